Background: an optimization exercise with open tools, aiming at small area. Do not read the settings as production practice. Only simulation tests tie the RTL to the original design; equivalence was not proved. Order is by start time. A run may have started before the one above it ended, and the first run may already hold edits. The series may have gaps, and a smaller design here may also do less where the tests do not look. Power figures rest on the tool's default switching activity, not on a simulated workload.

$ cat flow/config.mk
export PLATFORM = sky130hd
export DESIGN_NAME = systolic_array
export DESIGN_NICKNAME = systolic_array
export VERILOG_FILES = /design/flow/design.v
export SDC_FILE = /design/flow/constraint.sdc
export NUM_CORES = 8
export LEC_CHECK = 0
export CAP_MARGIN = 20
export CORE_MARGIN = 2
export CORE_UTILIZATION = 40
export SLEW_MARGIN = 20
$ cat flow/constraint.sdc
create_clock -name core_clock -period 12.0 [get_ports {clk}]
set_input_delay 2.4000 -clock core_clock [delete_from_list [all_inputs] [get_ports {clk}]]
set_output_delay 2.4000 -clock core_clock [all_outputs]
set_load 0.01 [all_outputs]
$ cat flow/design.v
module mac_unit #(
    parameter DATA_WIDTH = 8,
    parameter ACC_WIDTH = 32
)(
    input wire clk,
    input wire rst_n,
    input wire enable,
    input wire acc_clear,
    input wire signed [DATA_WIDTH-1:0] a_in,       
    input wire signed [DATA_WIDTH-1:0] w_in,       
    input wire signed [ACC_WIDTH-1:0] acc_in,      
    output reg signed [DATA_WIDTH-1:0] a_out,      
    output reg signed [DATA_WIDTH-1:0] w_out,      
    output reg signed [ACC_WIDTH-1:0] acc_out      
);
    reg signed [ACC_WIDTH-1:0] accumulator;
    wire signed [2*DATA_WIDTH-1:0] mult_result;
    assign mult_result = a_in * w_in;
    always @(posedge clk or negedge rst_n) begin
        if (!rst_n) begin
            accumulator <= {ACC_WIDTH{1'b0}};
            a_out <= {DATA_WIDTH{1'b0}};
            w_out <= {DATA_WIDTH{1'b0}};
            acc_out <= {ACC_WIDTH{1'b0}};
        end else if (enable) begin
            a_out <= a_in;
            w_out <= w_in;
            if (acc_clear) begin
                accumulator <= {{(ACC_WIDTH-2*DATA_WIDTH){mult_result[2*DATA_WIDTH-1]}}, mult_result};
            end else begin
                accumulator <= accumulator + {{(ACC_WIDTH-2*DATA_WIDTH){mult_result[2*DATA_WIDTH-1]}}, mult_result};
            end
            acc_out <= accumulator;
        end
    end
endmodule
module systolic_array #(
    parameter SIZE = 4,               
    parameter DATA_WIDTH = 8,
    parameter ACC_WIDTH = 32
)(
    input wire clk,
    input wire rst_n,
    input wire enable,
    input wire acc_clear,
    input wire signed [DATA_WIDTH-1:0] a_in_0,
    input wire signed [DATA_WIDTH-1:0] a_in_1,
    input wire signed [DATA_WIDTH-1:0] a_in_2,
    input wire signed [DATA_WIDTH-1:0] a_in_3,
    input wire signed [DATA_WIDTH-1:0] w_in_0,
    input wire signed [DATA_WIDTH-1:0] w_in_1,
    input wire signed [DATA_WIDTH-1:0] w_in_2,
    input wire signed [DATA_WIDTH-1:0] w_in_3,
    output wire signed [ACC_WIDTH-1:0] acc_out_00, acc_out_01, acc_out_02, acc_out_03,
    output wire signed [ACC_WIDTH-1:0] acc_out_10, acc_out_11, acc_out_12, acc_out_13,
    output wire signed [ACC_WIDTH-1:0] acc_out_20, acc_out_21, acc_out_22, acc_out_23,
    output wire signed [ACC_WIDTH-1:0] acc_out_30, acc_out_31, acc_out_32, acc_out_33
);
    wire signed [DATA_WIDTH-1:0] a_wire [0:SIZE-1][0:SIZE];
    wire signed [DATA_WIDTH-1:0] w_wire [0:SIZE][0:SIZE-1];
    wire signed [ACC_WIDTH-1:0] acc_wire [0:SIZE-1][0:SIZE-1];
    assign a_wire[0][0] = a_in_0;
    assign a_wire[1][0] = a_in_1;
    assign a_wire[2][0] = a_in_2;
    assign a_wire[3][0] = a_in_3;
    assign w_wire[0][0] = w_in_0;
    assign w_wire[0][1] = w_in_1;
    assign w_wire[0][2] = w_in_2;
    assign w_wire[0][3] = w_in_3;
    assign acc_out_00 = acc_wire[0][0];
    assign acc_out_01 = acc_wire[0][1];
    assign acc_out_02 = acc_wire[0][2];
    assign acc_out_03 = acc_wire[0][3];
    assign acc_out_10 = acc_wire[1][0];
    assign acc_out_11 = acc_wire[1][1];
    assign acc_out_12 = acc_wire[1][2];
    assign acc_out_13 = acc_wire[1][3];
    assign acc_out_20 = acc_wire[2][0];
    assign acc_out_21 = acc_wire[2][1];
    assign acc_out_22 = acc_wire[2][2];
    assign acc_out_23 = acc_wire[2][3];
    assign acc_out_30 = acc_wire[3][0];
    assign acc_out_31 = acc_wire[3][1];
    assign acc_out_32 = acc_wire[3][2];
    assign acc_out_33 = acc_wire[3][3];
    genvar row, col;
    generate
        for (row = 0; row < SIZE; row = row + 1) begin : gen_row
            for (col = 0; col < SIZE; col = col + 1) begin : gen_col
                mac_unit #(
                    .DATA_WIDTH(DATA_WIDTH),
                    .ACC_WIDTH(ACC_WIDTH)
                ) pe (
                    .clk(clk),
                    .rst_n(rst_n),
                    .enable(enable),
                    .acc_clear(acc_clear),
                    .a_in(a_wire[row][col]),
                    .w_in(w_wire[row][col]),
                    .acc_in({ACC_WIDTH{1'b0}}),   
                    .a_out(a_wire[row][col+1]),
                    .w_out(w_wire[row+1][col]),
                    .acc_out(acc_wire[row][col])
                );
            end
        end
    endgenerate
endmodule
$ cat flow/run.sh
#!/bin/bash
# synth_recipe.tcl (not shown) runs the flow's synth.tcl, then flattens the netlist and writes it again
# the make line also repeats each setting of config.mk as NAME=value (left out here)
make -C /OpenROAD-flow-scripts/flow DESIGN_CONFIG=/design/flow/config.mk WORK_HOME=/design/flow/orfs CLKGATE_MAP_FILE= SYNTH_SCRIPT=/design/flow/synth_recipe.tcl finish
==> results.cfg, run 1 <==
[die]
start_util_pct = 40.18
core_area_um2 = 276300
die_y_um = 530.8
chipWidth_um = 530.8
ios = 580
die-area_um2 = 281700
core.rowCount = 193

[cts]
cts.htree.levels = 4
post_cts_buffers = 0
hold_buffers = 0
cts_resized = 0
cts.sinks = 1216
insertion_delay_ns = 0.87
cts-root-buf = clkbuf_16
clk_pin_slew_ns = 0.06
numCtsBuffers = 158
cts_tree = built
cts_max_path_buffers = 4

[critical_path]
rr_worst_depth = 29
crit_path_end_kind = register
critical_path.reg2reg.endpoint = gen_row[2].gen_col[1].pe.accumulator[31]
critPathMaxStageDelay_ns = 0.61
r2r_start = gen_row[2].gen_col[0].pe.a_out[5]
cp.arrival_ns = 10.46
cp.required_ns = 12.67
crit_type = input port to register
critPathSlowestCell = clkdlybuf4s50_1
cp-start-kind = input port
worst-path-max-fanout = 16
reg2reg_setup_slack_ns = 3.83
cp_common_cell = inv_1

[synthesis]
synth_compound_area_share_pct = 13.84
synth_cell_types = 100
syn_inst = 11500
synth.top_cell.area_share_pct = 27.41
muxShareOfSynthArea_pct = 8.064
yosys_warnings = 2
synth_edf_count = 0
avgSynthCellArea_um2 = 9.653
synth_top_family_by_area = adder cells
synth-main-ff-cell = dfrtp_1
synth_area_leader_cell = dfrtp_1
netlist_area_um2 = 111000
syn-num-nets = 13420
synth-seq-cells = 1216
synthSimpleGateAreaFrac_pct = 12.20
yosys-top-cells-count = inv_1 (1518), dfrtp_1 (1216), ha_1 (960)
ys_top_cells_by_area = dfrtp_1 (27%), fa_1 (16%), ha_1 (11%), mux2_2 (7.5%), inv_1 (5.1%)
ys_seq_area_share_pct = 27.41
synth_fa_ha_area_share_pct = 26.98
ys_async_sr_fraction_pct = 100.0
synth_most_common_cell = inv_1
synth_xor_area_share_pct = 5.208

[grt]
gr-total-overflow = 0
grt_pass1_wl_um = 502000
grt_max_degree = 179
antenna_found_initial = 40
grt_pass1_vias = 87350
grtUsageTotal_pct = 22.54

[finish]
nFillCells = 26160
multi_input_area_um2 = 73700
nNetsFinal = 13880
drive_gt1_share_pct = 9.546
area_growth_pct = 13.99
final-seq-area_um2 = 30430

[route]
routed_wl_um = 316000
viasPerCell = 5.338
wl_per_cell_um = 20.01
via_count = 84290
drc = 0
dr.pass1.iters = 6
drtAntennaViolNets = 0
drt_iter0_markers = 4805

[timing]
fin_crit_sh_pct = 81.57
fin_ws_ns = 2.212
slew_headroom_pct = 32.33
fin_tns_setup_ns = 0
grt_setup_unrepaired = no
setup_viol = 0
skew_ns = 0.06379
finalCriticalPeriod_ns = 9.788
final_hold_viol_count = 0
fmax_mhz = 102.2
worst_pin_slew_ns = 1.004
report.final.slew_viol_count = 0

[run_status]
status = finished clean

[placement]
place_hpwl_um = 241300
gp_congestion = 0.9043
place_ws_ns = 1.358
portBuffers = 579

[hold_path]
worst_hold_path.endpoint = gen_row[1].gen_col[2].pe.acc_out[6]
hold_path_startpoint = gen_row[1].gen_col[2].pe.acc_out[6]
min_path_type = register to register
hold_depth = 1

[run]
maxCapViolCount = 0
-- worst max-delay path: cells and delay by family --
family / cells / cell delay (ns)
AO/OA/AOI/OAI: 13 / 2.60
XOR/XNOR: 1 / 0.50
adder cells (fa/ha/maj): 6 / 2.81
buffers and inverters: 7 / 1.36
multiplexers: 1 / 0.33
AND/OR/NAND/NOR: 2 / 0.44
-- sequential cells by signal (all words and copies together) (netlist names) --
register,flops
gen_row.gen_col.pe.w_out,96
gen_row.gen_col.pe.accumulator,512
gen_row.gen_col.pe.a_out,96
gen_row.gen_col.pe.acc_out,512
-- layout by cell type, fill, tap and decap left out, drive strengths merged, types with 52 or more instances in the layout --
| cell | count |
|---|---|
| a211oi | 70 |
| a21o | 301 |
| a21oi | 879 |
| a31oi | 127 |
| and2 | 719 |
| and3 | 52 |
| buf | 60 |
| clkbuf | 210 |
| clkdlybuf4s50 | 576 |
| dfrtp | 1216 |
| fa | 896 |
| ha | 960 |
| inv | 1525 |
| mux2 | 738 |
| mux2i | 64 |
| nand2 | 578 |
| nand2b | 100 |
| nand3 | 111 |
| nor2 | 721 |
| nor2b | 162 |
| nor3 | 100 |
| o211ai | 80 |
| o21a | 109 |
| o21ai | 363 |
| o21bai | 122 |
| o22a | 60 |
| xnor2 | 492 |
| xor2 | 168 |
-- worst max path at each step --
stage                   start                                  endpoint  slack (ns)  depth (start not counted)
floorplan           a_in_0[7]  gen_row[0].gen_col[0].pe.accumulator[31]        2.84                         26
global placement    w_in_1[2]  gen_row[0].gen_col[1].pe.accumulator[31]        1.46                         30
detailed placement  w_in_1[2]  gen_row[0].gen_col[1].pe.accumulator[31]        1.36                         30
CTS                 w_in_1[2]  gen_row[0].gen_col[1].pe.accumulator[31]        2.25                         30
global route        w_in_1[2]  gen_row[0].gen_col[1].pe.accumulator[31]        1.77                         30
finish              w_in_1[2]  gen_row[0].gen_col[1].pe.accumulator[31]        2.21                         30
-- layout make-up --
type	instances	area share, %
multi-input combinational	8424	58.25
sequential	1216	24.05
timing repair buffer	636	5.085
inverter	1518	4.511
tap	3705	3.664
clock buffer	210	3.600
clock inverter	74	0.8267
antenna	8	0.01582
-- stage by stage --
stage               hold WS (ns)  util, %  cells  instance area (µm²)
global route              0.5135    45.80  15790               126500
detailed placement        0.4947    43.75  15500               120900
CTS                       0.5074    45.78  15780               126500
finish                    0.5005    45.80  15790               126500
floorplan                 0.4732        -  11500               111000
global placement          0.4916    43.75  15500               120900
-- cells by family (layout without fill, tap and decap cells) --
| group | count (synthesis) | count (layout) |
|---|---|---|
| adder cells (fa/ha/maj) | 1856 | 1856 |
| multiplexers | 802 | 802 |
| AO/OA/AOI/OAI | 2399 | 2399 |
| other | 0 | 8 |
| flip-flops | 1216 | 1216 |
| XOR/XNOR | 660 | 660 |
| AND/OR/NAND/NOR | 2707 | 2707 |
| buffers and inverters | 1860 | 2438 |
-- metal layers --
metal  vias to the layer above  track usage [%]  wire length, µm
li1                      39730                -                -
met1                     42210            30.72           142500
met2                      1855            36.37           144800
met3                       458            3.287            16270
met4                        34            8.099            12270
met5                         -                0              194
Power of run 1 is not shown: default switching activity piles up to over one toggle a cycle in this logic, so the estimate is an artifact.
==> run 2, diff against run 1 <==
--- a/flow/design.v
+++ b/flow/design.v
@@ -7,28 +7,508 @@
     input wire enable,
-    input wire acc_clear,
-    input wire signed [DATA_WIDTH-1:0] a_in,       
-    input wire signed [DATA_WIDTH-1:0] w_in,       
-    input wire signed [ACC_WIDTH-1:0] acc_in,      
-    output reg signed [DATA_WIDTH-1:0] a_out,      
-    output reg signed [DATA_WIDTH-1:0] w_out,      
-    output reg signed [ACC_WIDTH-1:0] acc_out      
+    input wire clr,
+    input wire signed [7:0] a_in,
+    input wire signed [7:0] w_in,
+    output reg signed [7:0] a_out,
+    output reg signed [7:0] w_out,
+    output reg signed [31:0] acc_out
 );
-    reg signed [ACC_WIDTH-1:0] accumulator;
-    wire signed [2*DATA_WIDTH-1:0] mult_result;
-    assign mult_result = a_in * w_in;
+    wire [7:0] ag = a_out & {8{enable}};
+    wire [31:0] base = acc_out & {32{~clr}};
+    wire [31:0] nxt;
+    wire pp1;
+    wire pp2;
+    wire pp3;
+    wire pp4;
+    wire pp5;
+    wire pp6;
+    wire pp7;
+    wire pp8;
+    wire pp9;
+    wire pp10;
+    wire pp11;
+    wire pp12;
+    wire pp13;
+    wire pp14;
+    wire pp15;
+    wire pp16;
+    wire pp17;
+    wire pp18;
+    wire pp19;
+    wire pp20;
+    wire pp21;
+    wire pp22;
+    wire pp23;
+    wire pp24;
+    wire pp25;
+    wire pp26;
+    wire pp27;
+    wire pp28;
+    wire pp29;
+    wire pp30;
+    wire pp31;
+    wire pp32;
+    wire pp33;
+    wire pp34;
+    wire pp35;
+    wire pp36;
+    wire pp37;
+    wire pp38;
+    wire pp39;
+    wire pp40;
+    wire pp41;
+    wire pp42;
+    wire pp43;
+    wire pp44;
+    wire pp45;
+    wire pp46;
+    wire pp47;
+    wire pp48;
+    wire pp49;
+    wire pp50;
+    wire pp51;
+    wire pp52;
+    wire pp53;
+    wire pp54;
+    wire pp55;
+    wire pp56;
+    wire pp57;
+    wire pp58;
+    wire pp59;
+    wire pp60;
+    wire pp61;
+    wire pp62;
+    wire pp63;
+    wire pp64;
+    wire s65;
+    wire c66;
+    wire s67;
+    wire c68;
+    wire s69;
+    wire c70;
+    wire s71;
+    wire c72;
+    wire s73;
+    wire c74;
+    wire s75;
+    wire c76;
+    wire s77;
+    wire c78;
+    wire s79;
+    wire c80;
+    wire s81;
+    wire c82;
+    wire s83;
+    wire c84;
+    wire s85;
+    wire c86;
+    wire s87;
+    wire c88;
+    wire s89;
+    wire c90;
+    wire s91;
+    wire c92;
+    wire s93;
+    wire c94;
+    wire s95;
+    wire c96;
+    wire s97;
+    wire c98;
+    wire s99;
+    wire c100;
+    wire s101;
+    wire c102;
+    wire s103;
+    wire c104;
+    wire s105;
+    wire c106;
+    wire s107;
+    wire c108;
+    wire s109;
+    wire c110;
+    wire s111;
+    wire c112;
+    wire s113;
+    wire c114;
+    wire s115;
+    wire c116;
+    wire s117;
+    wire c118;
+    wire s119;
+    wire c120;
+    wire s121;
+    wire c122;
+    wire s123;
+    wire c124;
+    wire s125;
+    wire c126;
+    wire s127;
+    wire c128;
+    wire s129;
+    wire c130;
+    wire s131;
+    wire c132;
+    wire s133;
+    wire c134;
+    wire s135;
+    wire c136;
+    wire s137;
+    wire c138;
+    wire s139;
+    wire c140;
+    wire s141;
+    wire c142;
+    wire s143;
+    wire c144;
+    wire s145;
+    wire c146;
+    wire s147;
+    wire c148;
+    wire s149;
+    wire c150;
+    wire s151;
+    wire c152;
+    wire s153;
+    wire c154;
+    wire s155;
+    wire c156;
+    wire s157;
+    wire c158;
+    wire s159;
+    wire c160;
+    wire s161;
+    wire c162;
+    wire s163;
+    wire c164;
+    wire s165;
+    wire c166;
+    wire s167;
+    wire c168;
+    wire s169;
+    wire c170;
+    wire s171;
+    wire c172;
+    wire s173;
+    wire c174;
+    wire s175;
+    wire c176;
+    wire s177;
+    wire c178;
+    wire s179;
+    wire c180;
+    wire s181;
+    wire c182;
+    wire s183;
+    wire c184;
+    wire s185;
+    wire c186;
+    wire s187;
+    wire c188;
+    wire s189;
+    wire c190;
+    wire s191;
+    wire c192;
+    wire s193;
+    wire c194;
+    wire s195;
+    wire c196;
+    wire s197;
+    wire c198;
+    wire s199;
+    wire c200;
+    wire s201;
+    wire c202;
+    wire s203;
+    wire c204;
+    wire s205;
+    wire c206;
+    wire s207;
+    wire c208;
+    wire s209;
+    wire c210;
+    wire sg211;
+    wire s212;
+    wire c213;
+    wire s214;
+    wire c215;
+    wire s216;
+    wire c217;
+    wire s218;
+    wire c219;
+    wire s220;
+    wire c221;
+    wire s222;
+    wire c223;
+    wire s224;
+    wire c225;
+    wire s226;
+    wire c227;
+    wire s228;
+    wire c229;
+    wire s230;
+    wire c231;
+    wire s232;
+    wire c233;
+    wire s234;
+    wire c235;
+    wire s236;
+    wire c237;
+    wire s238;
+    wire c239;
+    wire s240;
+    wire c241;
+    wire s242;
+    assign pp1 = ag[0] & w_out[0];
+    assign pp2 = ag[0] & w_out[1];
+    assign pp3 = ag[0] & w_out[2];
+    assign pp4 = ag[0] & w_out[3];
+    assign pp5 = ag[0] & w_out[4];
+    assign pp6 = ag[0] & w_out[5];
+    assign pp7 = ag[0] & w_out[6];
+    assign pp8 = ~(ag[0] & w_out[7]);
+    assign pp9 = ag[1] & w_out[0];
+    assign pp10 = ag[1] & w_out[1];
+    assign pp11 = ag[1] & w_out[2];
+    assign pp12 = ag[1] & w_out[3];
+    assign pp13 = ag[1] & w_out[4];
+    assign pp14 = ag[1] & w_out[5];
+    assign pp15 = ag[1] & w_out[6];
+    assign pp16 = ~(ag[1] & w_out[7]);
+    assign pp17 = ag[2] & w_out[0];
+    assign pp18 = ag[2] & w_out[1];
+    assign pp19 = ag[2] & w_out[2];
+    assign pp20 = ag[2] & w_out[3];
+    assign pp21 = ag[2] & w_out[4];
+    assign pp22 = ag[2] & w_out[5];
+    assign pp23 = ag[2] & w_out[6];
+    assign pp24 = ~(ag[2] & w_out[7]);
+    assign pp25 = ag[3] & w_out[0];
+    assign pp26 = ag[3] & w_out[1];
+    assign pp27 = ag[3] & w_out[2];
+    assign pp28 = ag[3] & w_out[3];
+    assign pp29 = ag[3] & w_out[4];
+    assign pp30 = ag[3] & w_out[5];
+    assign pp31 = ag[3] & w_out[6];
+    assign pp32 = ~(ag[3] & w_out[7]);
+    assign pp33 = ag[4] & w_out[0];
+    assign pp34 = ag[4] & w_out[1];
+    assign pp35 = ag[4] & w_out[2];
+    assign pp36 = ag[4] & w_out[3];
+    assign pp37 = ag[4] & w_out[4];
+    assign pp38 = ag[4] & w_out[5];
+    assign pp39 = ag[4] & w_out[6];
+    assign pp40 = ~(ag[4] & w_out[7]);
+    assign pp41 = ag[5] & w_out[0];
+    assign pp42 = ag[5] & w_out[1];
+    assign pp43 = ag[5] & w_out[2];
+    assign pp44 = ag[5] & w_out[3];
+    assign pp45 = ag[5] & w_out[4];
+    assign pp46 = ag[5] & w_out[5];
+    assign pp47 = ag[5] & w_out[6];
+    assign pp48 = ~(ag[5] & w_out[7]);
+    assign pp49 = ag[6] & w_out[0];
+    assign pp50 = ag[6] & w_out[1];
+    assign pp51 = ag[6] & w_out[2];
+    assign pp52 = ag[6] & w_out[3];
+    assign pp53 = ag[6] & w_out[4];
+    assign pp54 = ag[6] & w_out[5];
+    assign pp55 = ag[6] & w_out[6];
+    assign pp56 = ~(ag[6] & w_out[7]);
+    assign pp57 = ~(ag[7] & w_out[0]);
+    assign pp58 = ~(ag[7] & w_out[1]);
+    assign pp59 = ~(ag[7] & w_out[2]);
+    assign pp60 = ~(ag[7] & w_out[3]);
+    assign pp61 = ~(ag[7] & w_out[4]);
+    assign pp62 = ~(ag[7] & w_out[5]);
+    assign pp63 = ~(ag[7] & w_out[6]);
+    assign pp64 = ag[7] & w_out[7];
+    assign s65 = base[0] ^ pp1;
+    assign c66 = base[0] & pp1;
+    assign s67 = base[1] ^ pp2 ^ pp9;
+    assign c68 = (base[1] & pp2) | (pp9 & (base[1] ^ pp2));
+    assign s69 = c66 ^ s67;
+    assign c70 = c66 & s67;
+    assign s71 = base[2] ^ pp10 ^ pp17;
+    assign c72 = (base[2] & pp10) | (pp17 & (base[2] ^ pp10));
+    assign s73 = pp3 ^ c68 ^ s71;
+    assign c74 = (pp3 & c68) | (s71 & (pp3 ^ c68));
+    assign s75 = c70 ^ s73;
+    assign c76 = c70 & s73;
+    assign s77 = base[3] ^ pp11 ^ pp18;
+    assign c78 = (base[3] & pp11) | (pp18 & (base[3] ^ pp11));
+    assign s79 = pp25 ^ pp4 ^ c72;
+    assign c80 = (pp25 & pp4) | (c72 & (pp25 ^ pp4));
+    assign s81 = s77 ^ c74 ^ s79;
+    assign c82 = (s77 & c74) | (s79 & (s77 ^ c74));
+    assign s83 = c76 ^ s81;
+    assign c84 = c76 & s81;
+    assign s85 = base[4] ^ pp12 ^ pp19;
+    assign c86 = (base[4] & pp12) | (pp19 & (base[4] ^ pp12));
+    assign s87 = pp26 ^ pp33 ^ pp5;
+    assign c88 = (pp26 & pp33) | (pp5 & (pp26 ^ pp33));
+    assign s89 = c78 ^ s85 ^ s87;
+    assign c90 = (c78 & s85) | (s87 & (c78 ^ s85));
+    assign s91 = c80 ^ s89 ^ c82;
+    assign c92 = (c80 & s89) | (c82 & (c80 ^ s89));
+    assign s93 = c84 ^ s91;
+    assign c94 = c84 & s91;
+    assign s95 = base[5] ^ pp13 ^ pp20;
+    assign c96 = (base[5] & pp13) | (pp20 & (base[5] ^ pp13));
+    assign s97 = pp27 ^ pp34 ^ pp41;
+    assign c98 = (pp27 & pp34) | (pp41 & (pp27 ^ pp34));
+    assign s99 = pp6 ^ c86 ^ c88;
+    assign c100 = (pp6 & c86) | (c88 & (pp6 ^ c86));
+    assign s101 = s95 ^ s97 ^ c90;
+    assign c102 = (s95 & s97) | (c90 & (s95 ^ s97));
+    assign s103 = s99 ^ s101 ^ c92;
+    assign c104 = (s99 & s101) | (c92 & (s99 ^ s101));
+    assign s105 = c94 ^ s103;
+    assign c106 = c94 & s103;
+    assign s107 = base[6] ^ pp14 ^ pp21;
+    assign c108 = (base[6] & pp14) | (pp21 & (base[6] ^ pp14));
+    assign s109 = pp28 ^ pp35 ^ pp42;
+    assign c110 = (pp28 & pp35) | (pp42 & (pp28 ^ pp35));
+    assign s111 = pp49 ^ pp7 ^ c96;
+    assign c112 = (pp49 & pp7) | (c96 & (pp49 ^ pp7));
+    assign s113 = c98 ^ s107 ^ s109;
+    assign c114 = (c98 & s107) | (s109 & (c98 ^ s107));
+    assign s115 = c100 ^ s111 ^ s113;
+    assign c116 = (c100 & s111) | (s113 & (c100 ^ s111));
+    assign s117 = c102 ^ s115 ^ c104;
+    assign c118 = (c102 & s115) | (c104 & (c102 ^ s115));
+    assign s119 = c106 ^ s117;
+    assign c120 = c106 & s117;
+    assign s121 = base[7] ^ pp15 ^ pp22;
+    assign c122 = (base[7] & pp15) | (pp22 & (base[7] ^ pp15));
+    assign s123 = pp29 ^ pp36 ^ pp43;
+    assign c124 = (pp29 & pp36) | (pp43 & (pp29 ^ pp36));
+    assign s125 = pp50 ^ pp57 ^ pp8;
+    assign c126 = (pp50 & pp57) | (pp8 & (pp50 ^ pp57));
+    assign s127 = c108 ^ c110 ^ s121;
+    assign c128 = (c108 & c110) | (s121 & (c108 ^ c110));
+    assign s129 = s123 ^ s125 ^ c112;
+    assign c130 = (s123 & s125) | (c112 & (s123 ^ s125));
+    assign s131 = c114 ^ s127 ^ s129;
+    assign c132 = (c114 & s127) | (s129 & (c114 ^ s127));
+    assign s133 = c116 ^ s131 ^ c118;
+    assign c134 = (c116 & s131) | (c118 & (c116 ^ s131));
+    assign s135 = c120 ^ s133;
+    assign c136 = c120 & s133;
+    assign s137 = 1'b1 ^ base[8] ^ pp16;
+    assign c138 = (1'b1 & base[8]) | (pp16 & (1'b1 ^ base[8]));
+    assign s139 = pp23 ^ pp30 ^ pp37;
+    assign c140 = (pp23 & pp30) | (pp37 & (pp23 ^ pp30));
+    assign s141 = pp44 ^ pp51 ^ pp58;
+    assign c142 = (pp44 & pp51) | (pp58 & (pp44 ^ pp51));
+    assign s143 = c122 ^ c124 ^ c126;
+    assign c144 = (c122 & c124) | (c126 & (c122 ^ c124));
+    assign s145 = s137 ^ s139 ^ s141;
+    assign c146 = (s137 & s139) | (s141 & (s137 ^ s139));
+    assign s147 = c128 ^ s143 ^ s145;
+    assign c148 = (c128 & s143) | (s145 & (c128 ^ s143));
+    assign s149 = c130 ^ s147 ^ c132;
+    assign c150 = (c130 & s147) | (c132 & (c130 ^ s147));
+    assign s151 = s149 ^ c134 ^ c136;
+    assign c152 = (s149 & c134) | (c136 & (s149 ^ c134));
+    assign s153 = base[9] ^ pp24 ^ pp31;
+    assign c154 = (base[9] & pp24) | (pp31 & (base[9] ^ pp24));
+    assign s155 = pp38 ^ pp45 ^ pp52;
+    assign c156 = (pp38 & pp45) | (pp52 & (pp38 ^ pp45));
+    assign s157 = pp59 ^ c138 ^ c140;
+    assign c158 = (pp59 & c138) | (c140 & (pp59 ^ c138));
+    assign s159 = c142 ^ s153 ^ s155;
+    assign c160 = (c142 & s153) | (s155 & (c142 ^ s153));
+    assign s161 = c144 ^ c146 ^ s157;
+    assign c162 = (c144 & c146) | (s157 & (c144 ^ c146));
+    assign s163 = s159 ^ c148 ^ s161;
+    assign c164 = (s159 & c148) | (s161 & (s159 ^ c148));
+    assign s165 = s163 ^ c150 ^ c152;
+    assign c166 = (s163 & c150) | (c152 & (s163 ^ c150));
+    assign s167 = base[10] ^ pp32 ^ pp39;
+    assign c168 = (base[10] & pp32) | (pp39 & (base[10] ^ pp32));
+    assign s169 = pp46 ^ pp53 ^ pp60;
+    assign c170 = (pp46 & pp53) | (pp60 & (pp46 ^ pp53));
+    assign s171 = c154 ^ c156 ^ s167;
+    assign c172 = (c154 & c156) | (s167 & (c154 ^ c156));
+    assign s173 = s169 ^ c158 ^ c160;
+    assign c174 = (s169 & c158) | (c160 & (s169 ^ c158));
+    assign s175 = s171 ^ c162 ^ s173;
+    assign c176 = (s171 & c162) | (s173 & (s171 ^ c162));
+    assign s177 = c164 ^ s175 ^ c166;
+    assign c178 = (c164 & s175) | (c166 & (c164 ^ s175));
+    assign s179 = base[11] ^ pp40 ^ pp47;
+    assign c180 = (base[11] & pp40) | (pp47 & (base[11] ^ pp40));
+    assign s181 = pp54 ^ pp61 ^ c168;
+    assign c182 = (pp54 & pp61) | (c168 & (pp54 ^ pp61));
+    assign s183 = c170 ^ s179 ^ c172;
+    assign c184 = (c170 & s179) | (c172 & (c170 ^ s179));
+    assign s185 = s181 ^ c174 ^ s183;
+    assign c186 = (s181 & c174) | (s183 & (s181 ^ c174));
+    assign s187 = c176 ^ s185 ^ c178;
+    assign c188 = (c176 & s185) | (c178 & (c176 ^ s185));
+    assign s189 = base[12] ^ pp48 ^ pp55;
+    assign c190 = (base[12] & pp48) | (pp55 & (base[12] ^ pp48));
+    assign s191 = pp62 ^ c180 ^ s189;
+    assign c192 = (pp62 & c180) | (s189 & (pp62 ^ c180));
+    assign s193 = c182 ^ s191 ^ c184;
+    assign c194 = (c182 & s191) | (c184 & (c182 ^ s191));
+    assign s195 = c186 ^ s193 ^ c188;
+    assign c196 = (c186 & s193) | (c188 & (c186 ^ s193));
+    assign s197 = base[13] ^ pp56 ^ pp63;
+    assign c198 = (base[13] & pp56) | (pp63 & (base[13] ^ pp56));
+    assign s199 = c190 ^ s197 ^ c192;
+    assign c200 = (c190 & s197) | (c192 & (c190 ^ s197));
+    assign s201 = s199 ^ c194 ^ c196;
+    assign c202 = (s199 & c194) | (c196 & (s199 ^ c194));
+    assign s203 = base[14] ^ pp64 ^ c198;
+    assign c204 = (base[14] & pp64) | (c198 & (base[14] ^ pp64));
+    assign s205 = s203 ^ c200 ^ c202;
+    assign c206 = (s203 & c200) | (c202 & (s203 ^ c200));
+    assign s207 = 1'b1 ^ base[15] ^ c204;
+    assign c208 = (1'b1 & base[15]) | (c204 & (1'b1 ^ base[15]));
+    assign s209 = s207 ^ c206;
+    assign c210 = s207 & c206;
+    assign sg211 = ~c208;
+    assign s212 = base[16] ^ sg211 ^ c210;
+    assign c213 = (base[16] & sg211) | (c210 & (base[16] ^ sg211));
+    assign s214 = base[17] ^ sg211 ^ c213;
+    assign c215 = (base[17] & sg211) | (c213 & (base[17] ^ sg211));
+    assign s216 = base[18] ^ sg211 ^ c215;
+    assign c217 = (base[18] & sg211) | (c215 & (base[18] ^ sg211));
+    assign s218 = base[19] ^ sg211 ^ c217;
+    assign c219 = (base[19] & sg211) | (c217 & (base[19] ^ sg211));
+    assign s220 = base[20] ^ sg211 ^ c219;
+    assign c221 = (base[20] & sg211) | (c219 & (base[20] ^ sg211));
+    assign s222 = base[21] ^ sg211 ^ c221;
+    assign c223 = (base[21] & sg211) | (c221 & (base[21] ^ sg211));
+    assign s224 = base[22] ^ sg211 ^ c223;
+    assign c225 = (base[22] & sg211) | (c223 & (base[22] ^ sg211));
+    assign s226 = base[23] ^ sg211 ^ c225;
+    assign c227 = (base[23] & sg211) | (c225 & (base[23] ^ sg211));
+    assign s228 = base[24] ^ sg211 ^ c227;
+    assign c229 = (base[24] & sg211) | (c227 & (base[24] ^ sg211));
+    assign s230 = base[25] ^ sg211 ^ c229;
+    assign c231 = (base[25] & sg211) | (c229 & (base[25] ^ sg211));
+    assign s232 = base[26] ^ sg211 ^ c231;
+    assign c233 = (base[26] & sg211) | (c231 & (base[26] ^ sg211));
+    assign s234 = base[27] ^ sg211 ^ c233;
+    assign c235 = (base[27] & sg211) | (c233 & (base[27] ^ sg211));
+    assign s236 = base[28] ^ sg211 ^ c235;
+    assign c237 = (base[28] & sg211) | (c235 & (base[28] ^ sg211));
+    assign s238 = base[29] ^ sg211 ^ c237;
+    assign c239 = (base[29] & sg211) | (c237 & (base[29] ^ sg211));
+    assign s240 = base[30] ^ sg211 ^ c239;
+    assign c241 = (base[30] & sg211) | (c239 & (base[30] ^ sg211));
+    assign s242 = base[31] ^ sg211 ^ c241;
+    assign nxt = {s242, s240, s238, s236, s234, s232, s230, s228, s226, s224, s222, s220, s218, s216, s214, s212, s209, s205, s201, s195, s187, s177, s165, s151, s135, s119, s105, s93, s83, s75, s69, s65};
     always @(posedge clk or negedge rst_n) begin
         if (!rst_n) begin
-            accumulator <= {ACC_WIDTH{1'b0}};
-            a_out <= {DATA_WIDTH{1'b0}};
-            w_out <= {DATA_WIDTH{1'b0}};
-            acc_out <= {ACC_WIDTH{1'b0}};
-        end else if (enable) begin
-            a_out <= a_in;
-            w_out <= w_in;
-            if (acc_clear) begin
-                accumulator <= {{(ACC_WIDTH-2*DATA_WIDTH){mult_result[2*DATA_WIDTH-1]}}, mult_result};
-            end else begin
-                accumulator <= accumulator + {{(ACC_WIDTH-2*DATA_WIDTH){mult_result[2*DATA_WIDTH-1]}}, mult_result};
+            a_out <= 8'd0;
+            w_out <= 8'd0;
+            acc_out <= 32'd0;
+        end else begin
+            if (enable) begin
+                a_out <= a_in;
+                w_out <= w_in;
             end
-            acc_out <= accumulator;
+            acc_out <= nxt;
         end
@@ -85,2 +565,10 @@
     assign acc_out_33 = acc_wire[3][3];
+    reg clr_q;
+    always @(posedge clk or negedge rst_n) begin
+        if (!rst_n)
+            clr_q <= 1'b0;
+        else if (enable)
+            clr_q <= acc_clear;
+    end
+    wire clr = enable & clr_q;
     genvar row, col;
@@ -96,6 +584,5 @@
                     .enable(enable),
-                    .acc_clear(acc_clear),
+                    .clr(clr),
                     .a_in(a_wire[row][col]),
                     .w_in(w_wire[row][col]),
-                    .acc_in({ACC_WIDTH{1'b0}}),   
                     .a_out(a_wire[row][col+1]),
==> run 2 against run 1 <==
Synthesized cell count decreased by 56%. Routed wire length is 44% lower. The layout now fails its checks (setup timing). Global-route usage is 0.60 points higher. Non-clock buffer count grew 361. Final area down 38%. Critical path type unchanged. Maximum frequency is 30% lower. Synthesized area fell by 44%. Clock skew decreased by 0.026 ns. Worst hold slack improved by 0.056 ns.
==> results.cfg, run 2 <==
[run_status]
status = finished with violations
violations = setup timing

[route]
dr.pass1.iters = 5
routed_wl_um = 175900
drtAntennaViolNets = 0
via_count = 39850
drc = 0
drt_iter0_markers = 2513
wl_per_cell_um = 22.33
viasPerCell = 5.057

[timing]
slew_headroom_pct = 35.91
worst_pin_slew_ns = 0.9614
fmax_mhz = 71.68
skew_ns = 0.03777
setup_viol = 98
grt_setup_unrepaired = yes
final_hold_viol_count = 0
fin_crit_sh_pct = 116.3
report.final.slew_viol_count = 0
finalCriticalPeriod_ns = 13.95
fin_ws_ns = -1.950

[critical_path]
crit_family = adder cells
worst-path-max-fanout = 9
crit_type = input port to register
critPathMaxStageDelay_ns = 0.49
r2r_start = clr_q
worstSetupStartpoint = enable
cp.required_ns = 12.60
cp_num_buf_inv = 6
cp.arrival_ns = 14.55
cp-start-kind = input port
crit_path_end_kind = register
critPathSlowestCell = fa_1
cp_common_cell = fa_2

[grt]
use_met1_pct = 31.65
grt_pass1_wl_um = 279900
grt_use_met3_pct = 5.408
grt_pass1_vias = 45750
gr-max-usage-layer = met2
grt_use_met2_pct = 36.40
grt_max_degree = 152
grtUsageTotal_pct = 23.14
gr-total-overflow = 0
antenna_found_initial = 11

[cts]
insertion_delay_ns = 0.72
cts_max_path_buffers = 3
hold_buffers = 0
numCtsBuffers = 96
cts.htree.levels = 3
cts-root-buf = clkbuf_16
clk_pin_slew_ns = 0.06
cts.sinks = 769
cts_tree = built

[finish]
nNetsFinal = 7230
layout_commonest_cell = dfrtp_1
top_register = gen_row.gen_col.pe.acc_out
mostFrequentLayoutCells = dfrtp_1 (769), fa_1 (756), inv_1 (641), and3_1 (623), clkdlybuf4s50_1 (577)
top_regs = gen_row.gen_col.pe.acc_out x512, gen_row.gen_col.pe.a_out x128, gen_row.gen_col.pe.w_out x128
drive_gt1_share_pct = 24.20
area_growth_pct = 25.38
largest_register_ffs = 512
nFillCells = 13410

[hold_path]
hold_path_startpoint = gen_row[0].gen_col[3].pe.w_out[4]
min_path_type = register to register

[die]
core.rowCount = 144
start_util_pct = 40.30
chipWidth_um = 397.9
die-area_um2 = 158400
ios = 580
core_area_um2 = 154000
die_y_um = 397.9

[synthesis]
synth_xor_area_share_pct = 0.4515
synth.top_cell.area_share_pct = 39.73
synth-seq-cells = 769
synth-main-ff-cell = dfrtp_1
synth_top_family_by_area = adder cells
synth_compound_area_share_pct = 0.1935
ys_top_cells_by_area = fa_1 (40%), dfrtp_1 (31%), and3_1 (6.3%), mux2_2 (4.6%), inv_1 (3.9%)
netlist_area_um2 = 62080
synth_edf_count = 0
muxShareOfSynthArea_pct = 4.662
synth_most_common_cell = fa_1
yosys_warnings = 2
avgSynthCellArea_um2 = 12.40
ys_async_sr_fraction_pct = 100.0
synth_area_leader_cell = fa_1
synth_fa_ha_area_share_pct = 43.28
synthSimpleGateAreaFrac_pct = 13.78
yosys-top-cells-count = fa_1 (1232), dfrtp_1 (769), inv_1 (642)
synth_cell_types = 21
syn-num-nets = 6483
syn_inst = 5007
ys_seq_area_share_pct = 31.00

[run]
maxCapViolCount = 0

[placement]
gp_congestion = 0.8687
place_ws_ns = -2.851
portBuffers = 579
place_hpwl_um = 133800
## run 2: cell types whose count changed in the layout (fill, tap and decap cells not counted), sizes merged, moves of 460 or more
cell	delta
and3	+574
mux2	-481
inv	-879
ha	-784
nor2	-721
a21oi	-879
xnor2	-460
## run 2: logic make-up after synthesis
family                   after synthesis
XOR/XNOR                              32
multiplexers                         257
AO/OA/AOI/OAI                         16
flip-flops                           769
adder cells (fa/ha/maj)             1408
AND/OR/NAND/NOR                     1535
buffers and inverters                990
## run 2: metal layers
metal	vias up	wire length, µm
li1	17160	-
met1	21310	73560
met2	1117	83380
met3	263	13070
met4	2	5914
met5	-	12
## run 2: through the flow
stage	util (%)	cells	area, µm²	setup TNS [ns]	hold slack, ns
2_1_floorplan	-	5007	63630	-120.38	0.5166
3_3_place_gp	47.32	7641	72890	-194.76	0.5450
3_5_place_dp	47.32	7641	72890	-208.17	0.5399
4_1_cts	50.21	7859	77350	-101.58	0.5594
5_1_grt	50.52	7876	77820	-127.95	0.5792
6_report	50.52	7880	77830	-105.30	0.5567
## run 2: cell type report
type | count | area [µm²] | share of cell area (%)
Antenna cell | 6 | 15.01 | 0.01929
Clock inverter | 47 | 556.8 | 0.7154
Timing Repair Buffer | 997 | 9893 | 12.71
Clock buffer | 127 | 2701 | 3.471
Multi-Input combinational cell | 3248 | 40450 | 51.98
Sequential cell | 769 | 19240 | 24.73
Tap cell | 2044 | 2557 | 3.286
Inverter | 642 | 2410 | 3.096
## run 2: timing repair
action                                 in CTS  in global routing
setup buffers                              35                 11
cloned                                     11                  5
endpoints found under the hold margin       0                  0
pin swaps                                  30                 18
setup endpoints to repair                 101                112
gates resized for setup                   128                 56
## run 2: worst paths after layout
kind	endpoint	slack, ns	depth (start not counted)
min in group asynchronous	gen_row[3].gen_col[3].pe.acc_out[0]	1.68	1
setup / recovery	gen_row[0].gen_col[3].pe.acc_out[31]	-1.95	41
setup reg to reg	gen_row[0].gen_col[0].pe.acc_out[31]	-0.61	37
hold / removal	gen_row[0].gen_col[3].pe.w_out[4]	0.56	1
hold reg to reg	gen_row[0].gen_col[3].pe.w_out[4]	0.56	1
max in group asynchronous	gen_row[0].gen_col[0].pe.acc_out[30]	8.18	3
Power of run 2 is not shown: the default activity estimate is doubtful for this run.
==> run 3, diff against run 2 <==
==> flow/design.v (replaced) <==
module mac_unit #(
    parameter DATA_WIDTH = 8,
    parameter ACC_WIDTH = 32
)(
    input wire clk,
    input wire rst_n,
    input wire enable,
    input wire clr,
    input wire signed [7:0] a_in,
    input wire signed [7:0] w_in,
    output reg signed [7:0] a_out,
    output reg signed [7:0] w_out,
    output reg signed [31:0] acc_out
);
    wire [7:0] ag = a_out & {8{enable}};
    wire [31:0] base = acc_out & {32{~clr}};
    wire [31:0] nxt;
    wire pp1;
    wire pp2;
    wire pp3;
    wire pp4;
    wire pp5;
    wire pp6;
    wire pp7;
    wire pp8;
    wire pp9;
    wire pp10;
    wire pp11;
    wire pp12;
    wire pp13;
    wire pp14;
    wire pp15;
    wire pp16;
    wire pp17;
    wire pp18;
    wire pp19;
    wire pp20;
    wire pp21;
    wire pp22;
    wire pp23;
    wire pp24;
    wire pp25;
    wire pp26;
    wire pp27;
    wire pp28;
    wire pp29;
    wire pp30;
    wire pp31;
    wire pp32;
    wire pp33;
    wire pp34;
    wire pp35;
    wire pp36;
    wire pp37;
    wire pp38;
    wire pp39;
    wire pp40;
    wire pp41;
    wire pp42;
    wire pp43;
    wire pp44;
    wire pp45;
    wire pp46;
    wire pp47;
    wire pp48;
    wire pp49;
    wire pp50;
    wire pp51;
    wire pp52;
    wire pp53;
    wire pp54;
    wire pp55;
    wire pp56;
    wire pp57;
    wire pp58;
    wire pp59;
    wire pp60;
    wire pp61;
    wire pp62;
    wire pp63;
    wire pp64;
    wire s65;
    wire c66;
    wire s67;
    wire c68;
    wire s69;
    wire c70;
    wire s71;
    wire c72;
    wire s73;
    wire c74;
    wire s75;
    wire c76;
    wire s77;
    wire c78;
    wire s79;
    wire c80;
    wire s81;
    wire c82;
    wire s83;
    wire c84;
    wire s85;
    wire c86;
    wire s87;
    wire c88;
    wire s89;
    wire c90;
    wire s91;
    wire c92;
    wire s93;
    wire c94;
    wire s95;
    wire c96;
    wire s97;
    wire c98;
    wire s99;
    wire c100;
    wire s101;
    wire c102;
    wire s103;
    wire c104;
    wire s105;
    wire c106;
    wire s107;
    wire c108;
    wire s109;
    wire c110;
    wire s111;
    wire c112;
    wire s113;
    wire c114;
    wire s115;
    wire c116;
    wire s117;
    wire c118;
    wire s119;
    wire c120;
    wire s121;
    wire c122;
    wire s123;
    wire c124;
    wire s125;
    wire c126;
    wire s127;
    wire c128;
    wire s129;
    wire c130;
    wire s131;
    wire c132;
    wire s133;
    wire c134;
    wire s135;
    wire c136;
    wire s137;
    wire c138;
    wire s139;
    wire c140;
    wire s141;
    wire c142;
    wire s143;
    wire c144;
    wire s145;
    wire c146;
    wire s147;
    wire c148;
    wire s149;
    wire c150;
    wire s151;
    wire c152;
    wire s153;
    wire c154;
    wire s155;
    wire c156;
    wire s157;
    wire c158;
    wire s159;
    wire c160;
    wire s161;
    wire c162;
    wire s163;
    wire c164;
    wire s165;
    wire c166;
    wire s167;
    wire c168;
    wire s169;
    wire c170;
    wire s171;
    wire c172;
    wire s173;
    wire c174;
    wire s175;
    wire c176;
    wire s177;
    wire c178;
    wire s179;
    wire c180;
    wire s181;
    wire c182;
    wire s183;
    wire c184;
    wire s185;
    wire c186;
    wire s187;
    wire c188;
    wire s189;
    wire c190;
    wire s191;
    wire c192;
    wire s193;
    wire c194;
    wire s195;
    wire c196;
    wire s197;
    wire c198;
    wire s199;
    wire c200;
    wire s201;
    wire c202;
    wire s203;
    wire c204;
    wire s205;
    wire c206;
    wire s207;
    wire c208;
    wire s209;
    wire up210;
    wire dn211;
    wire s212;
    wire ao213;
    wire az214;
    wire s215;
    wire ao216;
    wire az217;
    wire s218;
    wire ao219;
    wire az220;
    wire s221;
    wire ao222;
    wire az223;
    wire s224;
    wire ao225;
    wire az226;
    wire s227;
    wire ao228;
    wire az229;
    wire s230;
    wire ao231;
    wire az232;
    wire s233;
    wire ao234;
    wire az235;
    wire s236;
    wire ao237;
    wire az238;
    wire s239;
    wire ao240;
    wire az241;
    wire s242;
    wire ao243;
    wire az244;
    wire s245;
    wire ao246;
    wire az247;
    wire s248;
    wire ao249;
    wire az250;
    wire s251;
    wire ao252;
    wire az253;
    wire s254;
    wire ao255;
    wire az256;
    wire s257;
    assign pp1 = ag[0] & w_out[0];
    assign pp2 = ag[0] & w_out[1];
    assign pp3 = ag[1] & w_out[0];
    assign pp4 = ag[0] & w_out[2];
    assign pp5 = ag[1] & w_out[1];
    assign pp6 = ag[2] & w_out[0];
    assign pp7 = ag[0] & w_out[3];
    assign pp8 = ag[1] & w_out[2];
    assign pp9 = ag[2] & w_out[1];
    assign pp10 = ag[3] & w_out[0];
    assign pp11 = ag[0] & w_out[4];
    assign pp12 = ag[1] & w_out[3];
    assign pp13 = ag[2] & w_out[2];
    assign pp14 = ag[3] & w_out[1];
    assign pp15 = ag[4] & w_out[0];
    assign pp16 = ag[0] & w_out[5];
    assign pp17 = ag[1] & w_out[4];
    assign pp18 = ag[2] & w_out[3];
    assign pp19 = ag[3] & w_out[2];
    assign pp20 = ag[4] & w_out[1];
    assign pp21 = ag[5] & w_out[0];
    assign pp22 = ag[0] & w_out[6];
    assign pp23 = ag[1] & w_out[5];
    assign pp24 = ag[2] & w_out[4];
    assign pp25 = ag[3] & w_out[3];
    assign pp26 = ag[4] & w_out[2];
    assign pp27 = ag[5] & w_out[1];
    assign pp28 = ag[6] & w_out[0];
    assign pp29 = ~(ag[0] & w_out[7]);
    assign pp30 = ag[1] & w_out[6];
    assign pp31 = ag[2] & w_out[5];
    assign pp32 = ag[3] & w_out[4];
    assign pp33 = ag[4] & w_out[3];
    assign pp34 = ag[5] & w_out[2];
    assign pp35 = ag[6] & w_out[1];
    assign pp36 = ~(ag[7] & w_out[0]);
    assign pp37 = ~(ag[1] & w_out[7]);
    assign pp38 = ag[2] & w_out[6];
    assign pp39 = ag[3] & w_out[5];
    assign pp40 = ag[4] & w_out[4];
    assign pp41 = ag[5] & w_out[3];
    assign pp42 = ag[6] & w_out[2];
    assign pp43 = ~(ag[7] & w_out[1]);
    assign pp44 = ~(ag[2] & w_out[7]);
    assign pp45 = ag[3] & w_out[6];
    assign pp46 = ag[4] & w_out[5];
    assign pp47 = ag[5] & w_out[4];
    assign pp48 = ag[6] & w_out[3];
    assign pp49 = ~(ag[7] & w_out[2]);
    assign pp50 = ~(ag[3] & w_out[7]);
    assign pp51 = ag[4] & w_out[6];
    assign pp52 = ag[5] & w_out[5];
    assign pp53 = ag[6] & w_out[4];
    assign pp54 = ~(ag[7] & w_out[3]);
    assign pp55 = ~(ag[4] & w_out[7]);
    assign pp56 = ag[5] & w_out[6];
    assign pp57 = ag[6] & w_out[5];
    assign pp58 = ~(ag[7] & w_out[4]);
    assign pp59 = ~(ag[5] & w_out[7]);
    assign pp60 = ag[6] & w_out[6];
    assign pp61 = ~(ag[7] & w_out[5]);
    assign pp62 = ~(ag[6] & w_out[7]);
    assign pp63 = ~(ag[7] & w_out[6]);
    assign pp64 = ag[7] & w_out[7];
    mac_ha u_s65 (.a(base[0]), .b(pp1), .s(s65), .co(c66));
    mac_fa u_s67 (.a(base[1]), .b(pp2), .c(pp3), .s(s67), .co(c68));
    mac_ha u_s69 (.a(c66), .b(s67), .s(s69), .co(c70));
    mac_fa u_s71 (.a(base[2]), .b(pp4), .c(pp5), .s(s71), .co(c72));
    mac_fa u_s73 (.a(pp6), .b(c68), .c(s71), .s(s73), .co(c74));
    mac_ha u_s75 (.a(c70), .b(s73), .s(s75), .co(c76));
    mac_fa u_s77 (.a(base[3]), .b(pp10), .c(pp7), .s(s77), .co(c78));
    mac_fa u_s79 (.a(pp8), .b(pp9), .c(c72), .s(s79), .co(c80));
    mac_fa u_s81 (.a(s77), .b(c74), .c(s79), .s(s81), .co(c82));
    mac_ha u_s83 (.a(c76), .b(s81), .s(s83), .co(c84));
    mac_fa u_s85 (.a(base[4]), .b(pp11), .c(pp12), .s(s85), .co(c86));
    mac_fa u_s87 (.a(pp13), .b(pp14), .c(pp15), .s(s87), .co(c88));
    mac_fa u_s89 (.a(c78), .b(s85), .c(s87), .s(s89), .co(c90));
    mac_fa u_s91 (.a(c80), .b(s89), .c(c82), .s(s91), .co(c92));
    mac_ha u_s93 (.a(c84), .b(s91), .s(s93), .co(c94));
    mac_fa u_s95 (.a(base[5]), .b(pp16), .c(pp17), .s(s95), .co(c96));
    mac_fa u_s97 (.a(pp18), .b(pp19), .c(pp20), .s(s97), .co(c98));
    mac_fa u_s99 (.a(pp21), .b(c86), .c(c88), .s(s99), .co(c100));
    mac_fa u_s101 (.a(s95), .b(s97), .c(c90), .s(s101), .co(c102));
    mac_fa u_s103 (.a(s99), .b(s101), .c(c92), .s(s103), .co(c104));
    mac_ha u_s105 (.a(c94), .b(s103), .s(s105), .co(c106));
    mac_fa u_s107 (.a(base[6]), .b(pp22), .c(pp23), .s(s107), .co(c108));
    mac_fa u_s109 (.a(pp24), .b(pp25), .c(pp26), .s(s109), .co(c110));
    mac_fa u_s111 (.a(pp27), .b(pp28), .c(c96), .s(s111), .co(c112));
    mac_fa u_s113 (.a(c98), .b(s107), .c(s109), .s(s113), .co(c114));
    mac_fa u_s115 (.a(c100), .b(s111), .c(s113), .s(s115), .co(c116));
    mac_fa u_s117 (.a(c102), .b(s115), .c(c104), .s(s117), .co(c118));
    mac_ha u_s119 (.a(c106), .b(s117), .s(s119), .co(c120));
    mac_fa u_s121 (.a(base[7]), .b(pp29), .c(pp30), .s(s121), .co(c122));
    mac_fa u_s123 (.a(pp31), .b(pp32), .c(pp33), .s(s123), .co(c124));
    mac_fa u_s125 (.a(pp34), .b(pp35), .c(pp36), .s(s125), .co(c126));
    mac_fa u_s127 (.a(c108), .b(c110), .c(s121), .s(s127), .co(c128));
    mac_fa u_s129 (.a(s123), .b(s125), .c(c112), .s(s129), .co(c130));
    mac_fa u_s131 (.a(c114), .b(s127), .c(s129), .s(s131), .co(c132));
    mac_fa u_s133 (.a(c116), .b(s131), .c(c118), .s(s133), .co(c134));
    mac_ha u_s135 (.a(c120), .b(s133), .s(s135), .co(c136));
    mac_fa u_s137 (.a(base[8]), .b(pp37), .c(pp38), .s(s137), .co(c138));
    mac_fa u_s139 (.a(pp39), .b(pp40), .c(pp41), .s(s139), .co(c140));
    mac_fa u_s141 (.a(pp42), .b(pp43), .c(c122), .s(s141), .co(c142));
    mac_fa u_s143 (.a(c124), .b(c126), .c(s137), .s(s143), .co(c144));
    mac_fa u_s145 (.a(s139), .b(c128), .c(s141), .s(s145), .co(c146));
    mac_fa u_s147 (.a(s143), .b(c130), .c(s145), .s(s147), .co(c148));
    mac_fa u_s149 (.a(c132), .b(s147), .c(c134), .s(s149), .co(c150));
    assign s151 = ~(c136 ^ s149);
    assign c152 = c136 | s149;
    mac_fa u_s153 (.a(base[9]), .b(pp44), .c(pp45), .s(s153), .co(c154));
    mac_fa u_s155 (.a(pp46), .b(pp47), .c(pp48), .s(s155), .co(c156));
    mac_fa u_s157 (.a(pp49), .b(c138), .c(c140), .s(s157), .co(c158));
    mac_fa u_s159 (.a(s153), .b(s155), .c(c142), .s(s159), .co(c160));
    mac_fa u_s161 (.a(c144), .b(s157), .c(c146), .s(s161), .co(c162));
    mac_fa u_s163 (.a(s159), .b(c148), .c(s161), .s(s163), .co(c164));
    mac_fa u_s165 (.a(s163), .b(c150), .c(c152), .s(s165), .co(c166));
    mac_fa u_s167 (.a(base[10]), .b(pp50), .c(pp51), .s(s167), .co(c168));
    mac_fa u_s169 (.a(pp52), .b(pp53), .c(pp54), .s(s169), .co(c170));
    mac_fa u_s171 (.a(c154), .b(c156), .c(s167), .s(s171), .co(c172));
    mac_fa u_s173 (.a(s169), .b(c158), .c(s171), .s(s173), .co(c174));
    mac_fa u_s175 (.a(c160), .b(s173), .c(c162), .s(s175), .co(c176));
    mac_fa u_s177 (.a(s175), .b(c164), .c(c166), .s(s177), .co(c178));
    mac_fa u_s179 (.a(base[11]), .b(pp55), .c(pp56), .s(s179), .co(c180));
    mac_fa u_s181 (.a(pp57), .b(pp58), .c(c168), .s(s181), .co(c182));
    mac_fa u_s183 (.a(c170), .b(s179), .c(c172), .s(s183), .co(c184));
    mac_fa u_s185 (.a(s181), .b(c174), .c(s183), .s(s185), .co(c186));
    mac_fa u_s187 (.a(s185), .b(c176), .c(c178), .s(s187), .co(c188));
    mac_fa u_s189 (.a(base[12]), .b(pp59), .c(pp60), .s(s189), .co(c190));
    mac_fa u_s191 (.a(pp61), .b(c180), .c(s189), .s(s191), .co(c192));
    mac_fa u_s193 (.a(c182), .b(s191), .c(c184), .s(s193), .co(c194));
    mac_fa u_s195 (.a(s193), .b(c186), .c(c188), .s(s195), .co(c196));
    mac_fa u_s197 (.a(base[13]), .b(pp62), .c(pp63), .s(s197), .co(c198));
    mac_fa u_s199 (.a(c190), .b(s197), .c(c192), .s(s199), .co(c200));
    mac_fa u_s201 (.a(s199), .b(c194), .c(c196), .s(s201), .co(c202));
    mac_fa u_s203 (.a(base[14]), .b(pp64), .c(c198), .s(s203), .co(c204));
    mac_fa u_s205 (.a(s203), .b(c200), .c(c202), .s(s205), .co(c206));
    mac_fa u_s207 (.a(base[15]), .b(c204), .c(c206), .s(s207), .co(c208));
    assign s209 = ~s207;
    assign up210 = c208 & s207;
    assign dn211 = ~(c208 | s207);
    assign s212 = base[16] ^ (up210 | dn211);
    assign ao213 = base[16];
    assign az214 = ~base[16];
    assign s215 = base[17] ^ ((up210 & ao213) | (dn211 & az214));
    assign ao216 = ao213 & base[17];
    assign az217 = az214 & ~base[17];
    assign s218 = base[18] ^ ((up210 & ao216) | (dn211 & az217));
    assign ao219 = ao216 & base[18];
    assign az220 = az217 & ~base[18];
    assign s221 = base[19] ^ ((up210 & ao219) | (dn211 & az220));
    assign ao222 = ao219 & base[19];
    assign az223 = az220 & ~base[19];
    assign s224 = base[20] ^ ((up210 & ao222) | (dn211 & az223));
    assign ao225 = ao222 & base[20];
    assign az226 = az223 & ~base[20];
    assign s227 = base[21] ^ ((up210 & ao225) | (dn211 & az226));
    assign ao228 = ao225 & base[21];
    assign az229 = az226 & ~base[21];
    assign s230 = base[22] ^ ((up210 & ao228) | (dn211 & az229));
    assign ao231 = ao228 & base[22];
    assign az232 = az229 & ~base[22];
    assign s233 = base[23] ^ ((up210 & ao231) | (dn211 & az232));
    assign ao234 = ao231 & base[23];
    assign az235 = az232 & ~base[23];
    assign s236 = base[24] ^ ((up210 & ao234) | (dn211 & az235));
    assign ao237 = ao234 & base[24];
    assign az238 = az235 & ~base[24];
    assign s239 = base[25] ^ ((up210 & ao237) | (dn211 & az238));
    assign ao240 = ao237 & base[25];
    assign az241 = az238 & ~base[25];
    assign s242 = base[26] ^ ((up210 & ao240) | (dn211 & az241));
    assign ao243 = ao240 & base[26];
    assign az244 = az241 & ~base[26];
    assign s245 = base[27] ^ ((up210 & ao243) | (dn211 & az244));
    assign ao246 = ao243 & base[27];
    assign az247 = az244 & ~base[27];
    assign s248 = base[28] ^ ((up210 & ao246) | (dn211 & az247));
    assign ao249 = ao246 & base[28];
    assign az250 = az247 & ~base[28];
    assign s251 = base[29] ^ ((up210 & ao249) | (dn211 & az250));
    assign ao252 = ao249 & base[29];
    assign az253 = az250 & ~base[29];
    assign s254 = base[30] ^ ((up210 & ao252) | (dn211 & az253));
    assign ao255 = ao252 & base[30];
    assign az256 = az253 & ~base[30];
    assign s257 = base[31] ^ ((up210 & ao255) | (dn211 & az256));
    assign nxt = {s257, s254, s251, s248, s245, s242, s239, s236, s233, s230, s227, s224, s221, s218, s215, s212, s209, s205, s201, s195, s187, s177, s165, s151, s135, s119, s105, s93, s83, s75, s69, s65};
    always @(posedge clk or negedge rst_n) begin
        if (!rst_n) begin
            a_out <= 8'd0;
            w_out <= 8'd0;
            acc_out <= 32'd0;
        end else begin
            if (enable) begin
                a_out <= a_in;
                w_out <= w_in;
            end
            acc_out <= nxt;
        end
    end
endmodule
module mac_fa (
    input wire a,
    input wire b,
    input wire c,
    output wire s,
    output wire co
);
    assign s = a ^ b ^ c;
    assign co = (a & b) | (c & (a | b));
endmodule
module mac_ha (
    input wire a,
    input wire b,
    output wire s,
    output wire co
);
    assign s = a ^ b;
    assign co = a & b;
endmodule
module systolic_array #(
    parameter SIZE = 4,               
    parameter DATA_WIDTH = 8,
    parameter ACC_WIDTH = 32
)(
    input wire clk,
    input wire rst_n,
    input wire enable,
    input wire acc_clear,
    input wire signed [DATA_WIDTH-1:0] a_in_0,
    input wire signed [DATA_WIDTH-1:0] a_in_1,
    input wire signed [DATA_WIDTH-1:0] a_in_2,
    input wire signed [DATA_WIDTH-1:0] a_in_3,
    input wire signed [DATA_WIDTH-1:0] w_in_0,
    input wire signed [DATA_WIDTH-1:0] w_in_1,
    input wire signed [DATA_WIDTH-1:0] w_in_2,
    input wire signed [DATA_WIDTH-1:0] w_in_3,
    output wire signed [ACC_WIDTH-1:0] acc_out_00, acc_out_01, acc_out_02, acc_out_03,
    output wire signed [ACC_WIDTH-1:0] acc_out_10, acc_out_11, acc_out_12, acc_out_13,
    output wire signed [ACC_WIDTH-1:0] acc_out_20, acc_out_21, acc_out_22, acc_out_23,
    output wire signed [ACC_WIDTH-1:0] acc_out_30, acc_out_31, acc_out_32, acc_out_33
);
    wire signed [DATA_WIDTH-1:0] a_wire [0:SIZE-1][0:SIZE];
    wire signed [DATA_WIDTH-1:0] w_wire [0:SIZE][0:SIZE-1];
    wire signed [ACC_WIDTH-1:0] acc_wire [0:SIZE-1][0:SIZE-1];
    assign a_wire[0][0] = a_in_0;
    assign a_wire[1][0] = a_in_1;
    assign a_wire[2][0] = a_in_2;
    assign a_wire[3][0] = a_in_3;
    assign w_wire[0][0] = w_in_0;
    assign w_wire[0][1] = w_in_1;
    assign w_wire[0][2] = w_in_2;
    assign w_wire[0][3] = w_in_3;
    assign acc_out_00 = acc_wire[0][0];
    assign acc_out_01 = acc_wire[0][1];
    assign acc_out_02 = acc_wire[0][2];
    assign acc_out_03 = acc_wire[0][3];
    assign acc_out_10 = acc_wire[1][0];
    assign acc_out_11 = acc_wire[1][1];
    assign acc_out_12 = acc_wire[1][2];
    assign acc_out_13 = acc_wire[1][3];
    assign acc_out_20 = acc_wire[2][0];
    assign acc_out_21 = acc_wire[2][1];
    assign acc_out_22 = acc_wire[2][2];
    assign acc_out_23 = acc_wire[2][3];
    assign acc_out_30 = acc_wire[3][0];
    assign acc_out_31 = acc_wire[3][1];
    assign acc_out_32 = acc_wire[3][2];
    assign acc_out_33 = acc_wire[3][3];
    reg clr_q;
    always @(posedge clk or negedge rst_n) begin
        if (!rst_n)
            clr_q <= 1'b0;
        else if (enable)
            clr_q <= acc_clear;
    end
    wire clr = enable & clr_q;
    genvar row, col;
    generate
        for (row = 0; row < SIZE; row = row + 1) begin : gen_row
            for (col = 0; col < SIZE; col = col + 1) begin : gen_col
                mac_unit #(
                    .DATA_WIDTH(DATA_WIDTH),
                    .ACC_WIDTH(ACC_WIDTH)
                ) pe (
                    .clk(clk),
                    .rst_n(rst_n),
                    .enable(enable),
                    .clr(clr),
                    .a_in(a_wire[row][col]),
                    .w_in(w_wire[row][col]),
                    .a_out(a_wire[row][col+1]),
                    .w_out(w_wire[row+1][col]),
                    .acc_out(acc_wire[row][col])
                );
            end
        end
    endgenerate
endmodule
--- a/flow/config.mk
+++ b/flow/config.mk
@@ -7,2 +7,3 @@
 export LEC_CHECK = 0
+export ABC_AREA = 1
 export CAP_MARGIN = 20
@@ -11 +12,3 @@
 export SLEW_MARGIN = 20
+export SYNTH_HIERARCHICAL = 1
+export SYNTH_MINIMUM_KEEP_SIZE = 0
==> run 3 against run 2 <==
Now clean on timing, DRC and antenna. Routed wire length down 3.8%. Sequential cell count unchanged. Via count up 9.8%. Final cell count up 12%. Count of clock-buffer cells in the layout up 7. Clock skew down 0.016 ns. Global-route usage down 0.82 points. Final area down 7.2%. Setup slack better by 3.2 ns. First-iteration DRC count up 9.7%. Largest cell class unchanged. Highest routed layer unchanged.
==> results.cfg, run 3 <==
[synthesis]
syn-num-nets = 7387
synth-seq-cells = 769
synth_xor_area_share_pct = 3.003
ys_seq_area_share_pct = 31.72
ys_top_cells_by_area = fa_1 (33%), dfrtp_1 (32%), nor2_1 (7.7%), nand2_1 (5.6%), inv_1 (4.9%)
yosys_warnings = 8
synth_cell_types = 22
synth_edf_count = 0
muxShareOfSynthArea_pct = 2.376
avgSynthCellArea_um2 = 9.888
synth_compound_area_share_pct = 2.772
synth-main-ff-cell = dfrtp_1
synth_top_family_by_area = adder cells
yosys-top-cells-count = nor2_1 (1248), fa_1 (1008), nand2_1 (900)
syn_inst = 6135
synth_area_leader_cell = fa_1
synth_fa_ha_area_share_pct = 36.89
netlist_area_um2 = 60670
synth.top_cell.area_share_pct = 33.26
synth_most_common_cell = nor2_1
ys_async_sr_fraction_pct = 100.0
synthSimpleGateAreaFrac_pct = 17.28

[timing]
grt_setup_unrepaired = no
setup_viol = 0
finalCriticalPeriod_ns = 10.77
worst_pin_slew_ns = 0.9163
fmax_mhz = 92.89
skew_ns = 0.02196
slew_headroom_pct = 38.91
fin_tns_setup_ns = 0
report.final.slew_viol_count = 0
fin_crit_sh_pct = 89.71
final_hold_viol_count = 0

[die]
chipWidth_um = 393.4
core_area_um2 = 150100
die_y_um = 393.4
core.rowCount = 142
start_util_pct = 40.41
ios = 580
die-area_um2 = 154800

[finish]
area_growth_pct = 19.10
layout_commonest_cell = nor2_1
nNetsFinal = 7993
multi_input_area_um2 = 37810
finalInstanceArea_um2 = 72250
nFillCells = 13920
postLayoutCoreUtil_pct = 48.13
final-seq-area_um2 = 19240
top_register = gen_row.gen_col.pe.acc_out
mostFrequentLayoutCells = nor2_1 (1248), fa_1 (1008), nand2_1 (900), inv_1 (785), dfrtp_1 (769)
top_regs = gen_row.gen_col.pe.acc_out x512, gen_row.gen_col.pe.a_out x128, gen_row.gen_col.pe.w_out x128
largest_register_ffs = 512
drive_gt1_share_pct = 6.238

[route]
routed_wl_um = 169200
wl_per_cell_um = 19.16
drt_iter0_markers = 2756
drc = 0
drtAntennaViolNets = 0
viasPerCell = 4.956
dr.pass1.iters = 5
via_count = 43770

[grt]
gr-total-overflow = 0
grt_max_degree = 126
grtUsageTotal_pct = 22.32
grt_pass1_vias = 47180
antenna_found_initial = 6
grt_pass1_wl_um = 271000

[run_status]
status = finished clean

[placement]
place_hpwl_um = 134700
portBuffers = 579
gp_congestion = 0.9160
placed_area_um2 = 68890

[cts]
cts_max_path_buffers = 3
cts_tree = built
clk_pin_slew_ns = 0.05
cts.htree.levels = 3
cts.sinks = 769
insertion_delay_ns = 0.69
cts_resized = 0
numCtsBuffers = 96
hold_buffers = 0
cts-root-buf = clkbuf_16
post_cts_buffers = 0

[critical_path]
critPathMaxStageDelay_ns = 0.49
crit_type = input port to register
cp.arrival_ns = 11.33
crit_family = adder cells
worst-path-max-fanout = 27
crit_path_end_kind = register
critPathSlowestCell = fa_1
r2r_start = clr_q
cp.required_ns = 12.57
cp_num_buf_inv = 7
cp-start-kind = input port
cp_common_cell = fa_1
worstSetupStartpoint = enable

[power_and_ir_drop]
p_leak_nw = 34.96
p_per_area_nw_per_um2 = 300.2
ir_drop_v = 0.0002013

[hold_path]
hold_path_startpoint = gen_row[0].gen_col[3].pe.a_out[7]
min_path_type = register to register

[run]
maxCapViolCount = 0
==> run 3: path summary, 6_finish.rpt <==
kind	end	slack (ns)	cells after the start
max	gen_row[1].gen_col[2].pe.acc_out[28]	1.23	35
min	gen_row[0].gen_col[3].pe.a_out[7]	0.51	1
max reg2reg	gen_row[2].gen_col[1].pe.acc_out[28]	2.81	35
min reg2reg	gen_row[0].gen_col[3].pe.a_out[7]	0.51	1
max in group asynchronous	gen_row[0].gen_col[3].pe.acc_out[25]	7.94	3
min in group asynchronous	gen_row[1].gen_col[1].pe.acc_out[31]	1.75	1
==> run 3: logic make-up after synthesis <==
kind of cell / after synthesis
buf+inv: 930
fa+ha+maj: 1184
xor+xnor: 208
mux: 128
flops: 769
compound gates: 320
simple gates: 2596
==> run 3: report_power, final <==
part / switching (W) / internal [W]
Clock: 0.00122 / 0.00191
Combinational: 0.00752 / 0.00640
Sequential: 0.000777 / 0.00386
==> run 3: final cells by class <==
| type | count | area share (%) |
|---|---|---|
| flip-flops and latches | 769 | 26.63 |
| inverters | 802 | 4.177 |
| well taps | 2016 | 3.491 |
| diodes | 1 | 0.003463 |
| multi-input cells | 4436 | 52.33 |
| clock inverters | 36 | 0.7325 |
| clock buffers | 134 | 3.915 |
| repair buffers | 636 | 8.714 |
==> run 3: per-layer routing <==
layer  routed length (µm)  global-route usage [%]  vias to the layer above  part of all wire, %
met5                   65                       0                        -                0.038
met4                 5507                   7.308                       10                  3.3
met3                12340                   5.405                      261                  7.3
met2                79770                   35.92                     1279                   47
met1                71520                   29.67                    22160                   42
li1                     -                       -                    20050                    -
==> run 3: per-module statistics from Yosys (local to each module, per instance), excerpt <==
module,cells inside,flip-flops and latches
mac_fa,1,0
mac_ha,1,0
systolic_array,7,1
==> run 3: metrics by stage <==
| step | total power [W] | cells | setup slack, ns | hold WS, ns |
|---|---|---|---|---|
| 2_1_floorplan | 0.01382 | 6135 | 0.1482 | 0.4409 |
| 5_1_grt | 0.02426 | 8830 | 0.7151 | 0.5146 |
| 4_1_cts | 0.02220 | 8829 | 1.284 | 0.5081 |
| 6_report | 0.02169 | 8830 | 1.234 | 0.5070 |
| 3_3_place_gp | 0.01849 | 8659 | 0.6234 | 0.4936 |
| 3_5_place_dp | 0.01879 | 8659 | 0.4766 | 0.4962 |
==> run 4, diff against run 3 <==
--- a/flow/design.v
+++ b/flow/design.v
@@ -7,2 +7,3 @@
     input wire enable,
+    input wire gate,
     input wire clr,
@@ -14,3 +15,3 @@
 );
-    wire [7:0] ag = a_out & {8{enable}};
+    wire [7:0] ag = a_out & {8{gate}};
     wire [31:0] base = acc_out & {32{~clr}};
@@ -461,14 +462,13 @@
     assign nxt = {s257, s254, s251, s248, s245, s242, s239, s236, s233, s230, s227, s224, s221, s218, s215, s212, s209, s205, s201, s195, s187, s177, s165, s151, s135, s119, s105, s93, s83, s75, s69, s65};
+    always @(posedge clk) begin
+        if (enable) begin
+            a_out <= a_in;
+            w_out <= w_in;
+        end
+    end
     always @(posedge clk or negedge rst_n) begin
-        if (!rst_n) begin
-            a_out <= 8'd0;
-            w_out <= 8'd0;
+        if (!rst_n)
             acc_out <= 32'd0;
-        end else begin
-            if (enable) begin
-                a_out <= a_in;
-                w_out <= w_in;
-            end
+        else
             acc_out <= nxt;
-        end
     end
@@ -551,2 +551,9 @@
     wire clr = enable & clr_q;
+    reg [SIZE-1:0] loaded;
+    always @(posedge clk or negedge rst_n) begin
+        if (!rst_n)
+            loaded <= {SIZE{1'b0}};
+        else if (enable)
+            loaded <= {loaded[SIZE-2:0], 1'b1};
+    end
     genvar row, col;
@@ -562,2 +569,3 @@
                     .enable(enable),
+                    .gate(enable & loaded[(row > col) ? row : col]),
                     .clr(clr),
==> run 4 against run 3 <==
Still clean. Global-route usage shrank 0.24 points. Die area shrank 1.9%. Worst hold slack lost 0.052 ns. Synthesized cell count shrank 8.8%. Non-clock buffer count shrank 16. Sequential power shrank 2%. Utilization shrank 0.094 points. Count of clock-buffer cells in the layout is the same. Routed wire length shrank 3.8%. Final cell count shrank 6.6%. Largest cell class unchanged.
==> results.cfg, run 4 <==
[run_status]
status = finished clean

[critical_path]
crit_type = input port to register
cp-start-kind = input port
worstSetupStartpoint = enable
crit_path_end_kind = register
critPathSlowestCell = fa_1
critical_path.reg2reg.endpoint = gen_row[2].gen_col[3].pe.acc_out[30]
cp.arrival_ns = 11.59
r2r_start = loaded[3]
cp.required_ns = 12.63
worst-path-max-fanout = 59
cp_common_cell = fa_1
critPathCapture = gen_row[2].gen_col[3].pe.acc_out[30]
rr_worst_depth = 35
critPathMaxStageDelay_ns = 0.46
reg2reg_setup_slack_ns = 2.70

[timing]
skew_ns = 0.03399
finalCriticalPeriod_ns = 10.97
final_hold_viol_count = 0
grt_setup_unrepaired = no
report.final.slew_viol_count = 0
setup_viol = 0
slew_headroom_pct = 39.24
fin_tns_setup_ns = 0
fmax_mhz = 91.18
fin_crit_sh_pct = 91.39
worst_pin_slew_ns = 0.9114

[synthesis]
avgSynthCellArea_um2 = 10.64
yosys-top-cells-count = nor2_1 (1200), fa_1 (1008), inv_1 (741)
synth-seq-cells = 773
syn_inst = 5594
synth_most_common_cell = nor2_1
netlist_area_um2 = 59500
synth_area_leader_cell = fa_1
ys_seq_area_share_pct = 34.66
synth_cell_types = 27
synth-main-ff-cell = dfrtp_1
yosys_warnings = 8
ys_async_sr_fraction_pct = 66.88
syn-num-nets = 6846
synth.top_cell.area_share_pct = 33.91
ys_top_cells_by_area = fa_1 (34%), dfrtp_1 (22%), edfxtp_1 (13%), nor2_1 (7.6%), inv_1 (4.7%)
synth_edf_count = 256

[cts]
post_cts_buffers = 0
cts_max_path_buffers = 3
numCtsBuffers = 97
cts-root-buf = clkbuf_16
cts_tree = built
hold_buffers = 0
cts.htree.levels = 3
insertion_delay_ns = 0.71
cts_resized = 0
cts.sinks = 773
clk_pin_slew_ns = 0.06

[run]
maxCapViolCount = 0

[finish]
nFillCells = 13410
fin_cells = 8250
multi_input_area_um2 = 35470
layout_commonest_cell = nor2_1
final-seq-area_um2 = 20620
top_regs = gen_row.gen_col.pe.acc_out x512, gen_row.gen_col.pe.a_out x128, gen_row.gen_col.pe.w_out x128
drive_gt1_share_pct = 7.253
area_growth_pct = 19.19
top_register = gen_row.gen_col.pe.acc_out
largest_register_ffs = 512
finalInstanceArea_um2 = 70920
nNetsFinal = 7485
postLayoutCoreUtil_pct = 48.03
mostFrequentLayoutCells = nor2_1 (1200), fa_1 (1008), inv_1 (738), nand2_1 (702), clkdlybuf4s50_1 (577)

[grt]
grt_pass1_vias = 44480
grt_max_degree = 141
antenna_found_initial = 12
grt_pass1_wl_um = 257800
grtUsageTotal_pct = 22.08
gr-total-overflow = 0

[placement]
placed_cells = 8064
placed_area_um2 = 67670
portBuffers = 579
gp_congestion = 0.9277
place_hpwl_um = 130600

[route]
viasPerCell = 4.953
via_count = 40860
drt_iter0_markers = 2511
routed_wl_um = 162800
drc = 0
drtAntennaViolNets = 0
wl_per_cell_um = 19.73
dr.pass1.iters = 5

[die]
die_y_um = 389.7
core_area_um2 = 147700
core.rowCount = 141
start_util_pct = 40.30
die-area_um2 = 151900
chipWidth_um = 389.7
ios = 580

[power_and_ir_drop]
p_leak_nw = 33.37
p_per_area_nw_per_um2 = 279.2
ir_drop_v = 0.0002245

[hold_path]
min_path_type = register to register
-- run 4: final cells by class --
class	instances	area share (%)
tap	1930	3.405
sequential	773	29.08
antenna	5	0.01764
timing repair buffer	620	8.725
inverter	790	4.193
clock buffer	134	3.892
multi-input combinational	3951	50.02
clock inverter	47	0.6721
-- run 4: worst min-delay path by stage --
stage | start | endpoint | cells past startpoint
after detailed placement | gen_row[1].gen_col[0].pe.a_out[7] | gen_row[1].gen_col[1].pe.a_out[7] | 0
after CTS | gen_row[1].gen_col[0].pe.a_out[7] | gen_row[1].gen_col[1].pe.a_out[7] | 0
after global routing | gen_row[1].gen_col[0].pe.a_out[7] | gen_row[1].gen_col[1].pe.a_out[7] | 0
after floorplan | gen_row[0].gen_col[0].pe.w_out[7] | gen_row[1].gen_col[0].pe.w_out[7] | 0
final | gen_row[1].gen_col[0].pe.a_out[7] | gen_row[1].gen_col[1].pe.a_out[7] | 0
after global placement | gen_row[2].gen_col[0].pe.a_out[7] | gen_row[2].gen_col[1].pe.a_out[7] | 0
-- run 4: worst max-delay path: cells and delay by family --
family                   cells  cell delay (ns)
AO/OA/AOI/OAI                1             0.10
adder cells (fa/ha/maj)     17             6.53
buffers and inverters        7             1.05
AND/OR/NAND/NOR             11             1.38
-- run 4: metrics by stage --
stage	hold WS, ns	power, W	worst slack, ns
after floorplan	0.4244	0.01243	0.9611
after global placement	0.4310	0.01673	0.4563
after detailed placement	0.4409	0.01691	0.3494
after CTS	0.4565	0.02019	1.119
after global routing	0.4630	0.02197	0.5590
final	0.4545	0.01981	1.033
-- run 4: logic make-up after synthesis --
logic type      after synthesis  synth area share [%]
simple gates               2335                 16.58
xor+xnor                    224                 3.297
flops                       773                 34.66
compound gates              208                 2.120
buf+inv                     870                 5.724
fa+ha+maj                  1184                 37.61
-- run 4: where the power goes --
group | internal, W | total, W | switching, W | leakage, nW
clock | 0.00175 | 0.00299 | 0.00124 | 1.57
combinational | 0.00567 | 0.0123 | 0.00659 | 22.8
sequential | 0.00384 | 0.00456 | 0.000719 | 8.97
-- run 4: Yosys stat by module, one instance, submodules excluded, excerpt --
module / flip-flops and latches / copies in the design / cells inside
mac_fa: 0 / 1008 / 1
systolic_array: 5 / 1 / 26
mac_ha: 0 / 128 / 1
-- run 4: layer usage --
metal	global-route usage (%)	share of wire, %	vias up
li1	-	-	18520
met2	35.76	48	1283
met5	0	0.050	-
met4	7.526	3.6	12
met3	6.434	8.1	272
met1	28.39	40	20770
==> run 5, diff against run 4 <==
--- a/flow/design.v
+++ b/flow/design.v
@@ -7,3 +7,2 @@
     input wire enable,
-    input wire gate,
     input wire clr,
@@ -15,3 +14,3 @@
 );
-    wire [7:0] ag = a_out & {8{gate}};
+    wire [7:0] ag = a_out & {8{enable}};
     wire [31:0] base = acc_out & {32{~clr}};
@@ -462,13 +461,14 @@
     assign nxt = {s257, s254, s251, s248, s245, s242, s239, s236, s233, s230, s227, s224, s221, s218, s215, s212, s209, s205, s201, s195, s187, s177, s165, s151, s135, s119, s105, s93, s83, s75, s69, s65};
-    always @(posedge clk) begin
-        if (enable) begin
-            a_out <= a_in;
-            w_out <= w_in;
-        end
-    end
     always @(posedge clk or negedge rst_n) begin
-        if (!rst_n)
+        if (!rst_n) begin
+            a_out <= 8'd0;
+            w_out <= 8'd0;
             acc_out <= 32'd0;
-        else
+        end else begin
+            if (enable) begin
+                a_out <= a_in;
+                w_out <= w_in;
+            end
             acc_out <= nxt;
+        end
     end
@@ -551,9 +551,2 @@
     wire clr = enable & clr_q;
-    reg [SIZE-1:0] loaded;
-    always @(posedge clk or negedge rst_n) begin
-        if (!rst_n)
-            loaded <= {SIZE{1'b0}};
-        else if (enable)
-            loaded <= {loaded[SIZE-2:0], 1'b1};
-    end
     genvar row, col;
@@ -569,3 +562,2 @@
                     .enable(enable),
-                    .gate(enable & loaded[(row > col) ? row : col]),
                     .clr(clr),
--- a/flow/config.mk
+++ b/flow/config.mk
@@ -10,3 +10,4 @@
 export CORE_MARGIN = 2
-export CORE_UTILIZATION = 40
+export CORE_UTILIZATION = 60
+export CTS_BUF_LIST = sky130_fd_sc_hd__clkbuf_4
 export SLEW_MARGIN = 20
==> run 5 against run 4 <==
Final area shrank 0.54%. Sequential share of layout area shrank 1.8 points. Combinational power grew 13%. Non-clock buffer count is 2 higher. Count of clock-buffer cells in the layout increased by 179. Worst hold slack improved by 0.072 ns. Highest routed layer unchanged. Utilization up 22 points. Setup slack gained 0.59 ns. Power grew 5.4%.
==> results.cfg, run 5 <==
[synthesis]
yosys-top-cells-count = nor2_1 (1248), fa_1 (1008), nand2_1 (900)
yosys_warnings = 8
synth_edf_count = 0
ys_async_sr_fraction_pct = 100.0
synth.top_cell.area_share_pct = 33.26
syn-num-nets = 7387
avgSynthCellArea_um2 = 9.888
synth_cell_types = 22
ys_seq_area_share_pct = 31.72
synth-seq-cells = 769
synth_area_leader_cell = fa_1
synth_most_common_cell = nor2_1
syn_inst = 6135
synth-main-ff-cell = dfrtp_1
netlist_area_um2 = 60670
ys_top_cells_by_area = fa_1 (33%), dfrtp_1 (32%), nor2_1 (7.7%), nand2_1 (5.6%), inv_1 (4.9%)

[grt]
grt_max_degree = 154
grt_pass1_wl_um = 251400
gr-total-overflow = 0
grt_pass1_vias = 47700
grtUsageTotal_pct = 31.22
antenna_found_initial = 6

[die]
ios = 580
chipWidth_um = 322.0
core_area_um2 = 100100
die_y_um = 322.0
core.rowCount = 116
start_util_pct = 60.58
die-area_um2 = 103700

[run]
maxCapViolCount = 0

[critical_path]
critPathSlowestCell = fa_1
worst-path-max-fanout = 53
cp.required_ns = 12.99
critPathMaxStageDelay_ns = 0.49
crit_path_end_kind = register
cp_num_cells = 36
crit_type = input port to register
crit_family = adder cells
cp_num_buf_inv = 8
reg2reg_setup_slack_ns = 2.70
cp-start-kind = input port
cp.arrival_ns = 11.36
rr_worst_depth = 35
cp_common_cell = fa_1

[route]
dr.pass1.iters = 6
via_count = 45030
drt_iter0_markers = 3023
routed_wl_um = 155100
wl_per_cell_um = 18.67
drc = 0
viasPerCell = 5.420
drtAntennaViolNets = 0

[cts]
insertion_delay_ns = 1.15
cts.htree.levels = 4
numCtsBuffers = 213
cts-root-buf = clkbuf_4
clk_pin_slew_ns = 0.06
cts.sinks = 769
cts_max_path_buffers = 3
cts_resized = 0
post_cts_buffers = 0
hold_buffers = 0
cts_tree = built

[timing]
report.final.slew_viol_count = 0
setup_viol = 0
fmax_mhz = 96.41
finalCriticalPeriod_ns = 10.37
fin_crit_sh_pct = 86.43
final_hold_viol_count = 0
slew_headroom_pct = 35.95
grt_setup_unrepaired = no
worst_pin_slew_ns = 0.9608
skew_ns = 0.05980
fin_ws_ns = 1.628
fin_tns_setup_ns = 0

[power_and_ir_drop]
p_seq_share_pct = 22.1
p_leak_nw = 34.80
p_int_w = 0.01147
p_sw_w = 0.009408
ir_drop_v = 0.0002528
p_clk_share_pct = 11.3
comb_power_share_pct = 66.6
p_per_area_nw_per_um2 = 295.9
power_switching_share_pct = 45.06

[finish]
top_regs = gen_row.gen_col.pe.acc_out x512, gen_row.gen_col.pe.a_out x128, gen_row.gen_col.pe.w_out x128
mostFrequentLayoutCells = nor2_1 (1248), fa_1 (1008), nand2_1 (900), inv_1 (785), dfrtp_1 (769)
top_register = gen_row.gen_col.pe.acc_out
nNetsFinal = 8096
drive_gt1_share_pct = 8.258
multi_input_area_um2 = 37810
area_growth_pct = 16.27
layout_commonest_cell = nor2_1
nFillCells = 7895
largest_register_ffs = 512
final-seq-area_um2 = 19240

[hold_path]
hold_depth = 1
min_path_type = register to register

[placement]
gp_congestion = 0.9579
place_hpwl_um = 122000
place_ws_ns = 0.4655
portBuffers = 579

[run_status]
status = finished clean
## run 5: power groups by stage
stage	clock network, W	registers (W)	logic, W
floorplan	0	0.00475	0.00907
global placement	0	0.00463	0.0136
detailed placement	0	0.00463	0.0140
CTS	0.00243	0.00460	0.0142
global route	0.00257	0.00471	0.0161
finish	0.00236	0.00461	0.0139
## run 5: cells by family after synthesis
logic type / after synthesis / synth area share (%)
buffers and inverters: 930 / 5.952
xor gates and xnor gates: 208 / 3.003
AOI/OAI and AO/OA: 320 / 2.772
muxes: 128 / 2.376
adders and majority gates: 1184 / 36.89
DFF: 769 / 31.72
and+or+nand+nor: 2596 / 17.28
## run 5: per-module statistics from Yosys (local to each module, per instance), excerpt
module	cell area, µm²	times used	flops+latches
mac_fa	20.02	1008	0
systolic_array	47.55	1	1
mac_ha	12.51	128	0
## run 5: final cells by class
class,count,share of cell area (%)
diodes,10,0.03548
clock buffers,313,3.331
clock inverters,57,0.3565
inverters,802,4.278
multi-input cells,4436,53.60
flip-flops and latches,769,27.28
well taps,1298,2.302
repair buffers,622,8.812
## run 5: metrics by stage
stage	power, W	cell area (µm²)	std cells	utilization, %	hold WS, ns
floorplan	0.01382	60670	6135	-	0.4409
global placement	0.01825	67910	7927	67.81	0.5068
detailed placement	0.01859	67910	7927	67.81	0.5137
CTS	0.02121	70510	8297	70.41	0.5300
global route	0.02342	70540	8307	70.44	0.5574
finish	0.02088	70540	8307	70.44	0.5270
## run 5: path summary, 6_finish.rpt
| check | start | endpoint |
|---|---|---|
| max reg2reg | clr_q | gen_row[1].gen_col[3].pe.acc_out[28] |
| min in group asynchronous | rst_n | gen_row[3].gen_col[0].pe.acc_out[31] |
| min | gen_row[3].gen_col[0].pe.a_out[7] | gen_row[3].gen_col[1].pe.a_out[7] |
| max in group asynchronous | rst_n | gen_row[1].gen_col[3].pe.acc_out[25] |
| min reg2reg | gen_row[3].gen_col[0].pe.a_out[7] | gen_row[3].gen_col[1].pe.a_out[7] |
| max | enable | gen_row[1].gen_col[3].pe.acc_out[28] |
## run 5: routing by layer
| layer | GRT usage [%] | share of wire (%) |
|---|---|---|
| met5 | 0 | 0.0090 |
| met1 | 41.04 | 39 |
| met4 | 12.28 | 3.8 |
| met2 | 49.66 | 48 |
| met3 | 8.589 | 8.8 |
==> run 6, diff against run 5 <==
==> flow/flow/run.sh (new file) <==
#!/bin/bash
# Own layout flow: the standard layout, with the port buffers that global
# placement inserts on every input and output made of the smallest buffer cell.
set -euo pipefail
bash standard.sh finish \
  "BUFFER_PORTS_ARGS=-buffer_cell sky130_fd_sc_hd__buf_1" \
  > standard.log 2>&1
==> flow/standard.sh (new file) <==
#!/bin/bash
# synth_recipe.tcl (not shown) runs the flow's synth.tcl, then flattens the netlist and writes it again
# the make line also repeats each setting of config.mk as NAME=value (left out here)
make -C /OpenROAD-flow-scripts/flow DESIGN_CONFIG=/design/flow/config.mk WORK_HOME=/design/flow/orfs CLKGATE_MAP_FILE= SYNTH_SCRIPT=/design/flow/synth_recipe.tcl "${@:-finish}"
--- a/flow/config.mk
+++ b/flow/config.mk
@@ -10,4 +10,3 @@
 export CORE_MARGIN = 2
-export CORE_UTILIZATION = 60
-export CTS_BUF_LIST = sky130_fd_sc_hd__clkbuf_4
+export CORE_UTILIZATION = 40
 export SLEW_MARGIN = 20
removed: flow/run.sh
==> run 6 against run 5 <==
Critical path type unchanged. Non-clock buffer count rose by 6. Synthesized area stayed put. Global-route usage fell by 9.0 points. Power grew 0.12%. First-iteration DRC count fell by 13%. Synthesized cell count is the same. Final cell count increased by 6.4%. Clock skew decreased by 0.031 ns. Still clean on timing, DRC and antenna. Sequential cell count did not move. Count of clock-buffer cells in the layout shrank 177. Critical endpoint is now gen_row[1].gen_col[0].pe.acc_out[28]. Sequential share of layout area rose by 0.66 points. Routed wire length is 8.7% higher.
==> results.cfg, run 6 <==
[power_and_ir_drop]
p_clk_share_pct = 15.7
p_sw_w = 0.009550
p_seq_share_pct = 22.0
p_int_w = 0.01135
p_per_area_nw_per_um2 = 303.4
power_switching_share_pct = 45.69
p_leak_nw = 33.55
ir_drop_v = 0.0002431
comb_power_share_pct = 62.2

[hold_path]
hold_depth = 2
worst_hold_path.endpoint = gen_row[3].gen_col[3].pe.w_out[0]
min_path_type = register to register
hold_path_startpoint = gen_row[2].gen_col[3].pe.w_out[0]

[cts]
insertion_delay_ns = 0.72
cts.sinks = 769
clk_pin_slew_ns = 0.06
cts_max_path_buffers = 3
post_cts_buffers = 0
cts.htree.levels = 3
hold_buffers = 0
cts_resized = 0
cts_tree = built
cts-root-buf = clkbuf_16
numCtsBuffers = 98

[synthesis]
yosys-top-cells-count = nor2_1 (1248), fa_1 (1008), nand2_1 (900)
netlist_area_um2 = 60670
synth-seq-cells = 769
ys_top_cells_by_area = fa_1 (33%), dfrtp_1 (32%), nor2_1 (7.7%), nand2_1 (5.6%), inv_1 (4.9%)
synth_cell_types = 22
syn-num-nets = 7387
synth_area_leader_cell = fa_1
synth_edf_count = 0
yosys_warnings = 8
ys_async_sr_fraction_pct = 100.0
synth.top_cell.area_share_pct = 33.26
ys_seq_area_share_pct = 31.72
syn_inst = 6135
avgSynthCellArea_um2 = 9.888
synth-main-ff-cell = dfrtp_1
synth_most_common_cell = nor2_1

[timing]
fin_hold_ws_ns = 0.5111
slew_headroom_pct = 35.95
report.final.slew_viol_count = 0
fin_crit_sh_pct = 89.42
skew_ns = 0.02894
grt_setup_unrepaired = no
final_hold_viol_count = 0
worst_pin_slew_ns = 0.9608
setup_viol = 0
fin_tns_setup_ns = 0
finalCriticalPeriod_ns = 10.73
fmax_mhz = 93.20

[run]
maxCapViolCount = 0

[placement]
placed_cells = 8651
gp_congestion = 0.9174
place_hpwl_um = 134100
portBuffers = 579
placed_area_um2 = 65290

[critical_path]
crit_path_end_kind = register
r2r_start = clr_q
cp_common_cell = fa_1
critical_path.reg2reg.endpoint = gen_row[1].gen_col[0].pe.acc_out[28]
crit_type = input port to register
critPathSlowestCell = fa_1
rr_worst_depth = 35
critPathMaxStageDelay_ns = 0.49
cp.required_ns = 12.59
cp-start-kind = input port
cp.arrival_ns = 11.32
reg2reg_setup_slack_ns = 2.72
worst-path-max-fanout = 37

[finish]
fin_cells = 8838
top_register = gen_row.gen_col.pe.acc_out
drive_gt1_share_pct = 6.292
largest_register_ffs = 512
area_growth_pct = 13.55
postLayoutCoreUtil_pct = 45.88
top_regs = gen_row.gen_col.pe.acc_out x512, gen_row.gen_col.pe.a_out x128, gen_row.gen_col.pe.w_out x128
layout_commonest_cell = nor2_1
finalInstanceArea_um2 = 68880
mostFrequentLayoutCells = nor2_1 (1248), fa_1 (1008), nand2_1 (900), inv_1 (785), dfrtp_1 (769)
nNetsFinal = 7987

[route]
dr.pass1.iters = 6
wl_per_cell_um = 19.08
drt_iter0_markers = 2636
drtAntennaViolNets = 0
via_count = 44080
viasPerCell = 4.987
drc = 0
routed_wl_um = 168600

[die]
die-area_um2 = 154800
chipWidth_um = 393.4
core_area_um2 = 150100
start_util_pct = 40.41
die_y_um = 393.4
core.rowCount = 142
ios = 580

[grt]
grt_pass1_wl_um = 269100
gr-total-overflow = 0
grtUsageTotal_pct = 22.18
grt_max_degree = 150
grt_pass1_vias = 46840
antenna_found_initial = 9

[run_status]
status = finished clean
## run 6: cell counts after synthesis
Identical to the previous run, type by type.
## run 6: cell type report
cell class / count / area [µm²]
Fill cell: 14320 / 81250
Multi-Input combinational cell: 4436 / 37810
Sequential cell: 769 / 19240
Inverter: 802 / 3018
Clock buffer: 136 / 2846
Timing Repair Buffer: 628 / 2699
Tap cell: 2016 / 2522
Clock inverter: 47 / 733.2
Antenna cell: 4 / 10.01
## run 6: critical path, delay by kind of cell
kind / cells / cell delay (ns)
and+or+nand+nor: 9 / 0.98
buffers and inverters: 8 / 1.14
AOI/OAI and AO/OA: 2 / 0.25
adders and majority gates: 17 / 6.51
## run 6: cell families after synthesis
| kind of cell | Yosys count | synth area share [%] |
|---|---|---|
| DFF | 769 | 31.72 |
| adders and majority gates | 1184 | 36.89 |
| AOI/OAI and AO/OA | 320 | 2.772 |
| xor gates and xnor gates | 208 | 3.003 |
| and+or+nand+nor | 2596 | 17.28 |
| buffers and inverters | 930 | 5.952 |
| muxes | 128 | 2.376 |
## run 6: layer usage
metal | vias up | part of all wire [%] | GRT usage, %
li1 | 20050 | - | -
met1 | 22360 | 42 | 29.61
met2 | 1349 | 47 | 35.16
met3 | 306 | 7.7 | 5.310
met4 | 8 | 3.7 | 8.187
met5 | - | 0.031 | 0
## run 6: power groups by stage
stage          clock network (W)  registers (W)  logic, W
4_1_cts                  0.00340        0.00462    0.0134
6_report                 0.00329        0.00460    0.0130
3_5_place_dp                   0        0.00465    0.0132
2_1_floorplan                  0        0.00475   0.00907
5_1_grt                  0.00349        0.00472    0.0153
3_3_place_gp                   0        0.00463    0.0129
## run 6: Yosys stat by module (local to each module, per instance), a selection
module,copies in the design,area [µm²],flops+latches,cells inside
mac_ha,128,12.51,0,1
mac_fa,1008,20.02,0,1
systolic_array,1,47.55,1,7
## run 6: worst max path at each step
stage | startpoint | end | cells after the start
2_1_floorplan | enable | gen_row[0].gen_col[0].pe.acc_out[28] | 35
3_3_place_gp | enable | gen_row[1].gen_col[0].pe.acc_out[28] | 36
3_5_place_dp | enable | gen_row[1].gen_col[0].pe.acc_out[28] | 36
4_1_cts | enable | gen_row[1].gen_col[0].pe.acc_out[28] | 36
5_1_grt | enable | gen_row[0].gen_col[0].pe.acc_out[28] | 36
6_report | enable | gen_row[1].gen_col[0].pe.acc_out[28] | 36
## run 6: per-stage QoR
| stage | worst slack [ns] | total power, W |
|---|---|---|
| 2_1_floorplan | 0.1482 | 0.01382 |
| 3_3_place_gp | 0.6595 | 0.01754 |
| 3_5_place_dp | 0.4876 | 0.01781 |
| 4_1_cts | 1.282 | 0.02138 |
| 5_1_grt | 0.7090 | 0.02350 |
| 6_report | 1.270 | 0.02090 |
==> run 7, diff against run 6 <==
--- a/flow/design.v
+++ b/flow/design.v
@@ -7,2 +7,3 @@
     input wire enable,
+    input wire gate,
     input wire clr,
@@ -14,3 +15,3 @@
 );
-    wire [7:0] ag = a_out & {8{enable}};
+    wire [7:0] ag = a_out & {8{gate}};
     wire [31:0] base = acc_out & {32{~clr}};
@@ -461,14 +462,13 @@
     assign nxt = {s257, s254, s251, s248, s245, s242, s239, s236, s233, s230, s227, s224, s221, s218, s215, s212, s209, s205, s201, s195, s187, s177, s165, s151, s135, s119, s105, s93, s83, s75, s69, s65};
+    always @(posedge clk) begin
+        if (enable) begin
+            a_out <= a_in;
+            w_out <= w_in;
+        end
+    end
     always @(posedge clk or negedge rst_n) begin
-        if (!rst_n) begin
-            a_out <= 8'd0;
-            w_out <= 8'd0;
+        if (!rst_n)
             acc_out <= 32'd0;
-        end else begin
-            if (enable) begin
-                a_out <= a_in;
-                w_out <= w_in;
-            end
+        else
             acc_out <= nxt;
-        end
     end
@@ -551,2 +551,9 @@
     wire clr = enable & clr_q;
+    reg [SIZE-1:0] loaded;
+    always @(posedge clk or negedge rst_n) begin
+        if (!rst_n)
+            loaded <= {SIZE{1'b0}};
+        else if (enable)
+            loaded <= {loaded[SIZE-2:0], 1'b1};
+    end
     genvar row, col;
@@ -562,2 +569,3 @@
                     .enable(enable),
+                    .gate(enable & loaded[(row > col) ? row : col]),
                     .clr(clr),
==> flow/flow/run.sh (replaced) <==
#!/bin/bash
# Own layout flow: the standard layout (standard.sh) with three changes:
# - synthesis is the standard flow's (synth_recipe.tcl), but ABC maps with flow/abc_area.script;
# - the port buffers that global placement inserts on every input and output
#   are the smallest buffer cell (buf_1);
# - clock tree synthesis uses clkbuf_16 with up to 24 flip-flops per leaf
#   buffer and inserts no dummy loads.
# make's output goes to standard.log; ORFS keeps each step's log under orfs/logs.
set -euo pipefail
export OWN_WORK=$PWD
export OWN_ABC_SCRIPT=$PWD/flow/abc_area.script
bash standard.sh finish \
  "SYNTH_SCRIPT=$PWD/flow/synth.tcl" \
  "BUFFER_PORTS_ARGS=-buffer_cell sky130_fd_sc_hd__buf_1" \
  "CTS_ARGS=-sink_clustering_enable -repair_clock_nets -dont_use_dummy_load -buf_list sky130_fd_sc_hd__clkbuf_16 -sink_buffer_max_cap_derate 1.0 -sink_clustering_size 24 -sink_clustering_max_diameter 100" \
  > standard.log 2>&1
==> flow/flow/abc_area.script (new file) <==
strash
dch
amap
topo
==> flow/flow/synth.tcl (new file) <==
# The standard flow's synthesis (synth_recipe.tcl in the work folder), with ABC's
# technology mapping script replaced by flow/abc_area.script (area mapping
# without ABC's own buffering and sizing; the layout's repair steps size and
# buffer the netlist afterwards).
proc abc {args} {
  set i [lsearch -exact $args -script]
  if {$i >= 0} {
    set args [lreplace $args $i [expr {$i + 1}] -script $::env(OWN_ABC_SCRIPT)]
  }
  yosys abc {*}$args
}
source $::env(OWN_WORK)/synth_recipe.tcl
--- a/flow/config.mk
+++ b/flow/config.mk
@@ -10,3 +10,3 @@
 export CORE_MARGIN = 2
-export CORE_UTILIZATION = 40
+export CORE_UTILIZATION = 60
 export SLEW_MARGIN = 20
==> run 7 against run 6 <==
Non-clock buffer count down 5. Final cell count down 20%. Via count down 10%. Still clean on timing, DRC and antenna. Worst hold slack worse by 0.0042 ns. Synthesized area down 5.5%. Clock skew up 0.026 ns. Power down 12%. Routed wire length down 16%. Die area down 37%. Sequential share of layout area up 4.4 points.
==> results.cfg, run 7 <==
[critical_path]
crit_type = input port to register
crit_family = adder cells
cp.arrival_ns = 11.49
cp.required_ns = 12.53
critPathMaxStageDelay_ns = 0.55
crit_path_end_kind = register
cp_num_buf_inv = 7
critPathSlowestCell = fa_1
cp-start-kind = input port
cp_common_cell = fa_2
worst-path-max-fanout = 50

[timing]
finalCriticalPeriod_ns = 10.96
slew_headroom_pct = 33.72
fin_tns_setup_ns = 0
worst_pin_slew_ns = 0.9942
fin_hold_ws_ns = 0.5069
report.final.slew_viol_count = 0
grt_setup_unrepaired = no
final_hold_viol_count = 0
skew_ns = 0.05461
setup_viol = 0
fmax_mhz = 91.26
fin_crit_sh_pct = 91.31

[die]
start_util_pct = 60.45
core.rowCount = 113
core_area_um2 = 94870
die-area_um2 = 98080
ios = 580
chipWidth_um = 313.2
die_y_um = 313.2

[placement]
placed_area_um2 = 62720
place_hpwl_um = 114300
gp_congestion = 0.9424
portBuffers = 579
placed_cells = 6982

[cts]
cts.sinks = 773
hold_buffers = 0
cts.htree.levels = 2
clk_pin_slew_ns = 0.10
post_cts_buffers = 0
cts_tree = built
numCtsBuffers = 41
cts_resized = 0
cts-root-buf = clkbuf_16
insertion_delay_ns = 0.64
cts_max_path_buffers = 3

[finish]
nFillCells = 7491
postLayoutCoreUtil_pct = 67.21
layout_commonest_cell = nor2_1
top_register = gen_row.gen_col.pe.acc_out
fin_cells = 7028
mostFrequentLayoutCells = nor2_1 (1152), fa_1 (784), buf_1 (577), dfrtp_1 (517), nor2b_1 (432)
finalInstanceArea_um2 = 63760
nNetsFinal = 7012
area_growth_pct = 11.18
drive_gt1_share_pct = 7.555
largest_register_ffs = 512
top_regs = gen_row.gen_col.pe.acc_out x512, gen_row.gen_col.pe.a_out x128, gen_row.gen_col.pe.w_out x128

[route]
dr.pass1.iters = 6
wl_per_cell_um = 20.26
routed_wl_um = 142400
drc = 0
drt_iter0_markers = 2838
via_count = 39460
viasPerCell = 5.614
drtAntennaViolNets = 0

[run_status]
status = finished clean

[grt]
grt_pass1_wl_um = 230700
grt_max_degree = 134
antenna_found_initial = 8
grt_pass1_vias = 41910
grtUsageTotal_pct = 30.32
gr-total-overflow = 0

[synthesis]
syn_inst = 5094
synth-main-ff-cell = dfrtp_1
synth_cell_types = 20
netlist_area_um2 = 57350
synth_edf_count = 256
ys_seq_area_share_pct = 35.96
avgSynthCellArea_um2 = 11.26
synth-seq-cells = 773
ys_top_cells_by_area = fa_1 (35%), dfrtp_1 (23%), edfxtp_1 (13%), nor2_1 (7.7%), nor2b_1 (4.7%)
yosys_warnings = 8
synth_area_leader_cell = fa_1
synth.top_cell.area_share_pct = 35.18
syn-num-nets = 6346
yosys-top-cells-count = nor2_1 (1173), fa_1 (1008), dfrtp_1 (517)
synth_most_common_cell = nor2_1
ys_async_sr_fraction_pct = 66.88

[power_and_ir_drop]
p_leak_nw = 26.36
p_seq_share_pct = 23.6
p_sw_w = 0.008505
p_clk_share_pct = 8.0
p_per_area_nw_per_um2 = 289.6
power_switching_share_pct = 46.06
p_int_w = 0.009961
ir_drop_v = 0.0001790
comb_power_share_pct = 68.4

[hold_path]
min_path_type = register to register

[run]
maxCapViolCount = 0
## run 7: changes by cell type in the layout (fill, tap and decap cells not counted), sizes merged, moves of 252 or more
cell | previous run | this run
inv | 808 | 0
edfxtp | 0 | 256
nor2b | 0 | 432
clkinv | 19 | 358
dfrtp | 769 | 517
nand2 | 900 | 274
## run 7: cells by family after synthesis
kind of cell	count (synthesis)	share of synthesized area (%)
adders and majority gates	1184	39.02
AOI/OAI and AO/OA	468	4.405
buffers and inverters	358	2.343
DFF	773	35.96
and+or+nand+nor	2311	18.27
## run 7: modules after synthesis, one instance, submodules excluded, excerpt
module          copies in the design  cells  cell area (µm²)
systolic_array                     1     22            197.7
mac_fa                          1008      1            20.02
mac_ha                           128      1            12.51
## run 7: worst paths after layout
| path | depth (start not counted) | slack (ns) | startpoint | to |
|---|---|---|---|---|
| worst max-delay path | 36 | 1.04 | enable | gen_row[3].gen_col[0].pe.acc_out[31] |
| worst min-delay path | 0 | 0.51 | gen_row[0].gen_col[1].pe.w_out[6] | gen_row[1].gen_col[1].pe.w_out[6] |
| worst max register to register | 35 | 2.69 | loaded[3] | gen_row[3].gen_col[0].pe.acc_out[31] |
| worst min register to register | 0 | 0.51 | gen_row[0].gen_col[1].pe.w_out[6] | gen_row[1].gen_col[1].pe.w_out[6] |
| max in group asynchronous | 3 | 8.07 | rst_n | gen_row[2].gen_col[1].pe.acc_out[30] |
| min in group asynchronous | 1 | 1.83 | rst_n | gen_row[0].gen_col[3].pe.acc_out[3] |
## run 7: final cells by class
class	count	area, µm²	area share, %
multi-input cells	3963	36400	57.09
inverters	358	1491	2.339
well taps	1265	1583	2.482
flip-flops and latches	773	20620	32.35
repair buffers	623	2624	4.115
clock buffers	41	1026	1.609
diodes	5	12.51	0.01962
## run 7: power groups by stage
stage	Clock, W	Sequential [W]	Combinational [W]
4_1_cts	0.00153	0.00435	0.0129
2_1_floorplan	0	0.00461	0.00866
6_report	0.00148	0.00435	0.0126
5_1_grt	0.00161	0.00444	0.0145
3_3_place_gp	0	0.00438	0.0124
3_5_place_dp	0	0.00439	0.0126
## run 7: per-stage QoR
step / setup slack (ns) / power (W)
finish: 1.043 / 0.01847
detailed placement: 0.4677 / 0.01703
global route: 0.5795 / 0.02055
floorplan: -3.965 / 0.01327
CTS: 1.162 / 0.01878
global placement: 0.6834 / 0.01680
## run 7: layer usage
metal  vias to the layer above  GRT usage (%)  routed length, µm
met2                      1349          49.60              70120
met4                         6          10.96               6010
li1                      17850              -                  -
met3                       277          7.106              11000
met1                     19970          40.11              55190
met5                         -              0                 44
==> run 8, diff against run 7 <==
--- a/flow/flow/run.sh
+++ b/flow/flow/run.sh
@@ -3,2 +3,4 @@
 # - synthesis is the standard flow's (synth_recipe.tcl), but ABC maps with flow/abc_area.script;
+# - floorplan does not run repair_timing on the unplaced netlist (wire-load
+#   timing of the unbuffered high-fanout nets made it upsize gates needlessly);
 # - the port buffers that global placement inserts on every input and output
@@ -13,2 +15,3 @@
   "SYNTH_SCRIPT=$PWD/flow/synth.tcl" \
+  REMOVE_ABC_BUFFERS=1 \
   "BUFFER_PORTS_ARGS=-buffer_cell sky130_fd_sc_hd__buf_1" \
==> run 8 against run 7 <==
Final area decreased by 1.0%. First-iteration DRC count increased by 7.5%. Sequential cell count unchanged. Highest routed layer unchanged. Worst hold slack got worse by 0.0067 ns. Synthesized cell count unchanged. Global-route usage increased by 0.43 points. Still clean.
==> results.cfg, run 8 <==
[critical_path]
crit_path_end_kind = register
cp.arrival_ns = 11.77
critical_path.reg2reg.endpoint = gen_row[1].gen_col[2].pe.acc_out[31]
critPathSlowestCell = fa_1
cp.required_ns = 12.55
rr_worst_depth = 35
crit_type = input port to register
cp_common_cell = fa_1
worst-path-max-fanout = 10
cp-start-kind = input port
critPathMaxStageDelay_ns = 0.58
reg2reg_setup_slack_ns = 2.39
r2r_start = loaded[2]

[synthesis]
synth_most_common_cell = nor2_1
ys_seq_area_share_pct = 35.96
avgSynthCellArea_um2 = 11.26
synth_cell_types = 20
synth.top_cell.area_share_pct = 35.18
ys_top_cells_by_area = fa_1 (35%), dfrtp_1 (23%), edfxtp_1 (13%), nor2_1 (7.7%), nor2b_1 (4.7%)
synth_edf_count = 256
netlist_area_um2 = 57350
ys_async_sr_fraction_pct = 66.88
yosys-top-cells-count = nor2_1 (1173), fa_1 (1008), dfrtp_1 (517)
yosys_warnings = 8
synth-main-ff-cell = dfrtp_1
synth-seq-cells = 773
syn_inst = 5094
synth_area_leader_cell = fa_1

[cts]
post_cts_buffers = 0
clk_pin_slew_ns = 0.09
cts_max_path_buffers = 3
hold_buffers = 0
cts_resized = 0
insertion_delay_ns = 0.66
cts.sinks = 773
cts-root-buf = clkbuf_16
numCtsBuffers = 41
cts_tree = built
cts.htree.levels = 2

[grt]
grt_pass1_vias = 42190
grtUsageTotal_pct = 30.76
grt_max_degree = 120
antenna_found_initial = 7
grt_pass1_wl_um = 233500
gr-total-overflow = 0

[power_and_ir_drop]
power_switching_share_pct = 46.36
p_leak_nw = 26.73
p_sw_w = 0.008084
ir_drop_v = 0.0002330
p_per_area_nw_per_um2 = 276.3
p_seq_share_pct = 25.0
comb_power_share_pct = 66.5
p_int_w = 0.009353
p_clk_share_pct = 8.5

[timing]
skew_ns = 0.06676
final_hold_viol_count = 0
fmax_mhz = 89.11
worst_pin_slew_ns = 1.008
report.final.slew_viol_count = 0
fin_ws_ns = 0.7785
grt_setup_unrepaired = no
fin_crit_sh_pct = 93.51
finalCriticalPeriod_ns = 11.22
slew_headroom_pct = 32.79
setup_viol = 0

[route]
drc = 0
wl_per_cell_um = 20.26
drtAntennaViolNets = 0
wl_met3_um = 10770
routed_wl_um = 143600
dr.pass1.iters = 6
via_count = 39590
top_layer = met5
met2WireLength_um = 70200
drt_iter0_markers = 3050
viasPerCell = 5.584
met1_length_um = 56910

[finish]
nNetsFinal = 7076
top_regs = gen_row.gen_col.pe.acc_out x512, gen_row.gen_col.pe.a_out x128, gen_row.gen_col.pe.w_out x128
drive_gt1_share_pct = 2.662
finalInstanceArea_um2 = 63110
layout_commonest_cell = nor2_1
area_growth_pct = 10.03
mostFrequentLayoutCells = nor2_1 (1169), fa_1 (1008), buf_1 (577), dfrtp_1 (517), nor2b_1 (432)
top_register = gen_row.gen_col.pe.acc_out
largest_register_ffs = 512
nFillCells = 7642

[die]
core.rowCount = 113
die_y_um = 313.2
chipWidth_um = 313.2
die-area_um2 = 98080
ios = 580
start_util_pct = 60.45
core_area_um2 = 94870

[hold_path]
hold_depth = 0
min_path_type = register to register
worst_hold_path.endpoint = gen_row[3].gen_col[0].pe.w_out[5]
hold_path_startpoint = gen_row[2].gen_col[0].pe.w_out[5]

[run]
maxCapViolCount = 0

[placement]
gp_congestion = 0.9508
portBuffers = 579
place_ws_ns = 0.04993
placed_area_um2 = 62070
place_hpwl_um = 116400

[run_status]
status = finished clean
## run 8: area by class of cell
type | instances | area (µm²) | share of cell area (%)
inverter | 358 | 1344 | 2.129
sequential | 773 | 20620 | 32.68
clock buffer | 41 | 1026 | 1.626
tap | 1265 | 1583 | 2.508
antenna | 4 | 10.01 | 0.01586
multi-input combinational | 3963 | 35410 | 56.12
timing repair buffer | 687 | 3104 | 4.919
## run 8: per-layer routing
layer  vias to the layer above  global-route usage, %
li1                      18000                      -
met1                     20040                  41.30
met2                      1281                  49.77
met3                       263                  7.027
met4                         6                  11.17
met5                         -                      0
## run 8: worst max path at each step
stage / cells after the start / endpoint / slack [ns] / start
2_1_floorplan: 31 / gen_row[0].gen_col[0].pe.acc_out[31] / -16.61 / enable
3_3_place_gp: 37 / gen_row[1].gen_col[2].pe.acc_out[31] / 0.19 / enable
3_5_place_dp: 38 / gen_row[2].gen_col[1].pe.acc_out[31] / 0.05 / enable
4_1_cts: 36 / gen_row[1].gen_col[3].pe.acc_out[31] / 0.76 / enable
5_1_grt: 35 / gen_row[3].gen_col[1].pe.acc_out[31] / 0.19 / enable
6_report: 37 / gen_row[1].gen_col[2].pe.acc_out[31] / 0.78 / enable
## run 8: cell families (layout without fill, tap and decap cells)
logic type,count (synthesis),after routing,synth area share (%)
and+or+nand+nor,2311,2311,18.27
DFF,773,773,35.96
AOI/OAI and AO/OA,468,468,4.405
other,0,4,0
adders and majority gates,1184,1184,39.02
buffers and inverters,358,1086,2.343
## run 8: power by group through the flow
| stage | logic (W) | registers (W) | clock network (W) |
|---|---|---|---|
| finish | 0.0116 | 0.00437 | 0.00147 |
| global route | 0.0135 | 0.00446 | 0.00160 |
| CTS | 0.0119 | 0.00437 | 0.00152 |
| detailed placement | 0.0116 | 0.00441 | 0 |
| global placement | 0.0114 | 0.00440 | 0 |
| floorplan | 0.00773 | 0.00461 | 0 |
## run 8: Yosys stat by module, one instance, submodules excluded, excerpt
module          flops+latches  copies in the design  area (µm²)
systolic_array              5                     1       197.7
mac_ha                      0                   128       12.51
mac_fa                      0                  1008       20.02
## run 8: through the flow
stage | util, % | total power, W | hold slack, ns | cells | TNS [ns]
floorplan | - | 0.01234 | 0.4494 | 5094 | -6961.40
global placement | 65.43 | 0.01582 | 0.4712 | 7046 | 0
detailed placement | 65.43 | 0.01602 | 0.4786 | 7046 | 0
CTS | 66.51 | 0.01775 | 0.4978 | 7087 | 0
global route | 66.52 | 0.01954 | 0.5150 | 7090 | 0
finish | 66.52 | 0.01744 | 0.5002 | 7091 | 0
## run 8: critical path, delay by kind of cell
| kind | cells | cell delay [ns] |
|---|---|---|
| buffers and inverters | 7 | 0.81 |
| and+or+nand+nor | 11 | 1.68 |
| adders and majority gates | 17 | 6.67 |
| AOI/OAI and AO/OA | 2 | 0.17 |
==> run 9, diff against run 8 <==
--- a/flow/flow/run.sh
+++ b/flow/flow/run.sh
@@ -1,3 +1,3 @@
 #!/bin/bash
-# Own layout flow: the standard layout (standard.sh) with three changes:
+# Own layout flow: the standard layout (standard.sh) with these changes:
 # - synthesis is the standard flow's (synth_recipe.tcl), but ABC maps with flow/abc_area.script;
==> run 9 against run 8 <==
Clock skew did not move. Sequential cell count unchanged. Setup slack unchanged. First-iteration DRC count did not move. Clock power about the same. Register-to-register slack about the same. Routed wire length unchanged. Highest routed layer unchanged.
==> results.cfg, run 9 <==
[synthesis]
ys_top_cells_by_area = fa_1 (35%), dfrtp_1 (23%), edfxtp_1 (13%), nor2_1 (7.7%), nor2b_1 (4.7%)
yosys-top-cells-count = nor2_1 (1173), fa_1 (1008), dfrtp_1 (517)
synth-seq-cells = 773
synth_edf_count = 256
avgSynthCellArea_um2 = 11.26
synth.top_cell.area_share_pct = 35.18
synth_cell_types = 20
ys_async_sr_fraction_pct = 66.88
netlist_area_um2 = 57350
synth_most_common_cell = nor2_1
synth-main-ff-cell = dfrtp_1
yosys_warnings = 8
synth_area_leader_cell = fa_1
ys_seq_area_share_pct = 35.96
syn_inst = 5094

[timing]
fmax_mhz = 89.11
report.final.slew_viol_count = 0
fin_tns_setup_ns = 0
grt_setup_unrepaired = no
finalCriticalPeriod_ns = 11.22
fin_hold_ws_ns = 0.5002
final_hold_viol_count = 0
setup_viol = 0
slew_headroom_pct = 32.79
skew_ns = 0.06676
worst_pin_slew_ns = 1.008
fin_crit_sh_pct = 93.51

[critical_path]
cp.arrival_ns = 11.77
cp.required_ns = 12.55
worst-path-max-fanout = 10
crit_type = input port to register
crit_path_end_kind = register
critPathMaxStageDelay_ns = 0.58
cp_common_cell = fa_1
critPathSlowestCell = fa_1
cp-start-kind = input port

[placement]
gp_congestion = 0.9508
portBuffers = 579
place_hpwl_um = 116400

[cts]
cts-root-buf = clkbuf_16
insertion_delay_ns = 0.66
cts_max_path_buffers = 3
hold_buffers = 0
clk_pin_slew_ns = 0.09
cts_resized = 0
post_cts_buffers = 0
cts_tree = built
numCtsBuffers = 41
cts.htree.levels = 2
cts.sinks = 773

[power_and_ir_drop]
p_leak_nw = 26.73
ir_drop_v = 0.0002330
p_per_area_nw_per_um2 = 276.3

[grt]
grtUsageTotal_pct = 30.76
gr-total-overflow = 0
grt_max_degree = 120
antenna_found_initial = 7
grt_pass1_vias = 42190
grt_pass1_wl_um = 233500

[route]
drc = 0
routed_wl_um = 143600
drtAntennaViolNets = 0
drt_iter0_markers = 3050
via_count = 39590
dr.pass1.iters = 6
viasPerCell = 5.584
wl_per_cell_um = 20.26

[finish]
layout_commonest_cell = nor2_1
nFillCells = 7642
top_register = gen_row.gen_col.pe.acc_out
mostFrequentLayoutCells = nor2_1 (1169), fa_1 (1008), buf_1 (577), dfrtp_1 (517), nor2b_1 (432)
drive_gt1_share_pct = 2.662
largest_register_ffs = 512
final-seq-area_um2 = 20620
area_growth_pct = 10.03
top_regs = gen_row.gen_col.pe.acc_out x512, gen_row.gen_col.pe.a_out x128, gen_row.gen_col.pe.w_out x128
nNetsFinal = 7076
multi_input_area_um2 = 35410

[hold_path]
min_path_type = register to register

[die]
chipWidth_um = 313.2
die_y_um = 313.2
start_util_pct = 60.45
ios = 580
core_area_um2 = 94870
core.rowCount = 113
die-area_um2 = 98080

[run_status]
status = finished clean

[run]
maxCapViolCount = 0
[run 9: cell counts in the layout (fill, tap and decap cells not counted)]
Identical to the previous run, type by type.
[run 9: where the power goes]
group          switching [W]  internal [W]  leakage [nW]  total (W)
combinational        0.00668       0.00492          17.3     0.0116
sequential          0.000541       0.00383          8.96    0.00437
clock               0.000863      0.000612         0.505    0.00147
[run 9: metal layers]
| metal | vias up | GRT usage (%) | wire length (µm) |
|---|---|---|---|
| met2 | 1281 | 49.77 | 70200 |
| met5 | - | 0 | 41 |
| met1 | 20040 | 41.30 | 56910 |
| met3 | 263 | 7.027 | 10770 |
| met4 | 6 | 11.17 | 5722 |
| li1 | 18000 | - | - |
[run 9: final cells by class]
type | count | share of cell area [%]
diodes | 4 | 0.01586
clock buffers | 41 | 1.626
inverters | 358 | 2.129
multi-input cells | 3963 | 56.12
flip-flops and latches | 773 | 32.68
well taps | 1265 | 2.508
repair buffers | 687 | 4.919
[run 9: worst max-delay path: cells and delay by family]
| family | cells | cell delay, ns |
|---|---|---|
| adder cells (fa/ha/maj) | 17 | 6.67 |
| buffers and inverters | 7 | 0.81 |
| AND/OR/NAND/NOR | 11 | 1.68 |
| AO/OA/AOI/OAI | 2 | 0.17 |
[run 9: path summary, 6_finish.rpt]
path,start,endpoint,slack [ns],cells after the start
min in group asynchronous,rst_n,gen_row[0].gen_col[3].pe.acc_out[5],1.76,1
setup reg to reg,loaded[2],gen_row[1].gen_col[2].pe.acc_out[31],2.39,35
hold reg to reg,gen_row[2].gen_col[0].pe.w_out[5],gen_row[3].gen_col[0].pe.w_out[5],0.50,0
hold / removal,gen_row[2].gen_col[0].pe.w_out[5],gen_row[3].gen_col[0].pe.w_out[5],0.50,0
setup / recovery,enable,gen_row[1].gen_col[2].pe.acc_out[31],0.78,37
max in group asynchronous,rst_n,gen_row[2].gen_col[0].pe.acc_out[12],7.76,4
[run 9: cells by family (layout without fill, tap and decap cells)]
kind of cell	count (synthesis)	in the layout	synth area share (%)
simple gates	2311	2311	18.27
buf+inv	358	1086	2.343
flops	773	773	35.96
other cells	0	4	0
fa+ha+maj	1184	1184	39.02
compound gates	468	468	4.405
[run 9: per-stage QoR]
stage / cell area (µm²) / utilization (%) / worst slack (ns) / power (W) / instances
finish: 63110 / 66.52 / 0.7785 / 0.01744 / 7091
global route: 63100 / 66.52 / 0.1856 / 0.01954 / 7090
CTS: 63100 / 66.51 / 0.7639 / 0.01775 / 7087
detailed placement: 62070 / 65.43 / 0.04993 / 0.01602 / 7046
global placement: 62070 / 65.43 / 0.1854 / 0.01582 / 7046
floorplan: 57350 / - / -16.61 / 0.01234 / 5094
[run 9: modules after synthesis (local to each module, per instance), excerpt]
| module | cell area [µm²] | cells | copies in the design | flip-flops and latches |
|---|---|---|---|---|
| mac_fa | 20.02 | 1 | 1008 | 0 |
| systolic_array | 197.7 | 22 | 1 | 5 |
| mac_ha | 12.51 | 1 | 128 | 0 |
==> run 10, diff against run 9 <==
==> flow/design.v (replaced) <==
module mac_unit #(
    parameter DATA_WIDTH = 8,
    parameter ACC_WIDTH = 32
)(
    input wire clk,
    input wire rst_n,
    input wire enable,
    input wire gate,
    input wire clr,
    input wire signed [7:0] a_in,
    input wire signed [7:0] w_in,
    output reg signed [7:0] a_out,
    output reg signed [7:0] w_out,
    output reg signed [31:0] acc_out
);
    wire [31:0] base = acc_out & {32{~clr}};
    wire [31:0] nxt;
    wire one1;
    wire two2;
    wire neg3;
    wire one4;
    wire two5;
    wire neg6;
    wire one7;
    wire two8;
    wire neg9;
    wire one10;
    wire two11;
    wire neg12;
    wire pp13;
    wire pp14;
    wire pp15;
    wire pp16;
    wire pp17;
    wire pp18;
    wire pp19;
    wire pp20;
    wire pp21;
    wire pp22;
    wire pp23;
    wire pp24;
    wire pp25;
    wire pp26;
    wire pp27;
    wire pp28;
    wire pp29;
    wire pp30;
    wire pp31;
    wire pp32;
    wire pp33;
    wire pp34;
    wire pp35;
    wire pp36;
    wire pp37;
    wire pp38;
    wire pp39;
    wire pp40;
    wire pp41;
    wire pp42;
    wire pp43;
    wire pp44;
    wire pp45;
    wire pp46;
    wire pp47;
    wire pp48;
    wire pp49;
    wire pp50;
    wire pp51;
    wire pp52;
    wire pp53;
    wire pp54;
    wire s55;
    wire c56;
    wire s57;
    wire c58;
    wire s59;
    wire c60;
    wire s61;
    wire c62;
    wire s63;
    wire c64;
    wire s65;
    wire c66;
    wire s67;
    wire c68;
    wire s69;
    wire c70;
    wire s71;
    wire c72;
    wire s73;
    wire c74;
    wire s75;
    wire c76;
    wire s77;
    wire c78;
    wire s79;
    wire c80;
    wire s81;
    wire c82;
    wire s83;
    wire c84;
    wire s85;
    wire c86;
    wire s87;
    wire c88;
    wire s89;
    wire c90;
    wire s91;
    wire c92;
    wire s93;
    wire c94;
    wire s95;
    wire c96;
    wire s97;
    wire c98;
    wire s99;
    wire c100;
    wire s101;
    wire c102;
    wire s103;
    wire c104;
    wire s105;
    wire c106;
    wire s107;
    wire c108;
    wire s109;
    wire c110;
    wire s111;
    wire c112;
    wire s113;
    wire c114;
    wire s115;
    wire c116;
    wire s117;
    wire c118;
    wire s119;
    wire c120;
    wire s121;
    wire c122;
    wire s123;
    wire c124;
    wire s125;
    wire s126;
    wire c127;
    wire s128;
    wire c129;
    wire s130;
    wire c131;
    wire s132;
    wire c133;
    wire s134;
    wire c135;
    wire s136;
    wire s137;
    wire c138;
    wire s139;
    wire c140;
    wire s141;
    wire c142;
    wire s143;
    wire up144;
    wire dn145;
    wire s146;
    wire ao147;
    wire az148;
    wire s149;
    wire ao150;
    wire az151;
    wire s152;
    wire ao153;
    wire az154;
    wire s155;
    wire ao156;
    wire az157;
    wire s158;
    wire ao159;
    wire az160;
    wire s161;
    wire ao162;
    wire az163;
    wire s164;
    wire ao165;
    wire az166;
    wire s167;
    wire ao168;
    wire az169;
    wire s170;
    wire ao171;
    wire az172;
    wire s173;
    wire ao174;
    wire az175;
    wire s176;
    wire ao177;
    wire az178;
    wire s179;
    wire ao180;
    wire az181;
    wire s182;
    wire ao183;
    wire az184;
    wire s185;
    wire ao186;
    wire az187;
    wire s188;
    wire ao189;
    wire az190;
    wire s191;
    assign one1 = gate & a_out[0];
    assign two2 = gate & a_out[1] & ~a_out[0];
    assign neg3 = gate & a_out[1];
    assign one4 = gate & (a_out[2] ^ a_out[1]);
    assign two5 = gate & ((a_out[3] & ~a_out[2] & ~a_out[1]) | (~a_out[3] & a_out[2] & a_out[1]));
    assign neg6 = gate & a_out[3];
    assign one7 = gate & (a_out[4] ^ a_out[3]);
    assign two8 = gate & ((a_out[5] & ~a_out[4] & ~a_out[3]) | (~a_out[5] & a_out[4] & a_out[3]));
    assign neg9 = gate & a_out[5];
    assign one10 = gate & (a_out[6] ^ a_out[5]);
    assign two11 = gate & ((a_out[7] & ~a_out[6] & ~a_out[5]) | (~a_out[7] & a_out[6] & a_out[5]));
    assign neg12 = gate & a_out[7];
    assign pp13 = ((one1 & w_out[0])) ^ neg3;
    assign pp14 = neg3;
    assign pp15 = ((one1 & w_out[1]) | (two2 & w_out[0])) ^ neg3;
    assign pp16 = ((one1 & w_out[2]) | (two2 & w_out[1])) ^ neg3;
    assign pp17 = ((one4 & w_out[0])) ^ neg6;
    assign pp18 = neg6;
    assign pp19 = ((one1 & w_out[3]) | (two2 & w_out[2])) ^ neg3;
    assign pp20 = ((one4 & w_out[1]) | (two5 & w_out[0])) ^ neg6;
    assign pp21 = ((one1 & w_out[4]) | (two2 & w_out[3])) ^ neg3;
    assign pp22 = ((one4 & w_out[2]) | (two5 & w_out[1])) ^ neg6;
    assign pp23 = ((one7 & w_out[0])) ^ neg9;
    assign pp24 = neg9;
    assign pp25 = ((one1 & w_out[5]) | (two2 & w_out[4])) ^ neg3;
    assign pp26 = ((one4 & w_out[3]) | (two5 & w_out[2])) ^ neg6;
    assign pp27 = ((one7 & w_out[1]) | (two8 & w_out[0])) ^ neg9;
    assign pp28 = ((one1 & w_out[6]) | (two2 & w_out[5])) ^ neg3;
    assign pp29 = ((one4 & w_out[4]) | (two5 & w_out[3])) ^ neg6;
    assign pp30 = ((one7 & w_out[2]) | (two8 & w_out[1])) ^ neg9;
    assign pp31 = ((one10 & w_out[0])) ^ neg12;
    assign pp32 = neg12;
    assign pp33 = ((one1 & w_out[7]) | (two2 & w_out[6])) ^ neg3;
    assign pp34 = ((one4 & w_out[5]) | (two5 & w_out[4])) ^ neg6;
    assign pp35 = ((one7 & w_out[3]) | (two8 & w_out[2])) ^ neg9;
    assign pp36 = ((one10 & w_out[1]) | (two11 & w_out[0])) ^ neg12;
    assign pp37 = ((one4 & w_out[6]) | (two5 & w_out[5])) ^ neg6;
    assign pp38 = ((one7 & w_out[4]) | (two8 & w_out[3])) ^ neg9;
    assign pp39 = ((one10 & w_out[2]) | (two11 & w_out[1])) ^ neg12;
    assign pp40 = ((one1 & w_out[7]) | (two2 & w_out[7])) ^ neg3;
    assign pp41 = ((one4 & w_out[7]) | (two5 & w_out[6])) ^ neg6;
    assign pp42 = ((one7 & w_out[5]) | (two8 & w_out[4])) ^ neg9;
    assign pp43 = ((one10 & w_out[3]) | (two11 & w_out[2])) ^ neg12;
    assign pp44 = ((one1 & w_out[7]) | (two2 & w_out[7])) ^ neg3;
    assign pp45 = ((one7 & w_out[6]) | (two8 & w_out[5])) ^ neg9;
    assign pp46 = ((one10 & w_out[4]) | (two11 & w_out[3])) ^ neg12;
    assign pp47 = ~(((one4 & w_out[7]) | (two5 & w_out[7])) ^ neg6);
    assign pp48 = ~(((one1 & w_out[7]) | (two2 & w_out[7])) ^ neg3);
    assign pp49 = ((one7 & w_out[7]) | (two8 & w_out[6])) ^ neg9;
    assign pp50 = ((one10 & w_out[5]) | (two11 & w_out[4])) ^ neg12;
    assign pp51 = ((one10 & w_out[6]) | (two11 & w_out[5])) ^ neg12;
    assign pp52 = ~(((one7 & w_out[7]) | (two8 & w_out[7])) ^ neg9);
    assign pp53 = ((one10 & w_out[7]) | (two11 & w_out[6])) ^ neg12;
    assign pp54 = ~(((one10 & w_out[7]) | (two11 & w_out[7])) ^ neg12);
    mac_fa u_s55 (.a(base[0]), .b(pp13), .c(pp14), .s(s55), .co(c56));
    mac_fa u_s57 (.a(base[1]), .b(pp15), .c(c56), .s(s57), .co(c58));
    mac_fa u_s59 (.a(base[2]), .b(pp16), .c(pp17), .s(s59), .co(c60));
    mac_fa u_s61 (.a(pp18), .b(s59), .c(c58), .s(s61), .co(c62));
    mac_fa u_s63 (.a(base[3]), .b(pp19), .c(pp20), .s(s63), .co(c64));
    mac_fa u_s65 (.a(c60), .b(s63), .c(c62), .s(s65), .co(c66));
    mac_fa u_s67 (.a(base[4]), .b(pp21), .c(pp22), .s(s67), .co(c68));
    mac_fa u_s69 (.a(pp23), .b(pp24), .c(c64), .s(s69), .co(c70));
    mac_fa u_s71 (.a(s67), .b(s69), .c(c66), .s(s71), .co(c72));
    mac_fa u_s73 (.a(base[5]), .b(pp25), .c(pp26), .s(s73), .co(c74));
    mac_fa u_s75 (.a(pp27), .b(c68), .c(s73), .s(s75), .co(c76));
    mac_fa u_s77 (.a(c70), .b(s75), .c(c72), .s(s77), .co(c78));
    mac_fa u_s79 (.a(base[6]), .b(pp28), .c(pp29), .s(s79), .co(c80));
    mac_fa u_s81 (.a(pp30), .b(pp31), .c(pp32), .s(s81), .co(c82));
    mac_fa u_s83 (.a(c74), .b(s79), .c(s81), .s(s83), .co(c84));
    mac_fa u_s85 (.a(c76), .b(s83), .c(c78), .s(s85), .co(c86));
    mac_fa u_s87 (.a(base[7]), .b(pp33), .c(pp34), .s(s87), .co(c88));
    mac_fa u_s89 (.a(pp35), .b(pp36), .c(c80), .s(s89), .co(c90));
    mac_fa u_s91 (.a(c82), .b(s87), .c(c84), .s(s91), .co(c92));
    mac_fa u_s93 (.a(s89), .b(s91), .c(c86), .s(s93), .co(c94));
    mac_fa u_s95 (.a(base[8]), .b(pp37), .c(pp38), .s(s95), .co(c96));
    mac_fa u_s97 (.a(pp39), .b(pp40), .c(c88), .s(s97), .co(c98));
    mac_fa u_s99 (.a(s95), .b(c90), .c(s97), .s(s99), .co(c100));
    mac_fa u_s101 (.a(c92), .b(s99), .c(c94), .s(s101), .co(c102));
    mac_fa u_s103 (.a(base[9]), .b(pp41), .c(pp42), .s(s103), .co(c104));
    mac_fa u_s105 (.a(pp43), .b(pp44), .c(c96), .s(s105), .co(c106));
    mac_fa u_s107 (.a(s103), .b(c98), .c(s105), .s(s107), .co(c108));
    mac_fa u_s109 (.a(c100), .b(s107), .c(c102), .s(s109), .co(c110));
    mac_fa u_s111 (.a(base[10]), .b(pp45), .c(pp46), .s(s111), .co(c112));
    mac_fa u_s113 (.a(pp47), .b(pp48), .c(c104), .s(s113), .co(c114));
    mac_fa u_s115 (.a(s111), .b(c106), .c(s113), .s(s115), .co(c116));
    mac_fa u_s117 (.a(c108), .b(s115), .c(c110), .s(s117), .co(c118));
    mac_fa u_s119 (.a(base[11]), .b(pp49), .c(pp50), .s(s119), .co(c120));
    mac_fa u_s121 (.a(c112), .b(s119), .c(c114), .s(s121), .co(c122));
    mac_fa u_s123 (.a(c116), .b(s121), .c(c118), .s(s123), .co(c124));
    assign s125 = ~s123;
    mac_fa u_s126 (.a(base[12]), .b(pp51), .c(pp52), .s(s126), .co(c127));
    mac_fa u_s128 (.a(c120), .b(s126), .c(c122), .s(s128), .co(c129));
    mac_fa u_s130 (.a(s128), .b(c124), .c(s123), .s(s130), .co(c131));
    mac_fa u_s132 (.a(base[13]), .b(pp53), .c(c127), .s(s132), .co(c133));
    mac_fa u_s134 (.a(s132), .b(c129), .c(c131), .s(s134), .co(c135));
    assign s136 = ~s134;
    mac_fa u_s137 (.a(base[14]), .b(pp54), .c(c133), .s(s137), .co(c138));
    mac_fa u_s139 (.a(s137), .b(c135), .c(s134), .s(s139), .co(c140));
    mac_fa u_s141 (.a(base[15]), .b(c138), .c(c140), .s(s141), .co(c142));
    assign s143 = ~s141;
    assign up144 = c142 & s141;
    assign dn145 = ~(c142 | s141);
    assign s146 = base[16] ^ (up144 | dn145);
    assign ao147 = base[16];
    assign az148 = ~base[16];
    mac_tog u_s149 (.x(base[17]), .a(ao147), .z(az148), .up(up144), .dn(dn145), .y(s149));
    assign ao150 = ao147 & base[17];
    assign az151 = az148 & ~base[17];
    mac_tog u_s152 (.x(base[18]), .a(ao150), .z(az151), .up(up144), .dn(dn145), .y(s152));
    assign ao153 = ao150 & base[18];
    assign az154 = az151 & ~base[18];
    mac_tog u_s155 (.x(base[19]), .a(ao153), .z(az154), .up(up144), .dn(dn145), .y(s155));
    assign ao156 = ao153 & base[19];
    assign az157 = az154 & ~base[19];
    mac_tog u_s158 (.x(base[20]), .a(ao156), .z(az157), .up(up144), .dn(dn145), .y(s158));
    assign ao159 = ao156 & base[20];
    assign az160 = az157 & ~base[20];
    mac_tog u_s161 (.x(base[21]), .a(ao159), .z(az160), .up(up144), .dn(dn145), .y(s161));
    assign ao162 = ao159 & base[21];
    assign az163 = az160 & ~base[21];
    mac_tog u_s164 (.x(base[22]), .a(ao162), .z(az163), .up(up144), .dn(dn145), .y(s164));
    assign ao165 = ao162 & base[22];
    assign az166 = az163 & ~base[22];
    mac_tog u_s167 (.x(base[23]), .a(ao165), .z(az166), .up(up144), .dn(dn145), .y(s167));
    assign ao168 = ao165 & base[23];
    assign az169 = az166 & ~base[23];
    mac_tog u_s170 (.x(base[24]), .a(ao168), .z(az169), .up(up144), .dn(dn145), .y(s170));
    assign ao171 = ao168 & base[24];
    assign az172 = az169 & ~base[24];
    mac_tog u_s173 (.x(base[25]), .a(ao171), .z(az172), .up(up144), .dn(dn145), .y(s173));
    assign ao174 = ao171 & base[25];
    assign az175 = az172 & ~base[25];
    mac_tog u_s176 (.x(base[26]), .a(ao174), .z(az175), .up(up144), .dn(dn145), .y(s176));
    assign ao177 = ao174 & base[26];
    assign az178 = az175 & ~base[26];
    mac_tog u_s179 (.x(base[27]), .a(ao177), .z(az178), .up(up144), .dn(dn145), .y(s179));
    assign ao180 = ao177 & base[27];
    assign az181 = az178 & ~base[27];
    mac_tog u_s182 (.x(base[28]), .a(ao180), .z(az181), .up(up144), .dn(dn145), .y(s182));
    assign ao183 = ao180 & base[28];
    assign az184 = az181 & ~base[28];
    mac_tog u_s185 (.x(base[29]), .a(ao183), .z(az184), .up(up144), .dn(dn145), .y(s185));
    assign ao186 = ao183 & base[29];
    assign az187 = az184 & ~base[29];
    mac_tog u_s188 (.x(base[30]), .a(ao186), .z(az187), .up(up144), .dn(dn145), .y(s188));
    assign ao189 = ao186 & base[30];
    assign az190 = az187 & ~base[30];
    mac_tog u_s191 (.x(base[31]), .a(ao189), .z(az190), .up(up144), .dn(dn145), .y(s191));
    assign nxt = {s191, s188, s185, s182, s179, s176, s173, s170, s167, s164, s161, s158, s155, s152, s149, s146, s143, s139, s136, s130, s125, s117, s109, s101, s93, s85, s77, s71, s65, s61, s57, s55};
    always @(posedge clk) begin
        if (enable) begin
            a_out <= a_in;
            w_out <= w_in;
        end
    end
    always @(posedge clk or negedge rst_n) begin
        if (!rst_n)
            acc_out <= 32'd0;
        else
            acc_out <= nxt;
    end
endmodule
module mac_fa (
    input wire a,
    input wire b,
    input wire c,
    output wire s,
    output wire co
);
    assign s = a ^ b ^ c;
    assign co = (a & b) | (c & (a | b));
endmodule
module mac_tog (
    input wire x,
    input wire a,
    input wire z,
    input wire up,
    input wire dn,
    output wire y
);
    assign y = x ^ ((up & a) | (dn & z));
endmodule
module mac_ha (
    input wire a,
    input wire b,
    output wire s,
    output wire co
);
    assign s = a ^ b;
    assign co = a & b;
endmodule
module systolic_array #(
    parameter SIZE = 4,               
    parameter DATA_WIDTH = 8,
    parameter ACC_WIDTH = 32
)(
    input wire clk,
    input wire rst_n,
    input wire enable,
    input wire acc_clear,
    input wire signed [DATA_WIDTH-1:0] a_in_0,
    input wire signed [DATA_WIDTH-1:0] a_in_1,
    input wire signed [DATA_WIDTH-1:0] a_in_2,
    input wire signed [DATA_WIDTH-1:0] a_in_3,
    input wire signed [DATA_WIDTH-1:0] w_in_0,
    input wire signed [DATA_WIDTH-1:0] w_in_1,
    input wire signed [DATA_WIDTH-1:0] w_in_2,
    input wire signed [DATA_WIDTH-1:0] w_in_3,
    output wire signed [ACC_WIDTH-1:0] acc_out_00, acc_out_01, acc_out_02, acc_out_03,
    output wire signed [ACC_WIDTH-1:0] acc_out_10, acc_out_11, acc_out_12, acc_out_13,
    output wire signed [ACC_WIDTH-1:0] acc_out_20, acc_out_21, acc_out_22, acc_out_23,
    output wire signed [ACC_WIDTH-1:0] acc_out_30, acc_out_31, acc_out_32, acc_out_33
);
    wire signed [DATA_WIDTH-1:0] a_wire [0:SIZE-1][0:SIZE];
    wire signed [DATA_WIDTH-1:0] w_wire [0:SIZE][0:SIZE-1];
    wire signed [ACC_WIDTH-1:0] acc_wire [0:SIZE-1][0:SIZE-1];
    assign a_wire[0][0] = a_in_0;
    assign a_wire[1][0] = a_in_1;
    assign a_wire[2][0] = a_in_2;
    assign a_wire[3][0] = a_in_3;
    assign w_wire[0][0] = w_in_0;
    assign w_wire[0][1] = w_in_1;
    assign w_wire[0][2] = w_in_2;
    assign w_wire[0][3] = w_in_3;
    assign acc_out_00 = acc_wire[0][0];
    assign acc_out_01 = acc_wire[0][1];
    assign acc_out_02 = acc_wire[0][2];
    assign acc_out_03 = acc_wire[0][3];
    assign acc_out_10 = acc_wire[1][0];
    assign acc_out_11 = acc_wire[1][1];
    assign acc_out_12 = acc_wire[1][2];
    assign acc_out_13 = acc_wire[1][3];
    assign acc_out_20 = acc_wire[2][0];
    assign acc_out_21 = acc_wire[2][1];
    assign acc_out_22 = acc_wire[2][2];
    assign acc_out_23 = acc_wire[2][3];
    assign acc_out_30 = acc_wire[3][0];
    assign acc_out_31 = acc_wire[3][1];
    assign acc_out_32 = acc_wire[3][2];
    assign acc_out_33 = acc_wire[3][3];
    reg clr_q;
    always @(posedge clk or negedge rst_n) begin
        if (!rst_n)
            clr_q <= 1'b0;
        else if (enable)
            clr_q <= acc_clear;
    end
    wire clr = enable & clr_q;
    reg [SIZE-1:0] loaded;
    always @(posedge clk or negedge rst_n) begin
        if (!rst_n)
            loaded <= {SIZE{1'b0}};
        else if (enable)
            loaded <= {loaded[SIZE-2:0], 1'b1};
    end
    genvar row, col;
    generate
        for (row = 0; row < SIZE; row = row + 1) begin : gen_row
            for (col = 0; col < SIZE; col = col + 1) begin : gen_col
                mac_unit #(
                    .DATA_WIDTH(DATA_WIDTH),
                    .ACC_WIDTH(ACC_WIDTH)
                ) pe (
                    .clk(clk),
                    .rst_n(rst_n),
                    .enable(enable),
                    .gate(enable & loaded[(row > col) ? row : col]),
                    .clr(clr),
                    .a_in(a_wire[row][col]),
                    .w_in(w_wire[row][col]),
                    .a_out(a_wire[row][col+1]),
                    .w_out(w_wire[row+1][col]),
                    .acc_out(acc_wire[row][col])
                );
            end
        end
    endgenerate
endmodule
==> run 10 against run 9 <==
Still clean. Die area down 2.2%. Clock skew is 0.0013 ns lower. First-iteration DRC count increased by 27%. Final cell count increased by 9.2%. Global-route usage increased by 0.67 points. Non-clock buffer count down 27. Count of clock-buffer cells in the layout grew 1. Critical path type unchanged. Critical endpoint is now gen_row[0].gen_col[3].pe.acc_out[29].
==> results.cfg, run 10 <==
[run_status]
status = finished clean

[grt]
gr-total-overflow = 0
grt_pass1_wl_um = 234800
grt_max_degree = 126
antenna_found_initial = 6
grt_pass1_vias = 42880
grtUsageTotal_pct = 31.43

[die]
start_util_pct = 60.33
core.rowCount = 112
die-area_um2 = 95880
chipWidth_um = 309.6
core_area_um2 = 92910
die_y_um = 309.6
ios = 580

[finish]
top_register = gen_row.gen_col.pe.acc_out
mostFrequentLayoutCells = nor2_1 (801), fa_1 (688), clkinv_1 (598), buf_1 (577), dfrtp_1 (517)
top_regs = gen_row.gen_col.pe.acc_out x512, gen_row.gen_col.pe.a_out x128, gen_row.gen_col.pe.w_out x128
nNetsFinal = 7274
largest_register_ffs = 512
drive_gt1_share_pct = 1.990
layout_commonest_cell = nor2_1
area_growth_pct = 9.887

[synthesis]
synth-seq-cells = 773
synth-main-ff-cell = dfrtp_1
synth_most_common_cell = nor2_1
synth_edf_count = 256
syn_inst = 5782
netlist_area_um2 = 56050
muxShareOfSynthArea_pct = 0
ys_async_sr_fraction_pct = 66.88
yosys-top-cells-count = nor2_1 (805), fa_1 (688), clkinv_1 (598)
synth_cell_types = 18
synth_top_family_by_area = adder cells
ys_seq_area_share_pct = 36.80
synth_compound_area_share_pct = 17.86
synth.top_cell.area_share_pct = 24.57
ys_top_cells_by_area = fa_1 (25%), dfrtp_1 (23%), edfxtp_1 (14%), nor2_1 (5.4%), o22ai_1 (5.2%)
synth_xor_area_share_pct = 0
synthSimpleGateAreaFrac_pct = 16.05
yosys_warnings = 8
synth_area_leader_cell = fa_1
avgSynthCellArea_um2 = 9.694
synth_fa_ha_area_share_pct = 25.29

[cts]
cts_tree = built
numCtsBuffers = 42
post_cts_buffers = 0
clk_pin_slew_ns = 0.10
cts_resized = 0
cts.sinks = 773
cts-root-buf = clkbuf_16
insertion_delay_ns = 0.64
cts.htree.levels = 2
hold_buffers = 0
cts_max_path_buffers = 3

[timing]
skew_ns = 0.06542
finalCriticalPeriod_ns = 11.28
fin_hold_ws_ns = 0.4648
fmax_mhz = 88.67
setup_viol = 0
slew_headroom_pct = 40.73
final_hold_viol_count = 0
grt_setup_unrepaired = no
report.final.slew_viol_count = 0
fin_crit_sh_pct = 93.98
worst_pin_slew_ns = 0.8890

[critical_path]
cp_common_cell = fa_1
crit_type = input port to register
worst-path-max-fanout = 18
crit_family = adder cells
cp.required_ns = 12.52
crit_path_end_kind = register
critPathMaxStageDelay_ns = 0.57
cp_num_buf_inv = 5
cp-start-kind = input port
cp.arrival_ns = 11.80
critPathSlowestCell = fa_1

[route]
drtAntennaViolNets = 0
viasPerCell = 5.727
drt_iter0_markers = 3862
routed_wl_um = 148600
wl_per_cell_um = 19.19
via_count = 44350
dr.pass1.iters = 6
drc = 0

[placement]
portBuffers = 579
gp_congestion = 0.9603
place_hpwl_um = 118000

[run]
maxCapViolCount = 0

[hold_path]
min_path_type = register to register
-- run 10: changes by cell type after synthesis, moves of 240 or more --
| cell | before | now |
|---|---|---|
| clkinv_1 | 358 | 598 |
| o21ai_0 | 193 | 465 |
| fa_1 | 1008 | 688 |
| a21oi_1 | 192 | 496 |
| nor2_1 | 1173 | 805 |
| o22ai_1 | 35 | 467 |
-- run 10: stage by stage --
stage / setup WS, ns / utilization (%) / TNS (ns) / area, µm² / instances
finish: 0.7223 / 66.29 / 0 / 61590 / 7744
global route: 0.3473 / 66.29 / 0 / 61590 / 7744
CTS: 0.7630 / 66.28 / 0 / 61580 / 7738
detailed placement: 0.03693 / 65.15 / 0 / 60530 / 7696
global placement: 0.3147 / 65.15 / 0 / 60530 / 7696
floorplan: -17.16 / - / -7768.88 / 56050 / 5782
-- run 10: layout make-up --
| cell class | instances | area [µm²] |
|---|---|---|
| multi-input combinational | 4411 | 33210 |
| fill | 7703 | 31320 |
| sequential | 773 | 20620 |
| timing repair buffer | 660 | 2877 |
| inverter | 598 | 2245 |
| tap | 1254 | 1569 |
| clock buffer | 42 | 1051 |
| antenna | 6 | 15.01 |
-- run 10: final timing paths --
check                      slack (ns)                                    to                         startpoint  cells past startpoint
min reg2reg                      0.46     gen_row[0].gen_col[2].pe.a_out[4]  gen_row[0].gen_col[1].pe.a_out[4]                      0
max in group asynchronous        7.85  gen_row[0].gen_col[3].pe.acc_out[15]                              rst_n                      3
min                              0.46     gen_row[0].gen_col[2].pe.a_out[4]  gen_row[0].gen_col[1].pe.a_out[4]                      0
max                              0.72  gen_row[0].gen_col[3].pe.acc_out[29]                             enable                     28
min in group asynchronous        1.90  gen_row[3].gen_col[3].pe.acc_out[25]                              rst_n                      1
max reg2reg                      2.52  gen_row[0].gen_col[3].pe.acc_out[29]                          loaded[3]                     26
-- run 10: logic make-up (layout without fill, tap and decap cells) --
logic type               count (synthesis)  in the layout
buffers and inverters                  598           1300
other                                    0              6
AO/OA/AOI/OAI                         1716           1716
adder cells (fa/ha/maj)                720            720
AND/OR/NAND/NOR                       1975           1975
flip-flops                             773            773
-- run 10: per-layer routing --
layer	vias to the layer above	wire, µm	GRT usage (%)
li1	21480	-	-
met1	21220	59910	41.90
met2	1376	71560	51.20
met3	271	9365	4.980
met4	0	7768	14.19
met5	-	0	0
-- run 10: Yosys stat by module, one instance, submodules excluded, excerpt --
module / cell area, µm² / flip-flops and latches / times used
mac_tog: 16.27 / 0 / 240
mac_fa: 20.02 / 0 / 688
systolic_array: 197.7 / 5 / 1
-- run 10: worst register-to-register path, stage by stage (launching register included) --
cell	delay, ns
dfrtp_1	0.34
clkinv_1	0.13
nor2_4	0.16
buf_4	0.26
nand2_1	0.28
or2_0	0.39
o21ai_0	0.20
o22ai_1	0.11
fa_1	0.51
fa_1	0.43
fa_1	0.40
fa_1	0.40
fa_1	0.40
fa_1	0.39
fa_1	0.38
fa_1	0.41
fa_1	0.39
fa_1	0.40
fa_1	0.50
fa_1	0.40
fa_1	0.49
fa_1	0.53
fa_1	0.57
clkinv_1	0.09
ha_1	0.40
a22oi_1	0.32
o21ai_0	0.12
Power of run 10 is not shown: the default activity estimate is doubtful for this run.
==> run 11, diff against run 10 <==
--- a/flow/flow/run.sh
+++ b/flow/flow/run.sh
@@ -7,3 +7,3 @@
 #   are the smallest buffer cell (buf_1);
-# - clock tree synthesis uses clkbuf_16 with up to 24 flip-flops per leaf
+# - clock tree synthesis uses clkbuf_16 with up to 28 flip-flops per leaf
 #   buffer and inserts no dummy loads.
@@ -17,3 +17,3 @@
   "BUFFER_PORTS_ARGS=-buffer_cell sky130_fd_sc_hd__buf_1" \
-  "CTS_ARGS=-sink_clustering_enable -repair_clock_nets -dont_use_dummy_load -buf_list sky130_fd_sc_hd__clkbuf_16 -sink_buffer_max_cap_derate 1.0 -sink_clustering_size 24 -sink_clustering_max_diameter 100" \
+  "CTS_ARGS=-sink_clustering_enable -repair_clock_nets -dont_use_dummy_load -buf_list sky130_fd_sc_hd__clkbuf_16 -sink_buffer_max_cap_derate 1.0 -sink_clustering_size 28 -sink_clustering_max_diameter 100" \
   > standard.log 2>&1
--- a/flow/config.mk
+++ b/flow/config.mk
@@ -10,3 +10,3 @@
 export CORE_MARGIN = 2
-export CORE_UTILIZATION = 60
+export CORE_UTILIZATION = 70
 export SLEW_MARGIN = 20
==> run 11 against run 10 <==
Still clean. Via count increased by 2.9%. Final area decreased by 0.81%. Maximum frequency decreased by 1.7%. Sequential share of layout area increased by 0.27 points. Global-route usage increased by 5.0 points. Synthesized cell count unchanged. Final cell count decreased by 2.9%. First-iteration DRC count increased by 1.1%. Count of clock-buffer cells in the layout decreased by 6. Non-clock buffer count decreased by 16. Worst hold slack got worse by 0.0030 ns. Utilization increased by 11 points.
==> results.cfg, run 11 <==
[critical_path]
reg2reg_setup_slack_ns = 2.47
crit_path_end_kind = register
cp.arrival_ns = 11.99
worst-path-max-fanout = 47
critical_path.reg2reg.endpoint = gen_row[0].gen_col[2].pe.acc_out[21]
cp.required_ns = 12.52
rr_worst_depth = 27
crit_type = input port to register
r2r_start = loaded[2]
cp-start-kind = input port

[timing]
fmax_mhz = 87.12
fin_crit_sh_pct = 95.65
setup_viol = 0
worst_pin_slew_ns = 0.9698
report.final.slew_viol_count = 0
skew_ns = 0.07378
finalCriticalPeriod_ns = 11.48
fin_ws_ns = 0.5221
final_hold_viol_count = 0
slew_headroom_pct = 35.35
grt_setup_unrepaired = no

[synthesis]
synth.top_cell.area_share_pct = 24.57
ys_async_sr_fraction_pct = 66.88
avgSynthCellArea_um2 = 9.694
yosys_warnings = 8
synth-seq-cells = 773
synth_most_common_cell = nor2_1
ys_top_cells_by_area = fa_1 (25%), dfrtp_1 (23%), edfxtp_1 (14%), nor2_1 (5.4%), o22ai_1 (5.2%)
syn_inst = 5782
synth-main-ff-cell = dfrtp_1
synth_edf_count = 256
netlist_area_um2 = 56050
synth_area_leader_cell = fa_1
ys_seq_area_share_pct = 36.80
yosys-top-cells-count = nor2_1 (805), fa_1 (688), clkinv_1 (598)
synth_cell_types = 18

[cts]
cts.sinks = 773
cts_tree = built
cts.htree.levels = 2
clk_pin_slew_ns = 0.10
post_cts_buffers = 0
cts-root-buf = clkbuf_16
numCtsBuffers = 36
hold_buffers = 0
cts_max_path_buffers = 3
cts_resized = 0
insertion_delay_ns = 0.62

[finish]
drive_gt1_share_pct = 1.656
finalInstanceArea_um2 = 61090
nNetsFinal = 7252
layout_commonest_cell = nor2_1
top_register = gen_row.gen_col.pe.acc_out
area_growth_pct = 8.994
largest_register_ffs = 512
mostFrequentLayoutCells = nor2_1 (801), fa_1 (688), clkinv_1 (598), buf_1 (577), dfrtp_1 (517)
top_regs = gen_row.gen_col.pe.acc_out x512, gen_row.gen_col.pe.a_out x128, gen_row.gen_col.pe.w_out x128

[route]
drt_iter0_markers = 3906
via_count = 45620
drc = 0
drtAntennaViolNets = 0
wl_per_cell_um = 19.68
routed_wl_um = 148000
viasPerCell = 6.068
dr.pass1.iters = 9

[hold_path]
hold_depth = 0
min_path_type = register to register
hold_path_startpoint = gen_row[1].gen_col[1].pe.a_out[6]
worst_hold_path.endpoint = gen_row[1].gen_col[2].pe.a_out[6]

[run]
maxCapViolCount = 0

[grt]
antenna_found_initial = 7
gr-total-overflow = 0
grt_pass1_vias = 44160
grtUsageTotal_pct = 36.43
grt_pass1_wl_um = 235700
grt_max_degree = 156

[die]
ios = 580
die-area_um2 = 82350
start_util_pct = 70.84
core.rowCount = 103
die_y_um = 287.0
core_area_um2 = 79130
chipWidth_um = 287.0

[placement]
portBuffers = 579
gp_congestion = 0.9922
place_hpwl_um = 116400
placed_area_um2 = 60180
place_ws_ns = -0.1269

[run_status]
status = finished clean
==> run 11: how the worst max path moves through the flow <==
stage / start / endpoint / slack [ns] / cells past startpoint
4_1_cts: enable / gen_row[0].gen_col[2].pe.acc_out[21] / 0.53 / 28
2_1_floorplan: enable / gen_row[0].gen_col[0].pe.acc_out[17] / -17.16 / 24
6_report: enable / gen_row[0].gen_col[3].pe.acc_out[21] / 0.52 / 28
3_3_place_gp: enable / gen_row[1].gen_col[2].pe.acc_out[29] / 0.11 / 28
3_5_place_dp: enable / gen_row[0].gen_col[2].pe.acc_out[17] / -0.13 / 28
5_1_grt: enable / gen_row[1].gen_col[2].pe.acc_out[18] / 0.04 / 28
==> run 11: final cells by class <==
type,count,area (µm²)
inverters,598,2245
clock buffers,36,900.9
flip-flops and latches,773,20620
fillers,5482,18040
well taps,1050,1314
multi-input cells,4411,33210
repair buffers,644,2781
diodes,6,15.01
==> run 11: metrics by stage <==
step | instances | TNS (ns) | utilization (%) | hold slack (ns)
floorplan | 5782 | -7768.88 | - | 0.4423
global placement | 7476 | 0 | 76.05 | 0.4563
detailed placement | 7476 | -2.930 | 76.05 | 0.4604
CTS | 7512 | 0 | 77.19 | 0.4656
global route | 7518 | 0 | 77.21 | 0.4877
finish | 7518 | 0 | 77.21 | 0.4618
==> run 11: metal layers <==
layer / vias up / global-route usage, % / wire (µm)
met5: - / 0 / 16
met2: 1908 / 58.08 / 70520
met3: 430 / 7.079 / 11710
met1: 21850 / 47.18 / 55550
li1: 21430 / - / -
met4: 2 / 21.03 / 10180
==> run 11: logic make-up (layout without fill, tap and decap cells) <==
kind of cell	Yosys count	count (layout)	synth area share, %
flops	773	773	36.80
buf+inv	598	1278	4.005
fa+ha+maj	720	720	25.29
other cells	0	6	0
compound gates	1716	1716	17.86
simple gates	1975	1975	16.05
==> run 11: worst max-delay path: stages <==
cell      delay, ns
clkbuf_4       0.15
clkinv_1       0.36
nor2_4         0.24
buf_12         0.24
nand2_1        0.30
or2_0          0.39
o21ai_0        0.18
o22ai_1        0.11
fa_1           0.51
fa_1           0.43
fa_1           0.40
fa_1           0.39
fa_1           0.39
fa_1           0.39
fa_1           0.40
fa_1           0.39
fa_1           0.38
fa_1           0.40
fa_1           0.51
fa_1           0.42
fa_1           0.50
fa_1           0.50
fa_1           0.56
clkinv_1       0.09
ha_1           0.40
a22oi_1        0.32
nand2_1        0.09
o21ai_0        0.09
==> run 11: per-module statistics from Yosys (local to each module, per instance), excerpt <==
module	area, µm²	cells inside	flops+latches	times used
mac_fa	20.02	1	0	688
mac_tog	16.27	3	0	240
systolic_array	197.7	22	5	1
Power of run 11 is not shown: the default activity estimate is doubtful for this run.
==> run 12, diff against run 11 <==
--- a/flow/flow/run.sh
+++ b/flow/flow/run.sh
@@ -7,3 +7,3 @@
 #   are the smallest buffer cell (buf_1);
-# - clock tree synthesis uses clkbuf_16 with up to 28 flip-flops per leaf
+# - clock tree synthesis uses clkbuf_16 with up to 24 flip-flops per leaf
 #   buffer and inserts no dummy loads.
@@ -17,3 +17,3 @@
   "BUFFER_PORTS_ARGS=-buffer_cell sky130_fd_sc_hd__buf_1" \
-  "CTS_ARGS=-sink_clustering_enable -repair_clock_nets -dont_use_dummy_load -buf_list sky130_fd_sc_hd__clkbuf_16 -sink_buffer_max_cap_derate 1.0 -sink_clustering_size 28 -sink_clustering_max_diameter 100" \
+  "CTS_ARGS=-sink_clustering_enable -repair_clock_nets -dont_use_dummy_load -buf_list sky130_fd_sc_hd__clkbuf_16 -sink_buffer_max_cap_derate 1.0 -sink_clustering_size 24 -sink_clustering_max_diameter 100" \
   > standard.log 2>&1
==> run 12 against run 11 <==
First-iteration DRC count decreased by 2.9%. Utilization is 0.092 points higher. Register-to-register slack hardly changed. Sequential cell count is the same.
==> results.cfg, run 12 <==
[run_status]
status = finished clean

[critical_path]
cp.required_ns = 12.50
cp.arrival_ns = 11.97
critPathMaxStageDelay_ns = 0.57
cp-start-kind = input port
rr_worst_depth = 27
crit_path_end_kind = register
crit_type = input port to register
crit_family = adder cells
critPathSlowestCell = fa_1
cp_num_cells = 28
cp_num_buf_inv = 4
worst-path-max-fanout = 36
cp_common_cell = fa_1

[placement]
place_ws_ns = -0.1269
portBuffers = 579
place_hpwl_um = 116400
gp_congestion = 0.9922

[synthesis]
synth.top_cell.area_share_pct = 24.57
synth-main-ff-cell = dfrtp_1
synth_area_leader_cell = fa_1
synth_edf_count = 256
yosys-top-cells-count = nor2_1 (805), fa_1 (688), clkinv_1 (598)
syn_inst = 5782
ys_async_sr_fraction_pct = 66.88
synth_cell_types = 18
avgSynthCellArea_um2 = 9.694
ys_top_cells_by_area = fa_1 (25%), dfrtp_1 (23%), edfxtp_1 (14%), nor2_1 (5.4%), o22ai_1 (5.2%)
synth_most_common_cell = nor2_1
synth-seq-cells = 773
netlist_area_um2 = 56050
yosys_warnings = 8
ys_seq_area_share_pct = 36.80

[finish]
nNetsFinal = 7255
mostFrequentLayoutCells = nor2_1 (801), fa_1 (688), clkinv_1 (598), buf_1 (577), dfrtp_1 (517)
area_growth_pct = 9.123
top_regs = gen_row.gen_col.pe.acc_out x512, gen_row.gen_col.pe.a_out x128, gen_row.gen_col.pe.w_out x128
largest_register_ffs = 512
top_register = gen_row.gen_col.pe.acc_out
drive_gt1_share_pct = 1.701
layout_commonest_cell = nor2_1

[timing]
worst_pin_slew_ns = 0.9662
fin_crit_sh_pct = 95.61
grt_setup_unrepaired = no
slew_headroom_pct = 35.59
fin_ws_ns = 0.5271
setup_viol = 0
fmax_mhz = 87.16
report.final.slew_viol_count = 0
finalCriticalPeriod_ns = 11.47
skew_ns = 0.04662
final_hold_viol_count = 0

[route]
via_count = 45830
dr.pass1.iters = 7
viasPerCell = 6.094
routed_wl_um = 148000
drtAntennaViolNets = 0
drt_iter0_markers = 3794
drc = 0
wl_per_cell_um = 19.68

[die]
die-area_um2 = 82350
die_y_um = 287.0
core_area_um2 = 79130
core.rowCount = 103
chipWidth_um = 287.0
start_util_pct = 70.84
ios = 580

[grt]
gr-total-overflow = 0
grtUsageTotal_pct = 36.36
grt_pass1_wl_um = 235400
grt_max_degree = 156
antenna_found_initial = 8
grt_pass1_vias = 44150

[cts]
cts-root-buf = clkbuf_16
cts_resized = 0
cts.sinks = 773
cts_max_path_buffers = 3
hold_buffers = 0
numCtsBuffers = 39
cts.htree.levels = 2
cts_tree = built
post_cts_buffers = 0
clk_pin_slew_ns = 0.10
insertion_delay_ns = 0.62

[hold_path]
hold_depth = 0
min_path_type = register to register

[run]
maxCapViolCount = 0
==> run 12: modules after synthesis, one instance, submodules excluded, excerpt <==
module          cells inside  flip-flops and latches
mac_tog                    3                       0
systolic_array            22                       5
mac_fa                     1                       0
==> run 12: path summary, 6_finish.rpt <==
kind                                                        start                              endpoint  slack (ns)
worst max-delay path                                       enable  gen_row[0].gen_col[2].pe.acc_out[30]        0.53
worst min-delay path            gen_row[3].gen_col[0].pe.a_out[2]     gen_row[3].gen_col[1].pe.a_out[2]        0.48
worst max register to register                          loaded[2]  gen_row[0].gen_col[2].pe.acc_out[30]        2.48
worst min register to register  gen_row[3].gen_col[0].pe.a_out[2]     gen_row[3].gen_col[1].pe.a_out[2]        0.48
max in group asynchronous                                   rst_n  gen_row[0].gen_col[0].pe.acc_out[18]        7.87
min in group asynchronous                                   rst_n  gen_row[3].gen_col[3].pe.acc_out[29]        1.89
==> run 12: kinds of logic (layout without fill, tap and decap cells) <==
family	Yosys count	count (layout)	synth area share (%)
AND/OR/NAND/NOR	1975	1975	16.05
AO/OA/AOI/OAI	1716	1716	17.86
flip-flops	773	773	36.80
adder cells (fa/ha/maj)	720	720	25.29
buffers and inverters	598	1281	4.005
other	0	5	0
==> run 12: layout make-up <==
type | count | area (µm²)
clock buffers | 39 | 975.9
inverters | 598 | 2245
multi-input cells | 4411 | 33210
repair buffers | 644 | 2781
flip-flops and latches | 773 | 20620
fillers | 5493 | 17960
diodes | 5 | 12.51
well taps | 1050 | 1314
==> run 12: layer usage <==
| metal | vias up | global-route usage (%) | wire length, µm |
|---|---|---|---|
| met1 | 21870 | 47.26 | 55750 |
| met3 | 482 | 6.960 | 11570 |
| met5 | - | 0 | 30 |
| li1 | 21450 | - | - |
| met2 | 2022 | 57.41 | 69840 |
| met4 | 4 | 22.02 | 10780 |
==> run 12: stage by stage <==
stage                     std cells  hold slack [ns]  utilization, %  TNS (ns)  area (µm²)
after floorplan                5782           0.4423               -  -7768.88       56050
after global placement         7476           0.4563           76.05         0       60180
after detailed placement       7476           0.4604           76.05    -2.930       60180
after CTS                      7515           0.4813           77.28         0       61150
after global routing           7520           0.4862           77.30         0       61160
final                          7520           0.4810           77.30         0       61160
Power of run 12 is not shown: the default activity estimate is doubtful for this run.

what the ideal ports hide:
Ports are ideal in the flow. The routed layouts listed here were re-timed in OpenROAD. Step 1 sets driving cells, clkbuf_16 on the clock port and buf_2 on the other inputs (assumed; they add their load-dependent delay and slew). Step 2 also shifts input and output timing later by t, the mid clock arrival at the registers, as if the neighbouring blocks saw the same clock. Three values: no drivers, after step 1, after step 2; two values: the first two.
| run | shift t [ns] | setup WS [ns] | clock arrival spread, ns |
|---|---|---|---|
| run 1 | 0.931 | 2.212 / 2.283 / 1.352 | 0.073 / 0.073 |
| run 2 | 0.786 | -1.950 / -1.930 / -2.716 | 0.040 / 0.040 |
| run 3 | 0.762 | 1.234 / 1.225 / 0.463 | 0.028 / 0.028 |
| run 4 | 0.778 | 1.033 / 1.064 / 0.286 | 0.036 / 0.036 |
| run 5 | 1.197 | 1.628 / 1.632 / 0.435 | 0.068 / 0.068 |
| run 6 | 0.785 | 1.270 / 1.242 / 0.457 | 0.031 / 0.030 |
| run 7 | 0.688 | 1.043 / 1.084 / 0.397 | 0.058 / 0.059 |
| run 8 | 0.706 | 0.779 / 0.826 / 0.120 | 0.067 / 0.067 |
| run 9 | 0.706 | 0.779 / 0.826 / 0.120 | 0.067 / 0.067 |
| run 10 | 0.682 | 0.722 / 0.765 / 0.083 | 0.071 / 0.071 |
| run 11 | 0.659 | 0.522 / 0.567 / -0.092 | 0.082 / 0.082 |
| run 12 | 0.668 | 0.527 / 0.573 / -0.096 | 0.051 / 0.051 |
With both steps, setup timing fails in run 11 and run 12, where it was met with ideal ports. For run 5, which loses most, drivers alone change the setup slack by +0.004 ns; drivers and shift together by -1.193 ns.
